Background: an optimization exercise with open tools, aiming at small area. Do not read the settings as production practice. At most, simulation tests tie the RTL to the original design; equivalence was not proved. The runs stand in the order in which they began. Some may have run side by side, so a run need not build on the results above it, and the first need not be the original design. Some runs may be left out. An edit can pass the tests and still lose a function that they never use. The RTL of run 2 was laid out without a check of its function. No activity file was given, so power comes from the tool's default toggle rates.

`design/flow/config.mk`:
```
export PLATFORM = sky130hd
export DESIGN_NAME = AXI_connect
export DESIGN_NICKNAME = AXI_connect
export VERILOG_FILES = /design/flow/design.v
export SDC_FILE = /design/flow/constraint.sdc
export NUM_CORES = 4
export LEC_CHECK = 0
export CAP_MARGIN = 20
export CORE_AREA = 5 5 395 395
export DIE_AREA = 0 0 400 400
export PLACE_DENSITY = 0.4
export SLEW_MARGIN = 20
```
`design/flow/constraint.sdc`:
```
create_clock -name core_clock -period 6.0 [get_ports {clk}]
set_input_delay 1.2000 -clock core_clock [delete_from_list [all_inputs] [get_ports {clk}]]
set_output_delay 1.2000 -clock core_clock [all_outputs]
set_load 0.01 [all_outputs]
```
`design/flow/design.v`:
```
`timescale 1ns / 1ps
module decoder #(
    parameter [31:0] LOW0 = 32'b0100_0000_0001_0000_0000_0000_0000_0000,
    parameter [31:0] HIG0 = 32'b0100_0000_0001_0000_1111_1111_1111_1111,
    parameter [31:0] LOW1 = 32'b0100_0000_0001_0001_0000_0000_0000_0000,
    parameter [31:0] HIG1 = 32'b0100_0000_0001_0001_1111_1111_1111_1111,
    parameter [31:0] LOW2 = 32'b0100_0000_0001_0010_0000_0000_0000_0000,
    parameter [31:0] HIG2 = 32'b0100_0000_0001_0010_1111_1111_1111_1111,
    parameter [31:0] LOW3 = 32'b0110_0000_0000_0000_0000_0000_0000_0000,
    parameter [31:0] HIG3 = 32'b0110_0000_0000_0000_0001_1111_1111_1111,
    parameter [31:0] LOW4 = 32'b0100_0000_0001_0011_0000_0000_0000_0000,
    parameter [31:0] HIG4 = 32'b0100_0000_0001_0011_1111_1111_1111_1111,
    parameter [31:0] LOW5 = 32'b0100_0000_0000_0000_0000_0000_0000_0000,
    parameter [31:0] HIG5 = 32'b0100_0000_0000_0011_1111_1111_1111_1111
     )(
    input clk,
    input [31:0] AxADDR,
    input AxVALID,
    input rst,
    output [2:0] cntrl,
    output [2:0] held,
    output error
    );
    reg [2:0] out;
    reg [2:0] held_q;
    always@(*)
        begin
            if (rst==1'b1) out=3'b111;
            else 
            if(AxVALID==1'b1)
                if(AxADDR>=LOW0 && AxADDR<=HIG0)
                    out=3'b000;            
                else if(AxADDR>=LOW1 && AxADDR<=HIG1)
                    out=3'b001;
                else if(AxADDR>=LOW2 && AxADDR<=HIG2)
                    out=3'b010;
                else if(AxADDR>=LOW3 && AxADDR<=HIG3)
                    out=3'b011; 
                else if(AxADDR>=LOW4 && AxADDR<=HIG4)
                    out=3'b100;
                else if(AxADDR>=LOW5 && AxADDR<=HIG5)
                    out=3'b101;
                else
                    out=3'b110;
            else
                out=held_q;
        end
    always@(posedge clk)
        held_q <= out;
    assign cntrl = out; 
    assign held = held_q;
    assign error = (out == 3'b110);
endmodule
`timescale 1ns / 1ps
module WrstFSM(
    input AxVALID,
    input AxREADY,
    input xVALID,
    input xREADY,
    input BREADY,
    input BVALID,
    input BVALIDh,
    input decerr,
    input clk,
    input rst,
    output reg decoderrst
    );
    reg [2:0] ss, ss_next;
    localparam IDLE=3'b000, AHS=3'b001, DHS=3'b010, BHS=3'b011, ERRD=3'b100, RST=3'b111;
    always@(posedge clk)
        begin
            if(rst) ss<=RST;
            else ss<=ss_next;
        end
    always@(*)
        begin
            ss_next=ss;
            decoderrst=0;
            case(ss)
                RST:    begin
                                ss_next=IDLE;
                                decoderrst=1;
                        end
                IDLE:   begin
                            if(AxVALID && AxREADY && (decerr == 0))
                            begin
                            if(xVALID && xREADY) ss_next = DHS;
                            else ss_next=AHS;
                            end
                            if(BREADY && (decerr == 1)) ss_next=ERRD; 
                        end
                AHS:   begin
                            if(xVALID && xREADY) ss_next=DHS;
                        end
                DHS:   begin
                            if (BREADY && BVALID) ss_next=BHS;
                       end
                BHS:   begin
                            if(BVALIDh==0)
                                begin
                                    ss_next=IDLE;
                                    decoderrst=1;
                                end
                        end                        
                ERRD:   begin
                                ss_next=IDLE;
                                decoderrst=1;
                        end                        
            endcase                                                                           
        end
endmodule
`timescale 1ns / 1ps
module RrstFSM(
    input AxVALID,
    input AxREADY,
    input xVALID,
    input xREADY,
    input xVALIDh,
    input decerr,
    input clk,
    input rst,
    output reg decoderrst
    );
    reg [2:0] ss, ss_next;
    localparam IDLE=3'b000, AHS=3'b001, DHS=3'b010, ERRD=3'b011, RST=3'b111;
    always@(posedge clk)
        begin
            if(rst) ss<=RST;
            else ss<=ss_next;
        end
    always@(*)
        begin
            ss_next=ss;
            decoderrst=0;
            case(ss)
                RST:    begin
                                ss_next=IDLE;
                                decoderrst=1;
                        end
                IDLE:   begin
                            if(AxVALID && AxREADY && (decerr == 0) )
                                begin
                                if(xVALID && xREADY) ss_next = DHS;
                                else ss_next=AHS;
                                end
                            if(xREADY && decerr) ss_next = ERRD; 
                        end
                AHS:   begin
                            if(xVALID && xREADY) ss_next=DHS;
                        end
                DHS:   begin
                            if (xVALIDh == 0)
                                begin
                                    ss_next=IDLE;
                                    decoderrst=1;
                                end
                        end
                ERRD:   begin
                                ss_next=IDLE;
                                decoderrst=1;
                        end
            endcase                                                                           
        end
endmodule
`timescale 1ns / 1ps
module mux
        #(parameter
            A_LEN = 1,
            B_LEN = 1,
            C_LEN = 1,
            D_LEN = 1
        )
        (
            sel,
            a_out, b_out, c_out, d_out,
            a_00, b_00, c_00, d_00,
            a_01, b_01, c_01, d_01,
            a_02, b_02, c_02, d_02,
            a_03, b_03, c_03, d_03,
            a_04, b_04, c_04, d_04,
            a_05, b_05, c_05, d_05
        );
    input [2:0] sel;
    input [A_LEN - 1: 0] a_00, a_01, a_02, a_03, a_04, a_05;
    input [B_LEN - 1: 0] b_00, b_01, b_02, b_03, b_04, b_05;
    input [C_LEN - 1: 0] c_00, c_01, c_02, c_03, c_04, c_05;
    input [D_LEN - 1: 0] d_00, d_01, d_02, d_03, d_04, d_05;
    output reg [A_LEN - 1: 0] a_out;
    output reg [B_LEN - 1: 0] b_out;
    output reg [C_LEN - 1: 0] c_out;
    output reg [D_LEN - 1: 0] d_out;
    localparam  s00 = 3'b000,
                s01 = 3'b001,
                s02 = 3'b010,
                s03 = 3'b011,
                s04 = 3'b100,
                s05 = 3'b101,
                s_err = 3'b110;
    always@(
            sel,
            a_00, b_00, c_00, d_00,
            a_01, b_01, c_01, d_01,
            a_02, b_02, c_02, d_02,
            a_03, b_03, c_03, d_03,
            a_04, b_04, c_04, d_04,
            a_05, b_05, c_05, d_05
            )
    begin
    case (sel)
        s00:
        begin
            a_out = a_00;
            b_out = b_00;
            c_out = c_00;
            d_out = d_00;
        end
        s01:
        begin
            a_out = a_01;
            b_out = b_01;
            c_out = c_01;
            d_out = d_01;
        end
        s02:
        begin
            a_out = a_02;
            b_out = b_02;
            c_out = c_02;
            d_out = d_02;
        end
        s03:
        begin
            a_out = a_03;
            b_out = b_03;
            c_out = c_03;
            d_out = d_03;
        end
        s04:
        begin
            a_out = a_04;
            b_out = b_04;
            c_out = c_04;
            d_out = d_04;
        end
        s05:
        begin
            a_out = a_05;
            b_out = b_05;
            c_out = c_05;
            d_out = d_05;
        end
        s_err:
        begin            
            a_out = ~0;
            b_out = ~0;
            c_out = ~0;
            d_out = ~0;
        end
        default:
        begin
            a_out = 0;
            b_out = 0;
            c_out = 0;
            d_out = 0;
        end
    endcase
    end  
endmodule
`timescale 1ns / 1ps
module demuxer # 
            (parameter W = 1)
            (sel, a, b, c, d, e, f, in);
    input [2:0] sel;
    output reg [W-1:0] a; 
    output reg [W-1:0] b;
    output reg [W-1:0] c;
    output reg [W-1:0] d;
    output reg [W-1:0] e;
    output reg [W-1:0] f;
    input [W-1:0] in;
    always@ (*)
        begin
            a = {W{1'b0}};
            b = {W{1'b0}};
            c = {W{1'b0}};
            d = {W{1'b0}};
            e = {W{1'b0}};
            f = {W{1'b0}};
            case(sel)
                3'b000: a = in;
                3'b001: b = in;
                3'b010: c = in;
                3'b011: d = in;
                3'b100: e = in;
                3'b101: f = in;
            endcase
        end
endmodule
`timescale 1ns / 1ps
 module writeDemux #( parameter
                ADDR = 32,
                VALID = 1,
                PROT = 3,
                DATA = 32,
                STRB = 4,
                READY = 1,
                RESP = 2
    )
            (sel,
            M00_AWADDR, M00_AWVALID, M00_AWPROT, M00_WVALID, M00_WDATA, M00_WSTRB, M00_BREADY,
            S00_AWADDR, S00_AWVALID, S00_AWPROT, S00_WVALID, S00_WDATA, S00_WSTRB, S00_BREADY,
            S01_AWADDR, S01_AWVALID, S01_AWPROT, S01_WVALID, S01_WDATA, S01_WSTRB, S01_BREADY,
            S02_AWADDR, S02_AWVALID, S02_AWPROT, S02_WVALID, S02_WDATA, S02_WSTRB, S02_BREADY,
            S03_AWADDR, S03_AWVALID, S03_AWPROT, S03_WVALID, S03_WDATA, S03_WSTRB, S03_BREADY,
            S04_AWADDR, S04_AWVALID, S04_AWPROT, S04_WVALID, S04_WDATA, S04_WSTRB, S04_BREADY,
            S05_AWADDR, S05_AWVALID, S05_AWPROT, S05_WVALID, S05_WDATA, S05_WSTRB, S05_BREADY
            );
    input [2:0] sel;
    input [ADDR-1:0]    M00_AWADDR;
    input [VALID-1:0]     M00_AWVALID;
    input [PROT-1:0]     M00_AWPROT;
    input [VALID-1:0]     M00_WVALID;
    input [DATA-1:0]    M00_WDATA;
    input [STRB-1:0]     M00_WSTRB;
    input [READY-1:0]     M00_BREADY;
    output [ADDR-1:0]   S00_AWADDR;
    output [VALID-1:0]    S00_AWVALID;
    output [PROT-1:0]    S00_AWPROT;
    output [VALID-1:0]    S00_WVALID;
    output [DATA-1:0]   S00_WDATA;
    output [STRB-1:0]    S00_WSTRB;
    output [READY-1:0]    S00_BREADY;
    output [ADDR-1:0]   S01_AWADDR;
    output [VALID-1:0]    S01_AWVALID;
    output [PROT-1:0]    S01_AWPROT;
    output [VALID-1:0]    S01_WVALID;
    output [DATA-1:0]   S01_WDATA;
    output [STRB-1:0]    S01_WSTRB;
    output [READY-1:0]    S01_BREADY;
    output [ADDR-1:0]   S02_AWADDR;
    output [VALID-1:0]    S02_AWVALID;
    output [PROT-1:0]    S02_AWPROT;
    output [VALID-1:0]    S02_WVALID;
    output [DATA-1:0]   S02_WDATA;
    output [STRB-1:0]    S02_WSTRB;
    output [READY-1:0]    S02_BREADY;
    output [ADDR-1:0]   S03_AWADDR;
    output [VALID-1:0]    S03_AWVALID;
    output [PROT-1:0]    S03_AWPROT;
    output [VALID-1:0]    S03_WVALID;
    output [DATA-1:0]   S03_WDATA;
    output [STRB-1:0]    S03_WSTRB;
    output [READY-1:0]    S03_BREADY;
    output [ADDR-1:0]   S04_AWADDR;
    output [VALID-1:0]    S04_AWVALID;
    output [PROT-1:0]    S04_AWPROT;
    output [VALID-1:0]    S04_WVALID;
    output [DATA-1:0]   S04_WDATA;
    output [STRB-1:0]    S04_WSTRB;
    output [READY-1:0]    S04_BREADY;
    output [ADDR-1:0]   S05_AWADDR;
    output [VALID-1:0]    S05_AWVALID;
    output [PROT-1:0]    S05_AWPROT;
    output [VALID-1:0]    S05_WVALID;
    output [DATA-1:0]   S05_WDATA;
    output [STRB-1:0]    S05_WSTRB;
    output [READY-1:0]    S05_BREADY;
    demuxer #(ADDR)
        demuxAWADDR(
            .sel(sel),
            .a(S00_AWADDR), .b(S01_AWADDR), .c(S02_AWADDR), .d(S03_AWADDR), .e(S04_AWADDR), .f(S05_AWADDR),
            .in(M00_AWADDR)   
        );
    demuxer #(VALID)
        demuxAWVALID(
            .sel(sel),
            .a(S00_AWVALID), .b(S01_AWVALID), .c(S02_AWVALID), .d(S03_AWVALID), .e(S04_AWVALID), .f(S05_AWVALID),
            .in(M00_AWVALID)   
        );
    demuxer #(PROT)
        demuxAWPROT(
            .sel(sel),
            .a(S00_AWPROT), .b(S01_AWPROT), .c(S02_AWPROT), .d(S03_AWPROT), .e(S04_AWPROT), .f(S05_AWPROT),
            .in(M00_AWPROT)   
        );
    demuxer #(VALID)
        demuxWVALID(
            .sel(sel),
            .a(S00_WVALID), .b(S01_WVALID), .c(S02_WVALID), .d(S03_WVALID), .e(S04_WVALID), .f(S05_WVALID),
            .in(M00_WVALID)   
        );
    demuxer #(DATA)
        demuxWDATA(
            .sel(sel),
            .a(S00_WDATA), .b(S01_WDATA), .c(S02_WDATA), .d(S03_WDATA), .e(S04_WDATA), .f(S05_WDATA),
            .in(M00_WDATA)   
        );
     demuxer #(STRB)
        demuxWSTRB(
            .sel(sel),
            .a(S00_WSTRB), .b(S01_WSTRB), .c(S02_WSTRB), .d(S03_WSTRB), .e(S04_WSTRB), .f(S05_WSTRB),
            .in(M00_WSTRB)   
        );   
    demuxer #(READY)
        demuxNUTELLA(
            .sel(sel),
            .a(S00_BREADY), .b(S01_BREADY), .c(S02_BREADY), .d(S03_BREADY), .e(S04_BREADY), .f(S05_BREADY),
            .in(M00_BREADY)   
        );
endmodule
`timescale 1ns / 1ps
module R_demux
        #(parameter
            A_LEN = 1,
            B_LEN = 1,
            C_LEN = 1,
            D_LEN = 1
        )
        (
            sel,
            a_in, b_in, c_in, d_in,
            a_00_o, b_00_o, c_00_o, d_00_o,
            a_01_o, b_01_o, c_01_o, d_01_o,
            a_02_o, b_02_o, c_02_o, d_02_o,
            a_03_o, b_03_o, c_03_o, d_03_o,
            a_04_o, b_04_o, c_04_o, d_04_o,
            a_05_o, b_05_o, c_05_o, d_05_o
        );
    input [2:0] sel;    
    input [A_LEN - 1: 0] a_in;
    input [B_LEN - 1: 0] b_in;
    input [C_LEN - 1: 0] c_in;
    input [D_LEN - 1: 0] d_in;
    output reg [A_LEN - 1: 0] a_00_o, a_01_o, a_02_o, a_03_o, a_04_o, a_05_o;
    output reg [B_LEN - 1: 0] b_00_o, b_01_o, b_02_o, b_03_o, b_04_o, b_05_o;
    output reg [C_LEN - 1: 0] c_00_o, c_01_o, c_02_o, c_03_o, c_04_o, c_05_o;
    output reg [D_LEN - 1: 0] d_00_o, d_01_o, d_02_o, d_03_o, d_04_o, d_05_o;
    localparam  s00 = 3'b000,
                s01 = 3'b001,
                s02 = 3'b010,
                s03 = 3'b011,
                s04 = 3'b100,
                s05 = 3'b101;
    always@(
            sel,
            a_in, b_in, c_in, d_in
            )
    begin
    a_00_o = 0;
    b_00_o = 0;
    c_00_o = 0;
    d_00_o = 0;
    a_01_o = 0;
    b_01_o = 0;
    c_01_o = 0;
    d_01_o = 0;
    a_02_o = 0;
    b_02_o = 0;
    c_02_o = 0;
    d_02_o = 0;
    a_03_o = 0;
    b_03_o = 0;
    c_03_o = 0;
    d_03_o = 0;
    a_04_o = 0;
    b_04_o = 0;
    c_04_o = 0;
    d_04_o = 0;
    a_05_o = 0;
    b_05_o = 0;
    c_05_o = 0;
    d_05_o = 0;
    case (sel)
        s00:
        begin
            a_00_o = a_in;
            b_00_o = b_in;
            c_00_o = c_in;
            d_00_o = d_in;
        end
        s01:
        begin
            a_01_o = a_in;
            b_01_o = b_in;
            c_01_o = c_in;
            d_01_o = d_in;
        end
        s02:
        begin
            a_02_o = a_in;
            b_02_o = b_in;
            c_02_o = c_in;
            d_02_o = d_in;
        end
        s03:
        begin
            a_03_o = a_in;
            b_03_o = b_in;
            c_03_o = c_in;
            d_03_o = d_in;
        end
        s04:
        begin
            a_04_o = a_in;
            b_04_o = b_in;
            c_04_o = c_in;
            d_04_o = d_in;
        end
        s05:
        begin
            a_05_o = a_in;
            b_05_o = b_in;
            c_05_o = c_in;
            d_05_o = d_in;
        end
    endcase
    end  
endmodule
`timescale 1ns / 100ps
module AXI_connect
    #( parameter
                ADDR = 32,
                VALID = 1,
                PROT = 3,
                DATA = 32,
                STRB = 4,
                READY = 1,
                RESP = 2
    )
    ( clk, rst,
    M00_AWADDR, M00_ARADDR, M00_AWVALID, M00_WVALID, M00_ARVALID, M00_AWPROT, M00_ARPROT, M00_WDATA, M00_WSTRB, M00_BREADY, M00_RREADY,
    S00_BVALID, S00_RVALID, S00_RDATA, S00_AWREADY, S00_WREADY, S00_ARREADY, S00_BRESP, S00_RRESP,
    S01_BVALID, S01_RVALID, S01_RDATA, S01_AWREADY, S01_WREADY, S01_ARREADY, S01_BRESP, S01_RRESP,
    S02_BVALID, S02_RVALID, S02_RDATA, S02_AWREADY, S02_WREADY, S02_ARREADY, S02_BRESP, S02_RRESP,
    S03_BVALID, S03_RVALID, S03_RDATA, S03_AWREADY, S03_WREADY, S03_ARREADY, S03_BRESP, S03_RRESP,
    S04_BVALID, S04_RVALID, S04_RDATA, S04_AWREADY, S04_WREADY, S04_ARREADY, S04_BRESP, S04_RRESP,
    S05_BVALID, S05_RVALID, S05_RDATA, S05_AWREADY, S05_WREADY, S05_ARREADY, S05_BRESP, S05_RRESP,
    S00_AWADDR, S00_ARADDR, S00_AWVALID, S00_WVALID, S00_ARVALID, S00_AWPROT, S00_ARPROT, S00_WDATA, S00_WSTRB, S00_BREADY, S00_RREADY,
    S01_AWADDR, S01_ARADDR, S01_AWVALID, S01_WVALID, S01_ARVALID, S01_AWPROT, S01_ARPROT, S01_WDATA, S01_WSTRB, S01_BREADY, S01_RREADY,
    S02_AWADDR, S02_ARADDR, S02_AWVALID, S02_WVALID, S02_ARVALID, S02_AWPROT, S02_ARPROT, S02_WDATA, S02_WSTRB, S02_BREADY, S02_RREADY,
    S03_AWADDR, S03_ARADDR, S03_AWVALID, S03_WVALID, S03_ARVALID, S03_AWPROT, S03_ARPROT, S03_WDATA, S03_WSTRB, S03_BREADY, S03_RREADY,
    S04_AWADDR, S04_ARADDR, S04_AWVALID, S04_WVALID, S04_ARVALID, S04_AWPROT, S04_ARPROT, S04_WDATA, S04_WSTRB, S04_BREADY, S04_RREADY,
    S05_AWADDR, S05_ARADDR, S05_AWVALID, S05_WVALID, S05_ARVALID, S05_AWPROT, S05_ARPROT, S05_WDATA, S05_WSTRB, S05_BREADY, S05_RREADY,
    M00_BVALID, M00_RVALID, M00_RDATA, M00_AWREADY, M00_WREADY, M00_ARREADY, M00_BRESP, M00_RRESP
    );
    input clk, rst;
    input [ADDR - 1: 0]   M00_AWADDR,                                  M00_ARADDR;
    input [VALID - 1: 0]  M00_AWVALID, M00_WVALID,                  M00_ARVALID;
    input [PROT - 1: 0]   M00_AWPROT,                                  M00_ARPROT;
    input [DATA - 1: 0]                   M00_WDATA;
    input [STRB - 1: 0]                   M00_WSTRB;
    input [READY - 1: 0]                                  M00_BREADY,                  M00_RREADY;
    input [VALID - 1: 0]                                  S00_BVALID,                  S00_RVALID;
    input [DATA - 1: 0]                                                                   S00_RDATA;
    input [READY - 1: 0]  S00_AWREADY, S00_WREADY,                  S00_ARREADY;
    input [RESP - 1: 0]                                   S00_BRESP,                   S00_RRESP;
    input [VALID - 1: 0]                               S01_BVALID,                  S01_RVALID;
    input [DATA - 1: 0]                                                                   S01_RDATA;
    input [READY - 1: 0]  S01_AWREADY, S01_WREADY,                  S01_ARREADY;
    input [RESP - 1: 0]                                   S01_BRESP,                   S01_RRESP;
    input [VALID - 1: 0]                                  S02_BVALID,                  S02_RVALID;
    input [DATA - 1: 0]                                                                   S02_RDATA;
    input [READY - 1: 0]  S02_AWREADY, S02_WREADY,                  S02_ARREADY;
    input [RESP - 1: 0]                                   S02_BRESP,                   S02_RRESP;
    input [VALID - 1: 0]                                  S03_BVALID,                  S03_RVALID;
    input [DATA - 1: 0]                                                                   S03_RDATA;
    input [READY - 1: 0]  S03_AWREADY, S03_WREADY,                  S03_ARREADY;
    input [RESP - 1: 0]                                   S03_BRESP,                   S03_RRESP;
    input [VALID - 1: 0]                                  S04_BVALID,                  S04_RVALID;
    input [DATA - 1: 0]                                                                   S04_RDATA;
    input [READY - 1: 0]  S04_AWREADY, S04_WREADY,                  S04_ARREADY;
    input [RESP - 1: 0]                                   S04_BRESP,                   S04_RRESP;
    input [VALID - 1: 0]                                  S05_BVALID,                  S05_RVALID;
    input [DATA - 1: 0]                                                                   S05_RDATA;
    input [READY - 1: 0]  S05_AWREADY, S05_WREADY,                  S05_ARREADY;
    input [RESP - 1: 0]                                   S05_BRESP,                   S05_RRESP;
    output [ADDR - 1: 0]   S00_AWADDR,                                 S00_ARADDR;
    output [VALID - 1: 0]  S00_AWVALID, S00_WVALID,                 S00_ARVALID;
    output [PROT - 1: 0]   S00_AWPROT,                                 S00_ARPROT;
    output [DATA - 1: 0]                   S00_WDATA;
    output [STRB - 1: 0]                   S00_WSTRB;
    output [READY - 1: 0]                                  S00_BREADY,   S00_RREADY;
    output [ADDR - 1: 0]   S01_AWADDR,                                 S01_ARADDR;
    output [VALID - 1: 0]  S01_AWVALID, S01_WVALID,                 S01_ARVALID;
    output [PROT - 1: 0]   S01_AWPROT,                                 S01_ARPROT;
    output [DATA - 1: 0]                   S01_WDATA;
    output [STRB - 1: 0]                   S01_WSTRB;
    output [READY - 1: 0]                                  S01_BREADY,                 S01_RREADY;
    output [ADDR - 1: 0]   S02_AWADDR,                                 S02_ARADDR;
    output [VALID - 1: 0]  S02_AWVALID, S02_WVALID,                 S02_ARVALID;
    output [PROT - 1: 0]   S02_AWPROT,                                 S02_ARPROT;
    output [DATA - 1: 0]                   S02_WDATA;
    output [STRB - 1: 0]                   S02_WSTRB;
    output [READY - 1: 0]                                  S02_BREADY,                 S02_RREADY;
    output [ADDR - 1: 0]   S03_AWADDR,                                 S03_ARADDR;
    output [VALID - 1: 0]  S03_AWVALID, S03_WVALID,                 S03_ARVALID;
    output [PROT - 1: 0]   S03_AWPROT,                                 S03_ARPROT;
    output [DATA - 1: 0]                   S03_WDATA;
    output [STRB - 1: 0]                   S03_WSTRB;
    output [READY - 1: 0]                                  S03_BREADY,                 S03_RREADY;
    output [ADDR - 1: 0]   S04_AWADDR,                                 S04_ARADDR;
    output [VALID - 1: 0]  S04_AWVALID, S04_WVALID,                 S04_ARVALID;
    output [PROT - 1: 0]   S04_AWPROT,                                 S04_ARPROT;
    output [DATA - 1: 0]                   S04_WDATA;
    output [STRB - 1: 0]                   S04_WSTRB;
    output [READY - 1: 0]                                  S04_BREADY,                 S04_RREADY;
    output [ADDR - 1: 0]   S05_AWADDR,                                 S05_ARADDR;
    output [VALID - 1: 0]  S05_AWVALID, S05_WVALID,                 S05_ARVALID;
    output [PROT - 1: 0]   S05_AWPROT,                                 S05_ARPROT;
    output [DATA - 1: 0]                   S05_WDATA;
    output [STRB - 1: 0]                   S05_WSTRB;
    output [READY - 1: 0]                                  S05_BREADY,                 S05_RREADY;
    output [VALID - 1: 0]                                  M00_BVALID,                  M00_RVALID;
    output [DATA - 1: 0]                                                                   M00_RDATA;
    output [READY - 1: 0]  M00_AWREADY, M00_WREADY,                  M00_ARREADY;
    output [RESP - 1: 0]                                   M00_BRESP,                   M00_RRESP;
    wire rst_axi;
    wire [2:0] w_cntrl;
    wire [2:0] r_cntrl;
    wire w_rst_dec;
    wire r_rst_dec;
    wire w_decerr;
    wire r_decerr;
    wire [2:0] w_held;
    wire [2:0] r_held;
    reg w_bvalid_held;
    reg r_rvalid_held;
    assign rst_axi = ~rst;
    decoder write_dec(
                        .clk(clk),
                        .AxADDR(M00_AWADDR),
                        .AxVALID(M00_AWVALID),
                        .error(w_decerr),
                        .rst(w_rst_dec),
                        .cntrl(w_cntrl),
                        .held(w_held)
                        );
    decoder read_dec(
                        .clk(clk),
                        .AxADDR(M00_ARADDR),
                        .AxVALID(M00_ARVALID),
                        .error(r_decerr),
                        .rst(r_rst_dec),
                        .cntrl(r_cntrl),
                        .held(r_held)
                        );
    always@(*)
        begin
            case(w_held)
                3'b000: w_bvalid_held = S00_BVALID;
                3'b001: w_bvalid_held = S01_BVALID;
                3'b010: w_bvalid_held = S02_BVALID;
                3'b011: w_bvalid_held = S03_BVALID;
                3'b100: w_bvalid_held = S04_BVALID;
                3'b101: w_bvalid_held = S05_BVALID;
                3'b110: w_bvalid_held = 1'b1;
                default: w_bvalid_held = 1'b0;
            endcase
            case(r_held)
                3'b000: r_rvalid_held = S00_RVALID;
                3'b001: r_rvalid_held = S01_RVALID;
                3'b010: r_rvalid_held = S02_RVALID;
                3'b011: r_rvalid_held = S03_RVALID;
                3'b100: r_rvalid_held = S04_RVALID;
                3'b101: r_rvalid_held = S05_RVALID;
                3'b110: r_rvalid_held = 1'b1;
                default: r_rvalid_held = 1'b0;
            endcase
        end
    WrstFSM WriteASF(
            .AxVALID(M00_AWVALID),
            .AxREADY(M00_AWREADY),
            .xVALID(M00_WVALID),
            .xREADY(M00_WREADY),
            .BREADY(M00_BREADY),
            .BVALID(M00_BVALID),
            .BVALIDh(w_bvalid_held),
            .decerr(w_decerr),
            .clk(clk),
            .rst(rst_axi),
            .decoderrst(w_rst_dec)
            );
    RrstFSM ReadASF(
            .AxVALID(M00_ARVALID),
            .AxREADY(M00_ARREADY),
            .xVALID(M00_RVALID),
            .xREADY(M00_RREADY),
            .xVALIDh(r_rvalid_held),
            .decerr(r_decerr),
            .clk(clk),
            .rst(rst_axi),
            .decoderrst(r_rst_dec)
    );
    mux #(.A_LEN(READY), .B_LEN(READY), .C_LEN(VALID), .D_LEN(RESP))
        write_mux(    .sel(w_cntrl),
                        .a_out(M00_AWREADY), .b_out(M00_WREADY), .c_out(M00_BVALID), .d_out(M00_BRESP),
                        .a_00(S00_AWREADY), .b_00(S00_WREADY), .c_00(S00_BVALID), .d_00(S00_BRESP),
                        .a_01(S01_AWREADY), .b_01(S01_WREADY), .c_01(S01_BVALID), .d_01(S01_BRESP),
                        .a_02(S02_AWREADY), .b_02(S02_WREADY), .c_02(S02_BVALID), .d_02(S02_BRESP),
                        .a_03(S03_AWREADY), .b_03(S03_WREADY), .c_03(S03_BVALID), .d_03(S03_BRESP),
                        .a_04(S04_AWREADY), .b_04(S04_WREADY), .c_04(S04_BVALID), .d_04(S04_BRESP),
                        .a_05(S05_AWREADY), .b_05(S05_WREADY), .c_05(S05_BVALID), .d_05(S05_BRESP)
                    );
    mux #(.A_LEN(READY), .B_LEN(VALID), .C_LEN(DATA), .D_LEN(RESP))
        read_mux(    .sel(r_cntrl),
                        .a_out(M00_ARREADY), .b_out(M00_RVALID), .c_out(M00_RDATA), .d_out(M00_RRESP),
                        .a_00(S00_ARREADY), .b_00(S00_RVALID), .c_00(S00_RDATA), .d_00(S00_RRESP),
                        .a_01(S01_ARREADY), .b_01(S01_RVALID), .c_01(S01_RDATA), .d_01(S01_RRESP),
                        .a_02(S02_ARREADY), .b_02(S02_RVALID), .c_02(S02_RDATA), .d_02(S02_RRESP),
                        .a_03(S03_ARREADY), .b_03(S03_RVALID), .c_03(S03_RDATA), .d_03(S03_RRESP),
                        .a_04(S04_ARREADY), .b_04(S04_RVALID), .c_04(S04_RDATA), .d_04(S04_RRESP),
                        .a_05(S05_ARREADY), .b_05(S05_RVALID), .c_05(S05_RDATA), .d_05(S05_RRESP)
                    );
   writeDemux #(
                .ADDR(ADDR),
                .VALID(VALID),
                .PROT(PROT),
                .DATA(DATA),
                .STRB(STRB),
                .READY(READY),
                .RESP(RESP)
                )   
            writeDemuxer
            (.sel(w_cntrl),
            .M00_AWADDR(M00_AWADDR), .M00_AWVALID(M00_AWVALID), .M00_AWPROT(M00_AWPROT), .M00_WVALID(M00_WVALID), .M00_WDATA(M00_WDATA), .M00_WSTRB(M00_WSTRB), .M00_BREADY(M00_BREADY),
            .S00_AWADDR(S00_AWADDR), .S00_AWVALID(S00_AWVALID), .S00_AWPROT(S00_AWPROT), .S00_WVALID(S00_WVALID), .S00_WDATA(S00_WDATA), .S00_WSTRB(S00_WSTRB), .S00_BREADY(S00_BREADY),
            .S01_AWADDR(S01_AWADDR), .S01_AWVALID(S01_AWVALID), .S01_AWPROT(S01_AWPROT), .S01_WVALID(S01_WVALID), .S01_WDATA(S01_WDATA), .S01_WSTRB(S01_WSTRB), .S01_BREADY(S01_BREADY),
            .S02_AWADDR(S02_AWADDR), .S02_AWVALID(S02_AWVALID), .S02_AWPROT(S02_AWPROT), .S02_WVALID(S02_WVALID), .S02_WDATA(S02_WDATA), .S02_WSTRB(S02_WSTRB), .S02_BREADY(S02_BREADY),
            .S03_AWADDR(S03_AWADDR), .S03_AWVALID(S03_AWVALID), .S03_AWPROT(S03_AWPROT), .S03_WVALID(S03_WVALID), .S03_WDATA(S03_WDATA), .S03_WSTRB(S03_WSTRB), .S03_BREADY(S03_BREADY),
            .S04_AWADDR(S04_AWADDR), .S04_AWVALID(S04_AWVALID), .S04_AWPROT(S04_AWPROT), .S04_WVALID(S04_WVALID), .S04_WDATA(S04_WDATA), .S04_WSTRB(S04_WSTRB), .S04_BREADY(S04_BREADY),
            .S05_AWADDR(S05_AWADDR), .S05_AWVALID(S05_AWVALID), .S05_AWPROT(S05_AWPROT), .S05_WVALID(S05_WVALID), .S05_WDATA(S05_WDATA), .S05_WSTRB(S05_WSTRB), .S05_BREADY(S05_BREADY)
            );
    R_demux
        #(
            .A_LEN(VALID),
            .B_LEN(ADDR),
            .C_LEN(PROT),
            .D_LEN(READY)
        )
        readDemuxer
        (
            .sel(r_cntrl),
            .a_in(M00_ARVALID), .b_in(M00_ARADDR), .c_in(M00_ARPROT), .d_in(M00_RREADY),
            .a_00_o(S00_ARVALID), .b_00_o(S00_ARADDR), .c_00_o(S00_ARPROT), .d_00_o(S00_RREADY),
            .a_01_o(S01_ARVALID), .b_01_o(S01_ARADDR), .c_01_o(S01_ARPROT), .d_01_o(S01_RREADY),
            .a_02_o(S02_ARVALID), .b_02_o(S02_ARADDR), .c_02_o(S02_ARPROT), .d_02_o(S02_RREADY),
            .a_03_o(S03_ARVALID), .b_03_o(S03_ARADDR), .c_03_o(S03_ARPROT), .d_03_o(S03_RREADY),
            .a_04_o(S04_ARVALID), .b_04_o(S04_ARADDR), .c_04_o(S04_ARPROT), .d_04_o(S04_RREADY),
            .a_05_o(S05_ARVALID), .b_05_o(S05_ARADDR), .c_05_o(S05_ARPROT), .d_05_o(S05_RREADY)
        );
endmodule
```
`design/flow/run.sh`:
```
#!/bin/bash
# synth_recipe.tcl (not shown) runs the flow's synth.tcl, then flattens the netlist and writes it again
# the make line also repeats each setting of config.mk as NAME=value (left out here)
make -C /OpenROAD-flow-scripts/flow DESIGN_CONFIG=/design/flow/config.mk WORK_HOME=/design/flow/orfs CLKGATE_MAP_FILE= SYNTH_SCRIPT=/design/flow/synth_recipe.tcl finish
```
==> results.py, run 1 <==
metrics = {
    "pwr": {
        "p_comb_frac": 0.908,
        "max-vdd-ir-drop_uv": 83.64,
        "clock_power_share": 0.044,
        "total_power_mw": 3.179,
        "p_per_area_mw_per_mm2": 136.2,
        "leakage_nw": 9.798,
        "p_switching_mw": 1.663,
        "p_int_mw": 1.515,
        "swShare": 0.5233,
        "p_seq_frac": 0.048,
    },
    "synthesis": {
        "synth_top_cell_by_area": "and2_1",
        "async_flop_share": 0,
        "synth_top_cell_area_share": 0.3942,
        "syn_area_sq_mm": 0.007871,
        "synthCells": 1322,
        "syn_avg_cell_area_sq_um": 5.954,
        "ys_seq_area_frac": 0.03052,
        "synth-edff-count": 0,
        "ys_top_cells_by_area": "and2_1 39%, and3_1 11%, a21oi_1 7.0%",
        "synth_cell_type_count": 79,
        "ys_warn_count": 11,
        "synth_ff_type": "dfxtp_1",
        "ys_seq_elements": 12,
    },
    "clocking": {
        "root_buffer": "clkbuf_16",
        "clk_latency_ns": 0.26,
        "htree_num_levels": 1,
        "cts_buffers": 3,
        "numClockSinks": 12,
        "cts_hold_buf": 0,
        "tritoncts": "done",
        "clk_pin_slew_ns": 0.05,
        "clockBufferDepth": 2,
    },
    "floorplanning": {
        "io-pin-count": 1066,
        "num_rows": 143,
        "coreArea_sq_mm": 0.1515,
        "die_x_microns": 400,
        "die_area_sq_mm": 0.1600,
        "dieHeight_microns": 400,
        "initial_core_util": 0.05194,
    },
    "timing": {
        "tightest_slew_ns": 0.8397,
        "min_period_over_period": 0.9891,
        "slew_headroom": 0.4385,
        "drv_slew": 0,
        "fin_worst_skew_ns": 0.0008269,
        "finalHoldViolations": 0,
        "fin_tns_setup_ns": 0,
        "rsz0062_at_grt": "true",
        "max_freq_ghz": 0.1685,
        "fin_ws_ns": 0.06552,
        "min_period_ns": 5.934,
        "setup_viol": 0,
    },
    "routing": {
        "routed_wl_microns": 109600,
        "top_layer": "met5",
        "vias": 14670,
        "remaining_drc_errors": 0,
        "first_iter_violations": 688,
        "vias_per_cell": 3.243,
        "dr_wl_met2_microns": 56850,
        "first_pass_iters": 5,
        "wl_per_cell_microns": 24.22,
        "drt-met1-wl_microns": 41860,
        "antenna_left": 0,
        "wl_met3_microns": 8615,
    },
    "global_routing": {
        "grt_pass1_vias": 14680,
        "grt-ovfl-total": 0,
        "grt_max_degree": 43,
        "antenna_found_initial": 59,
        "grtUsageTotal": 0.1258,
        "grt_pass1_wl_microns": 138000,
    },
    "worst_setup_path": {
        "rr_startpoint": "write_dec.held_q[1]",
        "path_max_fanout": 12,
        "cp.required_ns": 4.80,
        "critPathCaptureType": "primary output",
        "rr_endpoint": "WriteASF.ss[0]",
        "crit_path_start_kind": "input port",
        "path_class": "input port to primary output",
        "cp_data_arrival_time_ns": 4.73,
        "r2r_cells": 16,
        "reg2reg_slack_ns": 1.90,
    },
    "layout": {
        "area_delta_synth_final_pct": 196.6,
        "mostFrequentLayoutCells": "963 x clkdlybuf4s50_1, 496 x and2_1, 184 x buf_4",
        "drive_above_1_share": 0.1252,
        "final_core_util": 0.1540,
        "final_common_cell": "clkdlybuf4s50_1",
        "nNetsFinal": 2837,
        "finish.instance_area_sq_mm": 0.02334,
    },
    "hold_path": {
        "holdPathStages": 2,
        "hold_path_end": "ReadASF.ss[2]",
        "hold_start": "ReadASF.ss[2]",
        "hold_class": "flop to flop",
    },
    "flow_run": {
        "cap_violations": 0,
    },
    "run_status": {
        "status": "timing/DRC/antenna clean",
    },
    "placed_design": {
        "place_area_sq_mm": 0.02283,
        "portBuffers": 1065,
        "place_ws_ns": -0.3104,
        "hpwl_microns": 96550,
        "place_congestion": 0.8395,
    },
}
logic make-up (layout without fill, tap and decap cells):
group           count (synthesis)  after routing  synth area share
buf+inv                       149           1303           0.07503
mux                            12             12           0.01717
flops                          12             12           0.03052
compound gates                256            256            0.1985
other cells                     0             18                 0
simple gates                  893            893            0.6787
power groups by stage:
stage | sequential [mW] | clock, mW | combinational (mW)
CTS | 0.152 | 0.154 | 2.94
global route | 0.160 | 0.158 | 3.10
finish | 0.152 | 0.141 | 2.89
floorplan | 0.133 | 0 | 1.02
global placement | 0.154 | 0 | 2.91
detailed placement | 0.153 | 0 | 2.90
area by class of cell:
cell class                 instances  area (sq um)
inverter                          19         76.32
antenna                           18         45.04
tap                             2030          2540
timing repair buffer            1281         13150
fill                           17420        128200
sequential                        12         240.2
clock buffer                       3         75.07
multi-input combinational       1161          7219
cell usage after synthesis (9+ instances only):
| library cell | n |
|---|---|
| o21ai_1 | 22 |
| a31oi_1 | 12 |
| and2_1 | 496 |
| and3_1 | 144 |
| nor3_1 | 22 |
| clkbuf_1 | 112 |
| dfxtp_1 | 12 |
| nand3_1 | 12 |
| a21oi_1 | 110 |
| nand2_1 | 121 |
| o21ai_0 | 41 |
| buf_2 | 10 |
| nor4_1 | 24 |
| inv_1 | 13 |
| nor2_1 | 27 |
| mux2i_1 | 9 |
registers in the layout (all words and copies together) (netlist names):
signal            count
read_dec.held_q       3
WriteASF.ss           3
write_dec.held_q      3
ReadASF.ss            3
metrics by stage:
| step | hold WS (ns) | std cells |
|---|---|---|
| 2_1_floorplan | 0.4761 | 1322 |
| 3_5_place_dp | 0.5206 | 4492 |
| 6_report | 0.5339 | 4524 |
| 5_1_grt | 0.5732 | 4509 |
| 4_1_cts | 0.5319 | 4501 |
| 3_3_place_gp | 0.5157 | 4492 |
worst max-delay path, cell delays in order:
cell	delay (ns)
clkdlybuf4s50_1	0.43
or4_4	0.56
or4_4	0.54
nor4b_2	0.31
a211oi_2	0.11
nor2_4	0.12
inv_2	0.11
buf_12	0.17
buf_12	0.14
o21ai_0	0.08
a21oi_1	0.13
a21oi_1	0.19
o21ai_1	0.12
clkdlybuf4s50_1	0.50
repair_timing:
item | CTS | global route
resized for setup | 25 | 69
pin swaps | 3 | 4
buffers inserted | 5 | 4
gates cloned | 1 | 1
setup endpoints to repair | 261 | 263
worst max path at each step:
stage | startpoint | cells after the start | slack, ns | endpoint
floorplan | M00_ARADDR[31] | 10 | 0.97 | M00_RDATA[12]
global placement | M00_AWADDR[20] | 13 | -0.33 | S03_WDATA[9]
detailed placement | M00_AWADDR[20] | 13 | -0.31 | S03_WDATA[9]
CTS | M00_ARADDR[28] | 12 | -0.002 | S03_ARADDR[17]
global route | M00_ARADDR[28] | 14 | -0.01 | M00_RDATA[27]
finish | M00_ARADDR[28] | 14 | 0.07 | M00_RDATA[11]
routing by layer:
| metal | vias up | track usage |
|---|---|---|
| met3 | 118 | 0.03212 |
| li1 | 6870 | - |
| met1 | 6927 | 0.1447 |
| met4 | 14 | 0.01815 |
| met5 | - | 0 |
| met2 | 743 | 0.2377 |
==> inputs of run 2 (changes only) <==
==> design/flow/design.v (replaced) <==
module addr_decode(
    input  [31:0] addr,
    output [5:0]  sel,
    output        err
    );
    wire hi401 = (addr[31:18] == 14'b0100_0000_0001_00);
    assign sel[0] = hi401 & (addr[17:16] == 2'b00);                  
    assign sel[1] = hi401 & (addr[17:16] == 2'b01);                  
    assign sel[2] = hi401 & (addr[17:16] == 2'b10);                  
    assign sel[3] = (addr[31:13] == 19'b0110_0000_0000_0000_000);    
    assign sel[4] = hi401 & (addr[17:16] == 2'b11);                  
    assign sel[5] = (addr[31:18] == 14'b0100_0000_0000_00);          
    assign err = ~(|sel);
endmodule
`timescale 1ns / 100ps
module AXI_connect
    #( parameter
                ADDR = 32,
                VALID = 1,
                PROT = 3,
                DATA = 32,
                STRB = 4,
                READY = 1,
                RESP = 2
    )
    ( clk, rst,
    M00_AWADDR, M00_ARADDR, M00_AWVALID, M00_WVALID, M00_ARVALID, M00_AWPROT, M00_ARPROT, M00_WDATA, M00_WSTRB, M00_BREADY, M00_RREADY,
    S00_BVALID, S00_RVALID, S00_RDATA, S00_AWREADY, S00_WREADY, S00_ARREADY, S00_BRESP, S00_RRESP,
    S01_BVALID, S01_RVALID, S01_RDATA, S01_AWREADY, S01_WREADY, S01_ARREADY, S01_BRESP, S01_RRESP,
    S02_BVALID, S02_RVALID, S02_RDATA, S02_AWREADY, S02_WREADY, S02_ARREADY, S02_BRESP, S02_RRESP,
    S03_BVALID, S03_RVALID, S03_RDATA, S03_AWREADY, S03_WREADY, S03_ARREADY, S03_BRESP, S03_RRESP,
    S04_BVALID, S04_RVALID, S04_RDATA, S04_AWREADY, S04_WREADY, S04_ARREADY, S04_BRESP, S04_RRESP,
    S05_BVALID, S05_RVALID, S05_RDATA, S05_AWREADY, S05_WREADY, S05_ARREADY, S05_BRESP, S05_RRESP,
    S00_AWADDR, S00_ARADDR, S00_AWVALID, S00_WVALID, S00_ARVALID, S00_AWPROT, S00_ARPROT, S00_WDATA, S00_WSTRB, S00_BREADY, S00_RREADY,
    S01_AWADDR, S01_ARADDR, S01_AWVALID, S01_WVALID, S01_ARVALID, S01_AWPROT, S01_ARPROT, S01_WDATA, S01_WSTRB, S01_BREADY, S01_RREADY,
    S02_AWADDR, S02_ARADDR, S02_AWVALID, S02_WVALID, S02_ARVALID, S02_AWPROT, S02_ARPROT, S02_WDATA, S02_WSTRB, S02_BREADY, S02_RREADY,
    S03_AWADDR, S03_ARADDR, S03_AWVALID, S03_WVALID, S03_ARVALID, S03_AWPROT, S03_ARPROT, S03_WDATA, S03_WSTRB, S03_BREADY, S03_RREADY,
    S04_AWADDR, S04_ARADDR, S04_AWVALID, S04_WVALID, S04_ARVALID, S04_AWPROT, S04_ARPROT, S04_WDATA, S04_WSTRB, S04_BREADY, S04_RREADY,
    S05_AWADDR, S05_ARADDR, S05_AWVALID, S05_WVALID, S05_ARVALID, S05_AWPROT, S05_ARPROT, S05_WDATA, S05_WSTRB, S05_BREADY, S05_RREADY,
    M00_BVALID, M00_RVALID, M00_RDATA, M00_AWREADY, M00_WREADY, M00_ARREADY, M00_BRESP, M00_RRESP
    );
    input clk, rst;
    input [ADDR - 1: 0]   M00_AWADDR,                                  M00_ARADDR;
    input [VALID - 1: 0]  M00_AWVALID, M00_WVALID,                  M00_ARVALID;
    input [PROT - 1: 0]   M00_AWPROT,                                  M00_ARPROT;
    input [DATA - 1: 0]                   M00_WDATA;
    input [STRB - 1: 0]                   M00_WSTRB;
    input [READY - 1: 0]                                  M00_BREADY,                  M00_RREADY;
    input [VALID - 1: 0]                                  S00_BVALID,                  S00_RVALID;
    input [DATA - 1: 0]                                                                   S00_RDATA;
    input [READY - 1: 0]  S00_AWREADY, S00_WREADY,                  S00_ARREADY;
    input [RESP - 1: 0]                                   S00_BRESP,                   S00_RRESP;
    input [VALID - 1: 0]                               S01_BVALID,                  S01_RVALID;
    input [DATA - 1: 0]                                                                   S01_RDATA;
    input [READY - 1: 0]  S01_AWREADY, S01_WREADY,                  S01_ARREADY;
    input [RESP - 1: 0]                                   S01_BRESP,                   S01_RRESP;
    input [VALID - 1: 0]                                  S02_BVALID,                  S02_RVALID;
    input [DATA - 1: 0]                                                                   S02_RDATA;
    input [READY - 1: 0]  S02_AWREADY, S02_WREADY,                  S02_ARREADY;
    input [RESP - 1: 0]                                   S02_BRESP,                   S02_RRESP;
    input [VALID - 1: 0]                                  S03_BVALID,                  S03_RVALID;
    input [DATA - 1: 0]                                                                   S03_RDATA;
    input [READY - 1: 0]  S03_AWREADY, S03_WREADY,                  S03_ARREADY;
    input [RESP - 1: 0]                                   S03_BRESP,                   S03_RRESP;
    input [VALID - 1: 0]                                  S04_BVALID,                  S04_RVALID;
    input [DATA - 1: 0]                                                                   S04_RDATA;
    input [READY - 1: 0]  S04_AWREADY, S04_WREADY,                  S04_ARREADY;
    input [RESP - 1: 0]                                   S04_BRESP,                   S04_RRESP;
    input [VALID - 1: 0]                                  S05_BVALID,                  S05_RVALID;
    input [DATA - 1: 0]                                                                   S05_RDATA;
    input [READY - 1: 0]  S05_AWREADY, S05_WREADY,                  S05_ARREADY;
    input [RESP - 1: 0]                                   S05_BRESP,                   S05_RRESP;
    output [ADDR - 1: 0]   S00_AWADDR,                                 S00_ARADDR;
    output [VALID - 1: 0]  S00_AWVALID, S00_WVALID,                 S00_ARVALID;
    output [PROT - 1: 0]   S00_AWPROT,                                 S00_ARPROT;
    output [DATA - 1: 0]                   S00_WDATA;
    output [STRB - 1: 0]                   S00_WSTRB;
    output [READY - 1: 0]                                  S00_BREADY,   S00_RREADY;
    output [ADDR - 1: 0]   S01_AWADDR,                                 S01_ARADDR;
    output [VALID - 1: 0]  S01_AWVALID, S01_WVALID,                 S01_ARVALID;
    output [PROT - 1: 0]   S01_AWPROT,                                 S01_ARPROT;
    output [DATA - 1: 0]                   S01_WDATA;
    output [STRB - 1: 0]                   S01_WSTRB;
    output [READY - 1: 0]                                  S01_BREADY,                 S01_RREADY;
    output [ADDR - 1: 0]   S02_AWADDR,                                 S02_ARADDR;
    output [VALID - 1: 0]  S02_AWVALID, S02_WVALID,                 S02_ARVALID;
    output [PROT - 1: 0]   S02_AWPROT,                                 S02_ARPROT;
    output [DATA - 1: 0]                   S02_WDATA;
    output [STRB - 1: 0]                   S02_WSTRB;
    output [READY - 1: 0]                                  S02_BREADY,                 S02_RREADY;
    output [ADDR - 1: 0]   S03_AWADDR,                                 S03_ARADDR;
    output [VALID - 1: 0]  S03_AWVALID, S03_WVALID,                 S03_ARVALID;
    output [PROT - 1: 0]   S03_AWPROT,                                 S03_ARPROT;
    output [DATA - 1: 0]                   S03_WDATA;
    output [STRB - 1: 0]                   S03_WSTRB;
    output [READY - 1: 0]                                  S03_BREADY,                 S03_RREADY;
    output [ADDR - 1: 0]   S04_AWADDR,                                 S04_ARADDR;
    output [VALID - 1: 0]  S04_AWVALID, S04_WVALID,                 S04_ARVALID;
    output [PROT - 1: 0]   S04_AWPROT,                                 S04_ARPROT;
    output [DATA - 1: 0]                   S04_WDATA;
    output [STRB - 1: 0]                   S04_WSTRB;
    output [READY - 1: 0]                                  S04_BREADY,                 S04_RREADY;
    output [ADDR - 1: 0]   S05_AWADDR,                                 S05_ARADDR;
    output [VALID - 1: 0]  S05_AWVALID, S05_WVALID,                 S05_ARVALID;
    output [PROT - 1: 0]   S05_AWPROT,                                 S05_ARPROT;
    output [DATA - 1: 0]                   S05_WDATA;
    output [STRB - 1: 0]                   S05_WSTRB;
    output [READY - 1: 0]                                  S05_BREADY,                 S05_RREADY;
    output [VALID - 1: 0]                                  M00_BVALID,                  M00_RVALID;
    output [DATA - 1: 0]                                                                   M00_RDATA;
    output [READY - 1: 0]  M00_AWREADY, M00_WREADY,                  M00_ARREADY;
    output [RESP - 1: 0]                                   M00_BRESP,                   M00_RRESP;
    wire [5:0] w_dec, r_dec;
    wire       w_dec_err, r_dec_err;
    addr_decode w_decode(.addr(M00_AWADDR), .sel(w_dec), .err(w_dec_err));
    addr_decode r_decode(.addr(M00_ARADDR), .sel(r_dec), .err(r_dec_err));
    reg        w_blk;
    reg  [5:0] w_held;
    reg        w_err_q;
    wire [5:0] w_sel = w_blk ? 6'b0 : (M00_AWVALID ? w_dec : w_held);
    wire       w_err = ~w_blk & (M00_AWVALID ? w_dec_err : w_err_q);
    wire [5:0] s_awready = {S05_AWREADY, S04_AWREADY, S03_AWREADY, S02_AWREADY, S01_AWREADY, S00_AWREADY};
    wire [5:0] s_wready  = {S05_WREADY,  S04_WREADY,  S03_WREADY,  S02_WREADY,  S01_WREADY,  S00_WREADY};
    wire [5:0] s_bvalid  = {S05_BVALID,  S04_BVALID,  S03_BVALID,  S02_BVALID,  S01_BVALID,  S00_BVALID};
    assign M00_AWREADY = w_err | (|(w_sel & s_awready));
    assign M00_WREADY  = w_err | (|(w_sel & s_wready));
    assign M00_BVALID  = w_err | (|s_bvalid);
    assign M00_BRESP   = {2{w_err}}
                       | ({2{S00_BVALID}} & S00_BRESP) | ({2{S01_BVALID}} & S01_BRESP)
                       | ({2{S02_BVALID}} & S02_BRESP) | ({2{S03_BVALID}} & S03_BRESP)
                       | ({2{S04_BVALID}} & S04_BRESP) | ({2{S05_BVALID}} & S05_BRESP);
    always @(posedge clk) begin
        w_blk   <= ~rst | (M00_BVALID & M00_BREADY);
        w_held  <= w_sel;
        w_err_q <= w_err;
    end
    wire [5:0] s_awvalid = {6{M00_AWVALID}} & w_sel;
    wire [5:0] s_wvalid  = {6{M00_WVALID}} & w_sel;
    assign {S05_AWVALID, S04_AWVALID, S03_AWVALID, S02_AWVALID, S01_AWVALID, S00_AWVALID} = s_awvalid;
    assign {S05_WVALID,  S04_WVALID,  S03_WVALID,  S02_WVALID,  S01_WVALID,  S00_WVALID}  = s_wvalid;
    reg        r_blk;
    reg        r_err_q;
    wire [5:0] r_sel = r_blk ? 6'b0 : (M00_ARVALID ? r_dec : 6'b0);
    wire       r_err = ~r_blk & (M00_ARVALID ? r_dec_err : r_err_q);
    wire [5:0] s_arready = {S05_ARREADY, S04_ARREADY, S03_ARREADY, S02_ARREADY, S01_ARREADY, S00_ARREADY};
    wire [5:0] s_rvalid  = {S05_RVALID,  S04_RVALID,  S03_RVALID,  S02_RVALID,  S01_RVALID,  S00_RVALID};
    assign M00_ARREADY = r_err | (|(r_sel & s_arready));
    assign M00_RVALID  = r_err | (|s_rvalid);
    assign M00_RDATA   = {32{r_err}}
                       | ({32{S00_RVALID}} & S00_RDATA) | ({32{S01_RVALID}} & S01_RDATA)
                       | ({32{S02_RVALID}} & S02_RDATA) | ({32{S03_RVALID}} & S03_RDATA)
                       | ({32{S04_RVALID}} & S04_RDATA) | ({32{S05_RVALID}} & S05_RDATA);
    assign M00_RRESP   = {2{r_err}}
                       | ({2{S00_RVALID}} & S00_RRESP) | ({2{S01_RVALID}} & S01_RRESP)
                       | ({2{S02_RVALID}} & S02_RRESP) | ({2{S03_RVALID}} & S03_RRESP)
                       | ({2{S04_RVALID}} & S04_RRESP) | ({2{S05_RVALID}} & S05_RRESP);
    always @(posedge clk) begin
        r_blk   <= ~rst | (M00_RVALID & M00_RREADY);
        r_err_q <= r_err;
    end
    assign {S05_ARVALID, S04_ARVALID, S03_ARVALID, S02_ARVALID, S01_ARVALID, S00_ARVALID} = r_sel;
    assign S00_AWADDR = M00_AWADDR; assign S01_AWADDR = M00_AWADDR; assign S02_AWADDR = M00_AWADDR;
    assign S03_AWADDR = M00_AWADDR; assign S04_AWADDR = M00_AWADDR; assign S05_AWADDR = M00_AWADDR;
    assign S00_AWPROT = M00_AWPROT; assign S01_AWPROT = M00_AWPROT; assign S02_AWPROT = M00_AWPROT;
    assign S03_AWPROT = M00_AWPROT; assign S04_AWPROT = M00_AWPROT; assign S05_AWPROT = M00_AWPROT;
    assign S00_WDATA = M00_WDATA; assign S01_WDATA = M00_WDATA; assign S02_WDATA = M00_WDATA;
    assign S03_WDATA = M00_WDATA; assign S04_WDATA = M00_WDATA; assign S05_WDATA = M00_WDATA;
    assign S00_WSTRB = M00_WSTRB; assign S01_WSTRB = M00_WSTRB; assign S02_WSTRB = M00_WSTRB;
    assign S03_WSTRB = M00_WSTRB; assign S04_WSTRB = M00_WSTRB; assign S05_WSTRB = M00_WSTRB;
    assign S00_ARADDR = M00_ARADDR; assign S01_ARADDR = M00_ARADDR; assign S02_ARADDR = M00_ARADDR;
    assign S03_ARADDR = M00_ARADDR; assign S04_ARADDR = M00_ARADDR; assign S05_ARADDR = M00_ARADDR;
    assign S00_ARPROT = M00_ARPROT; assign S01_ARPROT = M00_ARPROT; assign S02_ARPROT = M00_ARPROT;
    assign S03_ARPROT = M00_ARPROT; assign S04_ARPROT = M00_ARPROT; assign S05_ARPROT = M00_ARPROT;
    assign S00_BREADY = M00_BREADY; assign S01_BREADY = M00_BREADY; assign S02_BREADY = M00_BREADY;
    assign S03_BREADY = M00_BREADY; assign S04_BREADY = M00_BREADY; assign S05_BREADY = M00_BREADY;
    assign S00_RREADY = M00_RREADY; assign S01_RREADY = M00_RREADY; assign S02_RREADY = M00_RREADY;
    assign S03_RREADY = M00_RREADY; assign S04_RREADY = M00_RREADY; assign S05_RREADY = M00_RREADY;
endmodule
--- a/design/flow/config.mk
+++ b/design/flow/config.mk
@@ -6,7 +6,7 @@
 export NUM_CORES = 4
 export LEC_CHECK = 0
 export CAP_MARGIN = 20
-export CORE_AREA = 5 5 395 395
-export DIE_AREA = 0 0 400 400
-export PLACE_DENSITY = 0.4
+export CORE_AREA = 4 4 156 156
+export DIE_AREA = 0 0 160 160
+export PLACE_DENSITY = 0.6
 export SLEW_MARGIN = 20
==> run 2 against run 1 <==
The flow now stops in I/O pin placement (3_2_place_iop). Synthesized area down 10%. Synthesized cell count shrank 28%.
==> results.py, run 2 <==
metrics = {
    "synthesis": {
        "synth.most_common_cell": "buf_4",
        "synthCells": 951,
        "ys_warn_count": 1,
        "synth_cell_type_count": 45,
        "syn_area_sq_mm": 0.007068,
        "async_flop_share": 0,
        "synth_top_cell_by_area": "buf_4",
        "synth_ff_type": "dfxtp_1",
        "syn_avg_cell_area_sq_um": 7.432,
        "synth_top_cell_area_share": 0.6883,
        "ys_seq_elements": 10,
        "synth-edff-count": 0,
        "ys_seq_area_frac": 0.02832,
        "ys_top_cells_by_count": "648 x buf_4, 114 x a22oi_1, 40 x nand4_1",
        "ys_top_cells_by_area": "buf_4 69%, a22oi_1 12%, nand4_1 3.5%",
    },
    "run_status": {
        "haltStage": "I/O pin placement (3_2_place_iop)",
        "status": "stopped before the end",
        "tool.error": "[ERROR PPL-0024] Number of IO pins (1066) exceeds maximum number of available positions (572). Increase the die perimeter from 640.00um to 1449.76um.",
    },
    "floorplanning": {
        "dieHeight_microns": 160,
        "die_x_microns": 160,
        "num_rows": 55,
        "initial_core_util": 0.3112,
    },
}
-- run 2: logic make-up after synthesis --
family / synth area share
AND/OR/NAND/NOR: 0.1055
multiplexers: 0.007789
AO/OA/AOI/OAI: 0.1489
flip-flops: 0.02832
buffers and inverters: 0.7095
==> inputs of run 3 (changes only) <==
--- a/design/flow/design.v
+++ b/design/flow/design.v
@@ -117,8 +117,8 @@
     reg        w_blk;
     reg  [5:0] w_held;
     reg        w_err_q;
-    wire [5:0] w_sel = w_blk ? 6'b0 : (M00_AWVALID ? w_dec : w_held);
-    wire       w_err = ~w_blk & (M00_AWVALID ? w_dec_err : w_err_q);
+    wire [5:0] w_sel = M00_AWVALID ? (w_dec & {6{~w_blk}}) : w_held;
+    wire       w_err = M00_AWVALID ? (w_dec_err & ~w_blk) : w_err_q;
     wire [5:0] s_awready = {S05_AWREADY, S04_AWREADY, S03_AWREADY, S02_AWREADY, S01_AWREADY, S00_AWREADY};
     wire [5:0] s_wready  = {S05_WREADY,  S04_WREADY,  S03_WREADY,  S02_WREADY,  S01_WREADY,  S00_WREADY};
     wire [5:0] s_bvalid  = {S05_BVALID,  S04_BVALID,  S03_BVALID,  S02_BVALID,  S01_BVALID,  S00_BVALID};
@@ -132,7 +132,7 @@
     always @(posedge clk) begin
         w_blk   <= ~rst | (M00_BVALID & M00_BREADY);
         w_held  <= w_sel;
-        w_err_q <= w_err;
+        w_err_q <= w_err & ~M00_BREADY & rst;
     end
     wire [5:0] s_awvalid = {6{M00_AWVALID}} & w_sel;
     wire [5:0] s_wvalid  = {6{M00_WVALID}} & w_sel;
@@ -140,8 +140,8 @@
     assign {S05_WVALID,  S04_WVALID,  S03_WVALID,  S02_WVALID,  S01_WVALID,  S00_WVALID}  = s_wvalid;
     reg        r_blk;
     reg        r_err_q;
-    wire [5:0] r_sel = r_blk ? 6'b0 : (M00_ARVALID ? r_dec : 6'b0);
-    wire       r_err = ~r_blk & (M00_ARVALID ? r_dec_err : r_err_q);
+    wire [5:0] r_sel = r_dec & {6{M00_ARVALID & ~r_blk}};
+    wire       r_err = M00_ARVALID ? (r_dec_err & ~r_blk) : r_err_q;
     wire [5:0] s_arready = {S05_ARREADY, S04_ARREADY, S03_ARREADY, S02_ARREADY, S01_ARREADY, S00_ARREADY};
     wire [5:0] s_rvalid  = {S05_RVALID,  S04_RVALID,  S03_RVALID,  S02_RVALID,  S01_RVALID,  S00_RVALID};
     assign M00_ARREADY = r_err | (|(r_sel & s_arready));
@@ -156,7 +156,7 @@
                        | ({2{S04_RVALID}} & S04_RRESP) | ({2{S05_RVALID}} & S05_RRESP);
     always @(posedge clk) begin
         r_blk   <= ~rst | (M00_RVALID & M00_RREADY);
-        r_err_q <= r_err;
+        r_err_q <= r_err & ~M00_RREADY & rst;
     end
     assign {S05_ARVALID, S04_ARVALID, S03_ARVALID, S02_ARVALID, S01_ARVALID, S00_ARVALID} = r_sel;
     assign S00_AWADDR = M00_AWADDR; assign S01_AWADDR = M00_AWADDR; assign S02_AWADDR = M00_AWADDR;
==> design/flow/flow/run.sh (new file) <==
#!/bin/bash
# Standard ORFS layout, with the port buffers made of the smallest buffer cell.
set -o pipefail
export BUFFER_PORTS_ARGS="-buffer_cell sky130_fd_sc_hd__buf_1"
bash standard.sh > standard.log 2>&1
==> design/flow/standard.sh (new file) <==
#!/bin/bash
# synth_recipe.tcl (not shown) runs the flow's synth.tcl, then flattens the netlist and writes it again
# the make line also repeats each setting of config.mk as NAME=value (left out here)
make -C /OpenROAD-flow-scripts/flow DESIGN_CONFIG=/design/flow/config.mk WORK_HOME=/design/flow/orfs CLKGATE_MAP_FILE= SYNTH_SCRIPT=/design/flow/synth_recipe.tcl "${@:-finish}"
--- a/design/flow/config.mk
+++ b/design/flow/config.mk
@@ -6,7 +6,7 @@
 export NUM_CORES = 4
 export LEC_CHECK = 0
 export CAP_MARGIN = 20
-export CORE_AREA = 4 4 156 156
-export DIE_AREA = 0 0 160 160
-export PLACE_DENSITY = 0.6
+export CORE_AREA = 5 5 395 395
+export DIE_AREA = 0 0 400 400
+export PLACE_DENSITY = 0.4
 export SLEW_MARGIN = 20
removed: design/flow/run.sh
==> run 3 against run 2 <==
The run now finishes clean. Synthesized cell count down 2.5%. Synthesized area down 1.8%.
==> results.py, run 3 <==
metrics = {
    "run_status": {
        "status": "timing/DRC/antenna clean",
    },
    "synthesis": {
        "ys_warn_count": 1,
        "ys_seq_elements": 10,
        "syn_area_sq_mm": 0.006940,
        "synth_top_cell_by_area": "buf_4",
        "syn_avg_cell_area_sq_um": 7.487,
        "async_flop_share": 0,
        "synth.most_common_cell": "buf_4",
        "ys_seq_area_frac": 0.02884,
        "synth_cell_type_count": 45,
        "synth-edff-count": 0,
        "synth_top_cell_area_share": 0.7009,
        "synth_ff_type": "dfxtp_1",
        "ys_top_cells_by_area": "buf_4 70%, a22oi_1 12%, nand4_1 3.5%",
        "ys_top_cells_by_count": "648 x buf_4, 110 x a22oi_1, 39 x nand4_1",
        "synthCells": 927,
    },
    "hold_path": {
        "holdPathStages": 2,
        "hold_class": "flop to flop",
        "hold_start": "w_held[4]",
        "hold_path_end": "w_held[4]",
    },
    "clocking": {
        "clockBufferDepth": 2,
        "cts-resized-gates": 0,
        "htree_num_levels": 1,
        "numClockSinks": 10,
        "cts_hold_buf": 0,
        "clk_pin_slew_ns": 0.05,
        "cts_buffers": 3,
        "root_buffer": "clkbuf_16",
        "clk_latency_ns": 0.25,
        "cts_setup_buffers": 0,
        "tritoncts": "done",
    },
    "placed_design": {
        "hpwl_microns": 59930,
        "place_area_sq_mm": 0.006940,
        "portBuffers": 589,
        "place_congestion": 0.7390,
    },
    "layout": {
        "max_flop_register": "w_held",
        "drive_above_1_share": 0.05774,
        "largest_register_ffs": 6,
        "area_delta_synth_final_pct": 1.983,
        "final_common_cell": "buf_1",
        "finish.instance_area_sq_mm": 0.007078,
        "mostFrequentLayoutCells": "583 x buf_1, 110 x a22oi_1, 39 x nand4_1",
        "nNetsFinal": 1227,
    },
    "worst_setup_path": {
        "crit_path_start_kind": "input port",
        "critPathCaptureType": "primary output",
        "path_class": "input port to primary output",
        "cpPeakStageDelay_ns": 0.71,
        "cp.required_ns": 4.80,
        "r2r_cells": 4,
        "rr_endpoint": "w_held[4]",
        "crit_chain": "buf_1 > or4_1 > nor4_4 > nand3_1 > a21boi_1 > buf_1",
        "reg2reg_slack_ns": 4.26,
        "cp_data_arrival_time_ns": 3.37,
        "path_max_fanout": 7,
        "rr_startpoint": "w_blk",
        "cpMaxStageDelayCell": "or4_1",
        "crit_top_cell": "buf_1",
    },
    "routing": {
        "dr_wl_met2_microns": 29060,
        "antenna_left": 0,
        "wl_met3_microns": 8962,
        "vias": 6290,
        "top_layer": "met5",
        "first_pass_iters": 5,
        "drt-met1-wl_microns": 25900,
        "routed_wl_microns": 66250,
        "vias_per_cell": 2.155,
        "first_iter_violations": 582,
        "wl_per_cell_microns": 22.70,
        "remaining_drc_errors": 0,
    },
    "global_routing": {
        "grt_pass1_vias": 5583,
        "grt_max_degree": 39,
        "grtUsageTotal": 0.07502,
        "antenna_found_initial": 59,
        "grt_pass1_wl_microns": 74310,
        "grt-ovfl-total": 0,
    },
    "pwr": {
        "total_power_mw": 0.6445,
        "swShare": 0.5458,
        "p_per_area_mw_per_mm2": 91.05,
        "clock_power_share": 0.200,
        "max-vdd-ir-drop_uv": 64.02,
        "p_comb_frac": 0.694,
        "p_switching_mw": 0.3517,
        "leakage_nw": 1.567,
        "p_seq_frac": 0.106,
        "p_int_mw": 0.2927,
    },
    "floorplanning": {
        "die_x_microns": 400,
        "io-pin-count": 1066,
        "coreArea_sq_mm": 0.1515,
        "num_rows": 143,
        "initial_core_util": 0.04580,
        "dieHeight_microns": 400,
        "die_area_sq_mm": 0.1600,
    },
    "timing": {
        "fin_worst_skew_ns": 0.008903,
        "min_period_ns": 4.575,
        "finalHoldViolations": 0,
        "slew_headroom": 0.2990,
        "min_period_over_period": 0.7625,
        "drv_slew": 0,
        "fin_tns_setup_ns": 0,
        "whs_ns": 0.5140,
        "max_freq_ghz": 0.2186,
        "rsz0062_at_grt": "false",
        "tightest_slew_ns": 1.052,
        "setup_viol": 0,
    },
    "flow_run": {
        "cap_violations": 0,
    },
}
==> run 3: worst max path at each step <==
stage,from,to,slack (ns),cells past startpoint
2_1_floorplan,M00_AWADDR[27],S01_WVALID[0],2.24,4
3_3_place_gp,M00_AWADDR[27],S04_WVALID[0],1.30,6
3_5_place_dp,M00_AWADDR[27],S04_WVALID[0],1.29,6
4_1_cts,M00_AWADDR[27],S04_WVALID[0],1.30,6
5_1_grt,M00_AWADDR[27],S04_WVALID[0],1.27,6
6_report,M00_AWADDR[24],S04_WVALID[0],1.43,6
==> run 3: critical path, delay by kind of cell <==
| family | cells | cell delay [ns] |
|---|---|---|
| buffers and inverters | 2 | 0.36 |
| AO/OA/AOI/OAI | 1 | 0.22 |
| AND/OR/NAND/NOR | 3 | 1.59 |
==> run 3: area by class of cell <==
cell class | count | area, sq um
Tap cell | 2030 | 2540
Antenna cell | 23 | 57.56
Fill cell | 18150 | 144500
Sequential cell | 10 | 200.2
Timing Repair Buffer | 612 | 2421
Inverter | 6 | 22.52
Multi-Input combinational cell | 235 | 1762
Clock buffer | 3 | 75.07
==> run 3: power by group through the flow <==
| stage | sequential, mW | clock, mW | combinational [mW] |
|---|---|---|---|
| after floorplan | 0.0693 | 0 | 0.542 |
| after global placement | 0.0695 | 0 | 0.457 |
| after detailed placement | 0.0695 | 0 | 0.456 |
| after CTS | 0.0680 | 0.139 | 0.458 |
| after global routing | 0.0681 | 0.143 | 0.483 |
| final | 0.0681 | 0.129 | 0.447 |
==> run 3: kinds of logic after synthesis <==
group                  count (synthesis)  synth area share
buffers and inverters                682            0.7198
muxes                                  4           0.01118
DFF                                   10           0.02884
AOI/OAI and AO/OA                    131            0.1428
and+or+nand+nor                      100           0.09735
==> run 3: stage by stage <==
| stage | utilization | cells | worst slack (ns) |
|---|---|---|---|
| 6_report | 0.04671 | 2919 | 1.425 |
| 5_1_grt | 0.04642 | 2902 | 1.272 |
| 4_1_cts | 0.04629 | 2896 | 1.299 |
| 3_5_place_dp | 0.04580 | 2893 | 1.293 |
| 3_3_place_gp | 0.04580 | 2893 | 1.299 |
| 2_1_floorplan | - | 927 | 2.237 |
==> run 3: per-layer routing <==
layer / track usage / vias up
li1: - / 2423
met4: 0.01803 / 4
met3: 0.03874 / 120
met2: 0.1193 / 956
met5: 0.0009236 / -
met1: 0.08944 / 2787
==> inputs of run 4 (changes only) <==
--- a/design/flow/design.v
+++ b/design/flow/design.v
@@ -11,6 +11,16 @@
     assign sel[4] = hi401 & (addr[17:16] == 2'b11);                  
     assign sel[5] = (addr[31:18] == 14'b0100_0000_0000_00);          
     assign err = ~(|sel);
+endmodule
+module resp_mux #(parameter W = 1) (
+    input  [5:0]   v,
+    input  [W-1:0] d0, d1, d2, d3, d4, d5,
+    input          err,
+    output [W-1:0] y
+    );
+    wire [W-1:0] lo_n = ~(({W{v[0]}} & d0) | ({W{v[1]}} & d1) | ({W{v[2]}} & d2));
+    wire [W-1:0] hi_n = ~(({W{v[3]}} & d3) | ({W{v[4]}} & d4) | ({W{v[5]}} & d5));
+    assign y = ~(lo_n & hi_n & {W{~err}});
 endmodule
 `timescale 1ns / 100ps
 module AXI_connect
@@ -125,10 +135,10 @@
     assign M00_AWREADY = w_err | (|(w_sel & s_awready));
     assign M00_WREADY  = w_err | (|(w_sel & s_wready));
     assign M00_BVALID  = w_err | (|s_bvalid);
-    assign M00_BRESP   = {2{w_err}}
-                       | ({2{S00_BVALID}} & S00_BRESP) | ({2{S01_BVALID}} & S01_BRESP)
-                       | ({2{S02_BVALID}} & S02_BRESP) | ({2{S03_BVALID}} & S03_BRESP)
-                       | ({2{S04_BVALID}} & S04_BRESP) | ({2{S05_BVALID}} & S05_BRESP);
+    resp_mux #(.W(2)) b_resp_mux(
+        .v({S05_BVALID, S04_BVALID, S03_BVALID, S02_BVALID, S01_BVALID, S00_BVALID}),
+        .d0(S00_BRESP), .d1(S01_BRESP), .d2(S02_BRESP), .d3(S03_BRESP), .d4(S04_BRESP), .d5(S05_BRESP),
+        .err(w_err), .y(M00_BRESP));
     always @(posedge clk) begin
         w_blk   <= ~rst | (M00_BVALID & M00_BREADY);
         w_held  <= w_sel;
@@ -146,14 +156,11 @@
     wire [5:0] s_rvalid  = {S05_RVALID,  S04_RVALID,  S03_RVALID,  S02_RVALID,  S01_RVALID,  S00_RVALID};
     assign M00_ARREADY = r_err | (|(r_sel & s_arready));
     assign M00_RVALID  = r_err | (|s_rvalid);
-    assign M00_RDATA   = {32{r_err}}
-                       | ({32{S00_RVALID}} & S00_RDATA) | ({32{S01_RVALID}} & S01_RDATA)
-                       | ({32{S02_RVALID}} & S02_RDATA) | ({32{S03_RVALID}} & S03_RDATA)
-                       | ({32{S04_RVALID}} & S04_RDATA) | ({32{S05_RVALID}} & S05_RDATA);
-    assign M00_RRESP   = {2{r_err}}
-                       | ({2{S00_RVALID}} & S00_RRESP) | ({2{S01_RVALID}} & S01_RRESP)
-                       | ({2{S02_RVALID}} & S02_RRESP) | ({2{S03_RVALID}} & S03_RRESP)
-                       | ({2{S04_RVALID}} & S04_RRESP) | ({2{S05_RVALID}} & S05_RRESP);
+    resp_mux #(.W(34)) r_resp_mux(
+        .v({S05_RVALID, S04_RVALID, S03_RVALID, S02_RVALID, S01_RVALID, S00_RVALID}),
+        .d0({S00_RRESP, S00_RDATA}), .d1({S01_RRESP, S01_RDATA}), .d2({S02_RRESP, S02_RDATA}),
+        .d3({S03_RRESP, S03_RDATA}), .d4({S04_RRESP, S04_RDATA}), .d5({S05_RRESP, S05_RDATA}),
+        .err(r_err), .y({M00_RRESP, M00_RDATA}));
     always @(posedge clk) begin
         r_blk   <= ~rst | (M00_RVALID & M00_RREADY);
         r_err_q <= r_err & ~M00_RREADY & rst;
==> design/flow/flow/run.sh (replaced) <==
#!/bin/bash
# Standard ORFS layout with two changes:
#  - synthesis maps the logic with an area-oriented ABC script (flow/abc_speed.script);
#    everything else in ORFS's scripts is used unchanged (copied to ./orfs_scripts);
#  - the port buffers are the smallest buffer cell.
set -eo pipefail
here=$(pwd)
rm -rf "$here/orfs_scripts"
cp -r "$FLOW_HOME/scripts" "$here/orfs_scripts"
cp "$here/flow/abc_speed.script" "$here/orfs_scripts/abc_speed.script"
export BUFFER_PORTS_ARGS="-buffer_cell sky130_fd_sc_hd__buf_1"
bash standard.sh SCRIPTS_DIR="$here/orfs_scripts" synth > synth.log 2>&1
bash standard.sh > standard.log 2>&1
==> design/flow/flow/abc_speed.script (new file) <==
strash
dch
amap
--- a/design/flow/config.mk
+++ b/design/flow/config.mk
@@ -7,6 +7,8 @@
 export LEC_CHECK = 0
 export CAP_MARGIN = 20
 export CORE_AREA = 5 5 395 395
+export CTS_BUF_LIST = sky130_fd_sc_hd__clkbuf_2 sky130_fd_sc_hd__clkbuf_4 sky130_fd_sc_hd__clkbuf_8
 export DIE_AREA = 0 0 400 400
+export GPL_TIMING_DRIVEN = 0
 export PLACE_DENSITY = 0.4
 export SLEW_MARGIN = 20
==> run 4 against run 3 <==
Die area is the same. Register-to-register slack lost 0.67 ns. Setup slack lost 1.2 ns. Critical path type unchanged. Worst hold slack lost 0.0083 ns. Routed wire length grew 10%. Fmax shrank 20%. Clock power shrank 14%. Final area grew 86%. Largest cell class is now buffers. Still clean. Flip-flop and latch count is the same. Critical path depth grew 4. First-iteration DRC count grew 72%. Via count grew 53%.
==> results.py, run 4 <==
metrics = {
    "pwr": {
        "p_seq_frac": 0.060,
        "leakage_nw": 4.927,
        "max-vdd-ir-drop_uv": 50.11,
        "p_switching_mw": 0.5518,
        "clock_power_share": 0.098,
        "p_int_mw": 0.5797,
        "p_comb_frac": 0.842,
        "swShare": 0.4877,
        "p_per_area_mw_per_mm2": 85.89,
    },
    "clocking": {
        "cts_hold_buf": 0,
        "clockBufferDepth": 2,
        "clk_latency_ns": 0.28,
        "numClockSinks": 10,
        "cts_buffers": 3,
        "htree_num_levels": 1,
        "root_buffer": "clkbuf_8",
        "clk_pin_slew_ns": 0.08,
        "tritoncts": "done",
    },
    "hold_path": {
        "hold_path_end": "w_held[2]",
        "holdPathStages": 2,
        "hold_start": "w_held[2]",
        "hold_class": "flop to flop",
    },
    "synthesis": {
        "ys_top_cells_by_count": "648 x buf_4, 76 x a222oi_1, 41 x nand3_1",
        "synth-edff-count": 0,
        "synth.mux.area_fraction": 0,
        "synth_top_cell_by_area": "buf_4",
        "ys_seq_area_frac": 0.03088,
        "synth-xor-area-share": 0,
        "ys_top_cells_by_area": "buf_4 75%, a222oi_1 12%, nand3_1 3.2%",
        "synthCells": 859,
        "synth_top_cell_area_share": 0.7504,
        "synth-simple-area-share": 0.08319,
        "synth_compound_area_frac": 0.1268,
        "syn_area_sq_mm": 0.006482,
        "synth.most_common_cell": "buf_4",
        "syn_avg_cell_area_sq_um": 7.547,
        "ys_warn_count": 1,
        "synth_top_family_by_area": "buffers and inverters",
        "synth_ff_type": "dfxtp_1",
        "synthAdderAreaFrac": 0,
        "async_flop_share": 0,
        "synth_cell_type_count": 19,
        "ys_seq_elements": 10,
    },
    "timing": {
        "rsz0062_at_grt": "false",
        "fin_worst_skew_ns": 0.003813,
        "fin_tns_setup_ns": 0,
        "drv_slew": 0,
        "slew_headroom": 0.1338,
        "setup_viol": 0,
        "max_freq_ghz": 0.1744,
        "min_period_ns": 5.733,
        "min_period_over_period": 0.9555,
        "tightest_slew_ns": 1.299,
        "finalHoldViolations": 0,
    },
    "worst_setup_path": {
        "cp.required_ns": 4.80,
        "rr_startpoint": "r_blk",
        "path_max_fanout": 15,
        "cp_data_arrival_time_ns": 4.53,
        "critPathCaptureType": "primary output",
        "crit_path_start_kind": "input port",
        "reg2reg_slack_ns": 3.59,
        "path_class": "input port to primary output",
        "r2r_cells": 7,
        "rr_endpoint": "r_blk",
    },
    "layout": {
        "drive_above_1_share": 0.3647,
        "fin_cells": 3922,
        "nNetsFinal": 2241,
        "mostFrequentLayoutCells": "991 x buf_1, 652 x buf_4, 76 x a222oi_1",
        "multi_input_area_sq_mm": 0.001411,
        "seqCellArea_sq_um": 200.2,
        "largest_register_ffs": 6,
        "final_common_cell": "buf_1",
        "fillers": 18090,
        "final_core_util": 0.08693,
        "area_delta_synth_final_pct": 103.2,
        "max_flop_register": "w_held",
    },
    "routing": {
        "antenna_left": 0,
        "vias_per_cell": 2.461,
        "wl_met3_microns": 6802,
        "first_iter_violations": 999,
        "first_pass_iters": 10,
        "remaining_drc_errors": 0,
        "routed_wl_microns": 73150,
        "dr_wl_met2_microns": 33750,
        "drt-met1-wl_microns": 31610,
        "wl_per_cell_microns": 18.65,
        "vias": 9653,
        "top_layer": "met5",
    },
    "global_routing": {
        "grt_pass1_wl_microns": 85640,
        "grt_pass1_vias": 8452,
        "grtUsageTotal": 0.08244,
        "grt_max_degree": 22,
        "grt-ovfl-total": 0,
        "antenna_found_initial": 59,
    },
    "placed_design": {
        "portBuffers": 997,
        "place_congestion": 0.8758,
        "dpl.cell_count": 3905,
        "hpwl_microns": 68080,
    },
    "floorplanning": {
        "die_area_sq_mm": 0.1600,
        "initial_core_util": 0.04278,
        "io-pin-count": 1066,
        "num_rows": 143,
        "die_x_microns": 400,
        "dieHeight_microns": 400,
        "coreArea_sq_mm": 0.1515,
    },
    "run_status": {
        "status": "timing/DRC/antenna clean",
    },
    "flow_run": {
        "cap_violations": 0,
    },
}
-- run 4: critical path, stage by stage --
cell and delay [ns]:
buf_1 0.57, or4b_1 0.52, or3_1 0.36, nor3_1 0.34, nor4_2 0.17, a21oi_4 0.54
buf_16 0.24, buf_16 0.17, nand3_1 0.08, buf_1 0.27
-- run 4: what timing repair did --
| action | CTS | global route |
|---|---|---|
| resized for setup | 0 | 2 |
| setup endpoints to repair | 0 | 1 |
| setup buffers | 0 | 0 |
-- run 4: per-stage QoR --
step | hold slack [ns] | setup WS, ns | cell area (sq um) | total power [mW]
global route | 0.5347 | 0.1744 | 13150 | 1.212
detailed placement | 0.4836 | 0.03857 | 13060 | 1.029
finish | 0.5056 | 0.2670 | 13170 | 1.132
floorplan | 0.4468 | 0.6852 | 6482 | 0.5803
CTS | 0.5112 | 0.03720 | 13120 | 1.161
global placement | 0.4720 | -3.757 | 12760 | 1.009
-- run 4: power groups by stage --
stage	Combinational [mW]	Sequential [mW]	Clock [mW]
6_report	0.953	0.0677	0.111
5_1_grt	1.02	0.0680	0.128
4_1_cts	0.963	0.0679	0.130
3_5_place_dp	0.959	0.0694	0
3_3_place_gp	0.940	0.0693	0
2_1_floorplan	0.511	0.0690	0
-- run 4: worst max path at each step --
stage | from | endpoint | slack [ns] | depth (start not counted)
2_1_floorplan | M00_ARADDR[31] | M00_RVALID[0] | 0.69 | 6
3_3_place_gp | M00_ARADDR[30] | M00_ARREADY[0] | -3.76 | 8
3_5_place_dp | M00_AWADDR[14] | M00_WREADY[0] | 0.04 | 10
4_1_cts | M00_AWADDR[14] | M00_WREADY[0] | 0.04 | 10
5_1_grt | M00_ARADDR[30] | M00_RDATA[8] | 0.17 | 10
6_report | M00_ARADDR[30] | M00_RDATA[8] | 0.27 | 10
-- run 4: metal layers --
layer  global-route usage  vias to the layer above
met5                    0                        -
met4              0.01106                       10
met3              0.01941                       86
met2               0.1353                      680
met1               0.1124                     4482
li1                     -                     4395
-- run 4: cell families (layout without fill, tap and decap cells) --
logic type	Yosys count	after routing
simple gates	100	100
buf+inv	663	1685
other cells	0	11
compound gates	86	86
flops	10	10
-- run 4: final cells by class --
class | instances | share of cell area
plain buffers | 648 | 0.3693
repair buffers | 1018 | 0.3051
well taps | 2030 | 0.1928
multi-input cells | 186 | 0.1071
flip-flops and latches | 10 | 0.01520
inverters | 15 | 0.004274
clock buffers | 4 | 0.004179
diodes | 11 | 0.002089
==> inputs of run 5 (changes only) <==
--- a/design/flow/flow/run.sh
+++ b/design/flow/flow/run.sh
@@ -9,5 +9,6 @@
 cp -r "$FLOW_HOME/scripts" "$here/orfs_scripts"
 cp "$here/flow/abc_speed.script" "$here/orfs_scripts/abc_speed.script"
 export BUFFER_PORTS_ARGS="-buffer_cell sky130_fd_sc_hd__buf_1"
+export REMOVE_ABC_BUFFERS=1
 bash standard.sh SCRIPTS_DIR="$here/orfs_scripts" synth > synth.log 2>&1
 bash standard.sh > standard.log 2>&1
==> run 5 against run 4 <==
Register-to-register slack better by 0.09 ns. Setup slack better by 0.020 ns. Non-clock buffer count is 1050 lower. Worst hold slack worse by 0.0063 ns. Synthesized area stayed put. Utilization is 4.2 points lower.
==> results.py, run 5 <==
metrics = {
    "synthesis": {
        "ys_warn_count": 1,
        "async_flop_share": 0,
        "synth_top_cell_by_area": "buf_4",
        "synth.most_common_cell": "buf_4",
        "ys_top_cells_by_count": "648 x buf_4, 76 x a222oi_1, 41 x nand3_1",
        "synth-edff-count": 0,
        "synth_ff_type": "dfxtp_1",
        "synth_top_cell_area_share": 0.7504,
        "synth_cell_type_count": 19,
        "syn_avg_cell_area_sq_um": 7.547,
        "synthCells": 859,
        "syn_area_sq_mm": 0.006482,
        "ys_seq_area_frac": 0.03088,
        "ys_seq_elements": 10,
        "ys_top_cells_by_area": "buf_4 75%, a222oi_1 12%, nand3_1 3.2%",
    },
    "floorplanning": {
        "die_area_sq_mm": 0.1600,
        "initial_core_util": 0.04278,
        "coreArea_sq_mm": 0.1515,
        "dieHeight_microns": 400,
        "num_rows": 143,
        "die_x_microns": 400,
        "io-pin-count": 1066,
    },
    "worst_setup_path": {
        "rr_startpoint": "r_blk",
        "path_max_fanout": 7,
        "r2r_cells": 7,
        "cp.required_ns": 4.80,
        "path_class": "input port to primary output",
        "reg2reg_slack_ns": 3.68,
        "critPathCaptureType": "primary output",
        "crit_path_start_kind": "input port",
        "rr_endpoint": "r_blk",
        "cp_data_arrival_time_ns": 4.51,
    },
    "layout": {
        "largest_register_ffs": 6,
        "fin_cells": 2888,
        "nNetsFinal": 1191,
        "mostFrequentLayoutCells": "582 x buf_1, 76 x a222oi_1, 41 x nand3_1",
        "final_common_cell": "buf_1",
        "area_delta_synth_final_pct": 6.157,
        "drive_above_1_share": 0.05054,
        "max_flop_register": "w_held",
    },
    "timing": {
        "max_freq_ghz": 0.1751,
        "tightest_slew_ns": 1.077,
        "fin_worst_skew_ns": 0.01902,
        "min_period_over_period": 0.9521,
        "rsz0062_at_grt": "false",
        "drv_slew": 0,
        "min_period_ns": 5.713,
        "finalHoldViolations": 0,
        "slew_headroom": 0.2822,
        "setup_viol": 0,
    },
    "pwr": {
        "p_seq_frac": 0.111,
        "p_switching_mw": 0.3532,
        "p_comb_frac": 0.724,
        "max-vdd-ir-drop_uv": 56.86,
        "leakage_nw": 1.369,
        "p_per_area_mw_per_mm2": 90.39,
        "clock_power_share": 0.166,
        "swShare": 0.5678,
        "p_int_mw": 0.2688,
        "total_power_mw": 0.6220,
    },
    "clocking": {
        "clk_latency_ns": 0.27,
        "clk_pin_slew_ns": 0.08,
        "numClockSinks": 10,
        "root_buffer": "clkbuf_8",
        "clockBufferDepth": 2,
        "htree_num_levels": 1,
        "tritoncts": "done",
        "cts_buffers": 3,
        "cts_hold_buf": 0,
    },
    "placed_design": {
        "portBuffers": 589,
        "place_congestion": 0.8968,
        "hpwl_microns": 103400,
        "dpl.cell_count": 2854,
    },
    "routing": {
        "antenna_left": 0,
        "wl_per_cell_microns": 39.92,
        "first_iter_violations": 701,
        "routed_wl_microns": 115300,
        "first_pass_iters": 8,
        "vias_per_cell": 2.364,
        "remaining_drc_errors": 0,
        "vias": 6828,
    },
    "global_routing": {
        "grt_max_degree": 22,
        "grtUsageTotal": 0.1350,
        "grt_pass1_wl_microns": 126700,
        "antenna_found_initial": 84,
        "grt-ovfl-total": 0,
        "grt_pass1_vias": 5853,
    },
    "hold_path": {
        "holdPathStages": 2,
        "hold_class": "flop to flop",
        "hold_start": "w_held[1]",
        "hold_path_end": "w_held[1]",
    },
    "run_status": {
        "status": "timing/DRC/antenna clean",
    },
    "flow_run": {
        "cap_violations": 0,
    },
}
## run 5: logic make-up (layout without fill, tap and decap cells)
group,Yosys count,in the layout,share of synthesized area
buffers and inverters,663,635,0.7591
DFF,10,10,0.03088
AOI/OAI and AO/OA,86,86,0.1268
and+or+nand+nor,100,100,0.08319
other,0,27,0
## run 5: layout make-up
type | instances | area (sq um)
Timing Repair Buffer | 616 | 2571
Inverter | 15 | 56.30
Fill cell | 18170 | 144700
Clock buffer | 4 | 55.05
Tap cell | 2030 | 2540
Antenna cell | 27 | 67.56
Sequential cell | 10 | 200.2
Multi-Input combinational cell | 186 | 1391
## run 5: worst max-delay path, cell delays in order
cell      delay, ns
buf_1          0.21
or2_0          0.52
or3_1          0.44
or4_1          0.56
a32oi_2        0.36
clkinv_1       0.15
a221oi_1       0.72
nand3_1        0.17
buf_1          0.17
## run 5: worst max-delay path by stage
| stage | end | slack, ns | start | cells after the start |
|---|---|---|---|---|
| after CTS | M00_RDATA[29] | 0.06 | M00_ARADDR[25] | 11 |
| final | M00_WREADY[0] | 0.29 | M00_AWADDR[18] | 9 |
| after global placement | M00_RVALID[0] | -4.97 | M00_ARADDR[30] | 8 |
| after floorplan | M00_RVALID[0] | 0.69 | M00_ARADDR[31] | 6 |
| after global routing | M00_AWREADY[0] | 0.14 | M00_AWADDR[18] | 9 |
| after detailed placement | M00_RDATA[29] | -0.22 | M00_ARADDR[30] | 11 |
## run 5: what timing repair did
item                       4_1_cts  5_1_grt
setup buffers                    0        1
pin swaps                        0        0
setup endpoints to repair       15        1
gates resized for setup          2        0
## run 5: per-layer routing
metal,global-route usage,share of wire
met1,0.1273,0.31
met2,0.2221,0.46
met3,0.1042,0.18
met4,0.04468,0.042
met5,0.02863,0.0062
## run 5: metrics by stage
step	TNS [ns]	util	cell area, sq um	hold WS, ns	worst slack, ns
after global routing	0	0.04519	6849	0.5248	0.1404
after global placement	-154.44	0.04202	6369	0.4765	-4.965
after CTS	0	0.04481	6792	0.4982	0.06139
after floorplan	0	-	1618	0.4468	0.6852
after detailed placement	-0.7051	0.04440	6729	0.4748	-0.2217
final	0	0.04541	6882	0.4993	0.2873
## run 5: power by group through the flow
stage / registers (mW) / clock network [mW] / logic (mW)
after CTS: 0.0692 / 0.110 / 0.466
after global placement: 0.0708 / 0 / 0.436
final: 0.0689 / 0.103 / 0.450
after global routing: 0.0692 / 0.111 / 0.487
after detailed placement: 0.0708 / 0 / 0.464
after floorplan: 0.0690 / 0 / 0.0663
==> inputs of run 6 (changes only) <==
--- a/design/flow/flow/run.sh
+++ b/design/flow/flow/run.sh
@@ -9,6 +9,5 @@
 cp -r "$FLOW_HOME/scripts" "$here/orfs_scripts"
 cp "$here/flow/abc_speed.script" "$here/orfs_scripts/abc_speed.script"
 export BUFFER_PORTS_ARGS="-buffer_cell sky130_fd_sc_hd__buf_1"
-export REMOVE_ABC_BUFFERS=1
 bash standard.sh SCRIPTS_DIR="$here/orfs_scripts" synth > synth.log 2>&1
 bash standard.sh > standard.log 2>&1
--- a/design/flow/config.mk
+++ b/design/flow/config.mk
@@ -9,6 +9,5 @@
 export CORE_AREA = 5 5 395 395
 export CTS_BUF_LIST = sky130_fd_sc_hd__clkbuf_2 sky130_fd_sc_hd__clkbuf_4 sky130_fd_sc_hd__clkbuf_8
 export DIE_AREA = 0 0 400 400
-export GPL_TIMING_DRIVEN = 0
 export PLACE_DENSITY = 0.4
 export SLEW_MARGIN = 20
==> run 6 against run 5 <==
Now fails the layout checks on max-slew violations. Non-clock buffer count is 22 higher. Routed wire length is 42% lower. Sequential share of layout area hardly changed. Synthesized area stayed put. Utilization hardly changed. Clock power hardly changed. Via count is 10% lower. First-iteration DRC count is 22% higher. Cell count is 0.38% higher. Critical path type unchanged. Critical endpoint unchanged. Largest power group unchanged.
==> results.py, run 6 <==
metrics = {
    "run_status": {
        "status": "complete, but fails checks",
        "checkFailReasons": "max-slew violations",
    },
    "routing": {
        "first_iter_violations": 857,
        "remaining_drc_errors": 0,
        "wl_per_cell_microns": 22.89,
        "first_pass_iters": 12,
        "antenna_left": 0,
        "routed_wl_microns": 66370,
        "vias": 6140,
        "vias_per_cell": 2.118,
    },
    "placed_design": {
        "place_congestion": 0.7465,
        "portBuffers": 589,
        "hpwl_microns": 61920,
        "place_ws_ns": 0.3417,
    },
    "pwr": {
        "max-vdd-ir-drop_uv": 37.95,
        "leakage_nw": 1.412,
        "p_per_area_mw_per_mm2": 90.82,
    },
    "clocking": {
        "numClockSinks": 10,
        "clockBufferDepth": 2,
        "cts_hold_buf": 0,
        "clk_latency_ns": 0.27,
        "cts_setup_buffers": 0,
        "tritoncts": "done",
        "root_buffer": "clkbuf_8",
        "htree_num_levels": 1,
        "cts-resized-gates": 0,
        "clk_pin_slew_ns": 0.08,
        "cts_buffers": 3,
    },
    "timing": {
        "slew_headroom": -0.006771,
        "tightest_slew_ns": 1.510,
        "rsz0062_at_grt": "false",
        "setup_viol": 0,
        "drv_slew": 1,
        "min_period_over_period": 0.9191,
        "finalHoldViolations": 0,
        "fin_worst_skew_ns": 0.01426,
        "fin_ws_ns": 0.4856,
        "fin_tns_setup_ns": 0,
        "max_freq_ghz": 0.1813,
        "min_period_ns": 5.514,
    },
    "synthesis": {
        "synth.most_common_cell": "buf_4",
        "synth_top_cell_area_share": 0.7504,
        "ys_top_cells_by_count": "648 x buf_4, 76 x a222oi_1, 41 x nand3_1",
        "syn_area_sq_mm": 0.006482,
        "ys_top_cells_by_area": "buf_4 75%, a222oi_1 12%, nand3_1 3.2%",
        "ys_warn_count": 1,
        "async_flop_share": 0,
        "syn_avg_cell_area_sq_um": 7.547,
        "synth_ff_type": "dfxtp_1",
        "ys_seq_elements": 10,
        "synthCells": 859,
        "synth-edff-count": 0,
        "ys_seq_area_frac": 0.03088,
        "synth_top_cell_by_area": "buf_4",
        "synth_cell_type_count": 19,
    },
    "floorplanning": {
        "num_rows": 143,
        "die_area_sq_mm": 0.1600,
        "initial_core_util": 0.04278,
        "die_x_microns": 400,
        "io-pin-count": 1066,
        "dieHeight_microns": 400,
        "coreArea_sq_mm": 0.1515,
    },
    "flow_run": {
        "cap_violations": 0,
    },
    "global_routing": {
        "grt_pass1_vias": 5491,
        "grt_pass1_wl_microns": 74710,
        "grt-ovfl-total": 0,
        "antenna_found_initial": 66,
        "grtUsageTotal": 0.07631,
        "grt_max_degree": 27,
    },
    "layout": {
        "area_delta_synth_final_pct": 5.520,
        "nNetsFinal": 1213,
        "final_core_util": 0.04514,
        "largest_register_ffs": 6,
        "max_flop_register": "w_held",
        "mostFrequentLayoutCells": "582 x buf_1, 76 x a222oi_1, 42 x buf_4",
        "fillers": 18200,
        "final_common_cell": "buf_1",
        "drive_above_1_share": 0.07151,
    },
    "worst_setup_path": {
        "crit_path_start_kind": "input port",
        "cp.required_ns": 4.80,
        "critPathCaptureType": "primary output",
        "path_max_fanout": 7,
        "reg2reg_slack_ns": 3.60,
        "cp_data_arrival_time_ns": 4.31,
        "path_class": "input port to primary output",
    },
    "hold_path": {
        "hold_class": "flop to flop",
    },
}
## run 6: changes by cell type in the layout (fill, tap and decap cells not counted), sizes merged
cell	before	now
buf	613	632
diode	27	16
clkbuf	6	10
clkdlybuf4s15	1	0
## run 6: cell type report
type | count | area (sq um) | share of cell area
Tap cell | 2030 | 2540 | 0.3713
Inverter | 15 | 56.30 | 0.008231
Multi-Input combinational cell | 186 | 1373 | 0.2007
Timing Repair Buffer | 638 | 2576 | 0.3766
Antenna cell | 16 | 40.04 | 0.005853
Clock buffer | 4 | 55.05 | 0.008048
Sequential cell | 10 | 200.2 | 0.02927
## run 6: routing by layer
layer  routed length [microns]  track usage
met4                      1500      0.01681
met3                     11780      0.05393
met2                     28410       0.1163
met5                       125    0.0003079
met1                     24560      0.08684
## run 6: final timing paths
kind	cells after the start	from	end
max reg2reg	7	w_blk	w_blk
min	2	w_held[1]	w_held[1]
min reg2reg	2	w_held[1]	w_held[1]
max	9	M00_AWADDR[31]	M00_WREADY[0]
## run 6: where the power goes
group / switching [mW] / internal [mW] / leakage, nW
registers: 0.00110 / 0.0674 / 0.0812
clock network: 0.0441 / 0.0584 / 0.0289
logic: 0.310 / 0.140 / 1.30
## run 6: stage by stage
step	std cells	total power, mW	area (sq um)	hold slack (ns)
floorplan	859	0.5803	6482	0.4468
global placement	2868	0.5164	6676	0.4735
detailed placement	2879	0.5248	6745	0.4721
CTS	2883	0.6398	6800	0.4967
global route	2889	0.6637	6815	0.5260
finish	2899	0.6212	6840	0.4881
## run 6: logic make-up (layout without fill, tap and decap cells)
family / count (synthesis) / in the layout / share of synthesized area
buffers and inverters: 663 / 657 / 0.7591
AO/OA/AOI/OAI: 86 / 86 / 0.1268
AND/OR/NAND/NOR: 100 / 100 / 0.08319
other: 0 / 16 / 0
flip-flops: 10 / 10 / 0.03088
## run 6: worst max-delay path, stage by stage
cell,delay [ns]
buf_1,0.16
or4b_1,0.66
or3_1,0.36
or3_1,0.49
a32oi_1,0.46
clkinv_1,0.15
a221oi_1,0.48
nand3_1,0.16
buf_1,0.19
==> inputs of run 7 (changes only) <==
--- a/design/flow/design.v
+++ b/design/flow/design.v
@@ -3,14 +3,20 @@
     output [5:0]  sel,
     output        err
     );
-    wire hi401 = (addr[31:18] == 14'b0100_0000_0001_00);
-    assign sel[0] = hi401 & (addr[17:16] == 2'b00);                  
-    assign sel[1] = hi401 & (addr[17:16] == 2'b01);                  
-    assign sel[2] = hi401 & (addr[17:16] == 2'b10);                  
-    assign sel[3] = (addr[31:13] == 19'b0110_0000_0000_0000_000);    
-    assign sel[4] = hi401 & (addr[17:16] == 2'b11);                  
-    assign sel[5] = (addr[31:18] == 14'b0100_0000_0000_00);          
-    assign err = ~(|sel);
+    wire z_a  = ~(addr[28] | addr[27] | addr[26] | addr[25]);
+    wire z_b  = ~(addr[24] | addr[23] | addr[22] | addr[21]);
+    wire base = z_a & z_b & ~addr[31] & addr[30];                  
+    wire g40  = base & ~addr[29] & ~addr[19] & ~addr[18];
+    wire hi401 = g40 & addr[20];                                   
+    wire z_c  = ~(addr[20] | addr[19] | addr[18] | addr[17]);
+    wire z_d  = ~(addr[16] | addr[15] | addr[14] | addr[13]);
+    assign sel[0] = hi401 & ~addr[17] & ~addr[16];                 
+    assign sel[1] = hi401 & ~addr[17] &  addr[16];                 
+    assign sel[2] = hi401 &  addr[17] & ~addr[16];                 
+    assign sel[3] = base & addr[29] & z_c & z_d;                   
+    assign sel[4] = hi401 &  addr[17] &  addr[16];                 
+    assign sel[5] = g40 & ~addr[20];                               
+    assign err = ~(hi401 | sel[3] | sel[5]);
 endmodule
 module resp_mux #(parameter W = 1) (
     input  [5:0]   v,
--- a/design/flow/config.mk
+++ b/design/flow/config.mk
@@ -6,8 +6,8 @@
 export NUM_CORES = 4
 export LEC_CHECK = 0
 export CAP_MARGIN = 20
-export CORE_AREA = 5 5 395 395
+export CORE_AREA = 5 5 365 365
 export CTS_BUF_LIST = sky130_fd_sc_hd__clkbuf_2 sky130_fd_sc_hd__clkbuf_4 sky130_fd_sc_hd__clkbuf_8
-export DIE_AREA = 0 0 400 400
+export DIE_AREA = 0 0 370 370
 export PLACE_DENSITY = 0.4
 export SLEW_MARGIN = 20
==> run 7 against run 6 <==
Critical path depth is 5 higher. Largest cell class unchanged. Synthesized area fell by 0.39%. Worst hold slack improved by 0.014 ns. Combinational power about the same. Sequential share of layout area grew 0.16 points. Critical endpoint is now M00_AWREADY[0]. Power down 2.4%. Flip-flop and latch count stayed put. Die area is 14% lower. Now clean on timing, DRC and antenna. Fmax is 4.6% higher. Clock skew is 0.013 ns lower. Clock-buffer cell count stayed put.
==> results.py, run 7 <==
metrics = {
    "run_status": {
        "status": "timing/DRC/antenna clean",
    },
    "timing": {
        "whs_ns": 0.5026,
        "fin_ws_ns": 0.7288,
        "drv_slew": 0,
        "rsz0062_at_grt": "false",
        "min_period_ns": 5.271,
        "slew_headroom": 0.09500,
        "fin_worst_skew_ns": 0.0007714,
        "setup_viol": 0,
        "max_freq_ghz": 0.1897,
        "min_period_over_period": 0.8785,
        "tightest_slew_ns": 1.357,
        "finalHoldViolations": 0,
        "fin_tns_setup_ns": 0,
    },
    "clocking": {
        "cts_buffers": 3,
        "root_buffer": "clkbuf_8",
        "numClockSinks": 10,
        "clk_pin_slew_ns": 0.05,
        "cts-resized-gates": 0,
        "clk_latency_ns": 0.24,
        "cts_hold_buf": 0,
        "tritoncts": "done",
        "htree_num_levels": 1,
        "clockBufferDepth": 2,
        "cts_setup_buffers": 0,
    },
    "worst_setup_path": {
        "crit_chain": "buf_1 > or4_1 > nor3_1 > nand4b_1 > nor4_1 > clkinv_1 > or3_1 > nor2_1 > a21oi_1 > clkinv_1 > a22o_1 > a221oi_1 > nand3_1 > buf_1",
        "cpPeakStageDelay_ns": 0.57,
        "crit_path_start_kind": "input port",
        "path_max_fanout": 7,
        "critPathTopFamily": "simple AND/OR/NAND/NOR gates",
        "cp.required_ns": 4.80,
        "critPathCaptureType": "primary output",
        "cp_data_arrival_time_ns": 4.07,
        "path_class": "input port to primary output",
        "cpMaxStageDelayCell": "or4_1",
        "crit_buf_inv": 4,
    },
    "pwr": {
        "max-vdd-ir-drop_uv": 37.55,
        "leakage_nw": 1.440,
        "p_per_area_mw_per_mm2": 93.46,
        "total_power_mw": 0.6062,
    },
    "floorplanning": {
        "die_x_microns": 370,
        "num_rows": 132,
        "die_area_sq_mm": 0.1369,
        "coreArea_sq_mm": 0.1292,
        "initial_core_util": 0.05000,
        "dieHeight_microns": 370,
        "io-pin-count": 1066,
    },
    "synthesis": {
        "synthCells": 862,
        "ys_top_cells_by_count": "648 x buf_4, 74 x a222oi_1, 42 x nand3_1",
        "synth.most_common_cell": "buf_4",
        "syn_area_sq_mm": 0.006457,
        "synth_top_cell_area_share": 0.7533,
        "synth_cell_type_count": 20,
        "synth_top_cell_by_area": "buf_4",
        "ys_warn_count": 1,
        "ys_seq_area_frac": 0.03100,
        "synth_ff_type": "dfxtp_1",
        "async_flop_share": 0,
        "synth-edff-count": 0,
        "ys_seq_elements": 10,
        "ys_top_cells_by_area": "buf_4 75%, a222oi_1 11%, nand3_1 3.3%",
        "syn_avg_cell_area_sq_um": 7.491,
    },
    "global_routing": {
        "grtUsageTotal": 0.07761,
        "grt_pass1_wl_microns": 67650,
        "grt_max_degree": 36,
        "grt-ovfl-total": 0,
        "antenna_found_initial": 21,
        "grt_pass1_vias": 5455,
    },
    "routing": {
        "vias_per_cell": 2.320,
        "remaining_drc_errors": 0,
        "first_pass_iters": 12,
        "routed_wl_microns": 58610,
        "first_iter_violations": 702,
        "wl_per_cell_microns": 22.48,
        "antenna_left": 0,
        "vias": 6049,
    },
    "layout": {
        "nNetsFinal": 1219,
        "final_common_cell": "buf_1",
        "fillers": 15530,
        "finish.instance_area_sq_mm": 0.006486,
        "mostFrequentLayoutCells": "583 x buf_1, 74 x a222oi_1, 42 x nand3_1",
        "drive_above_1_share": 0.07451,
        "area_delta_synth_final_pct": 0.4456,
        "final_core_util": 0.05022,
        "max_flop_register": "w_held",
        "fin_cells": 2607,
        "largest_register_ffs": 6,
    },
    "hold_path": {
        "hold_class": "flop to flop",
    },
    "placed_design": {
        "place_ws_ns": 0.7841,
        "place_congestion": 0.7590,
        "hpwl_microns": 53610,
        "dpl.cell_count": 2595,
        "portBuffers": 589,
        "place_area_sq_mm": 0.006401,
    },
    "flow_run": {
        "cap_violations": 0,
    },
}
[run 7: cell types whose count changed in the layout (fill, tap and decap cells not counted), moves of 5 or more]
cell / before / now
buf_4: 42 / 37
diode_2: 16 / 6
nor2_1: 11 / 23
nor4_1: 7 / 2
[run 7: area by class of cell]
cell class / count / area, sq um / area share
multi-input cells: 191 / 1361 / 0.2099
well taps: 1742 / 2180 / 0.3360
flip-flops and latches: 10 / 200.2 / 0.03086
clock buffers: 4 / 55.05 / 0.008488
repair buffers: 641 / 2626 / 0.4049
diodes: 6 / 15.01 / 0.002315
inverters: 13 / 48.80 / 0.007523
[run 7: worst reg2reg max path: cells and delay by family, from the launching register on]
family                 cells  cell delay [ns]
buffers and inverters      1             0.19
AO/OA/AOI/OAI              1             0.18
flip-flops                 1             0.38
AND/OR/NAND/NOR            5             0.69
[run 7: final timing paths]
check,start,endpoint,slack [ns],cells past startpoint
setup / recovery,M00_AWADDR[23],M00_AWREADY[0],0.73,14
hold / removal,w_held[0],w_held[0],0.50,2
setup reg to reg,r_blk,r_blk,4.43,7
hold reg to reg,w_held[0],w_held[0],0.50,2
[run 7: kinds of logic (layout without fill, tap and decap cells)]
family | Yosys count | count (layout) | synth area share
AOI/OAI and AO/OA | 87 | 87 | 0.1273
and+or+nand+nor | 104 | 104 | 0.08080
DFF | 10 | 10 | 0.03100
other | 0 | 6 | 0
buffers and inverters | 661 | 658 | 0.7609
[run 7: power by group]
group | switching [mW] | total (mW) | internal (mW)
Sequential | 0.000871 | 0.0683 | 0.0675
Clock | 0.0295 | 0.0875 | 0.0580
Combinational | 0.306 | 0.450 | 0.145
[run 7: routing by layer]
metal  vias up  routed length (microns)  GRT usage
li1       2329                        -          -
met1      2798                    21830    0.08851
met2       847                    25000     0.1171
met3        73                    10100    0.05425
met4         2                     1668    0.02025
met5         -                       13          0
==> inputs of run 8 (changes only) <==
--- a/design/flow/config.mk
+++ b/design/flow/config.mk
@@ -6,8 +6,8 @@
 export NUM_CORES = 4
 export LEC_CHECK = 0
 export CAP_MARGIN = 20
-export CORE_AREA = 5 5 365 365
+export CORE_AREA = 5 5 395 395
 export CTS_BUF_LIST = sky130_fd_sc_hd__clkbuf_2 sky130_fd_sc_hd__clkbuf_4 sky130_fd_sc_hd__clkbuf_8
-export DIE_AREA = 0 0 370 370
+export DIE_AREA = 0 0 400 400
 export PLACE_DENSITY = 0.4
 export SLEW_MARGIN = 20
==> run 8 against run 7 <==
Setup slack better by 0.065 ns. Fmax is 1.2% higher. Utilization fell by 0.42 points. Clock-buffer cell count down 1. Cell count is 12% higher.
==> results.py, run 8 <==
metrics = {
    "run_status": {
        "status": "timing/DRC/antenna clean",
    },
    "pwr": {
        "p_comb_frac": 0.776,
        "p_per_area_mw_per_mm2": 88.74,
        "swShare": 0.5703,
        "max-vdd-ir-drop_uv": 41.10,
        "clock_power_share": 0.113,
        "p_switching_mw": 0.3528,
        "leakage_nw": 1.516,
        "p_int_mw": 0.2658,
        "p_seq_frac": 0.111,
    },
    "synthesis": {
        "ys_top_cells_by_count": "648 x buf_4, 74 x a222oi_1, 42 x nand3_1",
        "synth_top_family_by_area": "buffers and inverters",
        "ys_top_cells_by_area": "buf_4 75%, a222oi_1 11%, nand3_1 3.3%",
        "synth_cell_type_count": 20,
        "syn_avg_cell_area_sq_um": 7.491,
        "synth_top_cell_area_share": 0.7533,
        "synth_top_cell_by_area": "buf_4",
        "synthAdderAreaFrac": 0,
        "synth_ff_type": "dfxtp_1",
        "synth.mux.area_fraction": 0,
        "async_flop_share": 0,
        "synthCells": 862,
        "ys_seq_elements": 10,
        "synth-simple-area-share": 0.08080,
        "ys_warn_count": 1,
        "syn_area_sq_mm": 0.006457,
        "synth-xor-area-share": 0,
        "synth.most_common_cell": "buf_4",
        "synth_compound_area_frac": 0.1273,
        "ys_seq_area_frac": 0.03100,
        "synth-edff-count": 0,
    },
    "floorplanning": {
        "die_area_sq_mm": 0.1600,
        "num_rows": 143,
        "dieHeight_microns": 400,
        "initial_core_util": 0.04261,
        "die_x_microns": 400,
        "coreArea_sq_mm": 0.1515,
        "io-pin-count": 1066,
    },
    "timing": {
        "finalHoldViolations": 0,
        "drv_slew": 0,
        "max_freq_ghz": 0.1921,
        "min_period_ns": 5.206,
        "fin_tns_setup_ns": 0,
        "slew_headroom": 0.07457,
        "rsz0062_at_grt": "false",
        "min_period_over_period": 0.8677,
        "setup_viol": 0,
        "tightest_slew_ns": 1.388,
        "fin_worst_skew_ns": 0.002522,
    },
    "layout": {
        "largest_register_ffs": 6,
        "drive_above_1_share": 0.09153,
        "nNetsFinal": 1235,
        "max_flop_register": "w_held",
        "fillers": 18120,
        "finish.instance_area_sq_mm": 0.006972,
        "final_common_cell": "buf_1",
        "area_delta_synth_final_pct": 7.964,
        "mostFrequentLayoutCells": "581 x buf_1, 74 x a222oi_1, 57 x buf_4",
    },
    "placed_design": {
        "portBuffers": 589,
        "place_area_sq_mm": 0.006888,
        "place_congestion": 0.7355,
        "hpwl_microns": 62390,
    },
    "global_routing": {
        "grt_max_degree": 28,
        "grt_pass1_vias": 5413,
        "antenna_found_initial": 34,
        "grtUsageTotal": 0.07614,
        "grt_pass1_wl_microns": 74840,
        "grt-ovfl-total": 0,
    },
    "flow_run": {
        "cap_violations": 0,
    },
    "worst_setup_path": {
        "crit_path_start_kind": "input port",
        "path_max_fanout": 7,
        "cp_data_arrival_time_ns": 4.01,
        "critPathCaptureType": "primary output",
        "path_class": "input port to primary output",
        "cp.required_ns": 4.80,
    },
    "routing": {
        "vias_per_cell": 2.104,
        "routed_wl_microns": 67200,
        "wl_per_cell_microns": 23.03,
        "first_pass_iters": 8,
        "vias": 6139,
        "first_iter_violations": 632,
        "antenna_left": 0,
        "remaining_drc_errors": 0,
    },
    "clocking": {
        "numClockSinks": 10,
        "clk_latency_ns": 0.23,
        "clockBufferDepth": 2,
        "root_buffer": "clkbuf_8",
        "htree_num_levels": 1,
        "cts_buffers": 3,
        "cts-resized-gates": 0,
        "cts_setup_buffers": 0,
        "clk_pin_slew_ns": 0.05,
        "cts_hold_buf": 0,
        "tritoncts": "done",
    },
    "hold_path": {
        "hold_class": "flop to flop",
    },
}
## run 8: cell counts after synthesis
Identical to the previous run, type by type.
## run 8: metrics by stage
step,utilization,setup WS (ns),power (mW),instances,hold WS [ns]
floorplan,-,0.7466,0.5789,862,0.4475
global placement,0.04416,0.9219,0.5531,2871,0.4672
detailed placement,0.04545,0.8096,0.5750,2900,0.4822
CTS,0.04572,0.7911,0.6477,2903,0.4941
global route,0.04589,0.4252,0.6700,2911,0.5318
finish,0.04600,0.7937,0.6187,2918,0.4948
## run 8: kinds of logic after synthesis
family,after synthesis
flops,10
compound gates,87
simple gates,104
buf+inv,661
## run 8: power groups by stage
stage	Clock [mW]	Combinational, mW	Sequential [mW]
2_1_floorplan	0	0.510	0.0691
3_3_place_gp	0	0.483	0.0701
3_5_place_dp	0	0.505	0.0701
4_1_cts	0.0719	0.507	0.0688
5_1_grt	0.0760	0.525	0.0687
6_report	0.0698	0.480	0.0687
## run 8: cell type report
cell class	instances	area (sq um)	share of cell area
Clock buffer	3	41.29	0.005922
Antenna cell	14	35.03	0.005025
Inverter	13	48.80	0.006999
Sequential cell	10	200.2	0.02871
Multi-Input combinational cell	191	1355	0.1944
Timing Repair Buffer	657	2751	0.3947
Tap cell	2030	2540	0.3643
## run 8: path summary, 6_finish.rpt
check | slack (ns) | endpoint | cells past startpoint | start
worst max-delay path | 0.79 | M00_AWREADY[0] | 14 | M00_AWADDR[26]
worst min-delay path | 0.49 | w_held[1] | 2 | w_held[1]
worst max register to register | 4.39 | r_blk | 7 | r_blk
worst min register to register | 0.49 | w_held[1] | 2 | w_held[1]
## run 8: worst max-delay path, stage by stage
cell      delay, ns
buf_1          0.21
or4_1          0.51
nor3_1         0.17
nand4b_1       0.18
nor4_1         0.41
clkinv_1       0.17
or3_1          0.39
nor2_1         0.17
a21oi_1        0.08
clkinv_1       0.09
a22o_1         0.12
a221oi_1       0.04
nand3_1        0.10
buf_1          0.16
## run 8: layer usage
layer / vias up / GRT usage / share of wire
met5: - / 0.005542 / 0.0024
li1: 2376 / - / -
met4: 8 / 0.02845 / 0.045
met3: 95 / 0.04751 / 0.16
met1: 2805 / 0.08063 / 0.34
met2: 855 / 0.1223 / 0.45
==> inputs of run 9 (changes only) <==
==> design/flow/flow/run.sh (replaced) <==
#!/bin/bash
# Standard ORFS layout with two changes:
#  - synthesis maps the logic with an area-oriented ABC script (flow/abc_speed.script);
#    everything else in ORFS's scripts is used unchanged (copied to ./orfs_scripts);
#  - the port buffers are the smallest buffer cell;
#  - the pins of each bit of a routed signal are placed side by side (flow/pin_groups.txt).
set -eo pipefail
here=$(pwd)
rm -rf "$here/orfs_scripts"
cp -r "$FLOW_HOME/scripts" "$here/orfs_scripts"
cp "$here/flow/abc_speed.script" "$here/orfs_scripts/abc_speed.script"
export BUFFER_PORTS_ARGS="-buffer_cell sky130_fd_sc_hd__buf_1"
export PLACE_PINS_ARGS="$(cat "$here/flow/pin_groups.txt")"
bash standard.sh SCRIPTS_DIR="$here/orfs_scripts" synth > synth.log 2>&1
bash standard.sh > standard.log 2>&1
==> design/flow/flow/pin_groups.txt (new file) <==
-group_pins {M00_RDATA[0] S00_RDATA[0] S01_RDATA[0] S02_RDATA[0] S03_RDATA[0] S04_RDATA[0] S05_RDATA[0]} -group_pins {M00_RDATA[1] S00_RDATA[1] S01_RDATA[1] S02_RDATA[1] S03_RDATA[1] S04_RDATA[1] S05_RDATA[1]} -group_pins {M00_RDATA[2] S00_RDATA[2] S01_RDATA[2] S02_RDATA[2] S03_RDATA[2] S04_RDATA[2] S05_RDATA[2]} -group_pins {M00_RDATA[3] S00_RDATA[3] S01_RDATA[3] S02_RDATA[3] S03_RDATA[3] S04_RDATA[3] S05_RDATA[3]} -group_pins {M00_RDATA[4] S00_RDATA[4] S01_RDATA[4] S02_RDATA[4] S03_RDATA[4] S04_RDATA[4] S05_RDATA[4]} -group_pins {M00_RDATA[5] S00_RDATA[5] S01_RDATA[5] S02_RDATA[5] S03_RDATA[5] S04_RDATA[5] S05_RDATA[5]} -group_pins {M00_RDATA[6] S00_RDATA[6] S01_RDATA[6] S02_RDATA[6] S03_RDATA[6] S04_RDATA[6] S05_RDATA[6]} -group_pins {M00_RDATA[7] S00_RDATA[7] S01_RDATA[7] S02_RDATA[7] S03_RDATA[7] S04_RDATA[7] S05_RDATA[7]} -group_pins {M00_RDATA[8] S00_RDATA[8] S01_RDATA[8] S02_RDATA[8] S03_RDATA[8] S04_RDATA[8] S05_RDATA[8]} -group_pins {M00_RDATA[9] S00_RDATA[9] S01_RDATA[9] S02_RDATA[9] S03_RDATA[9] S04_RDATA[9] S05_RDATA[9]} -group_pins {M00_RDATA[10] S00_RDATA[10] S01_RDATA[10] S02_RDATA[10] S03_RDATA[10] S04_RDATA[10] S05_RDATA[10]} -group_pins {M00_RDATA[11] S00_RDATA[11] S01_RDATA[11] S02_RDATA[11] S03_RDATA[11] S04_RDATA[11] S05_RDATA[11]} -group_pins {M00_RDATA[12] S00_RDATA[12] S01_RDATA[12] S02_RDATA[12] S03_RDATA[12] S04_RDATA[12] S05_RDATA[12]} -group_pins {M00_RDATA[13] S00_RDATA[13] S01_RDATA[13] S02_RDATA[13] S03_RDATA[13] S04_RDATA[13] S05_RDATA[13]} -group_pins {M00_RDATA[14] S00_RDATA[14] S01_RDATA[14] S02_RDATA[14] S03_RDATA[14] S04_RDATA[14] S05_RDATA[14]} -group_pins {M00_RDATA[15] S00_RDATA[15] S01_RDATA[15] S02_RDATA[15] S03_RDATA[15] S04_RDATA[15] S05_RDATA[15]} -group_pins {M00_RDATA[16] S00_RDATA[16] S01_RDATA[16] S02_RDATA[16] S03_RDATA[16] S04_RDATA[16] S05_RDATA[16]} -group_pins {M00_RDATA[17] S00_RDATA[17] S01_RDATA[17] S02_RDATA[17] S03_RDATA[17] S04_RDATA[17] S05_RDATA[17]} -group_pins {M00_RDATA[18] S00_RDATA[18] S01_RDATA[18] S02_RDATA[18] S03_RDATA[18] S04_RDATA[18] S05_RDATA[18]} -group_pins {M00_RDATA[19] S00_RDATA[19] S01_RDATA[19] S02_RDATA[19] S03_RDATA[19] S04_RDATA[19] S05_RDATA[19]} -group_pins {M00_RDATA[20] S00_RDATA[20] S01_RDATA[20] S02_RDATA[20] S03_RDATA[20] S04_RDATA[20] S05_RDATA[20]} -group_pins {M00_RDATA[21] S00_RDATA[21] S01_RDATA[21] S02_RDATA[21] S03_RDATA[21] S04_RDATA[21] S05_RDATA[21]} -group_pins {M00_RDATA[22] S00_RDATA[22] S01_RDATA[22] S02_RDATA[22] S03_RDATA[22] S04_RDATA[22] S05_RDATA[22]} -group_pins {M00_RDATA[23] S00_RDATA[23] S01_RDATA[23] S02_RDATA[23] S03_RDATA[23] S04_RDATA[23] S05_RDATA[23]} -group_pins {M00_RDATA[24] S00_RDATA[24] S01_RDATA[24] S02_RDATA[24] S03_RDATA[24] S04_RDATA[24] S05_RDATA[24]} -group_pins {M00_RDATA[25] S00_RDATA[25] S01_RDATA[25] S02_RDATA[25] S03_RDATA[25] S04_RDATA[25] S05_RDATA[25]} -group_pins {M00_RDATA[26] S00_RDATA[26] S01_RDATA[26] S02_RDATA[26] S03_RDATA[26] S04_RDATA[26] S05_RDATA[26]} -group_pins {M00_RDATA[27] S00_RDATA[27] S01_RDATA[27] S02_RDATA[27] S03_RDATA[27] S04_RDATA[27] S05_RDATA[27]} -group_pins {M00_RDATA[28] S00_RDATA[28] S01_RDATA[28] S02_RDATA[28] S03_RDATA[28] S04_RDATA[28] S05_RDATA[28]} -group_pins {M00_RDATA[29] S00_RDATA[29] S01_RDATA[29] S02_RDATA[29] S03_RDATA[29] S04_RDATA[29] S05_RDATA[29]} -group_pins {M00_RDATA[30] S00_RDATA[30] S01_RDATA[30] S02_RDATA[30] S03_RDATA[30] S04_RDATA[30] S05_RDATA[30]} -group_pins {M00_RDATA[31] S00_RDATA[31] S01_RDATA[31] S02_RDATA[31] S03_RDATA[31] S04_RDATA[31] S05_RDATA[31]} -group_pins {M00_RRESP[0] S00_RRESP[0] S01_RRESP[0] S02_RRESP[0] S03_RRESP[0] S04_RRESP[0] S05_RRESP[0]} -group_pins {M00_RRESP[1] S00_RRESP[1] S01_RRESP[1] S02_RRESP[1] S03_RRESP[1] S04_RRESP[1] S05_RRESP[1]} -group_pins {M00_BRESP[0] S00_BRESP[0] S01_BRESP[0] S02_BRESP[0] S03_BRESP[0] S04_BRESP[0] S05_BRESP[0]} -group_pins {M00_BRESP[1] S00_BRESP[1] S01_BRESP[1] S02_BRESP[1] S03_BRESP[1] S04_BRESP[1] S05_BRESP[1]} -group_pins {M00_AWADDR[0] S00_AWADDR[0] S01_AWADDR[0] S02_AWADDR[0] S03_AWADDR[0] S04_AWADDR[0] S05_AWADDR[0]} -group_pins {M00_AWADDR[1] S00_AWADDR[1] S01_AWADDR[1] S02_AWADDR[1] S03_AWADDR[1] S04_AWADDR[1] S05_AWADDR[1]} -group_pins {M00_AWADDR[2] S00_AWADDR[2] S01_AWADDR[2] S02_AWADDR[2] S03_AWADDR[2] S04_AWADDR[2] S05_AWADDR[2]} -group_pins {M00_AWADDR[3] S00_AWADDR[3] S01_AWADDR[3] S02_AWADDR[3] S03_AWADDR[3] S04_AWADDR[3] S05_AWADDR[3]} -group_pins {M00_AWADDR[4] S00_AWADDR[4] S01_AWADDR[4] S02_AWADDR[4] S03_AWADDR[4] S04_AWADDR[4] S05_AWADDR[4]} -group_pins {M00_AWADDR[5] S00_AWADDR[5] S01_AWADDR[5] S02_AWADDR[5] S03_AWADDR[5] S04_AWADDR[5] S05_AWADDR[5]} -group_pins {M00_AWADDR[6] S00_AWADDR[6] S01_AWADDR[6] S02_AWADDR[6] S03_AWADDR[6] S04_AWADDR[6] S05_AWADDR[6]} -group_pins {M00_AWADDR[7] S00_AWADDR[7] S01_AWADDR[7] S02_AWADDR[7] S03_AWADDR[7] S04_AWADDR[7] S05_AWADDR[7]} -group_pins {M00_AWADDR[8] S00_AWADDR[8] S01_AWADDR[8] S02_AWADDR[8] S03_AWADDR[8] S04_AWADDR[8] S05_AWADDR[8]} -group_pins {M00_AWADDR[9] S00_AWADDR[9] S01_AWADDR[9] S02_AWADDR[9] S03_AWADDR[9] S04_AWADDR[9] S05_AWADDR[9]} -group_pins {M00_AWADDR[10] S00_AWADDR[10] S01_AWADDR[10] S02_AWADDR[10] S03_AWADDR[10] S04_AWADDR[10] S05_AWADDR[10]} -group_pins {M00_AWADDR[11] S00_AWADDR[11] S01_AWADDR[11] S02_AWADDR[11] S03_AWADDR[11] S04_AWADDR[11] S05_AWADDR[11]} -group_pins {M00_AWADDR[12] S00_AWADDR[12] S01_AWADDR[12] S02_AWADDR[12] S03_AWADDR[12] S04_AWADDR[12] S05_AWADDR[12]} -group_pins {M00_AWADDR[13] S00_AWADDR[13] S01_AWADDR[13] S02_AWADDR[13] S03_AWADDR[13] S04_AWADDR[13] S05_AWADDR[13]} -group_pins {M00_AWADDR[14] S00_AWADDR[14] S01_AWADDR[14] S02_AWADDR[14] S03_AWADDR[14] S04_AWADDR[14] S05_AWADDR[14]} -group_pins {M00_AWADDR[15] S00_AWADDR[15] S01_AWADDR[15] S02_AWADDR[15] S03_AWADDR[15] S04_AWADDR[15] S05_AWADDR[15]} -group_pins {M00_AWADDR[16] S00_AWADDR[16] S01_AWADDR[16] S02_AWADDR[16] S03_AWADDR[16] S04_AWADDR[16] S05_AWADDR[16]} -group_pins {M00_AWADDR[17] S00_AWADDR[17] S01_AWADDR[17] S02_AWADDR[17] S03_AWADDR[17] S04_AWADDR[17] S05_AWADDR[17]} -group_pins {M00_AWADDR[18] S00_AWADDR[18] S01_AWADDR[18] S02_AWADDR[18] S03_AWADDR[18] S04_AWADDR[18] S05_AWADDR[18]} -group_pins {M00_AWADDR[19] S00_AWADDR[19] S01_AWADDR[19] S02_AWADDR[19] S03_AWADDR[19] S04_AWADDR[19] S05_AWADDR[19]} -group_pins {M00_AWADDR[20] S00_AWADDR[20] S01_AWADDR[20] S02_AWADDR[20] S03_AWADDR[20] S04_AWADDR[20] S05_AWADDR[20]} -group_pins {M00_AWADDR[21] S00_AWADDR[21] S01_AWADDR[21] S02_AWADDR[21] S03_AWADDR[21] S04_AWADDR[21] S05_AWADDR[21]} -group_pins {M00_AWADDR[22] S00_AWADDR[22] S01_AWADDR[22] S02_AWADDR[22] S03_AWADDR[22] S04_AWADDR[22] S05_AWADDR[22]} -group_pins {M00_AWADDR[23] S00_AWADDR[23] S01_AWADDR[23] S02_AWADDR[23] S03_AWADDR[23] S04_AWADDR[23] S05_AWADDR[23]} -group_pins {M00_AWADDR[24] S00_AWADDR[24] S01_AWADDR[24] S02_AWADDR[24] S03_AWADDR[24] S04_AWADDR[24] S05_AWADDR[24]} -group_pins {M00_AWADDR[25] S00_AWADDR[25] S01_AWADDR[25] S02_AWADDR[25] S03_AWADDR[25] S04_AWADDR[25] S05_AWADDR[25]} -group_pins {M00_AWADDR[26] S00_AWADDR[26] S01_AWADDR[26] S02_AWADDR[26] S03_AWADDR[26] S04_AWADDR[26] S05_AWADDR[26]} -group_pins {M00_AWADDR[27] S00_AWADDR[27] S01_AWADDR[27] S02_AWADDR[27] S03_AWADDR[27] S04_AWADDR[27] S05_AWADDR[27]} -group_pins {M00_AWADDR[28] S00_AWADDR[28] S01_AWADDR[28] S02_AWADDR[28] S03_AWADDR[28] S04_AWADDR[28] S05_AWADDR[28]} -group_pins {M00_AWADDR[29] S00_AWADDR[29] S01_AWADDR[29] S02_AWADDR[29] S03_AWADDR[29] S04_AWADDR[29] S05_AWADDR[29]} -group_pins {M00_AWADDR[30] S00_AWADDR[30] S01_AWADDR[30] S02_AWADDR[30] S03_AWADDR[30] S04_AWADDR[30] S05_AWADDR[30]} -group_pins {M00_AWADDR[31] S00_AWADDR[31] S01_AWADDR[31] S02_AWADDR[31] S03_AWADDR[31] S04_AWADDR[31] S05_AWADDR[31]} -group_pins {M00_ARADDR[0] S00_ARADDR[0] S01_ARADDR[0] S02_ARADDR[0] S03_ARADDR[0] S04_ARADDR[0] S05_ARADDR[0]} -group_pins {M00_ARADDR[1] S00_ARADDR[1] S01_ARADDR[1] S02_ARADDR[1] S03_ARADDR[1] S04_ARADDR[1] S05_ARADDR[1]} -group_pins {M00_ARADDR[2] S00_ARADDR[2] S01_ARADDR[2] S02_ARADDR[2] S03_ARADDR[2] S04_ARADDR[2] S05_ARADDR[2]} -group_pins {M00_ARADDR[3] S00_ARADDR[3] S01_ARADDR[3] S02_ARADDR[3] S03_ARADDR[3] S04_ARADDR[3] S05_ARADDR[3]} -group_pins {M00_ARADDR[4] S00_ARADDR[4] S01_ARADDR[4] S02_ARADDR[4] S03_ARADDR[4] S04_ARADDR[4] S05_ARADDR[4]} -group_pins {M00_ARADDR[5] S00_ARADDR[5] S01_ARADDR[5] S02_ARADDR[5] S03_ARADDR[5] S04_ARADDR[5] S05_ARADDR[5]} -group_pins {M00_ARADDR[6] S00_ARADDR[6] S01_ARADDR[6] S02_ARADDR[6] S03_ARADDR[6] S04_ARADDR[6] S05_ARADDR[6]} -group_pins {M00_ARADDR[7] S00_ARADDR[7] S01_ARADDR[7] S02_ARADDR[7] S03_ARADDR[7] S04_ARADDR[7] S05_ARADDR[7]} -group_pins {M00_ARADDR[8] S00_ARADDR[8] S01_ARADDR[8] S02_ARADDR[8] S03_ARADDR[8] S04_ARADDR[8] S05_ARADDR[8]} -group_pins {M00_ARADDR[9] S00_ARADDR[9] S01_ARADDR[9] S02_ARADDR[9] S03_ARADDR[9] S04_ARADDR[9] S05_ARADDR[9]} -group_pins {M00_ARADDR[10] S00_ARADDR[10] S01_ARADDR[10] S02_ARADDR[10] S03_ARADDR[10] S04_ARADDR[10] S05_ARADDR[10]} -group_pins {M00_ARADDR[11] S00_ARADDR[11] S01_ARADDR[11] S02_ARADDR[11] S03_ARADDR[11] S04_ARADDR[11] S05_ARADDR[11]} -group_pins {M00_ARADDR[12] S00_ARADDR[12] S01_ARADDR[12] S02_ARADDR[12] S03_ARADDR[12] S04_ARADDR[12] S05_ARADDR[12]} -group_pins {M00_ARADDR[13] S00_ARADDR[13] S01_ARADDR[13] S02_ARADDR[13] S03_ARADDR[13] S04_ARADDR[13] S05_ARADDR[13]} -group_pins {M00_ARADDR[14] S00_ARADDR[14] S01_ARADDR[14] S02_ARADDR[14] S03_ARADDR[14] S04_ARADDR[14] S05_ARADDR[14]} -group_pins {M00_ARADDR[15] S00_ARADDR[15] S01_ARADDR[15] S02_ARADDR[15] S03_ARADDR[15] S04_ARADDR[15] S05_ARADDR[15]} -group_pins {M00_ARADDR[16] S00_ARADDR[16] S01_ARADDR[16] S02_ARADDR[16] S03_ARADDR[16] S04_ARADDR[16] S05_ARADDR[16]} -group_pins {M00_ARADDR[17] S00_ARADDR[17] S01_ARADDR[17] S02_ARADDR[17] S03_ARADDR[17] S04_ARADDR[17] S05_ARADDR[17]} -group_pins {M00_ARADDR[18] S00_ARADDR[18] S01_ARADDR[18] S02_ARADDR[18] S03_ARADDR[18] S04_ARADDR[18] S05_ARADDR[18]} -group_pins {M00_ARADDR[19] S00_ARADDR[19] S01_ARADDR[19] S02_ARADDR[19] S03_ARADDR[19] S04_ARADDR[19] S05_ARADDR[19]} -group_pins {M00_ARADDR[20] S00_ARADDR[20] S01_ARADDR[20] S02_ARADDR[20] S03_ARADDR[20] S04_ARADDR[20] S05_ARADDR[20]} -group_pins {M00_ARADDR[21] S00_ARADDR[21] S01_ARADDR[21] S02_ARADDR[21] S03_ARADDR[21] S04_ARADDR[21] S05_ARADDR[21]} -group_pins {M00_ARADDR[22] S00_ARADDR[22] S01_ARADDR[22] S02_ARADDR[22] S03_ARADDR[22] S04_ARADDR[22] S05_ARADDR[22]} -group_pins {M00_ARADDR[23] S00_ARADDR[23] S01_ARADDR[23] S02_ARADDR[23] S03_ARADDR[23] S04_ARADDR[23] S05_ARADDR[23]} -group_pins {M00_ARADDR[24] S00_ARADDR[24] S01_ARADDR[24] S02_ARADDR[24] S03_ARADDR[24] S04_ARADDR[24] S05_ARADDR[24]} -group_pins {M00_ARADDR[25] S00_ARADDR[25] S01_ARADDR[25] S02_ARADDR[25] S03_ARADDR[25] S04_ARADDR[25] S05_ARADDR[25]} -group_pins {M00_ARADDR[26] S00_ARADDR[26] S01_ARADDR[26] S02_ARADDR[26] S03_ARADDR[26] S04_ARADDR[26] S05_ARADDR[26]} -group_pins {M00_ARADDR[27] S00_ARADDR[27] S01_ARADDR[27] S02_ARADDR[27] S03_ARADDR[27] S04_ARADDR[27] S05_ARADDR[27]} -group_pins {M00_ARADDR[28] S00_ARADDR[28] S01_ARADDR[28] S02_ARADDR[28] S03_ARADDR[28] S04_ARADDR[28] S05_ARADDR[28]} -group_pins {M00_ARADDR[29] S00_ARADDR[29] S01_ARADDR[29] S02_ARADDR[29] S03_ARADDR[29] S04_ARADDR[29] S05_ARADDR[29]} -group_pins {M00_ARADDR[30] S00_ARADDR[30] S01_ARADDR[30] S02_ARADDR[30] S03_ARADDR[30] S04_ARADDR[30] S05_ARADDR[30]} -group_pins {M00_ARADDR[31] S00_ARADDR[31] S01_ARADDR[31] S02_ARADDR[31] S03_ARADDR[31] S04_ARADDR[31] S05_ARADDR[31]} -group_pins {M00_WDATA[0] S00_WDATA[0] S01_WDATA[0] S02_WDATA[0] S03_WDATA[0] S04_WDATA[0] S05_WDATA[0]} -group_pins {M00_WDATA[1] S00_WDATA[1] S01_WDATA[1] S02_WDATA[1] S03_WDATA[1] S04_WDATA[1] S05_WDATA[1]} -group_pins {M00_WDATA[2] S00_WDATA[2] S01_WDATA[2] S02_WDATA[2] S03_WDATA[2] S04_WDATA[2] S05_WDATA[2]} -group_pins {M00_WDATA[3] S00_WDATA[3] S01_WDATA[3] S02_WDATA[3] S03_WDATA[3] S04_WDATA[3] S05_WDATA[3]} -group_pins {M00_WDATA[4] S00_WDATA[4] S01_WDATA[4] S02_WDATA[4] S03_WDATA[4] S04_WDATA[4] S05_WDATA[4]} -group_pins {M00_WDATA[5] S00_WDATA[5] S01_WDATA[5] S02_WDATA[5] S03_WDATA[5] S04_WDATA[5] S05_WDATA[5]} -group_pins {M00_WDATA[6] S00_WDATA[6] S01_WDATA[6] S02_WDATA[6] S03_WDATA[6] S04_WDATA[6] S05_WDATA[6]} -group_pins {M00_WDATA[7] S00_WDATA[7] S01_WDATA[7] S02_WDATA[7] S03_WDATA[7] S04_WDATA[7] S05_WDATA[7]} -group_pins {M00_WDATA[8] S00_WDATA[8] S01_WDATA[8] S02_WDATA[8] S03_WDATA[8] S04_WDATA[8] S05_WDATA[8]} -group_pins {M00_WDATA[9] S00_WDATA[9] S01_WDATA[9] S02_WDATA[9] S03_WDATA[9] S04_WDATA[9] S05_WDATA[9]} -group_pins {M00_WDATA[10] S00_WDATA[10] S01_WDATA[10] S02_WDATA[10] S03_WDATA[10] S04_WDATA[10] S05_WDATA[10]} -group_pins {M00_WDATA[11] S00_WDATA[11] S01_WDATA[11] S02_WDATA[11] S03_WDATA[11] S04_WDATA[11] S05_WDATA[11]} -group_pins {M00_WDATA[12] S00_WDATA[12] S01_WDATA[12] S02_WDATA[12] S03_WDATA[12] S04_WDATA[12] S05_WDATA[12]} -group_pins {M00_WDATA[13] S00_WDATA[13] S01_WDATA[13] S02_WDATA[13] S03_WDATA[13] S04_WDATA[13] S05_WDATA[13]} -group_pins {M00_WDATA[14] S00_WDATA[14] S01_WDATA[14] S02_WDATA[14] S03_WDATA[14] S04_WDATA[14] S05_WDATA[14]} -group_pins {M00_WDATA[15] S00_WDATA[15] S01_WDATA[15] S02_WDATA[15] S03_WDATA[15] S04_WDATA[15] S05_WDATA[15]} -group_pins {M00_WDATA[16] S00_WDATA[16] S01_WDATA[16] S02_WDATA[16] S03_WDATA[16] S04_WDATA[16] S05_WDATA[16]} -group_pins {M00_WDATA[17] S00_WDATA[17] S01_WDATA[17] S02_WDATA[17] S03_WDATA[17] S04_WDATA[17] S05_WDATA[17]} -group_pins {M00_WDATA[18] S00_WDATA[18] S01_WDATA[18] S02_WDATA[18] S03_WDATA[18] S04_WDATA[18] S05_WDATA[18]} -group_pins {M00_WDATA[19] S00_WDATA[19] S01_WDATA[19] S02_WDATA[19] S03_WDATA[19] S04_WDATA[19] S05_WDATA[19]} -group_pins {M00_WDATA[20] S00_WDATA[20] S01_WDATA[20] S02_WDATA[20] S03_WDATA[20] S04_WDATA[20] S05_WDATA[20]} -group_pins {M00_WDATA[21] S00_WDATA[21] S01_WDATA[21] S02_WDATA[21] S03_WDATA[21] S04_WDATA[21] S05_WDATA[21]} -group_pins {M00_WDATA[22] S00_WDATA[22] S01_WDATA[22] S02_WDATA[22] S03_WDATA[22] S04_WDATA[22] S05_WDATA[22]} -group_pins {M00_WDATA[23] S00_WDATA[23] S01_WDATA[23] S02_WDATA[23] S03_WDATA[23] S04_WDATA[23] S05_WDATA[23]} -group_pins {M00_WDATA[24] S00_WDATA[24] S01_WDATA[24] S02_WDATA[24] S03_WDATA[24] S04_WDATA[24] S05_WDATA[24]} -group_pins {M00_WDATA[25] S00_WDATA[25] S01_WDATA[25] S02_WDATA[25] S03_WDATA[25] S04_WDATA[25] S05_WDATA[25]} -group_pins {M00_WDATA[26] S00_WDATA[26] S01_WDATA[26] S02_WDATA[26] S03_WDATA[26] S04_WDATA[26] S05_WDATA[26]} -group_pins {M00_WDATA[27] S00_WDATA[27] S01_WDATA[27] S02_WDATA[27] S03_WDATA[27] S04_WDATA[27] S05_WDATA[27]} -group_pins {M00_WDATA[28] S00_WDATA[28] S01_WDATA[28] S02_WDATA[28] S03_WDATA[28] S04_WDATA[28] S05_WDATA[28]} -group_pins {M00_WDATA[29] S00_WDATA[29] S01_WDATA[29] S02_WDATA[29] S03_WDATA[29] S04_WDATA[29] S05_WDATA[29]} -group_pins {M00_WDATA[30] S00_WDATA[30] S01_WDATA[30] S02_WDATA[30] S03_WDATA[30] S04_WDATA[30] S05_WDATA[30]} -group_pins {M00_WDATA[31] S00_WDATA[31] S01_WDATA[31] S02_WDATA[31] S03_WDATA[31] S04_WDATA[31] S05_WDATA[31]} -group_pins {M00_WSTRB[0] S00_WSTRB[0] S01_WSTRB[0] S02_WSTRB[0] S03_WSTRB[0] S04_WSTRB[0] S05_WSTRB[0]} -group_pins {M00_WSTRB[1] S00_WSTRB[1] S01_WSTRB[1] S02_WSTRB[1] S03_WSTRB[1] S04_WSTRB[1] S05_WSTRB[1]} -group_pins {M00_WSTRB[2] S00_WSTRB[2] S01_WSTRB[2] S02_WSTRB[2] S03_WSTRB[2] S04_WSTRB[2] S05_WSTRB[2]} -group_pins {M00_WSTRB[3] S00_WSTRB[3] S01_WSTRB[3] S02_WSTRB[3] S03_WSTRB[3] S04_WSTRB[3] S05_WSTRB[3]} -group_pins {M00_AWPROT[0] S00_AWPROT[0] S01_AWPROT[0] S02_AWPROT[0] S03_AWPROT[0] S04_AWPROT[0] S05_AWPROT[0]} -group_pins {M00_AWPROT[1] S00_AWPROT[1] S01_AWPROT[1] S02_AWPROT[1] S03_AWPROT[1] S04_AWPROT[1] S05_AWPROT[1]} -group_pins {M00_AWPROT[2] S00_AWPROT[2] S01_AWPROT[2] S02_AWPROT[2] S03_AWPROT[2] S04_AWPROT[2] S05_AWPROT[2]} -group_pins {M00_ARPROT[0] S00_ARPROT[0] S01_ARPROT[0] S02_ARPROT[0] S03_ARPROT[0] S04_ARPROT[0] S05_ARPROT[0]} -group_pins {M00_ARPROT[1] S00_ARPROT[1] S01_ARPROT[1] S02_ARPROT[1] S03_ARPROT[1] S04_ARPROT[1] S05_ARPROT[1]} -group_pins {M00_ARPROT[2] S00_ARPROT[2] S01_ARPROT[2] S02_ARPROT[2] S03_ARPROT[2] S04_ARPROT[2] S05_ARPROT[2]}
==> run 9 against run 8 <==
Critical path depth grew 1. Sequential power shrank 0.7%. Routed wire length shrank 63%. Combinational power shrank 28%. Clock skew grew 0.00065 ns. Worst hold slack is essentially flat. Via count shrank 22%. Clock-buffer cell count grew 1. Clock power grew 23%. First-iteration DRC count shrank 27%. Critical endpoint unchanged. Largest cell class is now tap cells. Largest power group unchanged. Highest routed layer unchanged.
==> results.py, run 9 <==
metrics = {
    "run_status": {
        "status": "timing/DRC/antenna clean",
    },
    "pwr": {
        "leakage_nw": 1.249,
        "total_power_mw": 0.4977,
        "p_switching_mw": 0.2493,
        "clock_power_share": 0.172,
        "p_per_area_mw_per_mm2": 76.07,
        "p_seq_frac": 0.137,
        "p_comb_frac": 0.691,
        "p_int_mw": 0.2484,
        "max-vdd-ir-drop_uv": 70.07,
        "swShare": 0.5008,
    },
    "worst_setup_path": {
        "cp_data_arrival_time_ns": 4.26,
        "rr_endpoint": "r_blk",
        "crit_top_cell": "clkinv_1",
        "r2r_cells": 7,
        "crit_path_start_kind": "input port",
        "reg2reg_slack_ns": 4.29,
        "cp.required_ns": 4.80,
        "cpMaxStageDelayCell": "or4_1",
        "path_class": "input port to primary output",
        "rr_startpoint": "r_blk",
        "path_max_fanout": 7,
        "critPathCaptureType": "primary output",
        "cpPeakStageDelay_ns": 0.52,
        "crit_chain": "buf_1 > or4_1 > nor3_1 > nand4b_1 > nor4_1 > buf_4 > clkinv_1 > or3_1 > nor2_1 > a21oi_1 > clkinv_1 > a22o_1 > a221oi_1 > nand3_1 > buf_12",
    },
    "layout": {
        "multi_input_area_sq_mm": 0.001355,
        "nNetsFinal": 1179,
        "max_flop_register": "w_held",
        "seqCellArea_sq_um": 200.2,
        "drive_above_1_share": 0.03053,
        "mostFrequentLayoutCells": "581 x buf_1, 74 x a222oi_1, 42 x nand3_1",
        "final_common_cell": "buf_1",
        "largest_register_ffs": 6,
        "final_core_util": 0.04317,
        "fillers": 18080,
        "area_delta_synth_final_pct": 1.318,
    },
    "routing": {
        "first_iter_violations": 459,
        "remaining_drc_errors": 0,
        "vias_per_cell": 1.681,
        "first_pass_iters": 7,
        "antenna_left": 0,
        "wl_per_cell_microns": 8.828,
        "routed_wl_microns": 25160,
        "vias": 4790,
    },
    "global_routing": {
        "grt_pass1_vias": 4043,
        "grt-ovfl-total": 0,
        "grt_max_degree": 36,
        "antenna_found_initial": 10,
        "grt_pass1_wl_microns": 29310,
        "grtUsageTotal": 0.02617,
    },
    "floorplanning": {
        "initial_core_util": 0.04261,
        "die_area_sq_mm": 0.1600,
        "num_rows": 143,
        "coreArea_sq_mm": 0.1515,
        "die_x_microns": 400,
        "io-pin-count": 1066,
        "dieHeight_microns": 400,
    },
    "synthesis": {
        "syn_avg_cell_area_sq_um": 7.491,
        "synth_top_cell_by_area": "buf_4",
        "synth_cell_type_count": 20,
        "ys_warn_count": 1,
        "ys_top_cells_by_count": "648 x buf_4, 74 x a222oi_1, 42 x nand3_1",
        "syn_area_sq_mm": 0.006457,
        "synth_top_cell_area_share": 0.7533,
        "synthCells": 862,
        "synth-edff-count": 0,
        "synth_ff_type": "dfxtp_1",
        "ys_seq_elements": 10,
        "synth.most_common_cell": "buf_4",
        "async_flop_share": 0,
        "ys_seq_area_frac": 0.03100,
        "ys_top_cells_by_area": "buf_4 75%, a222oi_1 11%, nand3_1 3.3%",
    },
    "placed_design": {
        "hpwl_microns": 22520,
        "place_congestion": 0.6944,
        "portBuffers": 589,
    },
    "timing": {
        "rsz0062_at_grt": "false",
        "setup_viol": 0,
        "max_freq_ghz": 0.1832,
        "finalHoldViolations": 0,
        "min_period_ns": 5.460,
        "slew_headroom": 0.3160,
        "fin_worst_skew_ns": 0.003174,
        "min_period_over_period": 0.9100,
        "tightest_slew_ns": 1.026,
        "fin_tns_setup_ns": 0,
        "drv_slew": 0,
    },
    "clocking": {
        "htree_num_levels": 1,
        "cts_hold_buf": 0,
        "root_buffer": "clkbuf_8",
        "numClockSinks": 10,
        "clk_pin_slew_ns": 0.05,
        "cts_setup_buffers": 0,
        "cts-resized-gates": 0,
        "clk_latency_ns": 0.24,
        "clockBufferDepth": 2,
        "cts_buffers": 3,
        "tritoncts": "done",
    },
    "hold_path": {
        "holdPathStages": 2,
        "hold_class": "flop to flop",
        "hold_start": "w_held[4]",
        "hold_path_end": "w_held[4]",
    },
    "flow_run": {
        "cap_violations": 0,
    },
}
## run 9: cell types whose count changed in the layout (fill, tap and decap cells not counted)
cell | before | now
clkbuf_8 | 3 | 4
buf_2 | 15 | 0
buf_4 | 57 | 12
clkbuf_2 | 0 | 6
clkbuf_4 | 1 | 0
diode_2 | 14 | 1
buf_12 | 3 | 2
## run 9: area by class of cell
class | count | area share
inverter | 13 | 0.007458
multi-input combinational | 191 | 0.2071
sequential | 10 | 0.03060
clock buffer | 4 | 0.008415
timing repair buffer | 601 | 0.3578
tap | 2030 | 0.3882
antenna | 1 | 0.0003825
## run 9: kinds of logic after synthesis
kind of cell | count (synthesis) | synth area share
flip-flops | 10 | 0.03100
buffers and inverters | 661 | 0.7609
AND/OR/NAND/NOR | 104 | 0.08080
AO/OA/AOI/OAI | 87 | 0.1273
## run 9: worst max-delay path by stage
stage,start,end,slack (ns)
after global routing,M00_AWADDR[26],M00_AWREADY[0],0.24
after CTS,M00_AWADDR[26],M00_AWREADY[0],0.53
after global placement,M00_AWADDR[26],M00_AWREADY[0],0.68
after floorplan,M00_ARADDR[23],M00_ARREADY[0],0.75
final,M00_AWADDR[26],M00_AWREADY[0],0.54
after detailed placement,M00_AWADDR[26],M00_AWREADY[0],0.54
## run 9: power groups by stage
stage                     clock (mW)  sequential [mW]  combinational [mW]
after detailed placement           0           0.0695               0.353
final                         0.0856           0.0682               0.344
after global placement             0           0.0695               0.351
after global routing          0.0912           0.0682               0.383
after CTS                     0.0857           0.0682               0.354
after floorplan                    0           0.0691               0.510
## run 9: critical path, delay by kind of cell
family / cells / cell delay, ns
compound gates: 3 / 0.27
buf+inv: 5 / 0.75
simple gates: 7 / 2.02
## run 9: metrics by stage
step | setup WS, ns | cell area, sq um | instances | hold slack, ns
global placement | 0.6823 | 6485 | 2845 | 0.4693
CTS | 0.5275 | 6540 | 2849 | 0.4921
finish | 0.5400 | 6543 | 2850 | 0.4950
floorplan | 0.7466 | 6457 | 862 | 0.4475
detailed placement | 0.5445 | 6485 | 2845 | 0.4774
global route | 0.2443 | 6540 | 2849 | 0.5244
## run 9: metal layers
layer,GRT usage,vias up,wire length [microns]
met5,0,-,13
met4,0.001342,2,93
met3,0.005523,10,3025
met2,0.04474,465,11460
met1,0.03548,2066,10570
li1,-,2247,-
==> inputs of run 10 (changes only) <==
--- a/design/flow/flow/run.sh
+++ b/design/flow/flow/run.sh
@@ -10,6 +10,7 @@
 cp -r "$FLOW_HOME/scripts" "$here/orfs_scripts"
 cp "$here/flow/abc_speed.script" "$here/orfs_scripts/abc_speed.script"
 export BUFFER_PORTS_ARGS="-buffer_cell sky130_fd_sc_hd__buf_1"
+export REMOVE_ABC_BUFFERS=1
 export PLACE_PINS_ARGS="$(cat "$here/flow/pin_groups.txt")"
 bash standard.sh SCRIPTS_DIR="$here/orfs_scripts" synth > synth.log 2>&1
 bash standard.sh > standard.log 2>&1
==> design/flow/flow/pin_groups.txt (replaced) <==
-group_pins {M00_RDATA[0] S00_RDATA[0] S01_RDATA[0] S02_RDATA[0] S03_RDATA[0] S04_RDATA[0] S05_RDATA[0]} -group_pins {M00_RDATA[1] S00_RDATA[1] S01_RDATA[1] S02_RDATA[1] S03_RDATA[1] S04_RDATA[1] S05_RDATA[1]} -group_pins {M00_RDATA[2] S00_RDATA[2] S01_RDATA[2] S02_RDATA[2] S03_RDATA[2] S04_RDATA[2] S05_RDATA[2]} -group_pins {M00_RDATA[3] S00_RDATA[3] S01_RDATA[3] S02_RDATA[3] S03_RDATA[3] S04_RDATA[3] S05_RDATA[3]} -group_pins {M00_RDATA[4] S00_RDATA[4] S01_RDATA[4] S02_RDATA[4] S03_RDATA[4] S04_RDATA[4] S05_RDATA[4]} -group_pins {M00_RDATA[5] S00_RDATA[5] S01_RDATA[5] S02_RDATA[5] S03_RDATA[5] S04_RDATA[5] S05_RDATA[5]} -group_pins {M00_RDATA[6] S00_RDATA[6] S01_RDATA[6] S02_RDATA[6] S03_RDATA[6] S04_RDATA[6] S05_RDATA[6]} -group_pins {M00_RDATA[7] S00_RDATA[7] S01_RDATA[7] S02_RDATA[7] S03_RDATA[7] S04_RDATA[7] S05_RDATA[7]} -group_pins {M00_RDATA[8] S00_RDATA[8] S01_RDATA[8] S02_RDATA[8] S03_RDATA[8] S04_RDATA[8] S05_RDATA[8]} -group_pins {M00_RDATA[9] S00_RDATA[9] S01_RDATA[9] S02_RDATA[9] S03_RDATA[9] S04_RDATA[9] S05_RDATA[9]} -group_pins {M00_RDATA[10] S00_RDATA[10] S01_RDATA[10] S02_RDATA[10] S03_RDATA[10] S04_RDATA[10] S05_RDATA[10]} -group_pins {M00_RDATA[11] S00_RDATA[11] S01_RDATA[11] S02_RDATA[11] S03_RDATA[11] S04_RDATA[11] S05_RDATA[11]} -group_pins {M00_RDATA[12] S00_RDATA[12] S01_RDATA[12] S02_RDATA[12] S03_RDATA[12] S04_RDATA[12] S05_RDATA[12]} -group_pins {M00_RDATA[13] S00_RDATA[13] S01_RDATA[13] S02_RDATA[13] S03_RDATA[13] S04_RDATA[13] S05_RDATA[13]} -group_pins {M00_RDATA[14] S00_RDATA[14] S01_RDATA[14] S02_RDATA[14] S03_RDATA[14] S04_RDATA[14] S05_RDATA[14]} -group_pins {M00_RDATA[15] S00_RDATA[15] S01_RDATA[15] S02_RDATA[15] S03_RDATA[15] S04_RDATA[15] S05_RDATA[15]} -group_pins {M00_RDATA[16] S00_RDATA[16] S01_RDATA[16] S02_RDATA[16] S03_RDATA[16] S04_RDATA[16] S05_RDATA[16]} -group_pins {M00_RDATA[17] S00_RDATA[17] S01_RDATA[17] S02_RDATA[17] S03_RDATA[17] S04_RDATA[17] S05_RDATA[17]} -group_pins {M00_RDATA[18] S00_RDATA[18] S01_RDATA[18] S02_RDATA[18] S03_RDATA[18] S04_RDATA[18] S05_RDATA[18]} -group_pins {M00_RDATA[19] S00_RDATA[19] S01_RDATA[19] S02_RDATA[19] S03_RDATA[19] S04_RDATA[19] S05_RDATA[19]} -group_pins {M00_RDATA[20] S00_RDATA[20] S01_RDATA[20] S02_RDATA[20] S03_RDATA[20] S04_RDATA[20] S05_RDATA[20]} -group_pins {M00_RDATA[21] S00_RDATA[21] S01_RDATA[21] S02_RDATA[21] S03_RDATA[21] S04_RDATA[21] S05_RDATA[21]} -group_pins {M00_RDATA[22] S00_RDATA[22] S01_RDATA[22] S02_RDATA[22] S03_RDATA[22] S04_RDATA[22] S05_RDATA[22]} -group_pins {M00_RDATA[23] S00_RDATA[23] S01_RDATA[23] S02_RDATA[23] S03_RDATA[23] S04_RDATA[23] S05_RDATA[23]} -group_pins {M00_RDATA[24] S00_RDATA[24] S01_RDATA[24] S02_RDATA[24] S03_RDATA[24] S04_RDATA[24] S05_RDATA[24]} -group_pins {M00_RDATA[25] S00_RDATA[25] S01_RDATA[25] S02_RDATA[25] S03_RDATA[25] S04_RDATA[25] S05_RDATA[25]} -group_pins {M00_RDATA[26] S00_RDATA[26] S01_RDATA[26] S02_RDATA[26] S03_RDATA[26] S04_RDATA[26] S05_RDATA[26]} -group_pins {M00_RDATA[27] S00_RDATA[27] S01_RDATA[27] S02_RDATA[27] S03_RDATA[27] S04_RDATA[27] S05_RDATA[27]} -group_pins {M00_RDATA[28] S00_RDATA[28] S01_RDATA[28] S02_RDATA[28] S03_RDATA[28] S04_RDATA[28] S05_RDATA[28]} -group_pins {M00_RDATA[29] S00_RDATA[29] S01_RDATA[29] S02_RDATA[29] S03_RDATA[29] S04_RDATA[29] S05_RDATA[29]} -group_pins {M00_RDATA[30] S00_RDATA[30] S01_RDATA[30] S02_RDATA[30] S03_RDATA[30] S04_RDATA[30] S05_RDATA[30]} -group_pins {M00_RDATA[31] S00_RDATA[31] S01_RDATA[31] S02_RDATA[31] S03_RDATA[31] S04_RDATA[31] S05_RDATA[31]} -group_pins {M00_RRESP[0] S00_RRESP[0] S01_RRESP[0] S02_RRESP[0] S03_RRESP[0] S04_RRESP[0] S05_RRESP[0]} -group_pins {M00_RRESP[1] S00_RRESP[1] S01_RRESP[1] S02_RRESP[1] S03_RRESP[1] S04_RRESP[1] S05_RRESP[1]} -group_pins {M00_BRESP[0] S00_BRESP[0] S01_BRESP[0] S02_BRESP[0] S03_BRESP[0] S04_BRESP[0] S05_BRESP[0]} -group_pins {M00_BRESP[1] S00_BRESP[1] S01_BRESP[1] S02_BRESP[1] S03_BRESP[1] S04_BRESP[1] S05_BRESP[1]} -group_pins {M00_AWADDR[0] S00_AWADDR[0] S01_AWADDR[0] S02_AWADDR[0] S03_AWADDR[0] S04_AWADDR[0] S05_AWADDR[0]} -group_pins {M00_AWADDR[1] S00_AWADDR[1] S01_AWADDR[1] S02_AWADDR[1] S03_AWADDR[1] S04_AWADDR[1] S05_AWADDR[1]} -group_pins {M00_AWADDR[2] S00_AWADDR[2] S01_AWADDR[2] S02_AWADDR[2] S03_AWADDR[2] S04_AWADDR[2] S05_AWADDR[2]} -group_pins {M00_AWADDR[3] S00_AWADDR[3] S01_AWADDR[3] S02_AWADDR[3] S03_AWADDR[3] S04_AWADDR[3] S05_AWADDR[3]} -group_pins {M00_AWADDR[4] S00_AWADDR[4] S01_AWADDR[4] S02_AWADDR[4] S03_AWADDR[4] S04_AWADDR[4] S05_AWADDR[4]} -group_pins {M00_AWADDR[5] S00_AWADDR[5] S01_AWADDR[5] S02_AWADDR[5] S03_AWADDR[5] S04_AWADDR[5] S05_AWADDR[5]} -group_pins {M00_AWADDR[6] S00_AWADDR[6] S01_AWADDR[6] S02_AWADDR[6] S03_AWADDR[6] S04_AWADDR[6] S05_AWADDR[6]} -group_pins {M00_AWADDR[7] S00_AWADDR[7] S01_AWADDR[7] S02_AWADDR[7] S03_AWADDR[7] S04_AWADDR[7] S05_AWADDR[7]} -group_pins {M00_AWADDR[8] S00_AWADDR[8] S01_AWADDR[8] S02_AWADDR[8] S03_AWADDR[8] S04_AWADDR[8] S05_AWADDR[8]} -group_pins {M00_AWADDR[9] S00_AWADDR[9] S01_AWADDR[9] S02_AWADDR[9] S03_AWADDR[9] S04_AWADDR[9] S05_AWADDR[9]} -group_pins {M00_AWADDR[10] S00_AWADDR[10] S01_AWADDR[10] S02_AWADDR[10] S03_AWADDR[10] S04_AWADDR[10] S05_AWADDR[10]} -group_pins {M00_AWADDR[11] S00_AWADDR[11] S01_AWADDR[11] S02_AWADDR[11] S03_AWADDR[11] S04_AWADDR[11] S05_AWADDR[11]} -group_pins {M00_AWADDR[12] S00_AWADDR[12] S01_AWADDR[12] S02_AWADDR[12] S03_AWADDR[12] S04_AWADDR[12] S05_AWADDR[12]} -group_pins {M00_AWADDR[13] S00_AWADDR[13] S01_AWADDR[13] S02_AWADDR[13] S03_AWADDR[13] S04_AWADDR[13] S05_AWADDR[13]} -group_pins {M00_AWADDR[14] S00_AWADDR[14] S01_AWADDR[14] S02_AWADDR[14] S03_AWADDR[14] S04_AWADDR[14] S05_AWADDR[14]} -group_pins {M00_AWADDR[15] S00_AWADDR[15] S01_AWADDR[15] S02_AWADDR[15] S03_AWADDR[15] S04_AWADDR[15] S05_AWADDR[15]} -group_pins {M00_AWADDR[16] S00_AWADDR[16] S01_AWADDR[16] S02_AWADDR[16] S03_AWADDR[16] S04_AWADDR[16] S05_AWADDR[16]} -group_pins {M00_AWADDR[17] S00_AWADDR[17] S01_AWADDR[17] S02_AWADDR[17] S03_AWADDR[17] S04_AWADDR[17] S05_AWADDR[17]} -group_pins {M00_AWADDR[18] S00_AWADDR[18] S01_AWADDR[18] S02_AWADDR[18] S03_AWADDR[18] S04_AWADDR[18] S05_AWADDR[18]} -group_pins {M00_AWADDR[19] S00_AWADDR[19] S01_AWADDR[19] S02_AWADDR[19] S03_AWADDR[19] S04_AWADDR[19] S05_AWADDR[19]} -group_pins {M00_AWADDR[20] S00_AWADDR[20] S01_AWADDR[20] S02_AWADDR[20] S03_AWADDR[20] S04_AWADDR[20] S05_AWADDR[20]} -group_pins {M00_AWADDR[21] S00_AWADDR[21] S01_AWADDR[21] S02_AWADDR[21] S03_AWADDR[21] S04_AWADDR[21] S05_AWADDR[21]} -group_pins {M00_AWADDR[22] S00_AWADDR[22] S01_AWADDR[22] S02_AWADDR[22] S03_AWADDR[22] S04_AWADDR[22] S05_AWADDR[22]} -group_pins {M00_AWADDR[23] S00_AWADDR[23] S01_AWADDR[23] S02_AWADDR[23] S03_AWADDR[23] S04_AWADDR[23] S05_AWADDR[23]} -group_pins {M00_AWADDR[24] S00_AWADDR[24] S01_AWADDR[24] S02_AWADDR[24] S03_AWADDR[24] S04_AWADDR[24] S05_AWADDR[24]} -group_pins {M00_AWADDR[25] S00_AWADDR[25] S01_AWADDR[25] S02_AWADDR[25] S03_AWADDR[25] S04_AWADDR[25] S05_AWADDR[25]} -group_pins {M00_AWADDR[26] S00_AWADDR[26] S01_AWADDR[26] S02_AWADDR[26] S03_AWADDR[26] S04_AWADDR[26] S05_AWADDR[26]} -group_pins {M00_AWADDR[27] S00_AWADDR[27] S01_AWADDR[27] S02_AWADDR[27] S03_AWADDR[27] S04_AWADDR[27] S05_AWADDR[27]} -group_pins {M00_AWADDR[28] S00_AWADDR[28] S01_AWADDR[28] S02_AWADDR[28] S03_AWADDR[28] S04_AWADDR[28] S05_AWADDR[28]} -group_pins {M00_AWADDR[29] S00_AWADDR[29] S01_AWADDR[29] S02_AWADDR[29] S03_AWADDR[29] S04_AWADDR[29] S05_AWADDR[29]} -group_pins {M00_AWADDR[30] S00_AWADDR[30] S01_AWADDR[30] S02_AWADDR[30] S03_AWADDR[30] S04_AWADDR[30] S05_AWADDR[30]} -group_pins {M00_AWADDR[31] S00_AWADDR[31] S01_AWADDR[31] S02_AWADDR[31] S03_AWADDR[31] S04_AWADDR[31] S05_AWADDR[31]} -group_pins {M00_ARADDR[0] S00_ARADDR[0] S01_ARADDR[0] S02_ARADDR[0] S03_ARADDR[0] S04_ARADDR[0] S05_ARADDR[0]} -group_pins {M00_ARADDR[1] S00_ARADDR[1] S01_ARADDR[1] S02_ARADDR[1] S03_ARADDR[1] S04_ARADDR[1] S05_ARADDR[1]} -group_pins {M00_ARADDR[2] S00_ARADDR[2] S01_ARADDR[2] S02_ARADDR[2] S03_ARADDR[2] S04_ARADDR[2] S05_ARADDR[2]} -group_pins {M00_ARADDR[3] S00_ARADDR[3] S01_ARADDR[3] S02_ARADDR[3] S03_ARADDR[3] S04_ARADDR[3] S05_ARADDR[3]} -group_pins {M00_ARADDR[4] S00_ARADDR[4] S01_ARADDR[4] S02_ARADDR[4] S03_ARADDR[4] S04_ARADDR[4] S05_ARADDR[4]} -group_pins {M00_ARADDR[5] S00_ARADDR[5] S01_ARADDR[5] S02_ARADDR[5] S03_ARADDR[5] S04_ARADDR[5] S05_ARADDR[5]} -group_pins {M00_ARADDR[6] S00_ARADDR[6] S01_ARADDR[6] S02_ARADDR[6] S03_ARADDR[6] S04_ARADDR[6] S05_ARADDR[6]} -group_pins {M00_ARADDR[7] S00_ARADDR[7] S01_ARADDR[7] S02_ARADDR[7] S03_ARADDR[7] S04_ARADDR[7] S05_ARADDR[7]} -group_pins {M00_ARADDR[8] S00_ARADDR[8] S01_ARADDR[8] S02_ARADDR[8] S03_ARADDR[8] S04_ARADDR[8] S05_ARADDR[8]} -group_pins {M00_ARADDR[9] S00_ARADDR[9] S01_ARADDR[9] S02_ARADDR[9] S03_ARADDR[9] S04_ARADDR[9] S05_ARADDR[9]} -group_pins {M00_ARADDR[10] S00_ARADDR[10] S01_ARADDR[10] S02_ARADDR[10] S03_ARADDR[10] S04_ARADDR[10] S05_ARADDR[10]} -group_pins {M00_ARADDR[11] S00_ARADDR[11] S01_ARADDR[11] S02_ARADDR[11] S03_ARADDR[11] S04_ARADDR[11] S05_ARADDR[11]} -group_pins {M00_ARADDR[12] S00_ARADDR[12] S01_ARADDR[12] S02_ARADDR[12] S03_ARADDR[12] S04_ARADDR[12] S05_ARADDR[12]} -group_pins {M00_ARADDR[13] S00_ARADDR[13] S01_ARADDR[13] S02_ARADDR[13] S03_ARADDR[13] S04_ARADDR[13] S05_ARADDR[13]} -group_pins {M00_ARADDR[14] S00_ARADDR[14] S01_ARADDR[14] S02_ARADDR[14] S03_ARADDR[14] S04_ARADDR[14] S05_ARADDR[14]} -group_pins {M00_ARADDR[15] S00_ARADDR[15] S01_ARADDR[15] S02_ARADDR[15] S03_ARADDR[15] S04_ARADDR[15] S05_ARADDR[15]} -group_pins {M00_ARADDR[16] S00_ARADDR[16] S01_ARADDR[16] S02_ARADDR[16] S03_ARADDR[16] S04_ARADDR[16] S05_ARADDR[16]} -group_pins {M00_ARADDR[17] S00_ARADDR[17] S01_ARADDR[17] S02_ARADDR[17] S03_ARADDR[17] S04_ARADDR[17] S05_ARADDR[17]} -group_pins {M00_ARADDR[18] S00_ARADDR[18] S01_ARADDR[18] S02_ARADDR[18] S03_ARADDR[18] S04_ARADDR[18] S05_ARADDR[18]} -group_pins {M00_ARADDR[19] S00_ARADDR[19] S01_ARADDR[19] S02_ARADDR[19] S03_ARADDR[19] S04_ARADDR[19] S05_ARADDR[19]} -group_pins {M00_ARADDR[20] S00_ARADDR[20] S01_ARADDR[20] S02_ARADDR[20] S03_ARADDR[20] S04_ARADDR[20] S05_ARADDR[20]} -group_pins {M00_ARADDR[21] S00_ARADDR[21] S01_ARADDR[21] S02_ARADDR[21] S03_ARADDR[21] S04_ARADDR[21] S05_ARADDR[21]} -group_pins {M00_ARADDR[22] S00_ARADDR[22] S01_ARADDR[22] S02_ARADDR[22] S03_ARADDR[22] S04_ARADDR[22] S05_ARADDR[22]} -group_pins {M00_ARADDR[23] S00_ARADDR[23] S01_ARADDR[23] S02_ARADDR[23] S03_ARADDR[23] S04_ARADDR[23] S05_ARADDR[23]} -group_pins {M00_ARADDR[24] S00_ARADDR[24] S01_ARADDR[24] S02_ARADDR[24] S03_ARADDR[24] S04_ARADDR[24] S05_ARADDR[24]} -group_pins {M00_ARADDR[25] S00_ARADDR[25] S01_ARADDR[25] S02_ARADDR[25] S03_ARADDR[25] S04_ARADDR[25] S05_ARADDR[25]} -group_pins {M00_ARADDR[26] S00_ARADDR[26] S01_ARADDR[26] S02_ARADDR[26] S03_ARADDR[26] S04_ARADDR[26] S05_ARADDR[26]} -group_pins {M00_ARADDR[27] S00_ARADDR[27] S01_ARADDR[27] S02_ARADDR[27] S03_ARADDR[27] S04_ARADDR[27] S05_ARADDR[27]} -group_pins {M00_ARADDR[28] S00_ARADDR[28] S01_ARADDR[28] S02_ARADDR[28] S03_ARADDR[28] S04_ARADDR[28] S05_ARADDR[28]} -group_pins {M00_ARADDR[29] S00_ARADDR[29] S01_ARADDR[29] S02_ARADDR[29] S03_ARADDR[29] S04_ARADDR[29] S05_ARADDR[29]} -group_pins {M00_ARADDR[30] S00_ARADDR[30] S01_ARADDR[30] S02_ARADDR[30] S03_ARADDR[30] S04_ARADDR[30] S05_ARADDR[30]} -group_pins {M00_ARADDR[31] S00_ARADDR[31] S01_ARADDR[31] S02_ARADDR[31] S03_ARADDR[31] S04_ARADDR[31] S05_ARADDR[31]} -group_pins {M00_WDATA[0] S00_WDATA[0] S01_WDATA[0] S02_WDATA[0] S03_WDATA[0] S04_WDATA[0] S05_WDATA[0]} -group_pins {M00_WDATA[1] S00_WDATA[1] S01_WDATA[1] S02_WDATA[1] S03_WDATA[1] S04_WDATA[1] S05_WDATA[1]} -group_pins {M00_WDATA[2] S00_WDATA[2] S01_WDATA[2] S02_WDATA[2] S03_WDATA[2] S04_WDATA[2] S05_WDATA[2]} -group_pins {M00_WDATA[3] S00_WDATA[3] S01_WDATA[3] S02_WDATA[3] S03_WDATA[3] S04_WDATA[3] S05_WDATA[3]} -group_pins {M00_WDATA[4] S00_WDATA[4] S01_WDATA[4] S02_WDATA[4] S03_WDATA[4] S04_WDATA[4] S05_WDATA[4]} -group_pins {M00_WDATA[5] S00_WDATA[5] S01_WDATA[5] S02_WDATA[5] S03_WDATA[5] S04_WDATA[5] S05_WDATA[5]} -group_pins {M00_WDATA[6] S00_WDATA[6] S01_WDATA[6] S02_WDATA[6] S03_WDATA[6] S04_WDATA[6] S05_WDATA[6]} -group_pins {M00_WDATA[7] S00_WDATA[7] S01_WDATA[7] S02_WDATA[7] S03_WDATA[7] S04_WDATA[7] S05_WDATA[7]} -group_pins {M00_WDATA[8] S00_WDATA[8] S01_WDATA[8] S02_WDATA[8] S03_WDATA[8] S04_WDATA[8] S05_WDATA[8]} -group_pins {M00_WDATA[9] S00_WDATA[9] S01_WDATA[9] S02_WDATA[9] S03_WDATA[9] S04_WDATA[9] S05_WDATA[9]} -group_pins {M00_WDATA[10] S00_WDATA[10] S01_WDATA[10] S02_WDATA[10] S03_WDATA[10] S04_WDATA[10] S05_WDATA[10]} -group_pins {M00_WDATA[11] S00_WDATA[11] S01_WDATA[11] S02_WDATA[11] S03_WDATA[11] S04_WDATA[11] S05_WDATA[11]} -group_pins {M00_WDATA[12] S00_WDATA[12] S01_WDATA[12] S02_WDATA[12] S03_WDATA[12] S04_WDATA[12] S05_WDATA[12]} -group_pins {M00_WDATA[13] S00_WDATA[13] S01_WDATA[13] S02_WDATA[13] S03_WDATA[13] S04_WDATA[13] S05_WDATA[13]} -group_pins {M00_WDATA[14] S00_WDATA[14] S01_WDATA[14] S02_WDATA[14] S03_WDATA[14] S04_WDATA[14] S05_WDATA[14]} -group_pins {M00_WDATA[15] S00_WDATA[15] S01_WDATA[15] S02_WDATA[15] S03_WDATA[15] S04_WDATA[15] S05_WDATA[15]} -group_pins {M00_WDATA[16] S00_WDATA[16] S01_WDATA[16] S02_WDATA[16] S03_WDATA[16] S04_WDATA[16] S05_WDATA[16]} -group_pins {M00_WDATA[17] S00_WDATA[17] S01_WDATA[17] S02_WDATA[17] S03_WDATA[17] S04_WDATA[17] S05_WDATA[17]} -group_pins {M00_WDATA[18] S00_WDATA[18] S01_WDATA[18] S02_WDATA[18] S03_WDATA[18] S04_WDATA[18] S05_WDATA[18]} -group_pins {M00_WDATA[19] S00_WDATA[19] S01_WDATA[19] S02_WDATA[19] S03_WDATA[19] S04_WDATA[19] S05_WDATA[19]} -group_pins {M00_WDATA[20] S00_WDATA[20] S01_WDATA[20] S02_WDATA[20] S03_WDATA[20] S04_WDATA[20] S05_WDATA[20]} -group_pins {M00_WDATA[21] S00_WDATA[21] S01_WDATA[21] S02_WDATA[21] S03_WDATA[21] S04_WDATA[21] S05_WDATA[21]} -group_pins {M00_WDATA[22] S00_WDATA[22] S01_WDATA[22] S02_WDATA[22] S03_WDATA[22] S04_WDATA[22] S05_WDATA[22]} -group_pins {M00_WDATA[23] S00_WDATA[23] S01_WDATA[23] S02_WDATA[23] S03_WDATA[23] S04_WDATA[23] S05_WDATA[23]} -group_pins {M00_WDATA[24] S00_WDATA[24] S01_WDATA[24] S02_WDATA[24] S03_WDATA[24] S04_WDATA[24] S05_WDATA[24]} -group_pins {M00_WDATA[25] S00_WDATA[25] S01_WDATA[25] S02_WDATA[25] S03_WDATA[25] S04_WDATA[25] S05_WDATA[25]} -group_pins {M00_WDATA[26] S00_WDATA[26] S01_WDATA[26] S02_WDATA[26] S03_WDATA[26] S04_WDATA[26] S05_WDATA[26]} -group_pins {M00_WDATA[27] S00_WDATA[27] S01_WDATA[27] S02_WDATA[27] S03_WDATA[27] S04_WDATA[27] S05_WDATA[27]} -group_pins {M00_WDATA[28] S00_WDATA[28] S01_WDATA[28] S02_WDATA[28] S03_WDATA[28] S04_WDATA[28] S05_WDATA[28]} -group_pins {M00_WDATA[29] S00_WDATA[29] S01_WDATA[29] S02_WDATA[29] S03_WDATA[29] S04_WDATA[29] S05_WDATA[29]} -group_pins {M00_WDATA[30] S00_WDATA[30] S01_WDATA[30] S02_WDATA[30] S03_WDATA[30] S04_WDATA[30] S05_WDATA[30]} -group_pins {M00_WDATA[31] S00_WDATA[31] S01_WDATA[31] S02_WDATA[31] S03_WDATA[31] S04_WDATA[31] S05_WDATA[31]} -group_pins {M00_WSTRB[0] S00_WSTRB[0] S01_WSTRB[0] S02_WSTRB[0] S03_WSTRB[0] S04_WSTRB[0] S05_WSTRB[0]} -group_pins {M00_WSTRB[1] S00_WSTRB[1] S01_WSTRB[1] S02_WSTRB[1] S03_WSTRB[1] S04_WSTRB[1] S05_WSTRB[1]} -group_pins {M00_WSTRB[2] S00_WSTRB[2] S01_WSTRB[2] S02_WSTRB[2] S03_WSTRB[2] S04_WSTRB[2] S05_WSTRB[2]} -group_pins {M00_WSTRB[3] S00_WSTRB[3] S01_WSTRB[3] S02_WSTRB[3] S03_WSTRB[3] S04_WSTRB[3] S05_WSTRB[3]} -group_pins {M00_AWPROT[0] S00_AWPROT[0] S01_AWPROT[0] S02_AWPROT[0] S03_AWPROT[0] S04_AWPROT[0] S05_AWPROT[0]} -group_pins {M00_AWPROT[1] S00_AWPROT[1] S01_AWPROT[1] S02_AWPROT[1] S03_AWPROT[1] S04_AWPROT[1] S05_AWPROT[1]} -group_pins {M00_AWPROT[2] S00_AWPROT[2] S01_AWPROT[2] S02_AWPROT[2] S03_AWPROT[2] S04_AWPROT[2] S05_AWPROT[2]} -group_pins {M00_ARPROT[0] S00_ARPROT[0] S01_ARPROT[0] S02_ARPROT[0] S03_ARPROT[0] S04_ARPROT[0] S05_ARPROT[0]} -group_pins {M00_ARPROT[1] S00_ARPROT[1] S01_ARPROT[1] S02_ARPROT[1] S03_ARPROT[1] S04_ARPROT[1] S05_ARPROT[1]} -group_pins {M00_ARPROT[2] S00_ARPROT[2] S01_ARPROT[2] S02_ARPROT[2] S03_ARPROT[2] S04_ARPROT[2] S05_ARPROT[2]} -group_pins {M00_AWVALID[0] S00_AWVALID[0] S01_AWVALID[0] S02_AWVALID[0] S03_AWVALID[0] S04_AWVALID[0] S05_AWVALID[0]} -group_pins {M00_AWREADY[0] S00_AWREADY[0] S01_AWREADY[0] S02_AWREADY[0] S03_AWREADY[0] S04_AWREADY[0] S05_AWREADY[0]} -group_pins {M00_WVALID[0] S00_WVALID[0] S01_WVALID[0] S02_WVALID[0] S03_WVALID[0] S04_WVALID[0] S05_WVALID[0]} -group_pins {M00_WREADY[0] S00_WREADY[0] S01_WREADY[0] S02_WREADY[0] S03_WREADY[0] S04_WREADY[0] S05_WREADY[0]} -group_pins {M00_BVALID[0] S00_BVALID[0] S01_BVALID[0] S02_BVALID[0] S03_BVALID[0] S04_BVALID[0] S05_BVALID[0]} -group_pins {M00_BREADY[0] S00_BREADY[0] S01_BREADY[0] S02_BREADY[0] S03_BREADY[0] S04_BREADY[0] S05_BREADY[0]} -group_pins {M00_ARVALID[0] S00_ARVALID[0] S01_ARVALID[0] S02_ARVALID[0] S03_ARVALID[0] S04_ARVALID[0] S05_ARVALID[0]} -group_pins {M00_ARREADY[0] S00_ARREADY[0] S01_ARREADY[0] S02_ARREADY[0] S03_ARREADY[0] S04_ARREADY[0] S05_ARREADY[0]} -group_pins {M00_RVALID[0] S00_RVALID[0] S01_RVALID[0] S02_RVALID[0] S03_RVALID[0] S04_RVALID[0] S05_RVALID[0]} -group_pins {M00_RREADY[0] S00_RREADY[0] S01_RREADY[0] S02_RREADY[0] S03_RREADY[0] S04_RREADY[0] S05_RREADY[0]}
--- a/design/flow/config.mk
+++ b/design/flow/config.mk
@@ -7,7 +7,8 @@
 export LEC_CHECK = 0
 export CAP_MARGIN = 20
 export CORE_AREA = 5 5 395 395
-export CTS_BUF_LIST = sky130_fd_sc_hd__clkbuf_2 sky130_fd_sc_hd__clkbuf_4 sky130_fd_sc_hd__clkbuf_8
+export CTS_BUF_LIST = sky130_fd_sc_hd__clkbuf_1 sky130_fd_sc_hd__clkbuf_2 sky130_fd_sc_hd__clkbuf_4
 export DIE_AREA = 0 0 400 400
+export GPL_TIMING_DRIVEN = 0
 export PLACE_DENSITY = 0.4
 export SLEW_MARGIN = 20
==> run 10 against run 9 <==
Final area is 0.63% higher. Fmax fell by 2.2%. Via count down 1.1%.
==> results.py, run 10 <==
metrics = {
    "synthesis": {
        "async_flop_share": 0,
        "synth_cell_type_count": 20,
        "synth_top_cell_area_share": 0.7533,
        "syn_avg_cell_area_sq_um": 7.491,
        "ys_top_cells_by_area": "buf_4 75%, a222oi_1 11%, nand3_1 3.3%",
        "ys_seq_elements": 10,
        "synth_ff_type": "dfxtp_1",
        "synth.most_common_cell": "buf_4",
        "ys_top_cells_by_count": "648 x buf_4, 74 x a222oi_1, 42 x nand3_1",
        "synth-edff-count": 0,
        "ys_seq_area_frac": 0.03100,
        "synth_top_cell_by_area": "buf_4",
        "ys_warn_count": 1,
        "syn_area_sq_mm": 0.006457,
        "synthCells": 862,
    },
    "worst_setup_path": {
        "cp_data_arrival_time_ns": 4.38,
        "crit_chain": "buf_1 > or4_1 > nor3_1 > nand4b_1 > nor4_1 > clkinv_1 > or3_1 > nor2_1 > a21oi_1 > clkinv_1 > a22o_1 > a221oi_1 > nand3_1 > buf_1",
        "cp.required_ns": 4.80,
        "critPathCaptureType": "primary output",
        "path_class": "input port to primary output",
        "cpPeakStageDelay_ns": 0.57,
        "path_max_fanout": 7,
        "crit_path_start_kind": "input port",
        "cpMaxStageDelayCell": "or4_1",
    },
    "clocking": {
        "cts_hold_buf": 0,
        "tritoncts": "done",
        "cts_setup_buffers": 0,
        "cts-resized-gates": 0,
        "clk_latency_ns": 0.27,
        "htree_num_levels": 1,
        "root_buffer": "clkbuf_4",
        "numClockSinks": 10,
        "cts_buffers": 3,
        "clockBufferDepth": 2,
        "clk_pin_slew_ns": 0.07,
    },
    "timing": {
        "max_freq_ghz": 0.1791,
        "drv_slew": 0,
        "min_period_ns": 5.584,
        "fin_worst_skew_ns": 0.002320,
        "min_period_over_period": 0.9306,
        "slew_headroom": 0.4131,
        "setup_viol": 0,
        "tightest_slew_ns": 0.8803,
        "rsz0062_at_grt": "false",
        "whs_ns": 0.5646,
        "finalHoldViolations": 0,
    },
    "pwr": {
        "p_per_area_mw_per_mm2": 70.62,
        "total_power_mw": 0.4649,
        "leakage_nw": 1.254,
        "max-vdd-ir-drop_uv": 45.60,
    },
    "layout": {
        "largest_register_ffs": 6,
        "final_core_util": 0.04344,
        "mostFrequentLayoutCells": "583 x buf_1, 74 x a222oi_1, 42 x nand3_1",
        "final_common_cell": "buf_1",
        "nNetsFinal": 1176,
        "drive_above_1_share": 0.02451,
        "area_delta_synth_final_pct": 1.957,
        "finish.instance_area_sq_mm": 0.006584,
        "max_flop_register": "w_held",
    },
    "routing": {
        "first_iter_violations": 396,
        "vias_per_cell": 1.663,
        "first_pass_iters": 6,
        "antenna_left": 0,
        "routed_wl_microns": 24770,
        "remaining_drc_errors": 0,
        "vias": 4737,
        "wl_per_cell_microns": 8.698,
    },
    "floorplanning": {
        "die_x_microns": 400,
        "die_area_sq_mm": 0.1600,
        "coreArea_sq_mm": 0.1515,
        "io-pin-count": 1066,
        "num_rows": 143,
        "dieHeight_microns": 400,
        "initial_core_util": 0.04261,
    },
    "global_routing": {
        "grtUsageTotal": 0.02681,
        "grt_pass1_wl_microns": 29170,
        "antenna_found_initial": 17,
        "grt-ovfl-total": 0,
        "grt_max_degree": 31,
        "grt_pass1_vias": 4065,
    },
    "placed_design": {
        "portBuffers": 589,
        "place_congestion": 0.6415,
        "place_area_sq_mm": 0.006553,
        "hpwl_microns": 22740,
    },
    "run_status": {
        "status": "timing/DRC/antenna clean",
    },
    "flow_run": {
        "cap_violations": 0,
    },
    "hold_path": {
        "hold_class": "flop to flop",
    },
}
==> run 10: cell count changes in the layout (fill, tap and decap cells not counted), moves of 3 or more <==
cell / delta
clkbuf_8: -4
buf_2: +6
clkbuf_2: -6
buf_4: -12
clkbuf_4: +3
buf_12: +4
==> run 10: logic make-up (layout without fill, tap and decap cells) <==
kind of cell,count (synthesis),in the layout,share of synthesized area
buffers and inverters,661,615,0.7609
AOI/OAI and AO/OA,87,87,0.1273
other,0,2,0
DFF,10,10,0.03100
and+or+nand+nor,104,104,0.08080
==> run 10: path summary, 6_finish.rpt <==
path / startpoint / endpoint / slack (ns) / cells after the start
worst max-delay path: M00_AWADDR[23] / M00_AWREADY[0] / 0.42 / 14
worst min-delay path: w_held[0] / w_held[0] / 0.56 / 2
worst min register to register: w_held[0] / w_held[0] / 0.56 / 2
worst max register to register: w_blk / w_blk / 3.88 / 7
==> run 10: final cells by class <==
cell class | instances | area, sq um
repair buffers | 598 | 2405
clock inverters | 1 | 3.754
flip-flops and latches | 10 | 200.2
diodes | 2 | 5.005
clock buffers | 3 | 22.52
well taps | 2030 | 2540
fillers | 18080 | 145000
multi-input cells | 191 | 1359
inverters | 13 | 48.80
==> run 10: power breakdown <==
group / leakage, nW / switching [mW] / internal (mW)
logic: 1.16 / 0.219 / 0.129
clock network: 0.0154 / 0.0256 / 0.0240
registers: 0.0812 / 0.000522 / 0.0673
==> run 10: critical path: cells and delay by family <==
kind / cells / cell delay (ns)
and+or+nand+nor: 7 / 2.28
buffers and inverters: 4 / 0.62
AOI/OAI and AO/OA: 3 / 0.28
==> run 10: through the flow <==
stage | worst slack [ns] | setup TNS, ns | cells
after floorplan | 0.7466 | 0 | 214
after global placement | -2.858 | -92.74 | 2833
after detailed placement | 0.3101 | 0 | 2842
after CTS | 0.2910 | 0 | 2846
after global routing | 0.04693 | 0 | 2847
final | 0.4163 | 0 | 2848
==> run 10: layer usage <==
metal	vias up	global-route usage	routed length, microns
met4	2	0.008821	361
li1	2240	-	-
met1	2009	0.03190	9497
met2	466	0.04763	11610
met3	20	0.005888	3290
met5	-	0	12
==> inputs of run 11 (changes only) <==
--- a/design/flow/flow/run.sh
+++ b/design/flow/flow/run.sh
@@ -10,7 +10,6 @@
 cp -r "$FLOW_HOME/scripts" "$here/orfs_scripts"
 cp "$here/flow/abc_speed.script" "$here/orfs_scripts/abc_speed.script"
 export BUFFER_PORTS_ARGS="-buffer_cell sky130_fd_sc_hd__buf_1"
-export REMOVE_ABC_BUFFERS=1
 export PLACE_PINS_ARGS="$(cat "$here/flow/pin_groups.txt")"
 bash standard.sh SCRIPTS_DIR="$here/orfs_scripts" synth > synth.log 2>&1
 bash standard.sh > standard.log 2>&1
--- a/design/flow/config.mk
+++ b/design/flow/config.mk
@@ -9,6 +9,5 @@
 export CORE_AREA = 5 5 395 395
 export CTS_BUF_LIST = sky130_fd_sc_hd__clkbuf_1 sky130_fd_sc_hd__clkbuf_2 sky130_fd_sc_hd__clkbuf_4
 export DIE_AREA = 0 0 400 400
-export GPL_TIMING_DRIVEN = 0
 export PLACE_DENSITY = 0.4
 export SLEW_MARGIN = 20
==> run 11 against run 10 <==
Still clean on timing, DRC and antenna. Clock power shrank 0.8%. First-iteration DRC count grew 4.0%. Setup slack gained 0.30 ns. Clock skew grew 0.0018 ns. Die area is the same. Synthesized cell count is the same. Register-to-register slack gained 0.50 ns. Via count grew 1.2%. Largest cell class unchanged.
==> results.py, run 11 <==
metrics = {
    "synthesis": {
        "ys_top_cells_by_area": "buf_4 75%, a222oi_1 11%, nand3_1 3.3%",
        "syn_avg_cell_area_sq_um": 7.491,
        "async_flop_share": 0,
        "synthCells": 862,
        "synth_top_cell_area_share": 0.7533,
        "ys_seq_elements": 10,
        "ys_top_cells_by_count": "648 x buf_4, 74 x a222oi_1, 42 x nand3_1",
        "synth.most_common_cell": "buf_4",
        "synth-edff-count": 0,
        "ys_warn_count": 1,
        "synth_top_cell_by_area": "buf_4",
        "ys_seq_area_frac": 0.03100,
        "syn_area_sq_mm": 0.006457,
        "synth_cell_type_count": 20,
        "synth_ff_type": "dfxtp_1",
    },
    "worst_setup_path": {
        "rr_startpoint": "w_blk",
        "cp.required_ns": 4.80,
        "crit_path_start_kind": "input port",
        "r2r_cells": 7,
        "reg2reg_slack_ns": 4.38,
        "path_max_fanout": 7,
        "path_class": "input port to primary output",
        "critPathCaptureType": "primary output",
        "cp_data_arrival_time_ns": 4.08,
        "rr_endpoint": "w_blk",
    },
    "placed_design": {
        "place_congestion": 0.6774,
        "hpwl_microns": 21760,
        "portBuffers": 589,
    },
    "routing": {
        "first_iter_violations": 412,
        "routed_wl_microns": 23560,
        "vias_per_cell": 1.682,
        "antenna_left": 0,
        "first_pass_iters": 6,
        "vias": 4796,
        "wl_per_cell_microns": 8.265,
        "remaining_drc_errors": 0,
    },
    "timing": {
        "tightest_slew_ns": 0.7412,
        "fin_worst_skew_ns": 0.004144,
        "fin_tns_setup_ns": 0,
        "finalHoldViolations": 0,
        "setup_viol": 0,
        "rsz0062_at_grt": "false",
        "max_freq_ghz": 0.1893,
        "slew_headroom": 0.5059,
        "min_period_over_period": 0.8806,
        "min_period_ns": 5.283,
        "drv_slew": 0,
    },
    "global_routing": {
        "grt-ovfl-total": 0,
        "grtUsageTotal": 0.02547,
        "grt_pass1_wl_microns": 28550,
        "antenna_found_initial": 11,
        "grt_max_degree": 38,
        "grt_pass1_vias": 4212,
    },
    "pwr": {
        "max-vdd-ir-drop_uv": 49.47,
        "p_per_area_mw_per_mm2": 69.59,
        "leakage_nw": 1.223,
    },
    "flow_run": {
        "cap_violations": 0,
    },
    "layout": {
        "seqCellArea_sq_um": 200.2,
        "area_delta_synth_final_pct": 0.5232,
        "final_core_util": 0.04283,
        "final_common_cell": "buf_1",
        "largest_register_ffs": 6,
        "mostFrequentLayoutCells": "583 x buf_1, 74 x a222oi_1, 42 x nand3_1",
        "nNetsFinal": 1178,
        "fillers": 18110,
        "drive_above_1_share": 0.02567,
        "multi_input_area_sq_mm": 0.001355,
        "max_flop_register": "w_held",
    },
    "floorplanning": {
        "num_rows": 143,
        "die_area_sq_mm": 0.1600,
        "initial_core_util": 0.04261,
        "coreArea_sq_mm": 0.1515,
        "io-pin-count": 1066,
        "die_x_microns": 400,
        "dieHeight_microns": 400,
    },
    "clocking": {
        "root_buffer": "clkbuf_4",
        "htree_num_levels": 1,
        "clk_latency_ns": 0.27,
        "clk_pin_slew_ns": 0.07,
        "tritoncts": "done",
        "numClockSinks": 10,
        "clockBufferDepth": 2,
        "cts_setup_buffers": 0,
        "cts_hold_buf": 0,
        "cts_buffers": 3,
        "cts-resized-gates": 0,
    },
    "hold_path": {
        "hold_class": "flop to flop",
        "holdPathStages": 2,
        "hold_path_end": "w_held[4]",
        "hold_start": "w_held[4]",
    },
    "run_status": {
        "status": "timing/DRC/antenna clean",
    },
}
run 11: cell counts after synthesis:
Identical to the previous run, type by type.
run 11: per-stage QoR:
stage / power, mW / cell area (sq um) / hold slack, ns / worst slack [ns] / instances
floorplan: 0.5789 / 6457 / 0.4475 / 0.7466 / 862
global placement: 0.4112 / 6457 / 0.5185 / 0.8373 / 2844
detailed placement: 0.4134 / 6457 / 0.5187 / 0.7206 / 2844
CTS: 0.4646 / 6484 / 0.5398 / 0.7015 / 2848
global route: 0.5002 / 6486 / 0.5504 / 0.4116 / 2849
finish: 0.4517 / 6491 / 0.5464 / 0.7166 / 2851
run 11: worst max-delay path by stage:
stage                   startpoint        endpoint  slack [ns]  depth (start not counted)
finish              M00_AWADDR[26]  M00_AWREADY[0]        0.72                         15
global route        M00_AWADDR[26]  M00_AWREADY[0]        0.41                         15
CTS                 M00_AWADDR[26]  M00_AWREADY[0]        0.70                         15
detailed placement  M00_AWADDR[26]  M00_AWREADY[0]        0.72                         15
global placement    M00_AWADDR[26]  M00_AWREADY[0]        0.84                         15
floorplan           M00_ARADDR[23]  M00_ARREADY[0]        0.75                          7
run 11: critical path: stages:
cell,delay [ns]
buf_1,0.23
or4_1,0.52
nor3_1,0.14
nand4b_1,0.21
nor4_1,0.32
buf_4,0.19
clkinv_1,0.07
or3_1,0.40
nor2_1,0.16
a21oi_1,0.09
clkinv_1,0.13
a22o_1,0.14
a221oi_1,0.04
nand3_1,0.09
buf_1,0.15
run 11: layer usage:
| metal | track usage | wire (microns) | vias to the layer above | part of all wire |
|---|---|---|---|---|
| met5 | 0 | 13 | - | 0.00055 |
| met4 | 0.007351 | 263 | 2 | 0.011 |
| met3 | 0.006132 | 2937 | 6 | 0.12 |
| met2 | 0.04529 | 11340 | 455 | 0.48 |
| met1 | 0.03035 | 9013 | 2089 | 0.38 |
| li1 | - | - | 2244 | - |
run 11: logic make-up (layout without fill, tap and decap cells):
| kind of cell | Yosys count | after routing | share of synthesized area |
|---|---|---|---|
| compound gates | 87 | 87 | 0.1273 |
| simple gates | 104 | 104 | 0.08080 |
| buf+inv | 661 | 617 | 0.7609 |
| other cells | 0 | 3 | 0 |
| flops | 10 | 10 | 0.03100 |
run 11: layout make-up:
class	count	share of cell area
well taps	2030	0.3913
multi-input cells	191	0.2088
repair buffers	600	0.3564
diodes	3	0.001157
clock inverters	1	0.0005783
inverters	13	0.007517
clock buffers	3	0.003470
flip-flops and latches	10	0.03084
run 11: where the power goes:
group / internal (mW) / total (mW) / leakage [nW] / switching, mW
Sequential: 0.0673 / 0.0677 / 0.0812 / 0.000420
Clock: 0.0240 / 0.0493 / 0.0154 / 0.0253
Combinational: 0.121 / 0.335 / 1.13 / 0.213
==> inputs of run 12 (changes only) <==
--- a/design/flow/config.mk
+++ b/design/flow/config.mk
@@ -6,8 +6,8 @@
 export NUM_CORES = 4
 export LEC_CHECK = 0
 export CAP_MARGIN = 20
-export CORE_AREA = 5 5 395 395
+export CORE_AREA = 5 5 365 365
 export CTS_BUF_LIST = sky130_fd_sc_hd__clkbuf_1 sky130_fd_sc_hd__clkbuf_2 sky130_fd_sc_hd__clkbuf_4
-export DIE_AREA = 0 0 400 400
+export DIE_AREA = 0 0 370 370
 export PLACE_DENSITY = 0.4
 export SLEW_MARGIN = 20
==> run 12 against run 11 <==
Flip-flop and latch count is the same. Sequential share of layout area grew 0.13 points. Sequential power is essentially flat. Global-route usage grew 0.82 points. Fmax shrank 2.5%. Clock-buffer cell count is the same. Die area shrank 14%. Critical endpoint unchanged.
==> results.py, run 12 <==
metrics = {
    "layout": {
        "final_core_util": 0.04824,
        "mostFrequentLayoutCells": "581 x buf_1, 74 x a222oi_1, 42 x nand3_1",
        "drive_above_1_share": 0.04337,
        "max_flop_register": "w_held",
        "largest_register_ffs": 6,
        "area_delta_synth_final_pct": -3.507,
        "finish.instance_area_sq_mm": 0.006231,
        "nNetsFinal": 1190,
        "final_common_cell": "buf_1",
    },
    "pwr": {
        "p_switching_mw": 0.2478,
        "p_int_mw": 0.2169,
        "total_power_mw": 0.4647,
        "p_comb_frac": 0.751,
        "max-vdd-ir-drop_uv": 26.74,
        "swShare": 0.5333,
        "p_per_area_mw_per_mm2": 74.58,
        "clock_power_share": 0.103,
        "leakage_nw": 1.291,
        "p_seq_frac": 0.146,
    },
    "synthesis": {
        "synth_ff_type": "dfxtp_1",
        "ys_seq_area_frac": 0.03100,
        "ys_top_cells_by_area": "buf_4 75%, a222oi_1 11%, nand3_1 3.3%",
        "synth_cell_type_count": 20,
        "synth-edff-count": 0,
        "ys_top_cells_by_count": "648 x buf_4, 74 x a222oi_1, 42 x nand3_1",
        "ys_warn_count": 1,
        "ys_seq_elements": 10,
        "synth.most_common_cell": "buf_4",
        "syn_avg_cell_area_sq_um": 7.491,
        "synth_top_cell_by_area": "buf_4",
        "async_flop_share": 0,
        "synth_top_cell_area_share": 0.7533,
        "syn_area_sq_mm": 0.006457,
        "synthCells": 862,
    },
    "placed_design": {
        "portBuffers": 589,
        "hpwl_microns": 24160,
        "place_area_sq_mm": 0.006200,
        "place_congestion": 0.6404,
        "place_ws_ns": 0.3629,
    },
    "timing": {
        "drv_slew": 0,
        "min_period_ns": 5.421,
        "fin_worst_skew_ns": 0.0003202,
        "rsz0062_at_grt": "false",
        "finalHoldViolations": 0,
        "max_freq_ghz": 0.1845,
        "setup_viol": 0,
        "tightest_slew_ns": 0.8853,
        "fin_tns_setup_ns": 0,
        "slew_headroom": 0.4098,
        "min_period_over_period": 0.9035,
        "fin_ws_ns": 0.5792,
    },
    "worst_setup_path": {
        "cp.required_ns": 4.80,
        "path_class": "input port to primary output",
        "cp_data_arrival_time_ns": 4.22,
        "path_max_fanout": 7,
        "crit_chain": "buf_1 > or4_1 > nor3_1 > nand4b_1 > nor4_1 > clkinv_1 > or3_1 > nor2_1 > a21oi_1 > clkinv_1 > a22o_1 > a221oi_1 > nand3_1 > buf_1",
        "crit_path_start_kind": "input port",
        "cpMaxStageDelayCell": "or4_1",
        "cpPeakStageDelay_ns": 0.55,
        "critPathCaptureType": "primary output",
    },
    "floorplanning": {
        "io-pin-count": 1066,
        "die_area_sq_mm": 0.1369,
        "initial_core_util": 0.05000,
        "dieHeight_microns": 370,
        "num_rows": 132,
        "die_x_microns": 370,
        "coreArea_sq_mm": 0.1292,
    },
    "routing": {
        "remaining_drc_errors": 0,
        "routed_wl_microns": 26400,
        "first_iter_violations": 292,
        "antenna_left": 0,
        "first_pass_iters": 6,
        "vias": 4794,
        "vias_per_cell": 1.862,
        "wl_per_cell_microns": 10.26,
    },
    "clocking": {
        "htree_num_levels": 1,
        "cts_setup_buffers": 0,
        "root_buffer": "clkbuf_4",
        "clk_pin_slew_ns": 0.07,
        "cts-resized-gates": 0,
        "cts_buffers": 3,
        "clockBufferDepth": 2,
        "tritoncts": "done",
        "numClockSinks": 10,
        "cts_hold_buf": 0,
        "clk_latency_ns": 0.26,
    },
    "global_routing": {
        "grt_use_met3": 0.008379,
        "antenna_found_initial": 10,
        "grt_pass1_vias": 4124,
        "grtUsageTotal": 0.03372,
        "grt-ovfl-total": 0,
        "use_met2": 0.06067,
        "grt_util_met1": 0.03902,
        "top_usage_layer": "met2",
        "grt_max_degree": 29,
        "grt_pass1_wl_microns": 31240,
    },
    "flow_run": {
        "cap_violations": 0,
    },
    "run_status": {
        "status": "timing/DRC/antenna clean",
    },
    "hold_path": {
        "hold_class": "flop to flop",
    },
}
## run 12: cell counts after synthesis
No cell type changed its count.
## run 12: cells by family (layout without fill, tap and decap cells)
family,Yosys count,count (layout),share of synthesized area
flops,10,10,0.03100
compound gates,87,87,0.1273
simple gates,104,104,0.08080
buf+inv,661,629,0.7609
other cells,0,2,0
## run 12: path summary, 6_finish.rpt
check,start,end,slack (ns),cells after the start
hold reg to reg,w_held[5],w_held[5],0.50,2
hold / removal,w_held[5],w_held[5],0.50,2
setup / recovery,M00_AWADDR[23],M00_AWREADY[0],0.58,14
setup reg to reg,r_blk,r_blk,4.18,7
## run 12: cell type report
type | instances | area [sq um]
diodes | 2 | 5.005
clock buffers | 3 | 22.52
clock inverters | 1 | 3.754
fillers | 15420 | 122900
inverters | 13 | 48.80
multi-input cells | 191 | 1360
flip-flops and latches | 10 | 200.2
well taps | 1742 | 2180
repair buffers | 612 | 2411
## run 12: metal layers
metal | vias up | part of all wire
met3 | 17 | 0.11
met5 | - | 0.00053
met4 | 2 | 0.020
li1 | 2268 | -
met2 | 460 | 0.50
met1 | 2047 | 0.37
## run 12: power groups by stage
stage	sequential (mW)	clock [mW]	combinational, mW
after global routing	0.0678	0.0537	0.387
final	0.0678	0.0478	0.349
after global placement	0.0694	0	0.361
after detailed placement	0.0694	0	0.363
after floorplan	0.0691	0	0.510
after CTS	0.0678	0.0509	0.364
## run 12: worst max-delay path: cells and delay by family
family                 cells  cell delay, ns
AND/OR/NAND/NOR            7            2.14
buffers and inverters      4            0.59
AO/OA/AOI/OAI              3            0.28
## run 12: per-stage QoR
step           hold slack, ns  instances
6_report               0.4986       2574
5_1_grt                0.5217       2573
4_1_cts                0.4977       2572
3_5_place_dp           0.4812       2568
3_3_place_gp           0.4889       2568
2_1_floorplan          0.4475        862
==> inputs of run 13 (changes only) <==
==> design/flow/config.mk (replaced) <==
export PLATFORM = sky130hd
export DESIGN_NAME = AXI_connect
export DESIGN_NICKNAME = AXI_connect
export VERILOG_FILES = /design/flow/design.v
export SDC_FILE = /design/flow/constraint.sdc
export NUM_CORES = 4
export LEC_CHECK = 0
export CAP_MARGIN = 10
export CORE_AREA = 5 5 395 395
export CTS_BUF_LIST = sky130_fd_sc_hd__clkbuf_1 sky130_fd_sc_hd__clkbuf_2 sky130_fd_sc_hd__clkbuf_4
export DIE_AREA = 0 0 400 400
export PLACE_DENSITY = 0.7
export SLEW_MARGIN = 10
==> run 13 against run 12 <==
Still clean. Clock power about the same. Sequential share of layout area down 0.12 points. Power down 3.4%. Flip-flop and latch count unchanged. Clock-buffer cell count unchanged. Sequential power about the same. Critical endpoint unchanged.
==> results.py, run 13 <==
metrics = {
    "placed_design": {
        "dpl.cell_count": 2844,
        "portBuffers": 589,
        "hpwl_microns": 19960,
        "place_area_sq_mm": 0.006445,
        "place_congestion": 0.7666,
    },
    "layout": {
        "mostFrequentLayoutCells": "583 x buf_1, 74 x a222oi_1, 42 x nand3_1",
        "area_delta_synth_final_pct": 0.3293,
        "final_core_util": 0.04275,
        "finish.instance_area_sq_mm": 0.006479,
        "fin_cells": 2851,
        "final_common_cell": "buf_1",
        "nNetsFinal": 1178,
        "max_flop_register": "w_held",
        "largest_register_ffs": 6,
        "drive_above_1_share": 0.02567,
    },
    "routing": {
        "antenna_left": 0,
        "vias_per_cell": 1.648,
        "vias": 4698,
        "routed_wl_microns": 22350,
        "first_iter_violations": 427,
        "remaining_drc_errors": 0,
        "first_pass_iters": 8,
        "wl_per_cell_microns": 7.839,
    },
    "floorplanning": {
        "num_rows": 143,
        "die_x_microns": 400,
        "initial_core_util": 0.04261,
        "dieHeight_microns": 400,
        "io-pin-count": 1066,
        "die_area_sq_mm": 0.1600,
        "coreArea_sq_mm": 0.1515,
    },
    "synthesis": {
        "ys_warn_count": 1,
        "synth_top_cell_area_share": 0.7533,
        "syn_area_sq_mm": 0.006457,
        "synth_ff_type": "dfxtp_1",
        "synth_cell_type_count": 20,
        "synth-edff-count": 0,
        "synthCells": 862,
        "async_flop_share": 0,
        "syn_avg_cell_area_sq_um": 7.491,
        "synth.most_common_cell": "buf_4",
        "ys_top_cells_by_count": "648 x buf_4, 74 x a222oi_1, 42 x nand3_1",
        "ys_seq_area_frac": 0.03100,
        "ys_top_cells_by_area": "buf_4 75%, a222oi_1 11%, nand3_1 3.3%",
        "ys_seq_elements": 10,
        "synth_top_cell_by_area": "buf_4",
    },
    "worst_setup_path": {
        "crit_path_start": "M00_AWADDR[24]",
        "rr_endpoint": "r_blk",
        "path_max_fanout": 7,
        "r2r_cells": 7,
        "path_class": "input port to primary output",
        "cp_data_arrival_time_ns": 4.49,
        "critPathCaptureType": "primary output",
        "crit_path_start_kind": "input port",
        "cp-endpoint": "M00_AWREADY[0]",
        "reg2reg_slack_ns": 4.35,
        "cp.required_ns": 4.80,
        "rr_startpoint": "r_blk",
    },
    "pwr": {
        "p_per_area_mw_per_mm2": 69.31,
        "leakage_nw": 1.216,
        "max-vdd-ir-drop_uv": 45.23,
        "total_power_mw": 0.4491,
    },
    "timing": {
        "fin_tns_setup_ns": 0,
        "tightest_slew_ns": 0.6978,
        "fin_worst_skew_ns": 0.009212,
        "min_period_over_period": 0.9485,
        "min_period_ns": 5.691,
        "slew_headroom": 0.5348,
        "setup_viol": 0,
        "drv_slew": 0,
        "max_freq_ghz": 0.1757,
        "finalHoldViolations": 0,
        "rsz0062_at_grt": "false",
    },
    "hold_path": {
        "hold_class": "flop to flop",
    },
    "clocking": {
        "htree_num_levels": 1,
        "clk_pin_slew_ns": 0.07,
        "clockBufferDepth": 2,
        "cts_buffers": 3,
        "cts_hold_buf": 0,
        "numClockSinks": 10,
        "clk_latency_ns": 0.27,
        "tritoncts": "done",
        "cts_setup_buffers": 0,
        "cts-resized-gates": 0,
        "root_buffer": "clkbuf_4",
    },
    "global_routing": {
        "grt-ovfl-total": 0,
        "antenna_found_initial": 9,
        "grtUsageTotal": 0.02365,
        "grt_max_degree": 36,
        "grt_pass1_vias": 3772,
        "grt_pass1_wl_microns": 26310,
    },
    "flow_run": {
        "cap_violations": 0,
    },
    "run_status": {
        "status": "timing/DRC/antenna clean",
    },
}
==> run 13: how the worst min path moves through the flow <==
stage / slack (ns) / endpoint / from / cells after the start
floorplan: 0.45 / w_held[4] / w_held[4] / 2
global placement: 0.48 / w_held[0] / w_held[0] / 2
detailed placement: 0.48 / w_held[1] / w_held[1] / 2
CTS: 0.49 / w_held[1] / w_held[1] / 2
global route: 0.52 / w_held[1] / w_held[1] / 2
finish: 0.51 / w_held[1] / w_held[1] / 2
==> run 13: layout make-up <==
class | count | area, sq um
inverters | 13 | 48.80
well taps | 2030 | 2540
diodes | 3 | 7.507
clock buffers | 3 | 22.52
flip-flops and latches | 10 | 200.2
fillers | 18020 | 145100
multi-input cells | 191 | 1355
clock inverters | 1 | 3.754
repair buffers | 600 | 2301
==> run 13: stage by stage <==
step	hold slack, ns	setup slack, ns
2_1_floorplan	0.4475	0.7466
6_report	0.5092	0.3092
3_3_place_gp	0.4815	0.5090
3_5_place_dp	0.4762	0.3983
4_1_cts	0.4947	0.3725
5_1_grt	0.5220	0.1179
==> run 13: cells by family (layout without fill, tap and decap cells) <==
logic type,after synthesis,after routing,share of synthesized area
buffers and inverters,661,617,0.7609
AO/OA/AOI/OAI,87,87,0.1273
AND/OR/NAND/NOR,104,104,0.08080
other,0,3,0
flip-flops,10,10,0.03100
==> run 13: worst max-delay path, stage by stage <==
cell	delay, ns
buf_1	0.18
or4_1	0.59
nor3_1	0.34
nand4b_1	0.23
nor4_1	0.51
clkinv_1	0.17
or3_1	0.40
nor2_1	0.15
a21oi_1	0.08
clkinv_1	0.10
a22o_1	0.14
a221oi_1	0.04
nand3_1	0.11
buf_1	0.24
==> run 13: report_power, final <==
part / switching, mW / leakage, nW / total, mW / internal (mW)
Clock: 0.0236 / 0.0154 / 0.0476 / 0.0240
Sequential: 0.000488 / 0.0812 / 0.0679 / 0.0674
Combinational: 0.213 / 1.12 / 0.334 / 0.121
Total: 0.237 / 1.22 / 0.449 / 0.212
==> run 13: routing by layer <==
layer,global-route usage,wire length (microns),share of wire
met5,0,28,0.0013
met1,0.02910,8644,0.39
met2,0.03904,10110,0.45
met3,0.007675,3309,0.15
met4,0.007543,257,0.011
==> inputs of run 14 (changes only) <==
--- a/design/flow/config.mk
+++ b/design/flow/config.mk
@@ -5,9 +5,9 @@
 export SDC_FILE = /design/flow/constraint.sdc
 export NUM_CORES = 4
 export LEC_CHECK = 0
-export CAP_MARGIN = 10
+export CAP_MARGIN = 0
 export CORE_AREA = 5 5 395 395
 export CTS_BUF_LIST = sky130_fd_sc_hd__clkbuf_1 sky130_fd_sc_hd__clkbuf_2 sky130_fd_sc_hd__clkbuf_4
 export DIE_AREA = 0 0 400 400
 export PLACE_DENSITY = 0.7
-export SLEW_MARGIN = 10
+export SLEW_MARGIN = 0
==> run 14 against run 13 <==
Flip-flop and latch count unchanged. Routed wire length did not move. Setup slack did not move.
==> results.py, run 14 <==
metrics = {
    "worst_setup_path": {
        "crit_chain": "buf_1 > or4_1 > nor3_1 > nand4b_1 > nor4_1 > clkinv_1 > or3_1 > nor2_1 > a21oi_1 > clkinv_1 > a22o_1 > a221oi_1 > nand3_1 > buf_1",
        "cpMaxStageDelayCell": "or4_1",
        "path_max_fanout": 7,
        "r2r_cells": 7,
        "critPathCaptureType": "primary output",
        "cpPeakStageDelay_ns": 0.59,
        "cp.required_ns": 4.80,
        "reg2reg_slack_ns": 4.35,
        "cp_data_arrival_time_ns": 4.49,
        "crit_path_start_kind": "input port",
        "rr_endpoint": "r_blk",
        "path_class": "input port to primary output",
        "rr_startpoint": "r_blk",
    },
    "layout": {
        "nNetsFinal": 1178,
        "final_common_cell": "buf_1",
        "finish.instance_area_sq_mm": 0.006479,
        "final_core_util": 0.04275,
        "drive_above_1_share": 0.02567,
        "fin_cells": 2851,
        "max_flop_register": "w_held",
        "area_delta_synth_final_pct": 0.3293,
        "mostFrequentLayoutCells": "583 x buf_1, 74 x a222oi_1, 42 x nand3_1",
        "largest_register_ffs": 6,
    },
    "synthesis": {
        "ys_warn_count": 1,
        "ys_seq_elements": 10,
        "synth_cell_type_count": 20,
        "synth_top_cell_area_share": 0.7533,
        "syn_avg_cell_area_sq_um": 7.491,
        "synth-edff-count": 0,
        "ys_top_cells_by_count": "648 x buf_4, 74 x a222oi_1, 42 x nand3_1",
        "ys_top_cells_by_area": "buf_4 75%, a222oi_1 11%, nand3_1 3.3%",
        "syn_area_sq_mm": 0.006457,
        "synth.most_common_cell": "buf_4",
        "synthCells": 862,
        "ys_seq_area_frac": 0.03100,
        "synth_ff_type": "dfxtp_1",
        "async_flop_share": 0,
        "synth_top_cell_by_area": "buf_4",
    },
    "hold_path": {
        "hold_path_end": "w_held[1]",
        "holdPathStages": 2,
        "hold_start": "w_held[1]",
        "hold_class": "flop to flop",
    },
    "floorplanning": {
        "dieHeight_microns": 400,
        "die_x_microns": 400,
        "io-pin-count": 1066,
        "initial_core_util": 0.04261,
        "coreArea_sq_mm": 0.1515,
        "die_area_sq_mm": 0.1600,
        "num_rows": 143,
    },
    "routing": {
        "routed_wl_microns": 22350,
        "vias": 4698,
        "first_iter_violations": 427,
        "first_pass_iters": 8,
        "antenna_left": 0,
        "remaining_drc_errors": 0,
        "wl_per_cell_microns": 7.839,
        "vias_per_cell": 1.648,
    },
    "placed_design": {
        "dpl.cell_count": 2844,
        "place_ws_ns": 0.3983,
        "place_congestion": 0.7666,
        "place_area_sq_mm": 0.006445,
        "portBuffers": 589,
        "hpwl_microns": 19960,
    },
    "timing": {
        "fin_tns_setup_ns": 0,
        "max_freq_ghz": 0.1757,
        "finalHoldViolations": 0,
        "slew_headroom": 0.5348,
        "drv_slew": 0,
        "tightest_slew_ns": 0.6978,
        "min_period_over_period": 0.9485,
        "fin_worst_skew_ns": 0.009212,
        "rsz0062_at_grt": "false",
        "min_period_ns": 5.691,
        "setup_viol": 0,
        "fin_ws_ns": 0.3092,
    },
    "clocking": {
        "clk_pin_slew_ns": 0.07,
        "root_buffer": "clkbuf_4",
        "cts_setup_buffers": 0,
        "cts-resized-gates": 0,
        "cts_hold_buf": 0,
        "cts_buffers": 3,
        "htree_num_levels": 1,
        "numClockSinks": 10,
        "clk_latency_ns": 0.27,
        "clockBufferDepth": 2,
        "tritoncts": "done",
    },
    "global_routing": {
        "antenna_found_initial": 9,
        "grt_pass1_wl_microns": 26310,
        "grt_pass1_vias": 3772,
        "grt_max_degree": 36,
        "grt-ovfl-total": 0,
        "grtUsageTotal": 0.02365,
    },
    "pwr": {
        "leakage_nw": 1.216,
        "p_per_area_mw_per_mm2": 69.31,
        "max-vdd-ir-drop_uv": 45.23,
    },
    "flow_run": {
        "cap_violations": 0,
    },
    "run_status": {
        "status": "timing/DRC/antenna clean",
    },
}
## run 14: worst max-delay path by stage
stage,from,end,slack (ns),cells after the start
after floorplan,M00_ARADDR[23],M00_ARREADY[0],0.75,7
after global placement,M00_AWADDR[24],M00_AWREADY[0],0.51,14
after detailed placement,M00_AWADDR[24],M00_AWREADY[0],0.40,14
after CTS,M00_AWADDR[24],M00_AWREADY[0],0.37,14
after global routing,M00_AWADDR[24],M00_AWREADY[0],0.12,14
final,M00_AWADDR[24],M00_AWREADY[0],0.31,14
## run 14: metrics by stage
stage               power, mW  hold WS, ns
global placement       0.4044       0.4815
CTS                    0.4548       0.4947
detailed placement     0.4077       0.4762
floorplan              0.5789       0.4475
finish                 0.4491       0.5092
global route           0.4920       0.5220
## run 14: cell type report
cell class / count / area (sq um)
inverters: 13 / 48.80
flip-flops and latches: 10 / 200.2
repair buffers: 600 / 2301
clock inverters: 1 / 3.754
diodes: 3 / 7.507
well taps: 2030 / 2540
clock buffers: 3 / 22.52
fillers: 18020 / 145100
multi-input cells: 191 / 1355
## run 14: metal layers
metal	vias to the layer above	track usage	share of wire	wire, microns
met4	4	0.007543	0.011	257
met3	10	0.007675	0.15	3309
met1	2003	0.02910	0.39	8644
met2	437	0.03904	0.45	10110
li1	2244	-	-	-
met5	-	0	0.0013	28
## run 14: kinds of logic after synthesis
group,count (synthesis),share of synthesized area
AOI/OAI and AO/OA,87,0.1273
and+or+nand+nor,104,0.08080
buffers and inverters,661,0.7609
DFF,10,0.03100
## run 14: report_power, final
part / internal, mW / switching (mW) / total [mW]
sequential: 0.0674 / 0.000488 / 0.0679
combinational: 0.121 / 0.213 / 0.334
clock: 0.0240 / 0.0236 / 0.0476
total: 0.212 / 0.237 / 0.449
## run 14: worst max-delay path: cells and delay by family
family / cells / cell delay, ns
compound gates: 3 / 0.26
buf+inv: 4 / 0.69
simple gates: 7 / 2.33
==> inputs of run 15 (changes only) <==
--- a/design/flow/flow/run.sh
+++ b/design/flow/flow/run.sh
@@ -4,6 +4,7 @@
 #    everything else in ORFS's scripts is used unchanged (copied to ./orfs_scripts);
 #  - the port buffers are the smallest buffer cell;
 #  - the pins of each bit of a routed signal are placed side by side (flow/pin_groups.txt).
+#  - the read data pins are kept on one edge (flow/pin_region.tcl).
 set -eo pipefail
 here=$(pwd)
 rm -rf "$here/orfs_scripts"
@@ -11,5 +12,6 @@
 cp "$here/flow/abc_speed.script" "$here/orfs_scripts/abc_speed.script"
 export BUFFER_PORTS_ARGS="-buffer_cell sky130_fd_sc_hd__buf_1"
 export PLACE_PINS_ARGS="$(cat "$here/flow/pin_groups.txt")"
+export PRE_IO_PLACEMENT_TCL="$here/flow/pin_region.tcl"
 bash standard.sh SCRIPTS_DIR="$here/orfs_scripts" synth > synth.log 2>&1
 bash standard.sh > standard.log 2>&1
==> design/flow/flow/pin_region.tcl (new file) <==
set_io_pin_constraint -region bottom:* -pin_names [list {M00_RDATA[0]} {S00_RDATA[0]} {S01_RDATA[0]} {S02_RDATA[0]} {S03_RDATA[0]} {S04_RDATA[0]} {S05_RDATA[0]} {M00_RDATA[1]} {S00_RDATA[1]} {S01_RDATA[1]} {S02_RDATA[1]} {S03_RDATA[1]} {S04_RDATA[1]} {S05_RDATA[1]} {M00_RDATA[2]} {S00_RDATA[2]} {S01_RDATA[2]} {S02_RDATA[2]} {S03_RDATA[2]} {S04_RDATA[2]} {S05_RDATA[2]} {M00_RDATA[3]} {S00_RDATA[3]} {S01_RDATA[3]} {S02_RDATA[3]} {S03_RDATA[3]} {S04_RDATA[3]} {S05_RDATA[3]} {M00_RDATA[4]} {S00_RDATA[4]} {S01_RDATA[4]} {S02_RDATA[4]} {S03_RDATA[4]} {S04_RDATA[4]} {S05_RDATA[4]} {M00_RDATA[5]} {S00_RDATA[5]} {S01_RDATA[5]} {S02_RDATA[5]} {S03_RDATA[5]} {S04_RDATA[5]} {S05_RDATA[5]} {M00_RDATA[6]} {S00_RDATA[6]} {S01_RDATA[6]} {S02_RDATA[6]} {S03_RDATA[6]} {S04_RDATA[6]} {S05_RDATA[6]} {M00_RDATA[7]} {S00_RDATA[7]} {S01_RDATA[7]} {S02_RDATA[7]} {S03_RDATA[7]} {S04_RDATA[7]} {S05_RDATA[7]} {M00_RDATA[8]} {S00_RDATA[8]} {S01_RDATA[8]} {S02_RDATA[8]} {S03_RDATA[8]} {S04_RDATA[8]} {S05_RDATA[8]} {M00_RDATA[9]} {S00_RDATA[9]} {S01_RDATA[9]} {S02_RDATA[9]} {S03_RDATA[9]} {S04_RDATA[9]} {S05_RDATA[9]} {M00_RDATA[10]} {S00_RDATA[10]} {S01_RDATA[10]} {S02_RDATA[10]} {S03_RDATA[10]} {S04_RDATA[10]} {S05_RDATA[10]} {M00_RDATA[11]} {S00_RDATA[11]} {S01_RDATA[11]} {S02_RDATA[11]} {S03_RDATA[11]} {S04_RDATA[11]} {S05_RDATA[11]} {M00_RDATA[12]} {S00_RDATA[12]} {S01_RDATA[12]} {S02_RDATA[12]} {S03_RDATA[12]} {S04_RDATA[12]} {S05_RDATA[12]} {M00_RDATA[13]} {S00_RDATA[13]} {S01_RDATA[13]} {S02_RDATA[13]} {S03_RDATA[13]} {S04_RDATA[13]} {S05_RDATA[13]} {M00_RDATA[14]} {S00_RDATA[14]} {S01_RDATA[14]} {S02_RDATA[14]} {S03_RDATA[14]} {S04_RDATA[14]} {S05_RDATA[14]} {M00_RDATA[15]} {S00_RDATA[15]} {S01_RDATA[15]} {S02_RDATA[15]} {S03_RDATA[15]} {S04_RDATA[15]} {S05_RDATA[15]} {M00_RDATA[16]} {S00_RDATA[16]} {S01_RDATA[16]} {S02_RDATA[16]} {S03_RDATA[16]} {S04_RDATA[16]} {S05_RDATA[16]} {M00_RDATA[17]} {S00_RDATA[17]} {S01_RDATA[17]} {S02_RDATA[17]} {S03_RDATA[17]} {S04_RDATA[17]} {S05_RDATA[17]} {M00_RDATA[18]} {S00_RDATA[18]} {S01_RDATA[18]} {S02_RDATA[18]} {S03_RDATA[18]} {S04_RDATA[18]} {S05_RDATA[18]} {M00_RDATA[19]} {S00_RDATA[19]} {S01_RDATA[19]} {S02_RDATA[19]} {S03_RDATA[19]} {S04_RDATA[19]} {S05_RDATA[19]} {M00_RDATA[20]} {S00_RDATA[20]} {S01_RDATA[20]} {S02_RDATA[20]} {S03_RDATA[20]} {S04_RDATA[20]} {S05_RDATA[20]} {M00_RDATA[21]} {S00_RDATA[21]} {S01_RDATA[21]} {S02_RDATA[21]} {S03_RDATA[21]} {S04_RDATA[21]} {S05_RDATA[21]} {M00_RDATA[22]} {S00_RDATA[22]} {S01_RDATA[22]} {S02_RDATA[22]} {S03_RDATA[22]} {S04_RDATA[22]} {S05_RDATA[22]} {M00_RDATA[23]} {S00_RDATA[23]} {S01_RDATA[23]} {S02_RDATA[23]} {S03_RDATA[23]} {S04_RDATA[23]} {S05_RDATA[23]} {M00_RDATA[24]} {S00_RDATA[24]} {S01_RDATA[24]} {S02_RDATA[24]} {S03_RDATA[24]} {S04_RDATA[24]} {S05_RDATA[24]} {M00_RDATA[25]} {S00_RDATA[25]} {S01_RDATA[25]} {S02_RDATA[25]} {S03_RDATA[25]} {S04_RDATA[25]} {S05_RDATA[25]} {M00_RDATA[26]} {S00_RDATA[26]} {S01_RDATA[26]} {S02_RDATA[26]} {S03_RDATA[26]} {S04_RDATA[26]} {S05_RDATA[26]} {M00_RDATA[27]} {S00_RDATA[27]} {S01_RDATA[27]} {S02_RDATA[27]} {S03_RDATA[27]} {S04_RDATA[27]} {S05_RDATA[27]} {M00_RDATA[28]} {S00_RDATA[28]} {S01_RDATA[28]} {S02_RDATA[28]} {S03_RDATA[28]} {S04_RDATA[28]} {S05_RDATA[28]} {M00_RDATA[29]} {S00_RDATA[29]} {S01_RDATA[29]} {S02_RDATA[29]} {S03_RDATA[29]} {S04_RDATA[29]} {S05_RDATA[29]} {M00_RDATA[30]} {S00_RDATA[30]} {S01_RDATA[30]} {S02_RDATA[30]} {S03_RDATA[30]} {S04_RDATA[30]} {S05_RDATA[30]} {M00_RDATA[31]} {S00_RDATA[31]} {S01_RDATA[31]} {S02_RDATA[31]} {S03_RDATA[31]} {S04_RDATA[31]} {S05_RDATA[31]} {M00_RRESP[0]} {S00_RRESP[0]} {S01_RRESP[0]} {S02_RRESP[0]} {S03_RRESP[0]} {S04_RRESP[0]} {S05_RRESP[0]} {M00_RRESP[1]} {S00_RRESP[1]} {S01_RRESP[1]} {S02_RRESP[1]} {S03_RRESP[1]} {S04_RRESP[1]} {S05_RRESP[1]} {M00_RVALID[0]} {S00_RVALID[0]} {S01_RVALID[0]} {S02_RVALID[0]} {S03_RVALID[0]} {S04_RVALID[0]} {S05_RVALID[0]}]
--- a/design/flow/config.mk
+++ b/design/flow/config.mk
@@ -5,9 +5,9 @@
 export SDC_FILE = /design/flow/constraint.sdc
 export NUM_CORES = 4
 export LEC_CHECK = 0
-export CAP_MARGIN = 0
+export CAP_MARGIN = 20
 export CORE_AREA = 5 5 395 395
 export CTS_BUF_LIST = sky130_fd_sc_hd__clkbuf_1 sky130_fd_sc_hd__clkbuf_2 sky130_fd_sc_hd__clkbuf_4
 export DIE_AREA = 0 0 400 400
 export PLACE_DENSITY = 0.7
-export SLEW_MARGIN = 0
+export SLEW_MARGIN = 20
==> run 15 against run 14 <==
Routed wire length rose by 16%. Global-route usage rose by 0.44 points. Clock-buffer cell count did not move. Power rose by 3.6%. Cell count rose by 0.11%. Critical path type unchanged. Largest cell class unchanged.
==> results.py, run 15 <==
metrics = {
    "timing": {
        "fin_worst_skew_ns": 0.01488,
        "finalHoldViolations": 0,
        "tightest_slew_ns": 0.6407,
        "fin_tns_setup_ns": 0,
        "min_period_ns": 5.272,
        "max_freq_ghz": 0.1897,
        "slew_headroom": 0.5729,
        "setup_viol": 0,
        "min_period_over_period": 0.8787,
        "drv_slew": 0,
        "rsz0062_at_grt": "false",
    },
    "routing": {
        "routed_wl_microns": 25910,
        "wl_per_cell_microns": 9.078,
        "vias_per_cell": 1.688,
        "first_pass_iters": 9,
        "remaining_drc_errors": 0,
        "vias": 4817,
        "first_iter_violations": 514,
        "antenna_left": 0,
    },
    "layout": {
        "max_flop_register": "w_held",
        "finish.instance_area_sq_mm": 0.006521,
        "area_delta_synth_final_pct": 0.9881,
        "mostFrequentLayoutCells": "587 x buf_1, 74 x a222oi_1, 42 x nand3_1",
        "final_common_cell": "buf_1",
        "nNetsFinal": 1183,
        "largest_register_ffs": 6,
        "drive_above_1_share": 0.02673,
    },
    "synthesis": {
        "synth_top_cell_area_share": 0.7533,
        "syn_avg_cell_area_sq_um": 7.491,
        "synthAdderAreaFrac": 0,
        "ys_seq_elements": 10,
        "synthCells": 862,
        "synth-xor-area-share": 0,
        "synth.most_common_cell": "buf_4",
        "ys_warn_count": 1,
        "synth-simple-area-share": 0.08080,
        "ys_seq_area_frac": 0.03100,
        "synth_cell_type_count": 20,
        "synth_ff_type": "dfxtp_1",
        "ys_top_cells_by_count": "648 x buf_4, 74 x a222oi_1, 42 x nand3_1",
        "synth_top_cell_by_area": "buf_4",
        "synth-edff-count": 0,
        "syn_area_sq_mm": 0.006457,
        "synth_compound_area_frac": 0.1273,
        "async_flop_share": 0,
        "ys_top_cells_by_area": "buf_4 75%, a222oi_1 11%, nand3_1 3.3%",
        "synth.mux.area_fraction": 0,
        "synth_top_family_by_area": "buffers and inverters",
    },
    "clocking": {
        "cts_hold_buf": 0,
        "clk_latency_ns": 0.34,
        "cts-resized-gates": 0,
        "clockBufferDepth": 2,
        "clk_pin_slew_ns": 0.09,
        "tritoncts": "done",
        "numClockSinks": 10,
        "cts_setup_buffers": 0,
        "cts_buffers": 3,
        "htree_num_levels": 1,
        "root_buffer": "clkbuf_4",
    },
    "worst_setup_path": {
        "cp_data_arrival_time_ns": 4.07,
        "crit_top_cell": "clkinv_1",
        "critPathCaptureType": "primary output",
        "cpMaxStageDelayCell": "or4_1",
        "cp.required_ns": 4.80,
        "crit_path_start_kind": "input port",
        "path_max_fanout": 7,
        "rr_endpoint": "r_blk",
        "crit_chain": "buf_1 > or4_1 > nor3_1 > nand4b_1 > nor4_1 > clkinv_1 > or3_1 > nor2_1 > a21oi_1 > clkinv_1 > a222oi_1 > nand2_1 > buf_4",
        "reg2reg_slack_ns": 4.16,
        "cpPeakStageDelay_ns": 0.51,
        "r2r_cells": 7,
        "path_class": "input port to primary output",
        "rr_startpoint": "r_blk",
    },
    "pwr": {
        "p_switching_mw": 0.2497,
        "p_per_area_mw_per_mm2": 71.33,
        "clock_power_share": 0.145,
        "swShare": 0.5369,
        "p_seq_frac": 0.147,
        "p_int_mw": 0.2154,
        "p_comb_frac": 0.708,
        "leakage_nw": 1.234,
        "max-vdd-ir-drop_uv": 37.69,
    },
    "floorplanning": {
        "io-pin-count": 1066,
        "num_rows": 143,
        "initial_core_util": 0.04261,
        "die_x_microns": 400,
        "die_area_sq_mm": 0.1600,
        "dieHeight_microns": 400,
        "coreArea_sq_mm": 0.1515,
    },
    "hold_path": {
        "hold_class": "flop to flop",
        "holdPathStages": 2,
        "hold_start": "w_held[4]",
        "hold_path_end": "w_held[4]",
    },
    "global_routing": {
        "grt_use_met3": 0.01202,
        "grt-ovfl-total": 0,
        "grt_max_degree": 36,
        "top_usage_layer": "met2",
        "grt_util_met1": 0.02424,
        "use_met2": 0.05714,
        "grtUsageTotal": 0.02806,
        "antenna_found_initial": 14,
        "grt_pass1_vias": 4105,
        "grt_pass1_wl_microns": 30740,
    },
    "placed_design": {
        "place_congestion": 0.7388,
        "place_area_sq_mm": 0.006492,
        "hpwl_microns": 23930,
        "portBuffers": 589,
    },
    "flow_run": {
        "cap_violations": 0,
    },
    "run_status": {
        "status": "timing/DRC/antenna clean",
    },
}
==> run 15: per-layer routing <==
metal / vias to the layer above / wire [microns]
li1: 2250 / -
met1: 2203 / 7364
met2: 325 / 14420
met3: 29 / 3719
met4: 10 / 338
met5: - / 64
==> run 15: kinds of logic after synthesis <==
| group | Yosys count |
|---|---|
| buffers and inverters | 661 |
| DFF | 10 |
| AOI/OAI and AO/OA | 87 |
| and+or+nand+nor | 104 |
==> run 15: critical path, delay by kind of cell <==
family,cells,cell delay [ns]
AO/OA/AOI/OAI,2,0.17
buffers and inverters,4,0.61
AND/OR/NAND/NOR,7,2.05
==> run 15: worst max-delay path by stage <==
stage | from | end | cells past startpoint
6_report | M00_AWADDR[24] | M00_WREADY[0] | 13
5_1_grt | M00_ARADDR[24] | M00_RDATA[7] | 10
4_1_cts | M00_ARADDR[24] | M00_RDATA[15] | 10
3_5_place_dp | M00_ARADDR[24] | M00_RDATA[15] | 10
3_3_place_gp | M00_ARADDR[24] | M00_RRESP[1] | 10
2_1_floorplan | M00_ARADDR[23] | M00_ARREADY[0] | 7
==> run 15: final cells by class <==
type                    instances  area, sq um
multi-input cells             191         1355
diodes                          1        2.502
fillers                     18050       145000
inverters                      13        48.80
repair buffers                605         2349
clock inverters                 1        3.754
flip-flops and latches         10        200.2
well taps                    2030         2540
clock buffers                   3        22.52
==> run 15: metrics by stage <==
stage	std cells	power, mW	worst slack (ns)	util	hold slack [ns]
6_report	2854	0.4652	0.7275	0.04303	0.5358
5_1_grt	2854	0.5154	0.3600	0.04303	0.5630
4_1_cts	2853	0.4904	0.4536	0.04301	0.5401
3_5_place_dp	2849	0.4100	0.4441	0.04284	0.5152
3_3_place_gp	2849	0.4066	0.5144	0.04283	0.5110
2_1_floorplan	862	0.5789	0.7466	-	0.4475
==> run 15: power groups by stage <==
stage	clock network, mW	registers, mW	logic, mW
final	0.0675	0.0683	0.329
after global routing	0.0769	0.0686	0.370
after CTS	0.0809	0.0687	0.341
after detailed placement	0	0.0703	0.340
after global placement	0	0.0703	0.336
after floorplan	0	0.0691	0.510
==> inputs of run 16 (changes only) <==
==> design/flow/flow/run.sh (replaced) <==
#!/bin/bash
# Standard ORFS layout with two changes:
#  - synthesis maps the logic with an area-oriented ABC script (flow/abc_speed.script);
#    everything else in ORFS's scripts is used unchanged (copied to ./orfs_scripts);
#  - the port buffers are the smallest buffer cell;
#  - the pins of each bit of a routed signal are placed side by side (flow/pin_groups.txt).
set -eo pipefail
here=$(pwd)
rm -rf "$here/orfs_scripts"
cp -r "$FLOW_HOME/scripts" "$here/orfs_scripts"
cp "$here/flow/abc_speed.script" "$here/orfs_scripts/abc_speed.script"
export BUFFER_PORTS_ARGS="-buffer_cell sky130_fd_sc_hd__buf_1"
export PLACE_PINS_ARGS="$(cat "$here/flow/pin_groups.txt")"
export PRE_RESIZE_TCL="$here/flow/presize.tcl"
export REMOVE_ABC_BUFFERS=1
bash standard.sh SCRIPTS_DIR="$here/orfs_scripts" synth > synth.log 2>&1
bash standard.sh > standard.log 2>&1
==> design/flow/flow/presize.tcl (new file) <==
# Before repair_design: drivers of high-fanout nets get a stronger cell of the same
# function, so the repair does not need to split those nets with large buffers.
foreach net [get_nets *] {
  set loads [get_pins -quiet -of_objects $net -filter "direction==input"]
  if { [llength $loads] < 16 } { continue }
  set drvr [get_pins -quiet -of_objects $net -filter "direction==output"]
  if { [llength $drvr] != 1 } { continue }
  set inst [get_cells -of_objects $drvr]
  set ref [get_property $inst ref_name]
  if { ![regexp {^(sky130_fd_sc_hd__\w+)_[12]$} $ref -> base] } { continue }
  set strong [get_lib_cells -quiet */${base}_4]
  if { [llength $strong] == 0 } { continue }
  puts "presize: [get_full_name $inst] $ref -> ${base}_4 (fanout [llength $loads])"
  replace_cell $inst [get_name [lindex $strong 0]]
}
--- a/design/flow/config.mk
+++ b/design/flow/config.mk
@@ -9,5 +9,6 @@
 export CORE_AREA = 5 5 395 395
 export CTS_BUF_LIST = sky130_fd_sc_hd__clkbuf_1 sky130_fd_sc_hd__clkbuf_2 sky130_fd_sc_hd__clkbuf_4
 export DIE_AREA = 0 0 400 400
+export GPL_TIMING_DRIVEN = 0
 export PLACE_DENSITY = 0.7
 export SLEW_MARGIN = 20
removed: design/flow/flow/pin_region.tcl
==> run 16 against run 15 <==
First-iteration DRC count is 3.3% lower. Synthesized cell count stayed put. Combinational power is 4% higher. Routed wire length is 7.6% lower. Cell count is 0.21% lower. Via count is 2.6% lower. Fmax is 7.4% lower. Clock power is 29% lower. Final area is 0.44% lower. Largest cell class unchanged.
==> results.py, run 16 <==
metrics = {
    "run_status": {
        "status": "timing/DRC/antenna clean",
    },
    "floorplanning": {
        "die_area_sq_mm": 0.1600,
        "io-pin-count": 1066,
        "initial_core_util": 0.04261,
        "dieHeight_microns": 400,
        "coreArea_sq_mm": 0.1515,
        "num_rows": 143,
        "die_x_microns": 400,
    },
    "timing": {
        "setup_viol": 0,
        "rsz0062_at_grt": "false",
        "drv_slew": 0,
        "fin_ws_ns": 0.3059,
        "min_period_over_period": 0.9490,
        "fin_worst_skew_ns": 0.002826,
        "slew_headroom": 0.3793,
        "finalHoldViolations": 0,
        "fin_tns_setup_ns": 0,
        "tightest_slew_ns": 0.9311,
        "min_period_ns": 5.694,
        "max_freq_ghz": 0.1756,
    },
    "pwr": {
        "p_per_area_mw_per_mm2": 70.38,
        "leakage_nw": 1.200,
        "max-vdd-ir-drop_uv": 49.26,
    },
    "routing": {
        "vias_per_cell": 1.648,
        "vias": 4694,
        "first_iter_violations": 497,
        "wl_per_cell_microns": 8.410,
        "routed_wl_microns": 23950,
        "antenna_left": 0,
        "first_pass_iters": 8,
        "remaining_drc_errors": 0,
    },
    "hold_path": {
        "hold_class": "flop to flop",
    },
    "synthesis": {
        "synthCells": 862,
        "synth_top_cell_by_area": "buf_4",
        "async_flop_share": 0,
        "synth.most_common_cell": "buf_4",
        "synth_ff_type": "dfxtp_1",
        "synth-edff-count": 0,
        "ys_seq_area_frac": 0.03100,
        "ys_warn_count": 1,
        "syn_area_sq_mm": 0.006457,
        "ys_top_cells_by_count": "648 x buf_4, 74 x a222oi_1, 42 x nand3_1",
        "synth_cell_type_count": 20,
        "ys_top_cells_by_area": "buf_4 75%, a222oi_1 11%, nand3_1 3.3%",
        "syn_avg_cell_area_sq_um": 7.491,
        "synth_top_cell_area_share": 0.7533,
        "ys_seq_elements": 10,
    },
    "worst_setup_path": {
        "cp_data_arrival_time_ns": 4.49,
        "path_class": "input port to primary output",
        "crit_path_start_kind": "input port",
        "critPathCaptureType": "primary output",
        "crit_chain": "buf_1 > or4_1 > nor3_1 > nand4b_1 > nor4_2 > clkinv_1 > or3_1 > nor2_1 > a21oi_1 > clkinv_1 > a22o_1 > a221oi_1 > nand3_1 > buf_1",
        "cpPeakStageDelay_ns": 0.58,
        "cpMaxStageDelayCell": "or4_1",
        "cp.required_ns": 4.80,
        "path_max_fanout": 7,
    },
    "layout": {
        "final_common_cell": "buf_1",
        "nNetsFinal": 1170,
        "fillers": 18010,
        "multi_input_area_sq_mm": 0.001365,
        "seqCellArea_sq_um": 200.2,
        "max_flop_register": "w_held",
        "fin_cells": 2848,
        "final_core_util": 0.04284,
        "drive_above_1_share": 0.01852,
        "mostFrequentLayoutCells": "583 x buf_1, 74 x a222oi_1, 42 x nand3_1",
        "area_delta_synth_final_pct": 0.5426,
        "largest_register_ffs": 6,
    },
    "global_routing": {
        "antenna_found_initial": 15,
        "grt-ovfl-total": 0,
        "grtUsageTotal": 0.02601,
        "grt_pass1_vias": 3823,
        "grt_max_degree": 36,
        "grt_pass1_wl_microns": 28080,
    },
    "clocking": {
        "htree_num_levels": 1,
        "cts_hold_buf": 0,
        "cts-resized-gates": 0,
        "numClockSinks": 10,
        "tritoncts": "done",
        "clockBufferDepth": 2,
        "clk_pin_slew_ns": 0.07,
        "cts_setup_buffers": 0,
        "root_buffer": "clkbuf_4",
        "clk_latency_ns": 0.26,
        "cts_buffers": 3,
    },
    "placed_design": {
        "place_ws_ns": 0.03430,
        "place_congestion": 0.6797,
        "hpwl_microns": 20610,
        "portBuffers": 589,
        "dpl.cell_count": 2836,
    },
    "flow_run": {
        "cap_violations": 0,
    },
}
==> run 16: changes by cell type in the layout (fill, tap and decap cells not counted), sizes merged <==
cell | previous run | this run
buf | 605 | 592
diode | 1 | 8
==> run 16: layout make-up <==
type	instances	share of cell area
Sequential cell	10	0.03083
Antenna cell	8	0.003083
Inverter	13	0.007516
Multi-Input combinational cell	191	0.2103
Clock buffer	3	0.003469
Clock inverter	1	0.0005781
Tap cell	2030	0.3912
Timing Repair Buffer	592	0.3531
==> run 16: final timing paths <==
check / from / end / slack (ns) / depth (start not counted)
worst max-delay path: M00_AWADDR[24] / M00_AWREADY[0] / 0.31 / 14
worst min-delay path: w_held[1] / w_held[1] / 0.51 / 2
worst max register to register: r_blk / r_blk / 4.40 / 7
worst min register to register: w_held[1] / w_held[1] / 0.51 / 2
==> run 16: routing by layer <==
| layer | track usage | routed length, microns |
|---|---|---|
| met2 | 0.04621 | 11400 |
| met4 | 0.008949 | 255 |
| met1 | 0.02812 | 7715 |
| met5 | 0 | 13 |
| met3 | 0.01015 | 4562 |
==> run 16: report_power, final <==
part	switching [mW]	leakage (nW)	internal (mW)
Sequential	0.000426	0.0812	0.0673
Clock	0.0241	0.0154	0.0240
Combinational	0.220	1.10	0.122
==> run 16: worst max-delay path, delay by kind of cell <==
| family | cells | cell delay, ns |
|---|---|---|
| AND/OR/NAND/NOR | 7 | 2.40 |
| AO/OA/AOI/OAI | 3 | 0.25 |
| buffers and inverters | 4 | 0.62 |
==> run 16: logic make-up after synthesis <==
kind of cell | synth area share
AO/OA/AOI/OAI | 0.1273
buffers and inverters | 0.7609
flip-flops | 0.03100
AND/OR/NAND/NOR | 0.08080
==> run 16: metrics by stage <==
step | cell area [sq um] | hold slack [ns] | total power [mW]
6_report | 6492 | 0.5133 | 0.4569
5_1_grt | 6477 | 0.5338 | 0.5004
4_1_cts | 6466 | 0.5062 | 0.4661
3_5_place_dp | 6440 | 0.4862 | 0.4168
3_3_place_gp | 6344 | 0.4905 | 0.4078
2_1_floorplan | 1593 | 0.4475 | 0.1339
==> inputs of run 17 (changes only) <==
--- a/design/flow/flow/run.sh
+++ b/design/flow/flow/run.sh
@@ -11,7 +11,5 @@
 cp "$here/flow/abc_speed.script" "$here/orfs_scripts/abc_speed.script"
 export BUFFER_PORTS_ARGS="-buffer_cell sky130_fd_sc_hd__buf_1"
 export PLACE_PINS_ARGS="$(cat "$here/flow/pin_groups.txt")"
-export PRE_RESIZE_TCL="$here/flow/presize.tcl"
-export REMOVE_ABC_BUFFERS=1
 bash standard.sh SCRIPTS_DIR="$here/orfs_scripts" synth > synth.log 2>&1
 bash standard.sh > standard.log 2>&1
--- a/design/flow/config.mk
+++ b/design/flow/config.mk
@@ -9,6 +9,5 @@
 export CORE_AREA = 5 5 395 395
 export CTS_BUF_LIST = sky130_fd_sc_hd__clkbuf_1 sky130_fd_sc_hd__clkbuf_2 sky130_fd_sc_hd__clkbuf_4
 export DIE_AREA = 0 0 400 400
-export GPL_TIMING_DRIVEN = 0
-export PLACE_DENSITY = 0.7
+export PLACE_DENSITY = 0.9
 export SLEW_MARGIN = 20
removed: design/flow/flow/presize.tcl
==> run 17 against run 16 <==
Largest power group unchanged. Register-to-register slack got worse by 0.36 ns. Via count grew 2.4%. Flip-flop and latch count did not move. Critical path depth up 1. Clock power down 2%. Global-route usage grew 0.32 points. Combinational power increased by 3%. Routed wire length grew 12%. Critical path type unchanged. Worst hold slack got worse by 0.0040 ns. Clock-buffer cell count unchanged.
==> results.py, run 17 <==
metrics = {
    "worst_setup_path": {
        "cpPeakStageDelay_ns": 0.53,
        "rr_endpoint": "w_blk",
        "path_class": "input port to primary output",
        "critPathCaptureType": "primary output",
        "path_max_fanout": 7,
        "r2r_cells": 6,
        "crit_chain": "buf_1 > or4_1 > nor3_1 > nand4b_1 > nor4_1 > buf_4 > clkinv_1 > or3_1 > nor2_1 > a21oi_1 > clkinv_1 > a22o_1 > a221oi_1 > nand3_1 > buf_1",
        "cp_data_arrival_time_ns": 4.16,
        "reg2reg_slack_ns": 4.04,
        "cpMaxStageDelayCell": "or4_1",
        "rr_startpoint": "w_blk",
        "cp.required_ns": 4.80,
        "crit_path_start_kind": "input port",
    },
    "synthesis": {
        "syn_avg_cell_area_sq_um": 7.491,
        "synth_cell_type_count": 20,
        "async_flop_share": 0,
        "syn_area_sq_mm": 0.006457,
        "ys_seq_elements": 10,
        "ys_top_cells_by_count": "648 x buf_4, 74 x a222oi_1, 42 x nand3_1",
        "ys_top_cells_by_area": "buf_4 75%, a222oi_1 11%, nand3_1 3.3%",
        "synth-edff-count": 0,
        "synth_ff_type": "dfxtp_1",
        "ys_warn_count": 1,
        "ys_seq_area_frac": 0.03100,
        "synthCells": 862,
        "synth_top_cell_area_share": 0.7533,
        "synth.most_common_cell": "buf_4",
        "synth_top_cell_by_area": "buf_4",
    },
    "layout": {
        "drive_above_1_share": 0.02567,
        "area_delta_synth_final_pct": 0.5232,
        "max_flop_register": "w_held",
        "mostFrequentLayoutCells": "583 x buf_1, 74 x a222oi_1, 42 x nand3_1",
        "final_core_util": 0.04283,
        "largest_register_ffs": 6,
        "final_common_cell": "buf_1",
        "nNetsFinal": 1178,
    },
    "flow_run": {
        "cap_violations": 0,
    },
    "timing": {
        "rsz0062_at_grt": "false",
        "slew_headroom": 0.3787,
        "min_period_over_period": 0.8935,
        "fin_ws_ns": 0.6393,
        "tightest_slew_ns": 0.9319,
        "fin_tns_setup_ns": 0,
        "fin_worst_skew_ns": 0.004862,
        "drv_slew": 0,
        "max_freq_ghz": 0.1865,
        "finalHoldViolations": 0,
        "min_period_ns": 5.361,
        "setup_viol": 0,
    },
    "routing": {
        "first_iter_violations": 476,
        "remaining_drc_errors": 0,
        "wl_per_cell_microns": 9.373,
        "routed_wl_microns": 26720,
        "vias": 4808,
        "vias_per_cell": 1.686,
        "first_pass_iters": 6,
        "antenna_left": 0,
    },
    "clocking": {
        "cts-resized-gates": 0,
        "cts_hold_buf": 0,
        "clk_latency_ns": 0.26,
        "htree_num_levels": 1,
        "cts_buffers": 3,
        "cts_setup_buffers": 0,
        "root_buffer": "clkbuf_4",
        "clk_pin_slew_ns": 0.07,
        "numClockSinks": 10,
        "clockBufferDepth": 2,
        "tritoncts": "done",
    },
    "floorplanning": {
        "coreArea_sq_mm": 0.1515,
        "num_rows": 143,
        "die_x_microns": 400,
        "initial_core_util": 0.04261,
        "dieHeight_microns": 400,
        "die_area_sq_mm": 0.1600,
        "io-pin-count": 1066,
    },
    "pwr": {
        "p_per_area_mw_per_mm2": 71.53,
        "leakage_nw": 1.223,
        "max-vdd-ir-drop_uv": 41.62,
    },
    "global_routing": {
        "grt_pass1_wl_microns": 30870,
        "grt_max_degree": 38,
        "antenna_found_initial": 11,
        "grtUsageTotal": 0.02920,
        "grt-ovfl-total": 0,
        "grt_pass1_vias": 3795,
    },
    "placed_design": {
        "place_ws_ns": 0.4242,
        "hpwl_microns": 24260,
        "portBuffers": 589,
        "place_congestion": 0.7480,
    },
    "hold_path": {
        "holdPathStages": 2,
        "hold_path_end": "w_held[5]",
        "hold_class": "flop to flop",
        "hold_start": "w_held[5]",
    },
    "run_status": {
        "status": "timing/DRC/antenna clean",
    },
}
-- run 17: worst max-delay path, delay by kind of cell --
family | cells | cell delay (ns)
buffers and inverters | 5 | 0.67
AOI/OAI and AO/OA | 3 | 0.27
and+or+nand+nor | 7 | 2.01
-- run 17: area by class of cell --
class | instances | area (sq um)
clock inverters | 1 | 3.754
diodes | 3 | 7.507
flip-flops and latches | 10 | 200.2
multi-input cells | 191 | 1355
fillers | 17960 | 145100
repair buffers | 600 | 2313
well taps | 2030 | 2540
inverters | 13 | 48.80
clock buffers | 3 | 22.52
-- run 17: cell families after synthesis --
kind of cell / share of synthesized area
buffers and inverters: 0.7609
AND/OR/NAND/NOR: 0.08080
AO/OA/AOI/OAI: 0.1273
flip-flops: 0.03100
-- run 17: how the worst max path moves through the flow --
stage                           endpoint  slack (ns)            from
after floorplan           M00_ARREADY[0]        0.75  M00_ARADDR[23]
after global placement     M00_RDATA[29]        0.50  M00_ARADDR[26]
after detailed placement    M00_RDATA[7]        0.42  M00_ARADDR[26]
after CTS                   M00_RDATA[7]        0.42  M00_ARADDR[26]
after global routing      M00_AWREADY[0]        0.27  M00_AWADDR[23]
final                     M00_AWREADY[0]        0.64  M00_AWADDR[23]
-- run 17: routing by layer --
layer	track usage	part of all wire	vias to the layer above
met5	0	0.0012	-
met4	0.007095	0.010	4
met3	0.01056	0.14	10
met2	0.05246	0.50	511
met1	0.03273	0.35	2034
li1	-	-	2249
-- run 17: metrics by stage --
| step | hold slack [ns] | power [mW] | cells | cell area (sq um) |
|---|---|---|---|---|
| after floorplan | 0.4475 | 0.5789 | 862 | 6457 |
| after CTS | 0.5122 | 0.4775 | 2848 | 6484 |
| final | 0.5092 | 0.4643 | 2851 | 6491 |
| after global placement | 0.4716 | 0.4232 | 2844 | 6457 |
| after global routing | 0.5221 | 0.5101 | 2849 | 6486 |
| after detailed placement | 0.4931 | 0.4282 | 2844 | 6457 |
-- run 17: report_power, final --
part,internal (mW),switching [mW]
combinational,0.122,0.228
sequential,0.0674,0.000419
clock,0.0240,0.0230
total,0.213,0.251
==> inputs of run 18 (changes only) <==
--- a/design/flow/flow/run.sh
+++ b/design/flow/flow/run.sh
@@ -11,5 +11,7 @@
 cp "$here/flow/abc_speed.script" "$here/orfs_scripts/abc_speed.script"
 export BUFFER_PORTS_ARGS="-buffer_cell sky130_fd_sc_hd__buf_1"
 export PLACE_PINS_ARGS="$(cat "$here/flow/pin_groups.txt")"
+export PRE_RESIZE_TCL="$here/flow/presize.tcl"
+export REMOVE_ABC_BUFFERS=1
 bash standard.sh SCRIPTS_DIR="$here/orfs_scripts" synth > synth.log 2>&1
 bash standard.sh > standard.log 2>&1
==> design/flow/flow/presize.tcl (new file) <==
# Before repair_design: drivers of high-fanout nets get a stronger cell of the same
# function, so the repair does not need to split those nets with large buffers.
foreach net [get_nets *] {
  set loads [get_pins -quiet -of_objects $net -filter "direction==input"]
  if { [llength $loads] < 16 } { continue }
  set drvr [get_pins -quiet -of_objects $net -filter "direction==output"]
  if { [llength $drvr] != 1 } { continue }
  set inst [get_cells -of_objects $drvr]
  set ref [get_property $inst ref_name]
  if { ![regexp {^(sky130_fd_sc_hd__\w+)_[12]$} $ref -> base] } { continue }
  set strong [get_lib_cells -quiet */${base}_4]
  if { [llength $strong] == 0 } { continue }
  puts "presize: [get_full_name $inst] $ref -> ${base}_4 (fanout [llength $loads])"
  replace_cell $inst [get_name [lindex $strong 0]]
}
--- a/design/flow/config.mk
+++ b/design/flow/config.mk
@@ -9,5 +9,6 @@
 export CORE_AREA = 5 5 395 395
 export CTS_BUF_LIST = sky130_fd_sc_hd__clkbuf_1 sky130_fd_sc_hd__clkbuf_2 sky130_fd_sc_hd__clkbuf_4
 export DIE_AREA = 0 0 400 400
+export GPL_TIMING_DRIVEN = 0
 export PLACE_DENSITY = 0.9
 export SLEW_MARGIN = 20
==> run 18 against run 17 <==
Still clean. Register-to-register slack improved by 0.10 ns. Sequential power hardly changed. Utilization about the same. Setup slack worse by 0.51 ns. Worst hold slack improved by 0.047 ns. Synthesized area is the same. Die area unchanged. Clock skew is 0.0011 ns lower. Critical path type unchanged.
==> results.py, run 18 <==
metrics = {
    "placed_design": {
        "hpwl_microns": 20740,
        "portBuffers": 589,
        "place_congestion": 0.7234,
        "place_area_sq_mm": 0.006429,
        "place_ws_ns": -0.08575,
    },
    "synthesis": {
        "synth-edff-count": 0,
        "ys_top_cells_by_count": "648 x buf_4, 74 x a222oi_1, 42 x nand3_1",
        "synth_top_cell_area_share": 0.7533,
        "ys_seq_area_frac": 0.03100,
        "ys_top_cells_by_area": "buf_4 75%, a222oi_1 11%, nand3_1 3.3%",
        "ys_warn_count": 1,
        "synth_top_cell_by_area": "buf_4",
        "synth.most_common_cell": "buf_4",
        "syn_area_sq_mm": 0.006457,
        "async_flop_share": 0,
        "synth_cell_type_count": 20,
        "synthCells": 862,
        "ys_seq_elements": 10,
        "synth_ff_type": "dfxtp_1",
        "syn_avg_cell_area_sq_um": 7.491,
    },
    "pwr": {
        "p_int_mw": 0.2122,
        "swShare": 0.5369,
        "p_per_area_mw_per_mm2": 70.63,
        "clock_power_share": 0.108,
        "leakage_nw": 1.194,
        "p_comb_frac": 0.744,
        "p_seq_frac": 0.148,
        "p_switching_mw": 0.2460,
        "max-vdd-ir-drop_uv": 50.01,
    },
    "global_routing": {
        "grt_pass1_vias": 3824,
        "antenna_found_initial": 11,
        "grt_max_degree": 36,
        "grt-ovfl-total": 0,
        "grtUsageTotal": 0.02625,
        "grt_pass1_wl_microns": 28470,
    },
    "timing": {
        "tightest_slew_ns": 0.8446,
        "slew_headroom": 0.4370,
        "rsz0062_at_grt": "false",
        "fin_tns_setup_ns": 0,
        "drv_slew": 0,
        "setup_viol": 0,
        "min_period_over_period": 0.9786,
        "fin_worst_skew_ns": 0.003716,
        "min_period_ns": 5.872,
        "finalHoldViolations": 0,
        "max_freq_ghz": 0.1703,
        "fin_ws_ns": 0.1283,
    },
    "clocking": {
        "tritoncts": "done",
        "htree_num_levels": 1,
        "cts_hold_buf": 0,
        "cts_buffers": 3,
        "numClockSinks": 10,
        "clk_pin_slew_ns": 0.07,
        "root_buffer": "clkbuf_4",
        "clockBufferDepth": 2,
        "clk_latency_ns": 0.27,
    },
    "worst_setup_path": {
        "crit_path_start_kind": "input port",
        "path_max_fanout": 7,
        "r2r_cells": 6,
        "critPathCaptureType": "primary output",
        "cp_data_arrival_time_ns": 4.67,
        "path_class": "input port to primary output",
        "cp.required_ns": 4.80,
    },
    "routing": {
        "wl_met3_microns": 3666,
        "first_pass_iters": 7,
        "vias_per_cell": 1.691,
        "dr_wl_met2_microns": 11800,
        "remaining_drc_errors": 0,
        "top_layer": "met5",
        "antenna_left": 0,
        "vias": 4820,
        "drt-met1-wl_microns": 8535,
        "wl_per_cell_microns": 8.528,
        "first_iter_violations": 538,
        "routed_wl_microns": 24310,
    },
    "layout": {
        "drive_above_1_share": 0.01731,
        "largest_register_ffs": 6,
        "nNetsFinal": 1169,
        "final_common_cell": "buf_1",
        "final_core_util": 0.04282,
        "mostFrequentLayoutCells": "583 x buf_1, 74 x a222oi_1, 42 x nand3_1",
        "max_flop_register": "w_held",
        "finish.instance_area_sq_mm": 0.006489,
        "area_delta_synth_final_pct": 0.4844,
    },
    "floorplanning": {
        "die_x_microns": 400,
        "num_rows": 143,
        "die_area_sq_mm": 0.1600,
        "initial_core_util": 0.04261,
        "dieHeight_microns": 400,
        "coreArea_sq_mm": 0.1515,
        "io-pin-count": 1066,
    },
    "run_status": {
        "status": "timing/DRC/antenna clean",
    },
    "flow_run": {
        "cap_violations": 0,
    },
    "hold_path": {
        "holdPathStages": 2,
        "hold_class": "flop to flop",
    },
}
run 18: changes by cell type in the layout (fill, tap and decap cells not counted), sizes merged:
cell    previous run  this run
buf              594       591
clkbuf             9         3
diode              3        11
run 18: critical path, stage by stage:
cell and delay, ns:
buf_1 0.19, or4_1 0.58, nor3_1 0.22, nand4b_1 0.37, nor4_2 0.60, clkinv_1 0.17
or3_1 0.45, nor2_1 0.18, a21oi_1 0.09, clkinv_1 0.15, a22o_1 0.16, a221oi_1 0.04
nand3_1 0.09, buf_1 0.17
run 18: through the flow:
stage / std cells / total power, mW / hold WS [ns]
global route: 2840 / 0.5002 / 0.5638
CTS: 2839 / 0.4651 / 0.5410
detailed placement: 2835 / 0.4156 / 0.5240
global placement: 2833 / 0.4040 / 0.5201
floorplan: 214 / 0.1339 / 0.4475
finish: 2850 / 0.4583 / 0.5563
run 18: cells by family after synthesis:
family                 count (synthesis)  share of synthesized area
buffers and inverters                661                     0.7609
AND/OR/NAND/NOR                      104                    0.08080
AO/OA/AOI/OAI                         87                     0.1273
flip-flops                            10                    0.03100
run 18: final cells by class:
cell class                 instances  area, sq um
antenna                           11        27.53
fill                           18000       145100
tap                             2030         2540
timing repair buffer             591         2281
inverter                          13        48.80
clock buffer                       3        22.52
multi-input combinational        191         1365
sequential                        10        200.2
clock inverter                     1        3.754
run 18: path summary, 6_finish.rpt:
check                  from              to  slack [ns]
max          M00_AWADDR[23]  M00_AWREADY[0]        0.13
min               w_held[3]       w_held[3]        0.56
max reg2reg           w_blk           w_blk        4.14
min reg2reg       w_held[3]       w_held[3]        0.56
run 18: layer usage:
metal	up-vias	global-route usage
li1	2249	-
met1	2038	0.02949
met2	519	0.04772
met3	12	0.007025
met4	2	0.008949
met5	-	0
run 18: timing repair:
| action | in CTS | in global routing |
|---|---|---|
| endpoints found under the hold margin | 0 | 0 |
| setup endpoints to repair | 2 | 0 |
| gates resized for setup | 1 | 0 |
| buffers inserted | 0 | 0 |
run 18: power groups by stage:
stage                     Clock [mW]  Sequential [mW]  Combinational (mW)
after floorplan                    0           0.0691              0.0649
after global placement             0           0.0692               0.335
after CTS                     0.0501           0.0678               0.347
final                         0.0496           0.0678               0.341
after detailed placement           0           0.0694               0.346
after global routing          0.0571           0.0679               0.375
==> inputs of run 19 (changes only) <==
--- a/design/flow/flow/run.sh
+++ b/design/flow/flow/run.sh
@@ -11,7 +11,5 @@
 cp "$here/flow/abc_speed.script" "$here/orfs_scripts/abc_speed.script"
 export BUFFER_PORTS_ARGS="-buffer_cell sky130_fd_sc_hd__buf_1"
 export PLACE_PINS_ARGS="$(cat "$here/flow/pin_groups.txt")"
-export PRE_RESIZE_TCL="$here/flow/presize.tcl"
-export REMOVE_ABC_BUFFERS=1
 bash standard.sh SCRIPTS_DIR="$here/orfs_scripts" synth > synth.log 2>&1
 bash standard.sh > standard.log 2>&1
--- a/design/flow/config.mk
+++ b/design/flow/config.mk
@@ -9,6 +9,5 @@
 export CORE_AREA = 5 5 395 395
 export CTS_BUF_LIST = sky130_fd_sc_hd__clkbuf_1 sky130_fd_sc_hd__clkbuf_2 sky130_fd_sc_hd__clkbuf_4
 export DIE_AREA = 0 0 400 400
-export GPL_TIMING_DRIVEN = 0
-export PLACE_DENSITY = 0.9
+export PLACE_DENSITY = 0.7
 export SLEW_MARGIN = 20
removed: design/flow/flow/presize.tcl
==> run 19 against run 18 <==
Synthesized cell count unchanged. Critical path depth unchanged. Worst hold slack worse by 0.047 ns. Cell count about the same. First-iteration DRC count down 21%. Register-to-register slack better by 0.21 ns. Sequential share of layout area about the same. Clock-buffer cell count unchanged. Utilization about the same. Highest routed layer unchanged.
==> results.py, run 19 <==
metrics = {
    "run_status": {
        "status": "timing/DRC/antenna clean",
    },
    "floorplanning": {
        "num_rows": 143,
        "io-pin-count": 1066,
        "die_x_microns": 400,
        "die_area_sq_mm": 0.1600,
        "coreArea_sq_mm": 0.1515,
        "initial_core_util": 0.04261,
        "dieHeight_microns": 400,
    },
    "timing": {
        "rsz0062_at_grt": "false",
        "finalHoldViolations": 0,
        "max_freq_ghz": 0.1757,
        "slew_headroom": 0.5348,
        "whs_ns": 0.5092,
        "fin_worst_skew_ns": 0.009212,
        "drv_slew": 0,
        "setup_viol": 0,
        "fin_tns_setup_ns": 0,
        "min_period_ns": 5.691,
        "tightest_slew_ns": 0.6978,
        "min_period_over_period": 0.9485,
    },
    "synthesis": {
        "synth_top_cell_area_share": 0.7533,
        "synth.most_common_cell": "buf_4",
        "ys_seq_area_frac": 0.03100,
        "synthCells": 862,
        "synth-edff-count": 0,
        "ys_warn_count": 1,
        "ys_seq_elements": 10,
        "syn_area_sq_mm": 0.006457,
        "synth_ff_type": "dfxtp_1",
        "ys_top_cells_by_count": "648 x buf_4, 74 x a222oi_1, 42 x nand3_1",
        "syn_avg_cell_area_sq_um": 7.491,
        "async_flop_share": 0,
        "synth_top_cell_by_area": "buf_4",
        "ys_top_cells_by_area": "buf_4 75%, a222oi_1 11%, nand3_1 3.3%",
        "synth_cell_type_count": 20,
    },
    "global_routing": {
        "grt_max_degree": 36,
        "grt_pass1_wl_microns": 26310,
        "grt-ovfl-total": 0,
        "antenna_found_initial": 9,
        "grt_pass1_vias": 3772,
        "grtUsageTotal": 0.02365,
    },
    "clocking": {
        "cts_buffers": 3,
        "clk_pin_slew_ns": 0.07,
        "cts_hold_buf": 0,
        "cts-resized-gates": 0,
        "root_buffer": "clkbuf_4",
        "tritoncts": "done",
        "clockBufferDepth": 2,
        "htree_num_levels": 1,
        "numClockSinks": 10,
        "clk_latency_ns": 0.27,
        "cts_setup_buffers": 0,
    },
    "worst_setup_path": {
        "path_class": "input port to primary output",
        "critPathCaptureType": "primary output",
        "crit_chain": "buf_1 > or4_1 > nor3_1 > nand4b_1 > nor4_1 > clkinv_1 > or3_1 > nor2_1 > a21oi_1 > clkinv_1 > a22o_1 > a221oi_1 > nand3_1 > buf_1",
        "path_max_fanout": 7,
        "crit_buf_inv": 4,
        "cp.required_ns": 4.80,
        "cp_data_arrival_time_ns": 4.49,
        "crit_path_start_kind": "input port",
        "critPathTopFamily": "simple AND/OR/NAND/NOR gates",
        "cpMaxStageDelayCell": "or4_1",
        "cpPeakStageDelay_ns": 0.59,
    },
    "routing": {
        "vias": 4698,
        "antenna_left": 0,
        "vias_per_cell": 1.648,
        "wl_per_cell_microns": 7.839,
        "remaining_drc_errors": 0,
        "first_iter_violations": 427,
        "first_pass_iters": 8,
        "routed_wl_microns": 22350,
    },
    "pwr": {
        "max-vdd-ir-drop_uv": 45.23,
        "p_seq_frac": 0.151,
        "p_switching_mw": 0.2370,
        "swShare": 0.5277,
        "total_power_mw": 0.4491,
        "p_comb_frac": 0.743,
        "leakage_nw": 1.216,
        "p_per_area_mw_per_mm2": 69.31,
        "clock_power_share": 0.106,
        "p_int_mw": 0.2121,
    },
    "layout": {
        "final_common_cell": "buf_1",
        "fillers": 18020,
        "seqCellArea_sq_um": 200.2,
        "largest_register_ffs": 6,
        "area_delta_synth_final_pct": 0.3293,
        "fin_cells": 2851,
        "nNetsFinal": 1178,
        "multi_input_area_sq_mm": 0.001355,
        "drive_above_1_share": 0.02567,
        "max_flop_register": "w_held",
        "mostFrequentLayoutCells": "583 x buf_1, 74 x a222oi_1, 42 x nand3_1",
    },
    "placed_design": {
        "dpl.cell_count": 2844,
        "portBuffers": 589,
        "place_congestion": 0.7666,
        "hpwl_microns": 19960,
    },
    "hold_path": {
        "hold_class": "flop to flop",
    },
    "flow_run": {
        "cap_violations": 0,
    },
}
[run 19: final cells by class]
cell class / count / area share
Antenna cell: 3 / 0.001159
Clock buffer: 3 / 0.003476
Clock inverter: 1 / 0.0005794
Inverter: 13 / 0.007532
Multi-Input combinational cell: 191 / 0.2092
Sequential cell: 10 / 0.03090
Tap cell: 2030 / 0.3920
Timing Repair Buffer: 600 / 0.3552
[run 19: path summary, 6_finish.rpt]
kind	start	endpoint	slack (ns)	cells past startpoint
worst max-delay path	M00_AWADDR[24]	M00_AWREADY[0]	0.31	14
worst min-delay path	w_held[1]	w_held[1]	0.51	2
worst max register to register	r_blk	r_blk	4.35	7
worst min register to register	w_held[1]	w_held[1]	0.51	2
[run 19: cell families (layout without fill, tap and decap cells)]
group           after synthesis  after routing  synth area share
flops                        10             10           0.03100
other cells                   0              3                 0
buf+inv                     661            617            0.7609
simple gates                104            104           0.08080
compound gates               87             87            0.1273
[run 19: worst min-delay path, stage by stage, from the launching register on]
cell and delay (ns):
dfxtp_1 0.31, a21oi_1 0.08, clkinv_1 0.08
[run 19: per-stage QoR]
stage | cell area [sq um] | util | worst slack (ns)
after floorplan | 6457 | - | 0.7466
after global placement | 6445 | 0.04253 | 0.5090
after detailed placement | 6445 | 0.04253 | 0.3983
after CTS | 6471 | 0.04270 | 0.3725
after global routing | 6474 | 0.04272 | 0.1179
final | 6479 | 0.04275 | 0.3092
[run 19: layer usage]
metal,track usage,up-vias,routed length (microns),part of all wire
li1,-,2244,-,-
met1,0.02910,2003,8644,0.39
met2,0.03904,437,10110,0.45
met3,0.007675,10,3309,0.15
met4,0.007543,4,257,0.011
met5,0,-,28,0.0013
[run 19: power groups by stage]
stage	registers [mW]	clock network (mW)	logic, mW
floorplan	0.0691	0	0.510
global placement	0.0693	0	0.335
detailed placement	0.0693	0	0.338
CTS	0.0678	0.0477	0.339
global route	0.0678	0.0535	0.371
finish	0.0679	0.0476	0.334
==> inputs of run 20 (changes only) <==
--- a/design/flow/config.mk
+++ b/design/flow/config.mk
@@ -7,7 +7,7 @@
 export LEC_CHECK = 0
 export CAP_MARGIN = 20
 export CORE_AREA = 5 5 395 395
-export CTS_BUF_LIST = sky130_fd_sc_hd__clkbuf_1 sky130_fd_sc_hd__clkbuf_2 sky130_fd_sc_hd__clkbuf_4
+export CTS_BUF_LIST = sky130_fd_sc_hd__clkbuf_1 sky130_fd_sc_hd__clkbuf_2
 export DIE_AREA = 0 0 400 400
 export PLACE_DENSITY = 0.7
 export SLEW_MARGIN = 20
==> run 20 against run 19 <==
Still clean. Clock power down 21%. Register-to-register slack worse by 0.05 ns. Setup slack worse by 0.016 ns. Sequential share of layout area about the same. Fmax down 0.29%. Via count up 0.96%. Critical path type unchanged.
==> results.py, run 20 <==
metrics = {
    "global_routing": {
        "use_met2": 0.03907,
        "antenna_found_initial": 9,
        "grt_util_met1": 0.02947,
        "grt_use_met3": 0.007066,
        "grt_pass1_vias": 3777,
        "grt_pass1_wl_microns": 26330,
        "grtUsageTotal": 0.02366,
        "top_usage_layer": "met2",
        "grt-ovfl-total": 0,
        "grt_max_degree": 36,
    },
    "timing": {
        "fin_ws_ns": 0.2927,
        "max_freq_ghz": 0.1752,
        "rsz0062_at_grt": "false",
        "drv_slew": 0,
        "min_period_ns": 5.707,
        "setup_viol": 0,
        "finalHoldViolations": 0,
        "fin_tns_setup_ns": 0,
        "slew_headroom": 0.5404,
        "min_period_over_period": 0.9512,
        "tightest_slew_ns": 0.6894,
        "whs_ns": 0.5243,
        "fin_worst_skew_ns": 0.01263,
    },
    "layout": {
        "nNetsFinal": 1178,
        "mostFrequentLayoutCells": "583 x buf_1, 74 x a222oi_1, 42 x nand3_1",
        "final_common_cell": "buf_1",
        "fillers": 18020,
        "max_flop_register": "w_held",
        "area_delta_synth_final_pct": 0.1356,
        "drive_above_1_share": 0.02567,
        "largest_register_ffs": 6,
    },
    "routing": {
        "first_pass_iters": 8,
        "first_iter_violations": 421,
        "antenna_left": 0,
        "routed_wl_microns": 22370,
        "vias": 4743,
        "remaining_drc_errors": 0,
        "wl_per_cell_microns": 7.851,
        "vias_per_cell": 1.665,
    },
    "floorplanning": {
        "die_area_sq_mm": 0.1600,
        "dieHeight_microns": 400,
        "initial_core_util": 0.04261,
        "die_x_microns": 400,
        "num_rows": 143,
        "io-pin-count": 1066,
        "coreArea_sq_mm": 0.1515,
    },
    "pwr": {
        "p_per_area_mw_per_mm2": 68.03,
        "p_switching_mw": 0.2374,
        "swShare": 0.5396,
        "p_comb_frac": 0.760,
        "max-vdd-ir-drop_uv": 39.86,
        "leakage_nw": 1.215,
        "p_int_mw": 0.2026,
        "p_seq_frac": 0.154,
        "clock_power_share": 0.086,
    },
    "hold_path": {
        "hold_class": "flop to flop",
        "holdPathStages": 2,
    },
    "worst_setup_path": {
        "path_max_fanout": 7,
        "crit_chain": "buf_1 > or4_1 > nor3_1 > nand4b_1 > nor4_1 > clkinv_1 > or3_1 > nor2_1 > a21oi_1 > clkinv_1 > a22o_1 > a221oi_1 > nand3_1 > buf_1",
        "cpMaxStageDelayCell": "or4_1",
        "crit_buf_inv": 4,
        "r2r_cells": 7,
        "cp.required_ns": 4.80,
        "critPathTopFamily": "simple AND/OR/NAND/NOR gates",
        "cpPeakStageDelay_ns": 0.59,
        "critPathCaptureType": "primary output",
        "path_class": "input port to primary output",
        "crit_path_start_kind": "input port",
        "cp_data_arrival_time_ns": 4.51,
        "cp_num_cells": 14,
    },
    "synthesis": {
        "synthCells": 862,
        "syn_avg_cell_area_sq_um": 7.491,
        "synth-edff-count": 0,
        "ys_seq_elements": 10,
        "synth_ff_type": "dfxtp_1",
        "ys_seq_area_frac": 0.03100,
        "ys_top_cells_by_area": "buf_4 75%, a222oi_1 11%, nand3_1 3.3%",
        "synth_top_cell_by_area": "buf_4",
        "synth.most_common_cell": "buf_4",
        "ys_top_cells_by_count": "648 x buf_4, 74 x a222oi_1, 42 x nand3_1",
        "synth_cell_type_count": 20,
        "async_flop_share": 0,
        "syn_area_sq_mm": 0.006457,
        "ys_warn_count": 1,
        "synth_top_cell_area_share": 0.7533,
    },
    "run_status": {
        "status": "timing/DRC/antenna clean",
    },
    "clocking": {
        "clk_pin_slew_ns": 0.11,
        "htree_num_levels": 1,
        "root_buffer": "clkbuf_2",
        "cts_setup_buffers": 0,
        "cts_buffers": 3,
        "cts_hold_buf": 0,
        "numClockSinks": 10,
        "tritoncts": "done",
        "clk_latency_ns": 0.26,
        "cts-resized-gates": 0,
        "clockBufferDepth": 2,
    },
    "placed_design": {
        "hpwl_microns": 19960,
        "place_ws_ns": 0.3983,
        "portBuffers": 589,
        "place_congestion": 0.7666,
    },
    "flow_run": {
        "cap_violations": 0,
    },
}
[run 20: area by class of cell]
cell class	instances	area (sq um)	area share
antenna	1	2.502	0.0003870
sequential	10	200.2	0.03096
tap	2030	2540	0.3928
multi-input combinational	191	1355	0.2096
inverter	13	48.80	0.007546
timing repair buffer	600	2301	0.3558
clock inverter	1	3.754	0.0005805
clock buffer	3	15.01	0.002322
[run 20: final timing paths]
path                     to  slack, ns      startpoint
max          M00_AWREADY[0]       0.29  M00_AWADDR[24]
min               w_held[0]       0.52       w_held[0]
max reg2reg           r_blk       4.30           r_blk
min reg2reg       w_held[0]       0.52       w_held[0]
[run 20: routing by layer]
layer | wire (microns) | vias to the layer above
met1 | 8615 | 2011
met5 | 28 | -
met3 | 3332 | 12
met4 | 281 | 4
li1 | - | 2242
met2 | 10110 | 474
[run 20: metrics by stage]
stage | cells | total power [mW] | cell area (sq um) | utilization
after global placement | 2844 | 0.4044 | 6445 | 0.04253
after detailed placement | 2844 | 0.4077 | 6445 | 0.04253
after floorplan | 862 | 0.5789 | 6457 | -
after global routing | 2849 | 0.4826 | 6466 | 0.04267
after CTS | 2848 | 0.4454 | 6464 | 0.04265
final | 2849 | 0.4399 | 6466 | 0.04267
[run 20: cells by family after synthesis]
group | synth area share
AO/OA/AOI/OAI | 0.1273
flip-flops | 0.03100
AND/OR/NAND/NOR | 0.08080
buffers and inverters | 0.7609
[run 20: power by group through the flow]
stage          Clock (mW)  Combinational [mW]  Sequential (mW)
2_1_floorplan           0               0.510           0.0691
5_1_grt            0.0442               0.370           0.0679
6_report           0.0378               0.334           0.0678
4_1_cts            0.0383               0.339           0.0678
3_5_place_dp            0               0.338           0.0693
3_3_place_gp            0               0.335           0.0693
[run 20: worst reg2reg max path, delay by kind of cell (launching register included)]
family / cells / cell delay (ns)
flops: 1 / 0.31
buf+inv: 1 / 0.25
compound gates: 1 / 0.05
simple gates: 5 / 1.04
==> inputs of run 21 (changes only) <==
==> design/flow/flow/run.sh (replaced) <==
#!/bin/bash
# Standard ORFS layout with these changes:
#  - synthesis maps the logic with an area-oriented ABC script (flow/abc_speed.script);
#    everything else in ORFS's scripts is used unchanged (copied to ./orfs_scripts);
#  - the port buffers are the smallest buffer cell;
#  - the pins of each bit of a routed signal are placed side by side (flow/pin_groups.txt);
#  - the read data pins are kept near one corner (flow/pin_region.tcl).
set -eo pipefail
here=$(pwd)
rm -rf "$here/orfs_scripts"
cp -r "$FLOW_HOME/scripts" "$here/orfs_scripts"
cp "$here/flow/abc_speed.script" "$here/orfs_scripts/abc_speed.script"
export BUFFER_PORTS_ARGS="-buffer_cell sky130_fd_sc_hd__buf_1"
export PLACE_PINS_ARGS="$(cat "$here/flow/pin_groups.txt")"
export PRE_IO_PLACEMENT_TCL="$here/flow/pin_region.tcl"
bash standard.sh SCRIPTS_DIR="$here/orfs_scripts" synth > synth.log 2>&1
bash standard.sh > standard.log 2>&1
==> design/flow/flow/pin_region.tcl (new file) <==
set_io_pin_constraint -region bottom:* -pin_names [list {M00_RDATA[0]} {S00_RDATA[0]} {S01_RDATA[0]} {S02_RDATA[0]} {S03_RDATA[0]} {S04_RDATA[0]} {S05_RDATA[0]} {M00_RDATA[1]} {S00_RDATA[1]} {S01_RDATA[1]} {S02_RDATA[1]} {S03_RDATA[1]} {S04_RDATA[1]} {S05_RDATA[1]} {M00_RDATA[2]} {S00_RDATA[2]} {S01_RDATA[2]} {S02_RDATA[2]} {S03_RDATA[2]} {S04_RDATA[2]} {S05_RDATA[2]} {M00_RDATA[3]} {S00_RDATA[3]} {S01_RDATA[3]} {S02_RDATA[3]} {S03_RDATA[3]} {S04_RDATA[3]} {S05_RDATA[3]} {M00_RDATA[4]} {S00_RDATA[4]} {S01_RDATA[4]} {S02_RDATA[4]} {S03_RDATA[4]} {S04_RDATA[4]} {S05_RDATA[4]} {M00_RDATA[5]} {S00_RDATA[5]} {S01_RDATA[5]} {S02_RDATA[5]} {S03_RDATA[5]} {S04_RDATA[5]} {S05_RDATA[5]} {M00_RDATA[6]} {S00_RDATA[6]} {S01_RDATA[6]} {S02_RDATA[6]} {S03_RDATA[6]} {S04_RDATA[6]} {S05_RDATA[6]} {M00_RDATA[7]} {S00_RDATA[7]} {S01_RDATA[7]} {S02_RDATA[7]} {S03_RDATA[7]} {S04_RDATA[7]} {S05_RDATA[7]} {M00_RDATA[8]} {S00_RDATA[8]} {S01_RDATA[8]} {S02_RDATA[8]} {S03_RDATA[8]} {S04_RDATA[8]} {S05_RDATA[8]} {M00_RDATA[9]} {S00_RDATA[9]} {S01_RDATA[9]} {S02_RDATA[9]} {S03_RDATA[9]} {S04_RDATA[9]} {S05_RDATA[9]} {M00_RDATA[10]} {S00_RDATA[10]} {S01_RDATA[10]} {S02_RDATA[10]} {S03_RDATA[10]} {S04_RDATA[10]} {S05_RDATA[10]} {M00_RDATA[11]} {S00_RDATA[11]} {S01_RDATA[11]} {S02_RDATA[11]} {S03_RDATA[11]} {S04_RDATA[11]} {S05_RDATA[11]} {M00_RDATA[12]} {S00_RDATA[12]} {S01_RDATA[12]} {S02_RDATA[12]} {S03_RDATA[12]} {S04_RDATA[12]} {S05_RDATA[12]} {M00_RDATA[13]} {S00_RDATA[13]} {S01_RDATA[13]} {S02_RDATA[13]} {S03_RDATA[13]} {S04_RDATA[13]} {S05_RDATA[13]} {M00_RDATA[14]} {S00_RDATA[14]} {S01_RDATA[14]} {S02_RDATA[14]} {S03_RDATA[14]} {S04_RDATA[14]} {S05_RDATA[14]} {M00_RDATA[15]} {S00_RDATA[15]} {S01_RDATA[15]} {S02_RDATA[15]} {S03_RDATA[15]} {S04_RDATA[15]} {S05_RDATA[15]} {M00_RDATA[16]} {S00_RDATA[16]} {S01_RDATA[16]} {S02_RDATA[16]} {S03_RDATA[16]} {S04_RDATA[16]} {S05_RDATA[16]} {M00_RVALID[0]} {S00_RVALID[0]} {S01_RVALID[0]} {S02_RVALID[0]} {S03_RVALID[0]} {S04_RVALID[0]} {S05_RVALID[0]}]
set_io_pin_constraint -region left:* -pin_names [list {M00_RDATA[17]} {S00_RDATA[17]} {S01_RDATA[17]} {S02_RDATA[17]} {S03_RDATA[17]} {S04_RDATA[17]} {S05_RDATA[17]} {M00_RDATA[18]} {S00_RDATA[18]} {S01_RDATA[18]} {S02_RDATA[18]} {S03_RDATA[18]} {S04_RDATA[18]} {S05_RDATA[18]} {M00_RDATA[19]} {S00_RDATA[19]} {S01_RDATA[19]} {S02_RDATA[19]} {S03_RDATA[19]} {S04_RDATA[19]} {S05_RDATA[19]} {M00_RDATA[20]} {S00_RDATA[20]} {S01_RDATA[20]} {S02_RDATA[20]} {S03_RDATA[20]} {S04_RDATA[20]} {S05_RDATA[20]} {M00_RDATA[21]} {S00_RDATA[21]} {S01_RDATA[21]} {S02_RDATA[21]} {S03_RDATA[21]} {S04_RDATA[21]} {S05_RDATA[21]} {M00_RDATA[22]} {S00_RDATA[22]} {S01_RDATA[22]} {S02_RDATA[22]} {S03_RDATA[22]} {S04_RDATA[22]} {S05_RDATA[22]} {M00_RDATA[23]} {S00_RDATA[23]} {S01_RDATA[23]} {S02_RDATA[23]} {S03_RDATA[23]} {S04_RDATA[23]} {S05_RDATA[23]} {M00_RDATA[24]} {S00_RDATA[24]} {S01_RDATA[24]} {S02_RDATA[24]} {S03_RDATA[24]} {S04_RDATA[24]} {S05_RDATA[24]} {M00_RDATA[25]} {S00_RDATA[25]} {S01_RDATA[25]} {S02_RDATA[25]} {S03_RDATA[25]} {S04_RDATA[25]} {S05_RDATA[25]} {M00_RDATA[26]} {S00_RDATA[26]} {S01_RDATA[26]} {S02_RDATA[26]} {S03_RDATA[26]} {S04_RDATA[26]} {S05_RDATA[26]} {M00_RDATA[27]} {S00_RDATA[27]} {S01_RDATA[27]} {S02_RDATA[27]} {S03_RDATA[27]} {S04_RDATA[27]} {S05_RDATA[27]} {M00_RDATA[28]} {S00_RDATA[28]} {S01_RDATA[28]} {S02_RDATA[28]} {S03_RDATA[28]} {S04_RDATA[28]} {S05_RDATA[28]} {M00_RDATA[29]} {S00_RDATA[29]} {S01_RDATA[29]} {S02_RDATA[29]} {S03_RDATA[29]} {S04_RDATA[29]} {S05_RDATA[29]} {M00_RDATA[30]} {S00_RDATA[30]} {S01_RDATA[30]} {S02_RDATA[30]} {S03_RDATA[30]} {S04_RDATA[30]} {S05_RDATA[30]} {M00_RDATA[31]} {S00_RDATA[31]} {S01_RDATA[31]} {S02_RDATA[31]} {S03_RDATA[31]} {S04_RDATA[31]} {S05_RDATA[31]} {M00_RRESP[0]} {S00_RRESP[0]} {S01_RRESP[0]} {S02_RRESP[0]} {S03_RRESP[0]} {S04_RRESP[0]} {S05_RRESP[0]} {M00_RRESP[1]} {S00_RRESP[1]} {S01_RRESP[1]} {S02_RRESP[1]} {S03_RRESP[1]} {S04_RRESP[1]} {S05_RRESP[1]}]
==> run 21 against run 20 <==
Critical endpoint unchanged. Sequential share of layout area hardly changed. Combinational power decreased by 3%. Clock skew is 0.0049 ns lower. Largest cell class unchanged. Sequential power barely moved. Setup slack better by 0.29 ns. Die area unchanged.
==> results.py, run 21 <==
metrics = {
    "flow_run": {
        "cap_violations": 0,
    },
    "clocking": {
        "cts_setup_buffers": 0,
        "clk_pin_slew_ns": 0.10,
        "cts_buffers": 3,
        "tritoncts": "done",
        "htree_num_levels": 1,
        "root_buffer": "clkbuf_2",
        "cts_hold_buf": 0,
        "cts-resized-gates": 0,
        "numClockSinks": 10,
        "clk_latency_ns": 0.24,
        "clockBufferDepth": 2,
    },
    "pwr": {
        "max-vdd-ir-drop_uv": 37.62,
        "p_per_area_mw_per_mm2": 66.58,
        "leakage_nw": 1.185,
    },
    "worst_setup_path": {
        "cpMaxStageDelayCell": "nor4_1",
        "critPathTopFamily": "simple AND/OR/NAND/NOR gates",
        "cp.required_ns": 4.80,
        "path_class": "input port to primary output",
        "r2r_cells": 6,
        "crit_chain": "buf_1 > or4_1 > nor3_1 > nand4b_1 > nor4_1 > clkinv_1 > or3_1 > nor2_1 > a21oi_1 > clkinv_1 > a22o_1 > a221oi_1 > nand3_1 > buf_1",
        "rr_startpoint": "w_blk",
        "path_max_fanout": 7,
        "rr_endpoint": "w_blk",
        "reg2reg_slack_ns": 4.33,
        "cp_data_arrival_time_ns": 4.22,
        "critPathCaptureType": "primary output",
        "cpPeakStageDelay_ns": 0.54,
        "crit_buf_inv": 4,
        "crit_path_start_kind": "input port",
    },
    "synthesis": {
        "syn_avg_cell_area_sq_um": 7.491,
        "ys_top_cells_by_count": "648 x buf_4, 74 x a222oi_1, 42 x nand3_1",
        "synth_ff_type": "dfxtp_1",
        "ys_top_cells_by_area": "buf_4 75%, a222oi_1 11%, nand3_1 3.3%",
        "ys_warn_count": 1,
        "syn_area_sq_mm": 0.006457,
        "synth_top_cell_by_area": "buf_4",
        "ys_seq_area_frac": 0.03100,
        "async_flop_share": 0,
        "synth-edff-count": 0,
        "synth_cell_type_count": 20,
        "synth.most_common_cell": "buf_4",
        "synthCells": 862,
        "synth_top_cell_area_share": 0.7533,
        "ys_seq_elements": 10,
    },
    "layout": {
        "fin_cells": 2842,
        "final_core_util": 0.04235,
        "final_common_cell": "buf_1",
        "multi_input_area_sq_mm": 0.001355,
        "nNetsFinal": 1172,
        "drive_above_1_share": 0.01850,
        "fillers": 18010,
        "max_flop_register": "w_held",
        "largest_register_ffs": 6,
        "area_delta_synth_final_pct": -0.6201,
        "mostFrequentLayoutCells": "583 x buf_1, 74 x a222oi_1, 42 x nand3_1",
        "seqCellArea_sq_um": 200.2,
    },
    "routing": {
        "first_pass_iters": 8,
        "wl_per_cell_microns": 7.373,
        "vias_per_cell": 1.630,
        "first_iter_violations": 457,
        "routed_wl_microns": 20950,
        "vias": 4632,
        "antenna_left": 0,
        "remaining_drc_errors": 0,
    },
    "placed_design": {
        "dpl.cell_count": 2838,
        "portBuffers": 589,
        "hpwl_microns": 19520,
        "place_congestion": 0.6879,
    },
    "global_routing": {
        "grt_pass1_vias": 3889,
        "grt_util_met1": 0.02225,
        "grt_pass1_wl_microns": 25250,
        "grtUsageTotal": 0.02230,
        "grt-ovfl-total": 0,
        "antenna_found_initial": 2,
        "top_usage_layer": "met2",
        "grt_max_degree": 36,
        "grt_use_met3": 0.004061,
        "use_met2": 0.04535,
    },
    "floorplanning": {
        "initial_core_util": 0.04261,
        "die_x_microns": 400,
        "dieHeight_microns": 400,
        "io-pin-count": 1066,
        "die_area_sq_mm": 0.1600,
        "num_rows": 143,
        "coreArea_sq_mm": 0.1515,
    },
    "timing": {
        "setup_viol": 0,
        "slew_headroom": 0.3556,
        "tightest_slew_ns": 0.9667,
        "min_period_ns": 5.417,
        "rsz0062_at_grt": "false",
        "drv_slew": 0,
        "fin_tns_setup_ns": 0,
        "min_period_over_period": 0.9028,
        "fin_worst_skew_ns": 0.007700,
        "finalHoldViolations": 0,
        "max_freq_ghz": 0.1846,
    },
    "hold_path": {
        "hold_path_end": "w_held[1]",
        "hold_class": "flop to flop",
        "holdPathStages": 2,
        "hold_start": "w_held[1]",
    },
    "run_status": {
        "status": "timing/DRC/antenna clean",
    },
}
## run 21: metrics by stage
stage                     hold slack [ns]  area (sq um)  power [mW]  setup WS [ns]
after floorplan                    0.4475          6457      0.5789         0.7466
after global placement             0.4699          6400      0.3988         0.7795
after detailed placement           0.4727          6400      0.4012         0.6860
after CTS                          0.4972          6415      0.4358         0.6822
after global routing               0.5254          6417      0.4701         0.3524
final                              0.5033          6417      0.4273         0.5833
## run 21: area by class of cell
cell class / count / share of cell area
well taps: 2030 / 0.3958
repair buffers: 594 / 0.3515
multi-input cells: 191 / 0.2112
flip-flops and latches: 10 / 0.03120
inverters: 13 / 0.007604
clock buffers: 3 / 0.002340
diodes: 1 / 0.0003899
## run 21: worst max path at each step
stage,startpoint,endpoint,slack [ns],cells past startpoint
floorplan,M00_ARADDR[23],M00_ARREADY[0],0.75,7
global placement,M00_ARADDR[23],M00_RDATA[24],0.78,11
detailed placement,M00_AWADDR[23],M00_AWREADY[0],0.69,14
CTS,M00_AWADDR[23],M00_AWREADY[0],0.68,14
global route,M00_AWADDR[23],M00_AWREADY[0],0.35,14
finish,M00_AWADDR[23],M00_AWREADY[0],0.58,14
## run 21: worst min-delay path, stage by stage (launching register included)
cell,delay [ns]
dfxtp_1,0.32
a21oi_1,0.08
clkinv_1,0.08
## run 21: cells by family after synthesis
group,Yosys count,share of synthesized area
buffers and inverters,661,0.7609
AND/OR/NAND/NOR,104,0.08080
AO/OA/AOI/OAI,87,0.1273
flip-flops,10,0.03100
## run 21: routing by layer
layer | up-vias | wire, microns
met2 | 384 | 11520
met5 | - | 0
met3 | 8 | 2432
met1 | 2009 | 6741
li1 | 2231 | -
met4 | 0 | 261
## run 21: where the power goes
part           total (mW)  internal (mW)  leakage [nW]  switching, mW
Combinational       0.325          0.118          1.09          0.206
Sequential         0.0677         0.0673        0.0812       0.000360
Clock              0.0350         0.0136        0.0125         0.0214

## static timing again, ports no longer ideal
No port has a modelled driver above. Below, the same layouts with a new extraction and two added sets of constraints.
Step 1 assumes that a clkbuf_16 drives the clock port and a buf_2 every other input.
Step 2 moves the port delays by t, midway between the first and last clock arrival at a register: inputs arrive t later, outputs are due t later. That takes back most of the time a late clock gives input paths.
Three values: no drivers, after step 1, after step 2; two values: the first two.
run | shift t [ns] | setup WS [ns] | worst setup path at the end | clock arrival spread, ns | cell pins on the clock port's net
run 1 | 0.308 | 0.066 / 0.030 / 0.030 | input to output | 0.004 / 0.003 | 1
run 3 | 0.291 | 1.425 / 1.402 / 1.402 | input to output | 0.009 / 0.009 | 1
run 4 | 0.341 | 0.267 / 0.235 / 0.235 | input to output | 0.007 / 0.007 | 1
run 5 | 0.299 | 0.287 / 0.266 / 0.266 | input to output | 0.020 / 0.020 | 1
run 6 | 0.317 | 0.486 / 0.448 / 0.448 | input to output | 0.015 / 0.015 | 1
run 7 | 0.282 | 0.729 / 0.701 / 0.701 | input to output | 0.001 / 0.001 | 1
run 8 | 0.265 | 0.794 / 0.772 / 0.772 | input to output | 0.003 / 0.003 | 1
run 9 | 0.260 | 0.540 / 0.518 / 0.518 | input to output | 0.003 / 0.003 | 1
run 10 | 0.336 | 0.416 / 0.394 / 0.394 | input to output | 0.003 / 0.003 | 1
run 11 | 0.341 | 0.717 / 0.692 / 0.692 | input to output | 0.004 / 0.004 | 1
run 12 | 0.324 | 0.579 / 0.558 / 0.558 | input to output | 0.001 / 0.001 | 1
run 13 | 0.326 | 0.309 / 0.284 / 0.284 | input to output | 0.009 / 0.010 | 1
run 14 | 0.326 | 0.309 / 0.284 / 0.284 | input to output | 0.009 / 0.010 | 1
run 15 | 0.373 | 0.728 / 0.705 / 0.705 | input to output | 0.015 / 0.016 | 1
run 16 | 0.329 | 0.306 / 0.283 / 0.283 | input to output | 0.003 / 0.003 | 1
run 17 | 0.324 | 0.639 / 0.615 / 0.615 | input to output | 0.005 / 0.005 | 1
run 18 | 0.332 | 0.128 / 0.104 / 0.104 | input to output | 0.004 / 0.004 | 1
run 19 | 0.326 | 0.309 / 0.284 / 0.284 | input to output | 0.009 / 0.010 | 1
run 20 | 0.311 | 0.293 / 0.268 / 0.268 | input to output | 0.013 / 0.013 | 1
run 21 | 0.301 | 0.583 / 0.560 / 0.560 | input to output | 0.007 / 0.007 | 1
For run 6, which loses most, drivers alone change the setup slack by -0.038 ns; drivers and shift together by -0.038 ns.
